This design comes from an exercise in tuning for small area on the open sky130 flow, not from production work. At most, simulation tests tie the RTL to the original design; equivalence was not proved. Runs are listed by start time; runs that overlapped did not see each other's results, and the first one shown may already differ from the original design. The series may have gaps, and a smaller design here may also do less where the tests do not look. No functional check of the RTL was part of run 9. The clock cells of runs 5 to 16 come from the design's own scripts or RTL, not from TritonCTS. The flow treats the clock pin as an ideal source. Dropping or thinning the clock tree relies on that and would not hold on a real chip. Power figures rest on the tool's default switching activity, not on a simulated workload.

<file path="design.v">
module sensor_finish (
    input wire mclk,
    input wire rst,
    input wire sensor_clk,
    output wire es_verde,
    output wire es_rojo,
    output wire es_otro,
    output wire [1:0] filtro_sel
);
	reg [31:0] periodo;
	reg [31:0] counter; 
	reg [17:0] counter_timer; 
	reg [2:0] color_detectado;
	assign filtro_sel = 2'b00;
	assign es_rojo = color_detectado[2];
	assign es_verde = color_detectado[1];
	assign es_otro = color_detectado[0];
	parameter max=25000000; 
	always @(posedge mclk) begin   
		if (rst) begin
			counter <= 32'd0;
			periodo <= 32'd0;
		end else if(sensor_clk) begin
			counter <= counter + 32'b1;
		end else begin
			if(counter != 32'b0) begin
				periodo <= counter;
			end 
			counter <= + 32'b0;
		end
	end
	always @(posedge mclk) begin 
		if (rst) begin
		counter_timer <= 18'd0;
		color_detectado <= 3'b000;
		end else if(counter_timer >= max) begin
		counter_timer <= 18'd0;
			if ( periodo > 32'd18000 && periodo < 32'd23000) begin 
			color_detectado<=3'b100; 
			end
			else if( periodo > 32'd10400 && periodo < 32'd17900) begin 
			color_detectado<=3'b010; 
			end
			else begin 
			color_detectado<=3'b001; 
			end
		end
		else begin
		counter_timer <= counter_timer + 1;
		end
	end
endmodule
module servomotor_finish(
    input wire clk,      
    input wire rst,      
    input wire state, 
    output reg pwm_out   
);
    reg [12:0] pwm_counter;   
    parameter CLK_FREQ = 25000000;    
    parameter PWM_PERIOD = 500000;   
    parameter PULSE_90 = 50000;       
    parameter PULSE_0 = 25000;        
    parameter WAIT_TIME = 75000000;   
    always @(posedge clk) begin
        if (rst) begin
            pwm_counter <= 0;
            pwm_out <= 0;
        end else begin
        if (pwm_counter >= PWM_PERIOD) begin
            pwm_counter <= 0;
        end else begin
            pwm_counter <= pwm_counter + 1;
        end
        case (state)
            1'b0: begin
                if (pwm_counter <= PULSE_90) begin
                    pwm_out <= 1;
                end else begin
                    pwm_out <= 0;
                end
            end
            1'b1: begin
                if (pwm_counter <= PULSE_0) begin
                    pwm_out <= 1;
                end else begin
                    pwm_out <= 0;
                end
            end
        endcase
        end
    end
endmodule
module stepper_motor_control (
    input wire clk,           
    input wire rst,           
    output reg [3:0] motor    
);
    reg [7:0] counter;        
    reg [2:0] step_index;     
    reg [3:0] step_sequence;
    parameter STEP_DELAY = 22000;   
    always @(*) begin
        case (step_index)
            3'd0: step_sequence = 4'b1000;
            3'd1: step_sequence = 4'b1100;
            3'd2: step_sequence = 4'b0100;
            3'd3: step_sequence = 4'b0110;
            3'd4: step_sequence = 4'b0010;
            3'd5: step_sequence = 4'b0011;
            3'd6: step_sequence = 4'b0001;
            default: step_sequence = 4'b1001;
        endcase
    end
    always @(posedge clk) begin
        if (rst) begin
            counter <= 0;
            step_index <= 0;
            motor <= 4'b0000;
        end else if (counter >= STEP_DELAY) begin
            counter <= 0;
            step_index <= step_index + 1;
            motor <= step_sequence;
        end else begin
            counter <= counter + 1;
        end
    end
endmodule
module top (
   input wire mclk,         
   input wire rst,          
   input wire sensor_clk,   
   input wire detecto,  
   output wire [1:0] filtro_sel,   
   output wire pwm_out1,     
   output wire pwm_out2,     
   output wire motor1,        
   output wire motor2,        
   output wire motor3,        
   output wire motor4,         
   output wire motor5,        
   output wire motor6,        
   output wire motor7,        
   output wire motor8         
);
   wire es_verde; 
   wire es_rojo;
   wire es_otro;
   reg [1:0] estado_servos;
   reg cont_iniciado;
   reg [18:0] contador_main;   
   parameter max_contador = 32'd500000;
   sensor_finish #(.max(250000)) sensor (
      .mclk(mclk),
      .rst(rst),
      .sensor_clk(sensor_clk),
      .es_verde(es_verde),
      .es_rojo(es_rojo),
      .es_otro(es_otro),
      .filtro_sel(filtro_sel)
   );
   servomotor_finish #(.PWM_PERIOD(5000), .PULSE_90(500), .PULSE_0(250)) servo1 (
      .clk(mclk),    
      .rst(rst),
      .pwm_out(pwm_out1),
      .state(estado_servos[0])  
   );
   servomotor_finish #(.PWM_PERIOD(5000), .PULSE_90(500), .PULSE_0(250)) servo2 (
      .clk(mclk),   
      .rst(rst),
      .pwm_out(pwm_out2),
      .state(estado_servos[1])  
   );
    stepper_motor_control #(.STEP_DELAY(220)) motor_control (
        .clk(mclk),                         
        .rst(rst),
        .motor({motor4, motor3, motor2, motor1})   
    );
    stepper_motor_control #(.STEP_DELAY(220)) motor_control2 (
        .clk(mclk),                         
        .rst(rst),
        .motor({motor8, motor7, motor6, motor5})   
    );
   always @(posedge mclk) begin
      if (rst) begin
         estado_servos <= 2'b00;
         cont_iniciado <= 1'b0;
         contador_main <= 19'd0;
      end
      else if (!detecto && !cont_iniciado) begin
            cont_iniciado <= 1'b1;
            if(es_verde) begin
            estado_servos <= 2'b10;
            end
            else if(es_rojo) begin
            estado_servos <= 2'b01; 
            end
            else begin 
            estado_servos <= 2'b00; 
            end
      end 
      else if (cont_iniciado && contador_main < max_contador) begin
         contador_main <= contador_main + 1;
      end 
      else if (cont_iniciado && contador_main >= max_contador) begin
         estado_servos <= 2'b00;
         cont_iniciado <= 1'b0;       
         contador_main <= 19'd0;        
      end
   end
endmodule
</file>
<file path="run.sh">
#!/bin/bash
# synth_recipe.tcl (not shown) runs the flow's synth.tcl, then flattens the netlist and writes it again
# the make line also repeats each setting of config.mk as NAME=value (left out here)
make -C /OpenROAD-flow-scripts/flow DESIGN_CONFIG=/design/flow/config.mk WORK_HOME=/design/flow/orfs CLKGATE_MAP_FILE= SYNTH_SCRIPT=/design/flow/synth_recipe.tcl finish
</file>
<file path="config.mk">
export PLATFORM = sky130hd
export DESIGN_NAME = top
export DESIGN_NICKNAME = top
export VERILOG_FILES = /design/flow/design.v
export SDC_FILE = /design/flow/constraint.sdc
export NUM_CORES = 4
export LEC_CHECK = 0
export CAP_MARGIN = 20
export CORE_MARGIN = 2
export CORE_UTILIZATION = 40
export SLEW_MARGIN = 20
</file>
<file path="constraint.sdc">
create_clock -name core_clock -period 5.0 [get_ports {mclk}]
set_input_delay 1.0000 -clock core_clock [delete_from_list [all_inputs] [get_ports {mclk}]]
set_output_delay 1.0000 -clock core_clock [all_outputs]
set_load 0.01 [all_outputs]
</file>
==> results.py, run 1 <==
metrics = {
    "routing": {
        "ant_nets": 0,
        "routed_wl_mm": 13.4,
        "wl_per_cell_um": 12.3,
        "firstDrtPassIters": 4,
        "drt-initial-drc-count": 297,
        "drc": 0,
        "viasPerCell": 5.09,
        "vias": 5543,
    },
    "grt": {
        "grt_pass1_vias": 5021,
        "grt_use_total_pct": 14.3,
        "antenna_found_initial": 0,
        "grt_overflow": 0,
        "grt_pass1_wl_mm": 23.3,
        "grt_max_degree": 39,
    },
    "yosys": {
        "syn_area_um2": 7380,
        "dominantRegCellSynth": "dfxtp_1",
        "ys_seq_elements": 164,
        "synth_async_sr_flop_share_pct": 0,
        "synthDistinctLibCells": 58,
        "ys_seq_area_share_pct": 44.5,
        "syn_area_per_cell_um2": 8.74,
        "synthCells": 845,
        "synth_edf_count": 0,
        "yosysWarningCount": 4,
    },
    "setup_path": {
        "critical_path.top_delay_family": "buffers and inverters",
        "worst_setup_path_start_kind": "flip-flop",
        "max_stage_delay_ns": 0.55,
        "path_buf_inv": 1,
        "critPathKind": "flip-flop to output port",
        "crit_fanout": 2,
        "crit_chain": "clkdlybuf4s50_1",
        "worst_setup_path_end_kind": "output port",
        "worst_ep_required_time_ns": 4.00,
        "arrival_ns": 1.33,
        "crit_path_top_delay_cell": "clkdlybuf4s50_1",
    },
    "final_layout": {
        "nets": 875,
        "drive_gt1_share_pct": 5.81,
        "area_growth_pct": 11.6,
        "diodes": 0,
    },
    "status": {
        "status": "timing/DRC/antenna clean",
    },
    "sta": {
        "fin_skew_ns": 0.00963,
        "finalCritPeriodShare_pct": 46.7,
        "tightest_slew_ns": 0.953,
        "max_freq_mhz": 428,
        "whs_ns": 0.449,
        "final.setup.tns_ns": 0,
        "slew_headroom_pct": 36.2,
        "hold_viol_final": 0,
        "rsz0062_at_grt": "no",
        "period_minus_slack_ns": 2.33,
        "setup_viol": 0,
        "drv_slew": 0,
    },
    "floorplanning": {
        "start_util_pct": 41.0,
        "dieHeight_um": 140,
        "io_pins": 16,
        "core_area_um2": 18000,
        "placement_rows": 49,
        "dieArea_um2": 19600,
        "fp.dieW_um": 140,
    },
    "clocking": {
        "clk_latency_ns": 0.43,
        "cts_buffer_depth": 2,
        "cts_setup_buffers": 0,
        "cts.hold.buffers_added": 0,
        "tritoncts": "built",
        "htreeDepth": 4,
        "cts.sinks": 164,
        "numCtsBuffers": 17,
        "clk_pin_slew_ns": 0.07,
        "cts-root-buf": "clkbuf_16",
        "cts_resized": 0,
    },
    "pwr": {
        "pwr-share-clk_pct": 47.6,
        "power_switching_mw": 0.609,
        "p_leak_nw": 3.12,
        "ir_worst_vdd_mv": 0.214,
        "p_int_mw": 2.09,
        "power.density_nw_per_um2": 327,
        "total_power_mw": 2.70,
        "pwr-share-comb_pct": 2.8,
        "p_sw_share_pct": 22.6,
        "p_seq_share_pct": 49.7,
    },
    "placement": {
        "gp_congestion": 0.754,
        "place_hpwl_mm": 8.87,
        "portBuffers": 13,
    },
    "flow_run": {
        "cap_viol_max_count": 0,
    },
    "hold_path": {
        "min_path_type": "flip-flop to flip-flop",
    },
}
[per-stage QoR]
step	utilization [%]	cells	cell area [um^2]	setup WS, ns
after floorplan	-	846	7390	3.04
after global placement	42.5	1058	7660	2.45
after detailed placement	42.5	1058	7660	2.43
after CTS	45.7	1090	8240	2.65
after global routing	45.7	1090	8240	2.64
final	45.7	1090	8240	2.67
[placed cells by master, fill, tap and decap left out, types with 3 or more instances in the layout]
cell type and instances:
buf_4 3, inv_6 3, nor2_1 177, clkinv_2 3
and4_1 4, ha_1 23, nor3_1 24, o21ai_0 19
clkdlybuf4s50_1 12, xnor2_1 48, clkbuf_16 17, nand4b_1 3
a21o_1 3, or3_1 9, a21oi_1 32, nand2b_1 5
and3_1 15, xor2_1 41, nand3_1 42, and2_1 3
mux2i_1 33, inv_1 34, dfxtp_1 164, o211ai_1 5
o31ai_1 3, nor4_1 21, nand4_1 21, nand2_1 41
clkinvlp_4 5
[flip-flops by register name, indices dropped and copies added (netlist names)]
name,cells
motor_control2.counter,8
motor_control2.motor,4
motor_control.counter,8
servo1.pwm_counter,13
sensor.counter,32
motor_control.motor,4
motor_control.step_index,3
servo1.pwm_out,1
motor_control2.step_index,3
estado_servos,2
servo2.pwm_out,1
servo2.pwm_counter,13
sensor.color_detectado,2
sensor.counter_timer,18
contador_main,19
sensor.periodo,32
cont_iniciado,1
[worst reg2reg max path: stages, from the launching register on]
cell and delay, ns:
dfxtp_1 0.37, inv_1 0.08, ha_1 0.14, nor4b_1 0.27, nand4_1 0.20, o21bai_4 0.16, buf_4 0.46, mux2i_1 0.27
nor2_1 0.05
[cell families (layout without fill, tap and decap cells)]
group | count (synthesis) | count (layout) | synth area share [%]
buffers and inverters | 67 | 82 | 4.05
muxes | 33 | 33 | 4.47
and+or+nand+nor | 383 | 383 | 25.3
xor gates and xnor gates | 89 | 89 | 10.6
AOI/OAI and AO/OA | 85 | 85 | 7.17
DFF | 164 | 164 | 44.5
adders and majority gates | 23 | 23 | 3.90
other | 1 | 2 | 0.0508
[power groups by stage]
stage	Clock, mW	Combinational (mW)	Sequential [mW]
final	1.28	0.0747	1.34
after CTS	1.32	0.0766	1.34
after global routing	1.37	0.0855	1.34
after detailed placement	0	0.0763	1.37
after floorplan	0	0.0649	1.36
after global placement	0	0.0756	1.37
[cells in the mapped netlist, drive strengths merged (5+ instances only)]
library cell    n  share of area (%)
or3             9               0.76
nand2b          5               0.42
a21oi          32                2.2
xor2           41                4.9
buf            15                1.2
nand2          41                2.1
inv            34                1.7
clkbuf         18                1.1
ha             23                3.9
o21ai          20                1.4
nand4          23                2.4
nand3          42                2.8
o211ai          5               0.51
and4            5               0.63
nor2          178                9.1
and3           17                1.5
dfxtp         164                 44
mux2i          33                4.5
nor4           24                2.4
xnor2          48                5.7
nor3           24                1.6
[layout make-up]
type                    count  area [um^2]
fillers                  1786         9780
inverters                  34          128
clock inverters            15          156
flip-flops and latches    164         3280
multi-input cells         615         3820
clock buffers              17          425
well taps                 229          287
repair buffers             16          148
[layer usage]
layer  part of all wire (%)  up-vias  track usage [%]
li1                       -     2890                -
met2                     43       61             21.3
met5                      0        -                0
met3                    3.0       21             3.85
met1                     52     2571             19.8
met4                    1.9        0             5.63
[worst paths after layout]
kind                                               from                      to  slack (ns)  cells after the start
worst max-delay path            motor_control2.motor[2]                  motor7        2.67                      1
worst min-delay path             motor_control.motor[3]  motor_control.motor[3]        0.45                      2
worst max register to register        sensor.counter[0]       sensor.periodo[3]        2.86                      8
worst min register to register   motor_control.motor[3]  motor_control.motor[3]        0.45                      2
==> inputs of run 2 (changes only) <==
==> design.v (replaced) <==
module top (
   input wire mclk,
   input wire rst,
   input wire sensor_clk,
   input wire detecto,
   output wire [1:0] filtro_sel,
   output wire pwm_out1,
   output wire pwm_out2,
   output wire motor1,
   output wire motor2,
   output wire motor3,
   output wire motor4,
   output wire motor5,
   output wire motor6,
   output wire motor7,
   output wire motor8
);
   assign filtro_sel = 2'b00;
   reg [14:0] scnt;
   reg        p_red, p_green;       
   reg [17:0] tmr;                  
   reg        c_red, c_green;       
   wire       s_sat = scnt[14] & scnt[13];
   wire       s_nz  = |scnt;
   wire       tmr_end = tmr[17] & tmr[16] & tmr[15] & tmr[14] & tmr[12] & tmr[7] & tmr[4];
   always @(posedge mclk) begin
      if (rst)
         scnt <= 15'd0;
      else if (sensor_clk)
         scnt <= scnt + {14'd0, ~s_sat};
      else
         scnt <= 15'd0;
   end
   always @(posedge mclk) begin
      if (rst) begin
         p_red <= 1'b0;
         p_green <= 1'b0;
      end else if (!sensor_clk && s_nz) begin
         p_red <= (scnt > 15'd18000) && (scnt < 15'd23000);
         p_green <= (scnt > 15'd10400) && (scnt < 15'd17900);
      end
   end
   always @(posedge mclk) begin
      if (rst) begin
         tmr <= 18'd0;
         c_red <= 1'b0;
         c_green <= 1'b0;
      end else if (tmr_end) begin
         tmr <= 18'd0;
         c_red <= p_red;
         c_green <= p_green;
      end else
         tmr <= tmr + 18'd1;
   end
   reg [1:0]  est;
   reg        run;
   reg [18:0] mc;
   wire       mc_end = mc[18] & mc[17] & mc[16] & mc[15] & mc[13] & mc[8] & mc[5];
   always @(posedge mclk) begin
      if (rst) begin
         est <= 2'b00;
         run <= 1'b0;
         mc <= 19'd0;
      end else if (!detecto && !run) begin
         run <= 1'b1;
         est <= {c_green, c_red};
      end else if (run && !mc_end)
         mc <= mc + 19'd1;
      else if (run) begin
         est <= 2'b00;
         run <= 1'b0;
         mc <= 19'd0;
      end
   end
   reg [12:0] pc;
   reg        pwm1, pwm2;
   wire       pc_end = pc[12] & pc[9] & pc[8] & pc[7] & pc[3];
   wire       le250 = pc <= 13'd250;
   wire       le500 = pc <= 13'd500;
   always @(posedge mclk) begin
      if (rst) begin
         pc <= 13'd0;
         pwm1 <= 1'b0;
         pwm2 <= 1'b0;
      end else begin
         pc <= pc_end ? 13'd0 : pc + 13'd1;
         pwm1 <= est[0] ? le250 : le500;
         pwm2 <= est[1] ? le250 : le500;
      end
   end
   assign pwm_out1 = pwm1;
   assign pwm_out2 = pwm2;
   reg [7:0] sc;
   reg [3:0] m;                     
   wire      sc_end = sc[7] & sc[6] & sc[4] & sc[3] & sc[2];
   always @(posedge mclk) begin
      if (rst) begin
         sc <= 8'd0;
         m <= 4'b0000;
      end else if (sc_end) begin
         sc <= 8'd0;
         m[3] <= ~(m[2] | m[1]);
         m[2] <= (m[3] | m[2]) & ~(m[1] | m[0]);
         m[1] <= (m[2] | m[1]) & ~(m[0] | m[3]);
         m[0] <= (m[1] | m[0]) & ~(m[3] | m[2]);
      end else
         sc <= sc + 8'd1;
   end
   assign {motor4, motor3, motor2, motor1} = m;
   assign {motor8, motor7, motor6, motor5} = m;
endmodule
==> run 2 against run 1 <==
Against the previous run:
- still clean on timing, DRC and antenna
- final area is 47% lower
- first-iteration DRC count is 63% lower
- sequential power decreased by 48%
- cell count fell by 45%
- flip-flop and latch count shrank 78
- register-to-register slack improved by 0.34 ns
- via count is 45% lower
- clock skew grew 0.0021 ns
- maximum frequency fell by 17%
- synthesized area shrank 47%
- sequential share of layout area is 0.65 points lower
- count of clock-buffer cells in the layout is 6 lower
==> results.py, run 2 <==
metrics = {
    "status": {
        "status": "timing/DRC/antenna clean",
    },
    "grt": {
        "grt_overflow": 0,
        "grt_pass1_wl_mm": 12.9,
        "grt_use_total_pct": 15.1,
        "grt.met3_usage_pct": 3.32,
        "antenna_found_initial": 0,
        "met2_usage_pct": 22.7,
        "grt_busiest_layer": "met2",
        "grt_util_met1_pct": 21.2,
        "grt_pass1_vias": 2882,
        "grt_max_degree": 19,
    },
    "routing": {
        "viasPerCell": 5.09,
        "routed_wl_mm": 7.22,
        "ant_nets": 0,
        "drc": 0,
        "vias": 3048,
        "wl_per_cell_um": 12.1,
        "firstDrtPassIters": 4,
        "drt-initial-drc-count": 110,
    },
    "placement": {
        "gp_congestion": 0.865,
        "place_hpwl_mm": 4.98,
        "portBuffers": 13,
        "pre_cts_slack_ns": 1.78,
    },
    "floorplanning": {
        "dieArea_um2": 10600,
        "start_util_pct": 40.6,
        "dieHeight_um": 103,
        "placement_rows": 36,
        "core_area_um2": 9640,
        "fp.dieW_um": 103,
        "io_pins": 16,
    },
    "sta": {
        "drv_slew": 0,
        "setup_viol": 0,
        "slew_headroom_pct": 51.6,
        "hold_viol_final": 0,
        "max_freq_mhz": 355,
        "final.setup.tns_ns": 0,
        "fin_ws_ns": 2.18,
        "finalCritPeriodShare_pct": 56.3,
        "fin_skew_ns": 0.0118,
        "tightest_slew_ns": 0.726,
        "period_minus_slack_ns": 2.82,
        "rsz0062_at_grt": "no",
    },
    "yosys": {
        "synth_edf_count": 0,
        "yosys.area.top_type": "dfxtp_1",
        "syn_area_per_cell_um2": 8.52,
        "synthDistinctLibCells": 46,
        "dominantRegCellSynth": "dfxtp_1",
        "ys_seq_elements": 86,
        "yosysMostFrequentCell": "dfxtp_1",
        "synth_async_sr_flop_share_pct": 0,
        "synth_top_cell_area_share_pct": 43.9,
        "synth.cells.most_frequent": "86 x dfxtp_1, 80 x nor2_1, 27 x xor2_1",
        "yosysWarningCount": 1,
        "synth_area_leaders": "dfxtp_1 44%, nor2_1 7.7%, xor2_1 6.0%, xnor2_1 4.7%, nand3_1 3.2%",
        "ys_seq_area_share_pct": 43.9,
        "synthCells": 460,
        "syn_area_um2": 3920,
    },
    "final_layout": {
        "largest_reg_flops": 19,
        "diodes": 0,
        "mostFrequentLayoutCells": "86 x dfxtp_1, 80 x nor2_1, 27 x xor2_1",
        "nets": 472,
        "area_growth_pct": 12.2,
        "final_common_cell": "dfxtp_1",
        "drive_gt1_share_pct": 5.58,
        "top_regs": "mc: 19 flops, tmr: 18 flops, scnt: 15 flops",
        "regMostFlops": "mc",
    },
    "setup_path": {
        "crit_fanout": 18,
        "crit_path_top_delay_cell": "clkdlybuf4s50_1",
        "worst_setup_path_start_kind": "primary input",
        "worst_setup_path_end_kind": "flip-flop",
        "arrival_ns": 3.12,
        "worst_ep_required_time_ns": 5.30,
        "max_stage_delay_ns": 0.73,
        "cpMostUsedCell": "nand2_1",
        "path_buf_inv": 2,
        "critical_path.top_delay_family": "buffers and inverters",
        "crit_chain": "clkdlybuf4s50_1 > inv_1 > nand2_1 > or4_1 > nand2_1",
        "critPathKind": "primary input to flip-flop",
    },
    "clocking": {
        "tritoncts": "built",
        "cts_setup_buffers": 0,
        "cts.hold.buffers_added": 0,
        "numCtsBuffers": 9,
        "cts-root-buf": "clkbuf_8",
        "cts_buffer_depth": 2,
        "cts.sinks": 86,
        "htreeDepth": 3,
        "cts_resized": 0,
        "clk_latency_ns": 0.36,
        "clk_pin_slew_ns": 0.08,
    },
    "hold_path": {
        "min_path_type": "flip-flop to flip-flop",
    },
    "pwr": {
        "p_leak_nw": 1.51,
        "power.density_nw_per_um2": 319,
        "ir_worst_vdd_mv": 0.155,
    },
    "flow_run": {
        "cap_viol_max_count": 0,
    },
}
## run 2: final timing paths
check          from       end  slack, ns  cells past startpoint
min           sc[0]     sc[0]       0.44                      1
max             rst  scnt[13]       2.18                      5
min reg2reg   sc[0]     sc[0]       0.44                      1
max reg2reg  tmr[0]   tmr[16]       3.20                      5
## run 2: report_power, final
part | internal, mW | switching [mW]
combinational | 0.0167 | 0.0267
sequential | 0.694 | 0.00951
clock | 0.411 | 0.243
## run 2: final cells by class
class	instances	area, um^2
Clock inverter	5	129
Fill cell	977	5250
Clock buffer	11	151
Inverter	14	52.6
Sequential cell	86	1720
Tap cell	133	166
Multi-Input combinational cell	336	2040
Timing Repair Buffer	14	138
## run 2: cells by family (layout without fill, tap and decap cells)
family / after synthesis / after routing / synth area share (%)
XOR/XNOR: 48 / 48 / 10.7
multiplexers: 5 / 5 / 1.28
AO/OA/AOI/OAI: 61 / 61 / 9.84
flip-flops: 86 / 86 / 43.9
other: 1 / 2 / 0.0957
AND/OR/NAND/NOR: 213 / 213 / 27.2
adder cells (fa/ha/maj): 7 / 7 / 2.24
buffers and inverters: 39 / 44 / 4.63
## run 2: metrics by stage
stage	cell area [um^2]	total power, mW	util, %	std cells	hold WS, ns
final	4390	1.40	45.6	599	0.443
after global routing	4390	1.46	45.6	599	0.483
after CTS	4390	1.42	45.6	599	0.453
after detailed placement	4110	0.763	42.7	583	0.438
after global placement	4100	0.761	42.5	583	0.425
after floorplan	3920	0.749	-	461	0.413
## run 2: routing by layer
| metal | up-vias | share of wire, % | wire length [um] |
|---|---|---|---|
| li1 | 1593 | - | - |
| met1 | 1401 | 52 | 3760 |
| met2 | 44 | 43 | 3100 |
| met3 | 10 | 3.3 | 239 |
| met4 | 0 | 1.7 | 120 |
| met5 | - | 0 | 0 |
==> inputs of run 3 (changes only) <==
==> design.v (replaced) <==
module top (
   input wire mclk,
   input wire rst,
   input wire sensor_clk,
   input wire detecto,
   output wire [1:0] filtro_sel,
   output wire pwm_out1,
   output wire pwm_out2,
   output wire motor1,
   output wire motor2,
   output wire motor3,
   output wire motor4,
   output wire motor5,
   output wire motor6,
   output wire motor7,
   output wire motor8
);
   assign filtro_sel = 2'b00;
   localparam ZZ = 3'b000, Z0 = 3'b001, Z1 = 3'b011, Z2 = 3'b010, Z3 = 3'b110, Z4 = 3'b111;
   reg [2:0] z;
   reg       p_red, p_green;        
   reg       c_red, c_green;        
   reg [13:0] sl;
   always @(posedge mclk)
      if (rst | ~sensor_clk) sl <= 14'd0;
      else sl <= {~sl[12:0], sl[0] ^ sl[13]};
   wire sd0 = ~sl[0] & sl[1] & sl[2] & ~sl[3] & sl[4] & ~sl[6] & ~sl[7] & ~sl[8] & ~sl[9] & ~sl[10] & sl[11] & ~sl[12];
   wire sd1 = ~sl[0] & ~sl[1] & sl[2] & ~sl[3] & sl[4] & ~sl[5] & ~sl[7] & sl[8] & sl[9] & sl[10] & ~sl[11] & ~sl[12];
   wire sd2 = ~sl[4] & sl[6] & sl[8] & ~sl[12];
   wire sd3 = sl[0] & ~sl[1] & sl[3] & sl[4] & ~sl[5] & sl[7] & ~sl[8] & sl[9] & ~sl[11] & sl[12] & ~sl[13];
   always @(posedge mclk) begin
      if (rst | ~sensor_clk)
         z <= ZZ;
      else case (z)
         ZZ: z <= Z0;
         Z0: if (sd0) z <= Z1;
         Z1: if (sd1) z <= Z2;
         Z2: if (sd2) z <= Z3;
         Z3: if (sd3) z <= Z4;
         default: z <= Z4;
      endcase
   end
   always @(posedge mclk) begin
      if (rst) begin
         p_red <= 1'b0;
         p_green <= 1'b0;
      end else if (~sensor_clk && z != ZZ) begin
         p_red <= z == Z3;
         p_green <= z == Z1;
      end
   end
   wire tmr_end;
   reg [17:0] tmr;
   always @(posedge mclk)
      if (rst | tmr_end) tmr <= 18'd0;
      else tmr <= {~tmr[16:0], tmr[0] ^ tmr[17]};
   wire tmr_last = ~tmr[0] & tmr[1] & ~tmr[2] & tmr[3] & tmr[4] & tmr[5] & tmr[6] & ~tmr[7] & ~tmr[8] & ~tmr[9] & tmr[10] & tmr[11] & tmr[12] & ~tmr[13] & tmr[14] & tmr[15] & tmr[16] & ~tmr[17];
   assign tmr_end = tmr_last;
   always @(posedge mclk) begin
      if (rst) begin
         c_red <= 1'b0;
         c_green <= 1'b0;
      end else if (tmr_end) begin
         c_red <= p_red;
         c_green <= p_green;
      end
   end
   reg [1:0] est;
   reg       run;
   wire      mc_end;
   reg [18:0] mc;
   always @(posedge mclk)
      if (rst | ~run | mc_end) mc <= 19'd0;
      else mc <= {~mc[17:0], mc[11] ^ mc[18]};
   wire mc_last = ~mc[0] & mc[1] & ~mc[2] & mc[3] & ~mc[4] & mc[5] & mc[6] & mc[7] & mc[8] & mc[10] & mc[11] & ~mc[12] & ~mc[13] & mc[14] & ~mc[15] & ~mc[16] & mc[17] & mc[18];
   assign mc_end = mc_last;
   always @(posedge mclk) begin
      if (rst) begin
         est <= 2'b00;
         run <= 1'b0;
      end else if (!run) begin
         if (!detecto) begin
            run <= 1'b1;
            est <= {c_green, c_red};
         end
      end else if (mc_end) begin
         est <= 2'b00;
         run <= 1'b0;
      end
   end
   wire pc_end;
   reg  f250, f500, pwm1, pwm2;
   reg [12:0] pc;
   always @(posedge mclk)
      if (rst | pc_end) pc <= 13'd0;
      else pc <= {~pc[11:0], ~(pc[2] ^ pc[12])};
   wire pc_last = ~pc[1] & ~pc[2] & ~pc[3] & ~pc[4] & ~pc[5] & pc[6] & ~pc[7] & pc[8] & ~pc[9] & ~pc[10];
   wire pc250 = ~pc[0] & ~pc[4] & pc[7] & pc[11] & ~pc[12];
   wire pc500 = pc[0] & pc[3] & pc[4] & pc[5] & pc[6] & ~pc[8] & pc[9];
   assign pc_end = pc_last;
   always @(posedge mclk) begin
      if (rst | pc_end) begin
         f250 <= 1'b1;
         f500 <= 1'b1;
      end else begin
         if (pc250) f250 <= 1'b0;
         if (pc500) f500 <= 1'b0;
      end
   end
   always @(posedge mclk) begin
      if (rst) begin
         pwm1 <= 1'b0;
         pwm2 <= 1'b0;
      end else begin
         pwm1 <= est[0] ? f250 : f500;
         pwm2 <= est[1] ? f250 : f500;
      end
   end
   assign pwm_out1 = pwm1;
   assign pwm_out2 = pwm2;
   wire sc_end;
   reg [3:0] m;                     
   reg [7:0] sc;
   always @(posedge mclk)
      if (rst | sc_end) sc <= 8'd0;
      else sc <= {~sc[6:0], sc[1] ^ sc[2] ^ sc[5] ^ sc[7]};
   wire sc_last = sc[0] & sc[1] & ~sc[2] & ~sc[4] & ~sc[6] & sc[7];
   assign sc_end = sc_last;
   always @(posedge mclk) begin
      if (rst)
         m <= 4'b0000;
      else if (sc_end) begin
         m[3] <= ~(m[2] | m[1]);
         m[2] <= (m[3] | m[2]) & ~(m[1] | m[0]);
         m[1] <= (m[2] | m[1]) & ~(m[0] | m[3]);
         m[0] <= (m[1] | m[0]) & ~(m[3] | m[2]);
      end
   end
   assign {motor4, motor3, motor2, motor1} = m;
   assign {motor8, motor7, motor6, motor5} = m;
endmodule
==> run 3 against run 2 <==
Against the previous run:
- power shrank 6.9%
- die area is 27% lower
- worst hold slack worse by 0.060 ns
- critical path type is now flip-flop to output port
- largest cell class is now sequential cells
- highest routed layer unchanged
==> results.py, run 3 <==
metrics = {
    "yosys": {
        "syn_area_um2": 2840,
        "synth_async_sr_flop_share_pct": 0,
        "synth_top_cell_area_share_pct": 63.5,
        "ys_seq_area_share_pct": 63.5,
        "synth_edf_count": 0,
        "dominantRegCellSynth": "dfxtp_1",
        "synth.cells.most_frequent": "90 x dfxtp_1, 82 x nor2_1, 8 x a21oi_1",
        "synthCells": 274,
        "ys_seq_elements": 90,
        "yosysMostFrequentCell": "dfxtp_1",
        "synth_area_leaders": "dfxtp_1 63%, nor2_1 11%, buf_4 1.9%, xnor2_1 1.9%, mux2i_1 1.8%",
        "yosysWarningCount": 1,
        "synthDistinctLibCells": 40,
        "syn_area_per_cell_um2": 10.4,
        "yosys.area.top_type": "dfxtp_1",
    },
    "setup_path": {
        "worst_setup_path_start_kind": "flip-flop",
        "max_stage_delay_ns": 0.57,
        "crit_path_top_delay_cell": "clkdlybuf4s50_1",
        "crit_fanout": 6,
        "path_buf_inv": 1,
        "startpoint": "m[3]",
        "arrival_ns": 1.34,
        "worst_ep_required_time_ns": 4.00,
        "crit_chain": "clkdlybuf4s50_1",
        "rr_startpoint": "mc[2]",
        "critical_path.top_delay_family": "buffers and inverters",
        "critPathKind": "flip-flop to output port",
        "worst_setup_path_end_kind": "output port",
    },
    "pwr": {
        "p_leak_nw": 1.25,
        "ir_worst_vdd_mv": 0.245,
        "power.density_nw_per_um2": 410,
    },
    "status": {
        "status": "timing/DRC/antenna clean",
    },
    "routing": {
        "vias": 1794,
        "drc": 0,
        "wl_per_cell_um": 11.0,
        "firstDrtPassIters": 4,
        "viasPerCell": 4.67,
        "ant_nets": 0,
        "drt-initial-drc-count": 45,
        "routed_wl_mm": 4.23,
    },
    "placement": {
        "gp_congestion": 0.725,
        "portBuffers": 13,
        "place_hpwl_mm": 2.87,
        "dp.cells": 369,
    },
    "clocking": {
        "numCtsBuffers": 9,
        "cts_resized": 0,
        "htreeDepth": 3,
        "clk_latency_ns": 0.34,
        "clk_pin_slew_ns": 0.08,
        "cts-root-buf": "clkbuf_8",
        "cts.sinks": 90,
        "tritoncts": "built",
        "cts_setup_buffers": 0,
        "cts.hold.buffers_added": 0,
        "cts_buffer_depth": 2,
    },
    "flow_run": {
        "cap_viol_max_count": 0,
    },
    "grt": {
        "antenna_found_initial": 0,
        "grt_pass1_wl_mm": 7.24,
        "grt_overflow": 0,
        "grt_max_degree": 20,
        "grt_use_total_pct": 12.0,
        "grt_pass1_vias": 1658,
    },
    "final_layout": {
        "nets": 288,
        "largest_reg_flops": 19,
        "drive_gt1_share_pct": 8.68,
        "top_regs": "mc: 19 flops, tmr: 18 flops, sl: 14 flops",
        "regMostFlops": "mc",
        "finalNonFillerCells": 384,
        "mostFrequentLayoutCells": "90 x dfxtp_1, 82 x nor2_1, 13 x clkdlybuf4s50_1",
        "final_common_cell": "dfxtp_1",
        "area_growth_pct": 12.2,
        "diodes": 0,
    },
    "sta": {
        "rsz0062_at_grt": "no",
        "fin_skew_ns": 0.00887,
        "setup_viol": 0,
        "slew_headroom_pct": 52.8,
        "final.setup.tns_ns": 0,
        "tightest_slew_ns": 0.707,
        "drv_slew": 0,
        "finalCritPeriodShare_pct": 46.8,
        "hold_viol_final": 0,
        "max_freq_mhz": 428,
        "period_minus_slack_ns": 2.34,
    },
    "floorplanning": {
        "dieHeight_um": 88.2,
        "core_area_um2": 6830,
        "start_util_pct": 41.5,
        "dieArea_um2": 7780,
        "fp.dieW_um": 88.2,
        "placement_rows": 30,
        "io_pins": 16,
    },
    "hold_path": {
        "min_path_type": "flip-flop to flip-flop",
        "hp-start": "mc[9]",
    },
}
run 3: cell types whose count changed after synthesis, sizes merged, moves of 12 or more:
cell / previous run / this run
a21oi: 21 / 8
nand4: 16 / 3
xor2: 27 / 1
nand2: 25 / 1
xnor2: 21 / 6
nand3: 25 / 4
inv: 14 / 2
run 3: layout make-up:
cell class	instances	area [um^2]
fill	676	3650
sequential	90	1800
multi-input combinational	167	932
timing repair buffer	14	138
clock buffer	10	128
tap	96	120
clock inverter	5	56.3
inverter	2	7.51
run 3: power breakdown:
| part | switching, mW | total (mW) | internal (mW) |
|---|---|---|---|
| Combinational | 0.0289 | 0.0574 | 0.0286 |
| Clock | 0.231 | 0.458 | 0.227 |
| Sequential | 0.0281 | 0.789 | 0.761 |
| Total | 0.288 | 1.30 | 1.02 |
run 3: cells by family (layout without fill, tap and decap cells):
family	Yosys count	count (layout)	synth area share, %
other cells	1	2	0.132
buf+inv	18	31	3.79
flops	90	90	63.5
mux	5	5	1.76
xor+xnor	7	7	2.16
compound gates	24	24	5.60
simple gates	129	129	23.1
run 3: final timing paths:
kind	endpoint	slack, ns	cells past startpoint
max	motor4	2.66	1
min	mc[10]	0.38	1
max reg2reg	mc[0]	3.37	4
min reg2reg	mc[10]	0.38	1
run 3: per-layer routing:
layer  GRT usage, %  vias to the layer above  part of all wire [%]
li1               -                      933                     -
met1           15.2                      832                    49
met2           17.9                       23                    45
met3           5.41                        6                   4.1
met4           4.96                        0                   1.4
met5              0                        -                     0
run 3: metrics by stage:
step | hold slack [ns] | utilization [%] | area, um^2 | total power [mW] | setup WS [ns]
final | 0.383 | 46.6 | 3180 | 1.30 | 2.66
after CTS | 0.388 | 46.6 | 3180 | 1.32 | 2.64
after global routing | 0.403 | 46.6 | 3180 | 1.37 | 2.53
after detailed placement | 0.377 | 43.9 | 3000 | 0.864 | 2.30
after floorplan | 0.368 | - | 2840 | 0.847 | 3.15
after global placement | 0.369 | 43.9 | 3000 | 0.862 | 2.33
==> inputs of run 4 (changes only) <==
--- a/config.mk
+++ b/config.mk
@@ -7,5 +7,8 @@
 export LEC_CHECK = 0
 export CAP_MARGIN = 20
 export CORE_MARGIN = 2
-export CORE_UTILIZATION = 40
+export CORE_UTILIZATION = 60
+export CTS_BUF_LIST = sky130_fd_sc_hd__clkbuf_16
+export CTS_CLUSTER_DIAMETER = 500
+export CTS_CLUSTER_SIZE = 100
 export SLEW_MARGIN = 20
==> run 4 against run 3 <==
Against the previous run:
- still clean
- flip-flop and latch count unchanged
- sequential power is essentially flat
- wire length grew 2.1%
- critical endpoint is now motor7
- highest routed layer unchanged
==> results.py, run 4 <==
metrics = {
    "final_layout": {
        "drive_gt1_share_pct": 8.39,
        "largest_reg_flops": 19,
        "regMostFlops": "mc",
        "finalNonFillerCells": 340,
        "final_common_cell": "dfxtp_1",
        "fin_area_um2": 3240,
        "area_growth_pct": 14.2,
        "multi_input_area_um2": 932,
        "diodes": 0,
        "top_regs": "mc: 19 flops, tmr: 18 flops, sl: 14 flops",
        "nFillCells": 349,
        "mostFrequentLayoutCells": "90 x dfxtp_1, 82 x nor2_1, 13 x clkdlybuf4s50_1",
        "seq_area_um2": 1800,
        "nets": 288,
    },
    "clocking": {
        "clk_pin_slew_ns": 0.06,
        "cts_resized": 0,
        "tritoncts": "built",
        "cts_setup_buffers": 0,
        "cts.hold.buffers_added": 0,
        "cts-root-buf": "clkbuf_16",
        "clk_latency_ns": 0.33,
        "cts.sinks": 90,
        "cts_buffer_depth": 2,
        "htreeDepth": 3,
        "numCtsBuffers": 9,
    },
    "floorplanning": {
        "core_area_um2": 4630,
        "dieHeight_um": 72.8,
        "fp.dieW_um": 72.8,
        "placement_rows": 25,
        "start_util_pct": 61.3,
        "io_pins": 16,
        "dieArea_um2": 5300,
    },
    "setup_path": {
        "crit_fanout": 6,
        "r2r-end": "mc[12]",
        "crit_chain": "clkdlybuf4s50_1",
        "crit_path_top_delay_cell": "clkdlybuf4s50_1",
        "max_stage_delay_ns": 0.58,
        "worst_setup_path_start_kind": "flip-flop",
        "worst_setup_path_end_kind": "output port",
        "r2r_setup_slack_ns": 3.34,
        "rr_startpoint": "mc[2]",
        "critPathKind": "flip-flop to output port",
        "worst_ep_required_time_ns": 4.00,
        "arrival_ns": 1.34,
        "critical_path.top_delay_family": "buffers and inverters",
        "path_buf_inv": 1,
        "r2r_cells": 4,
    },
    "yosys": {
        "synth_area_leaders": "dfxtp_1 63%, nor2_1 11%, buf_4 1.9%, xnor2_1 1.9%, mux2i_1 1.8%",
        "synth_edf_count": 0,
        "syn_area_per_cell_um2": 10.4,
        "yosys.area.top_type": "dfxtp_1",
        "yosysWarningCount": 1,
        "synthCells": 274,
        "synth_top_cell_area_share_pct": 63.5,
        "synth.cells.most_frequent": "90 x dfxtp_1, 82 x nor2_1, 8 x a21oi_1",
        "ys_seq_area_share_pct": 63.5,
        "dominantRegCellSynth": "dfxtp_1",
        "synthDistinctLibCells": 40,
        "yosysMostFrequentCell": "dfxtp_1",
        "syn_area_um2": 2840,
        "synth_async_sr_flop_share_pct": 0,
        "ys_seq_elements": 90,
    },
    "grt": {
        "grt_overflow": 0,
        "grt_use_total_pct": 18.6,
        "antenna_found_initial": 0,
        "grt_pass1_wl_mm": 7.48,
        "grt_pass1_vias": 1648,
        "grt_max_degree": 20,
    },
    "sta": {
        "fin_skew_ns": 0.00581,
        "setup_viol": 0,
        "hold_viol_final": 0,
        "final.setup.tns_ns": 0,
        "slew_headroom_pct": 54.9,
        "tightest_slew_ns": 0.676,
        "rsz0062_at_grt": "no",
        "drv_slew": 0,
        "max_freq_mhz": 427,
        "finalCritPeriodShare_pct": 46.8,
        "whs_ns": 0.385,
        "period_minus_slack_ns": 2.34,
    },
    "hold_path": {
        "hold_depth": 1,
        "hp-start": "mc[9]",
        "min_path_type": "flip-flop to flip-flop",
        "whs_endpoint": "mc[10]",
    },
    "placement": {
        "portBuffers": 13,
        "dp.cells": 327,
        "placed_area_um2": 2950,
        "place_hpwl_mm": 2.95,
        "gp_congestion": 0.745,
    },
    "routing": {
        "drt-initial-drc-count": 124,
        "ant_nets": 0,
        "top_layer": "met4",
        "wl_met2_mm": 1.78,
        "wl_met3_um": 170,
        "viasPerCell": 5.29,
        "wl_met1_mm": 2.30,
        "routed_wl_mm": 4.31,
        "wl_per_cell_um": 12.7,
        "firstDrtPassIters": 4,
        "vias": 1800,
        "drc": 0,
    },
    "pwr": {
        "p_leak_nw": 1.30,
        "ir_worst_vdd_mv": 0.277,
        "power.density_nw_per_um2": 469,
    },
    "flow_run": {
        "cap_viol_max_count": 0,
    },
    "status": {
        "status": "timing/DRC/antenna clean",
    },
}
run 4: report_power, final:
part	switching, mW	internal, mW	leakage, nW
combinational	0.0298	0.0286	0.409
clock	0.245	0.427	0.147
sequential	0.0289	0.762	0.746
total	0.303	1.22	1.30
run 4: layout make-up:
cell class	instances	share of cell area, %
sequential	90	55.6
multi-input combinational	167	28.8
clock buffer	9	6.95
timing repair buffer	14	4.25
clock inverter	4	2.16
tap	54	2.08
inverter	2	0.232
run 4: routing by layer:
layer / track usage [%] / up-vias
met1: 27.0 / 822
li1: - / 941
met4: 8.44 / 0
met5: 0 / -
met2: 24.9 / 26
met3: 6.49 / 11
run 4: cells by family after synthesis:
family,count (synthesis),share of synthesized area (%)
DFF,90,63.5
muxes,5,1.76
and+or+nand+nor,129,23.1
buffers and inverters,18,3.79
AOI/OAI and AO/OA,24,5.60
other,1,0.132
xor gates and xnor gates,7,2.16
run 4: worst max path at each step:
stage / start / endpoint / slack (ns) / cells after the start
6_report: m[2] / motor7 / 2.66 / 1
5_1_grt: rst / mc[12] / 2.50 / 5
4_1_cts: m[2] / motor7 / 2.65 / 1
3_5_place_dp: rst / mc[0] / 2.32 / 5
3_3_place_gp: rst / z[1] / 2.32 / 3
2_1_floorplan: rst / sl[5] / 3.15 / 5
run 4: per-stage QoR:
step / utilization (%) / worst slack [ns] / total power, mW
floorplan: - / 3.15 / 0.847
global placement: 63.6 / 2.32 / 0.863
detailed placement: 63.6 / 2.32 / 0.864
CTS: 70.0 / 2.65 / 1.53
global route: 70.0 / 2.50 / 1.58
finish: 70.0 / 2.66 / 1.52
==> inputs of run 5 (changes only) <==
==> flow/run.sh (new file) <==
#!/bin/bash
# Standard ORFS layout, with two changes:
#  - ports are buffered with sky130_fd_sc_hd__buf_1 instead of the default buffer;
#  - the clock tree is a single level of CLK_K clock buffers (CLK_BUF), each driving one
#    placement cluster of registers, built by flow/clock_tree.tcl in place of TritonCTS.
set -euo pipefail
export BUFFER_PORTS_ARGS="-buffer_cell sky130_fd_sc_hd__buf_1"
export PRE_CTS_TCL="$PWD/flow/clock_tree.tcl"
export CLK_K="${CLK_K:-3}"
export CLK_BUF="${CLK_BUF:-sky130_fd_sc_hd__clkbuf_16}"
bash standard.sh finish > standard.log 2>&1
==> flow/clock_tree.tcl (new file) <==
# Replaces TritonCTS: cluster the register clock pins by placement (k-means) and drive each
# cluster from its own clock buffer, placed at the cluster's centre. The clock port drives
# only these buffers, so every register sees one buffer between the port and its clock pin.
set K $::env(CLK_K)
set clk_net [[ord::get_db_block] findNet mclk]
set pts {}
foreach it [$clk_net getITerms] {
  set b [[$it getInst] getBBox]
  lappend pts [list [expr {([$b xMin] + [$b xMax]) / 2000.0}] \
                    [expr {([$b yMin] + [$b yMax]) / 2000.0}] [$it getName]]
}
set pts [lsort -real -index 0 $pts]
set cs {}
for {set i 0} {$i < $K} {incr i} {
  lappend cs [lrange [lindex $pts [expr {($i * [llength $pts] + [llength $pts] / 2) / $K}]] 0 1]
}
for {set iter 0} {$iter < 50} {incr iter} {
  set asg {}
  foreach p $pts {
    set best 0
    set bd 1e18
    for {set i 0} {$i < $K} {incr i} {
      set c [lindex $cs $i]
      set d [expr {abs([lindex $p 0] - [lindex $c 0]) + abs([lindex $p 1] - [lindex $c 1])}]
      if {$d < $bd} { set bd $d; set best $i }
    }
    lappend asg $best
  }
  set ncs {}
  for {set i 0} {$i < $K} {incr i} {
    set sx 0; set sy 0; set n 0
    foreach p $pts a $asg {
      if {$a == $i} { set sx [expr {$sx + [lindex $p 0]}]; set sy [expr {$sy + [lindex $p 1]}]; incr n }
    }
    if {$n} { lappend ncs [list [expr {$sx / $n}] [expr {$sy / $n}]] } else { lappend ncs [lindex $cs $i] }
  }
  set cs $ncs
}
for {set i 0} {$i < $K} {incr i} {
  set pins {}
  foreach p $pts a $asg { if {$a == $i} { lappend pins [get_pins [lindex $p 2]] } }
  if {[llength $pins] == 0} { continue }
  puts "clock cluster $i: [llength $pins] registers at [lindex $cs $i]"
  insert_buffer -buffer_cell $::env(CLK_BUF) -net mclk -load_pins $pins \
    -location [lindex $cs $i] -buffer_name clkbuf_leaf_$i -net_name clknet_leaf_$i
}
# The tree is built; the CTS step then only marks the clock as propagated.
proc clock_tree_synthesis { args } {
  puts "clock tree built by clock_tree.tcl"
  set_propagated_clock [all_clocks]
}
==> standard.sh (new file) <==
#!/bin/bash
# synth_recipe.tcl (not shown) runs the flow's synth.tcl, then flattens the netlist and writes it again
# the make line also repeats each setting of config.mk as NAME=value (left out here)
make -C /OpenROAD-flow-scripts/flow DESIGN_CONFIG=/design/flow/config.mk WORK_HOME=/design/flow/orfs CLKGATE_MAP_FILE= SYNTH_SCRIPT=/design/flow/synth_recipe.tcl "${@:-finish}"
==> config.mk (replaced) <==
export PLATFORM = sky130hd
export DESIGN_NAME = top
export DESIGN_NICKNAME = top
export VERILOG_FILES = /design/flow/design.v
export SDC_FILE = /design/flow/constraint.sdc
export NUM_CORES = 4
export LEC_CHECK = 0
export CAP_MARGIN = 20
export CORE_MARGIN = 2
export CORE_UTILIZATION = 40
export SLEW_MARGIN = 20
removed: run.sh
==> run 5 against run 4 <==
Against the previous run:
- global-route usage decreased by 8.1 points
- worst setup slack improved by 0.20 ns
- clock skew increased by 0.0080 ns
- critical path type is now primary input to flip-flop
- critical endpoint is now z[1]
- largest cell class unchanged
==> results.py, run 5 <==
metrics = {
    "grt": {
        "grt_use_total_pct": 10.5,
        "antenna_found_initial": 0,
        "grt_max_degree": 33,
        "grt_pass1_wl_mm": 7.01,
        "grt_pass1_vias": 1589,
        "grt_overflow": 0,
    },
    "routing": {
        "ant_nets": 0,
        "vias": 1722,
        "drt-initial-drc-count": 47,
        "viasPerCell": 4.63,
        "drc": 0,
        "routed_wl_mm": 4.02,
        "firstDrtPassIters": 4,
        "wl_per_cell_um": 10.8,
    },
    "final_layout": {
        "nets": 282,
        "final_common_cell": "dfxtp_1",
        "diodes": 0,
        "mostFrequentLayoutCells": "90 x dfxtp_1, 82 x nor2_1, 13 x buf_1",
        "regMostFlops": "mc",
        "largest_reg_flops": 19,
        "top_regs": "mc: 19 flops, tmr: 18 flops, sl: 14 flops",
        "area_growth_pct": 5.47,
        "drive_gt1_share_pct": 5.07,
        "nFillCells": 703,
        "finalNonFillerCells": 372,
    },
    "placement": {
        "gp_congestion": 0.753,
        "place_hpwl_mm": 2.88,
        "pre_cts_slack_ns": 2.63,
        "dp.cells": 369,
        "portBuffers": 13,
    },
    "status": {
        "status": "timing/DRC/antenna clean",
    },
    "yosys": {
        "synthCells": 274,
        "syn_area_um2": 2840,
        "dominantRegCellSynth": "dfxtp_1",
        "yosysWarningCount": 1,
        "yosys.area.top_type": "dfxtp_1",
        "synthDistinctLibCells": 40,
        "ys_seq_elements": 90,
        "synth.cells.most_frequent": "90 x dfxtp_1, 82 x nor2_1, 8 x a21oi_1",
        "synth_edf_count": 0,
        "synth_area_leaders": "dfxtp_1 63%, nor2_1 11%, buf_4 1.9%, xnor2_1 1.9%, mux2i_1 1.8%",
        "yosysMostFrequentCell": "dfxtp_1",
        "syn_area_per_cell_um2": 10.4,
        "synth_top_cell_area_share_pct": 63.5,
        "ys_seq_area_share_pct": 63.5,
        "synth_async_sr_flop_share_pct": 0,
    },
    "setup_path": {
        "crit_chain": "buf_1 > buf_4 > nand2b_1 > nor2_1",
        "r2r_cells": 4,
        "critical_path.top_delay_family": "simple AND/OR/NAND/NOR gates",
        "crit_fanout": 20,
        "crit_path_top_delay_cell": "nand2b_1",
        "r2r-end": "mc[0]",
        "path_buf_inv": 2,
        "arrival_ns": 2.20,
        "r2r_setup_slack_ns": 3.33,
        "rr_startpoint": "mc[2]",
        "max_stage_delay_ns": 0.52,
        "worst_setup_path_end_kind": "flip-flop",
        "critPathKind": "primary input to flip-flop",
        "worst_setup_path_start_kind": "primary input",
        "worst_ep_required_time_ns": 5.05,
    },
    "flow_run": {
        "cap_viol_max_count": 0,
    },
    "clocking": {
        "clk_pin_slew_ns": 0.11,
        "cts.hold.buffers_added": 0,
        "cts_setup_buffers": 0,
        "cts_resized": 0,
        "clk_latency_ns": 0.17,
    },
    "sta": {
        "finalCritPeriodShare_pct": 42.9,
        "fin_ws_ns": 2.85,
        "period_minus_slack_ns": 2.15,
        "slew_headroom_pct": 52.8,
        "final.setup.tns_ns": 0,
        "fin_skew_ns": 0.0138,
        "max_freq_mhz": 466,
        "rsz0062_at_grt": "no",
        "drv_slew": 0,
        "setup_viol": 0,
        "hold_viol_final": 0,
        "tightest_slew_ns": 0.708,
    },
    "floorplanning": {
        "io_pins": 16,
        "core_area_um2": 6830,
        "dieArea_um2": 7780,
        "fp.dieW_um": 88.2,
        "dieHeight_um": 88.2,
        "start_util_pct": 41.5,
        "placement_rows": 30,
    },
    "hold_path": {
        "hp-start": "sc[3]",
        "hold_depth": 1,
        "min_path_type": "flip-flop to flip-flop",
        "whs_endpoint": "sc[4]",
    },
    "pwr": {
        "p_leak_nw": 1.16,
        "power.density_nw_per_um2": 375,
        "ir_worst_vdd_mv": 0.208,
        "total_power_mw": 1.12,
    },
}
==> run 5: cell types whose count changed in the layout (fill, tap and decap cells not counted) <==
cell	change
buf_1	+13
clkinv_2	-2
clkdlybuf4s50_1	-13
bufinv_16	-2
clkbuf_16	-6
==> run 5: stage by stage <==
| stage | instance area, um^2 | hold WS, ns | utilization, % |
|---|---|---|---|
| after global routing | 2990 | 0.403 | 43.8 |
| after floorplan | 2840 | 0.368 | - |
| after global placement | 2920 | 0.370 | 42.7 |
| after detailed placement | 2920 | 0.375 | 42.7 |
| final | 2990 | 0.386 | 43.8 |
| after CTS | 2990 | 0.390 | 43.8 |
==> run 5: worst max-delay path by stage <==
stage	from	endpoint	slack [ns]	cells after the start
2_1_floorplan	rst	sl[5]	3.15	5
3_3_place_gp	rst	z[1]	2.65	4
3_5_place_dp	rst	z[1]	2.63	4
4_1_cts	rst	z[1]	2.83	4
5_1_grt	rst	z[2]	2.69	4
6_report	rst	z[1]	2.85	4
==> run 5: cell families (layout without fill, tap and decap cells) <==
kind of cell | Yosys count | in the layout | synth area share (%)
multiplexers | 5 | 5 | 1.76
flip-flops | 90 | 90 | 63.5
buffers and inverters | 18 | 19 | 3.79
AND/OR/NAND/NOR | 129 | 129 | 23.1
other | 1 | 2 | 0.132
XOR/XNOR | 7 | 7 | 2.16
AO/OA/AOI/OAI | 24 | 24 | 5.60
==> run 5: cell type report, without the clock buffers <==
cell class	count	area (um^2)	share of cell area (%)
flip-flops and latches	90	1800	60.2
repair buffers	14	56.3	1.88
well taps	96	120	4.01
inverters	2	7.51	0.251
multi-input cells	167	932	31.1
==> run 5: power by group <==
| group | total [mW] | leakage (nW) | internal (mW) | switching [mW] |
|---|---|---|---|---|
| clock network | 0.279 | 0.0370 | 0.111 | 0.168 |
| registers | 0.789 | 0.746 | 0.761 | 0.0277 |
| logic | 0.0543 | 0.377 | 0.0255 | 0.0288 |
| total | 1.12 | 1.16 | 0.898 | 0.225 |
==> run 5: routing by layer <==
layer | wire [um] | global-route usage, %
met2 | 1780 | 18.3
met5 | 0 | 0
met4 | 38 | 0.826
met3 | 83 | 0.933
met1 | 2120 | 15.0
==> run 5: worst reg2reg max path, stage by stage, from the launching register on <==
cell      delay, ns
dfxtp_1        0.33
nor4_1         0.31
nand4b_1       0.18
o21ai_2        0.61
nor2_1         0.10
==> inputs of run 6 (changes only) <==
--- a/design.v
+++ b/design.v
@@ -31,22 +31,19 @@
    always @(posedge mclk) begin
       if (rst | ~sensor_clk)
          z <= ZZ;
-      else case (z)
-         ZZ: z <= Z0;
-         Z0: if (sd0) z <= Z1;
-         Z1: if (sd1) z <= Z2;
-         Z2: if (sd2) z <= Z3;
-         Z3: if (sd3) z <= Z4;
-         default: z <= Z4;
-      endcase
+      else begin
+         z[0] <= ~z[1] | (z[0] & ~z[2] & ~sd1) | (z[2] & (z[0] | sd3));
+         z[1] <= z[1] | (z[0] & sd0);
+         z[2] <= z[2] | (z[1] & ~z[0] & sd2);
+      end
    end
    always @(posedge mclk) begin
       if (rst) begin
          p_red <= 1'b0;
          p_green <= 1'b0;
-      end else if (~sensor_clk && z != ZZ) begin
-         p_red <= z == Z3;
-         p_green <= z == Z1;
+      end else if (~sensor_clk && (z[0] | z[1])) begin
+         p_red <= z[2] & ~z[0];
+         p_green <= z[0] & z[1] & ~z[2];
       end
    end
    wire tmr_end;
@@ -65,9 +62,10 @@
          c_green <= p_green;
       end
    end
-   reg [1:0] est;
-   reg       run;
-   wire      mc_end;
+   reg  [1:0] srt;
+   wire       run = srt[1] | srt[0];
+   wire [1:0] est = {srt[1] & ~srt[0], srt[0] & ~srt[1]};    
+   wire       mc_end;
    reg [18:0] mc;
    always @(posedge mclk)
       if (rst | ~run | mc_end) mc <= 19'd0;
@@ -75,18 +73,13 @@
    wire mc_last = ~mc[0] & mc[1] & ~mc[2] & mc[3] & ~mc[4] & mc[5] & mc[6] & mc[7] & mc[8] & mc[10] & mc[11] & ~mc[12] & ~mc[13] & mc[14] & ~mc[15] & ~mc[16] & mc[17] & mc[18];
    assign mc_end = mc_last;
    always @(posedge mclk) begin
-      if (rst) begin
-         est <= 2'b00;
-         run <= 1'b0;
-      end else if (!run) begin
-         if (!detecto) begin
-            run <= 1'b1;
-            est <= {c_green, c_red};
-         end
-      end else if (mc_end) begin
-         est <= 2'b00;
-         run <= 1'b0;
-      end
+      if (rst)
+         srt <= 2'b00;
+      else if (!run) begin
+         if (!detecto)
+            srt <= {~c_red, ~c_green};
+      end else if (mc_end)
+         srt <= 2'b00;
    end
    wire pc_end;
    reg  f250, f500, pwm1, pwm2;
@@ -112,8 +105,8 @@
          pwm1 <= 1'b0;
          pwm2 <= 1'b0;
       end else begin
-         pwm1 <= est[0] ? f250 : f500;
-         pwm2 <= est[1] ? f250 : f500;
+         pwm1 <= f250 | (f500 & ~est[0]);    
+         pwm2 <= f250 | (f500 & ~est[1]);
       end
    end
    assign pwm_out1 = pwm1;
==> run 6 against run 5 <==
Against the previous run:
- largest power group unchanged
- core utilization down 0.66 points
- clock skew down 0.0048 ns
- combinational power up 19%
- worst setup slack better by 0.19 ns
- sequential power up 0.9%
- first-iteration DRC count down 4.3%
- die area down 2.1%
- power up 0.88%
==> results.py, run 6 <==
metrics = {
    "pwr": {
        "ir_worst_vdd_mv": 0.167,
        "p_leak_nw": 1.13,
        "total_power_mw": 1.13,
        "power.density_nw_per_um2": 388,
    },
    "final_layout": {
        "fin_util_pct": 43.1,
        "area_growth_pct": 5.10,
        "final_common_cell": "dfxtp_1",
        "top_regs": "mc: 19 flops, tmr: 18 flops, sl: 14 flops",
        "nFillCells": 663,
        "fin_area_um2": 2920,
        "regMostFlops": "mc",
        "drive_gt1_share_pct": 2.93,
        "finalNonFillerCells": 353,
        "diodes": 0,
        "seq_area_um2": 1780,
        "nets": 279,
        "mostFrequentLayoutCells": "89 x dfxtp_1, 82 x nor2_1, 13 x buf_1",
        "multi_input_area_um2": 902,
        "largest_reg_flops": 19,
    },
    "routing": {
        "wl_met1_mm": 2.13,
        "firstDrtPassIters": 4,
        "vias": 1745,
        "ant_nets": 0,
        "wl_met3_um": 90,
        "drt-initial-drc-count": 45,
        "drc": 0,
        "routed_wl_mm": 4.05,
        "top_layer": "met4",
        "viasPerCell": 4.94,
        "wl_met2_mm": 1.73,
        "wl_per_cell_um": 11.5,
    },
    "placement": {
        "portBuffers": 13,
        "dp.cells": 350,
        "pre_cts_slack_ns": 2.87,
        "gp_congestion": 0.762,
        "place_hpwl_mm": 2.85,
        "placed_area_um2": 2840,
    },
    "hold_path": {
        "hold_depth": 1,
        "hp-start": "mc[9]",
        "whs_endpoint": "mc[10]",
        "min_path_type": "flip-flop to flip-flop",
    },
    "floorplanning": {
        "fp.dieW_um": 87.3,
        "placement_rows": 30,
        "start_util_pct": 41.1,
        "core_area_um2": 6760,
        "io_pins": 16,
        "dieArea_um2": 7620,
        "dieHeight_um": 87.3,
    },
    "setup_path": {
        "rr_startpoint": "tmr[1]",
        "r2r-end": "tmr[0]",
        "crit_chain": "buf_1 > buf_4 > nand2b_1 > nor2_1",
        "critPathKind": "primary input to flip-flop",
        "worst_setup_path_start_kind": "primary input",
        "r2r_cells": 4,
        "worst_ep_required_time_ns": 5.04,
        "max_stage_delay_ns": 0.53,
        "r2r_setup_slack_ns": 3.39,
        "crit_path_top_delay_cell": "nand2b_1",
        "arrival_ns": 1.99,
        "worst_setup_path_end_kind": "flip-flop",
        "crit_fanout": 26,
    },
    "yosys": {
        "ys_seq_area_share_pct": 64.2,
        "ys_seq_elements": 89,
        "synth_top_cell_area_share_pct": 64.2,
        "synth.cells.most_frequent": "89 x dfxtp_1, 82 x nor2_1, 11 x a21oi_1",
        "yosysMostFrequentCell": "dfxtp_1",
        "dominantRegCellSynth": "dfxtp_1",
        "synth_edf_count": 0,
        "syn_area_per_cell_um2": 10.3,
        "synth_area_leaders": "dfxtp_1 64%, nor2_1 11%, a21oi_1 2.0%, buf_4 1.9%, xnor2_1 1.9%",
        "syn_area_um2": 2770,
        "synthCells": 270,
        "yosysWarningCount": 1,
        "yosys.area.top_type": "dfxtp_1",
        "synth_async_sr_flop_share_pct": 0,
        "synthDistinctLibCells": 36,
    },
    "sta": {
        "tightest_slew_ns": 0.592,
        "max_freq_mhz": 512,
        "setup_viol": 0,
        "fin_skew_ns": 0.00901,
        "hold_viol_final": 0,
        "fin_ws_ns": 3.05,
        "slew_headroom_pct": 60.5,
        "whs_ns": 0.387,
        "period_minus_slack_ns": 1.95,
        "finalCritPeriodShare_pct": 39.0,
        "drv_slew": 0,
        "rsz0062_at_grt": "no",
        "final.setup.tns_ns": 0,
    },
    "clocking": {
        "cts_setup_buffers": 0,
        "cts.hold.buffers_added": 0,
        "cts_resized": 0,
        "clk_pin_slew_ns": 0.11,
        "clk_latency_ns": 0.16,
    },
    "grt": {
        "grt_pass1_wl_mm": 7.03,
        "grt_use_total_pct": 10.8,
        "antenna_found_initial": 0,
        "grt_max_degree": 34,
        "grt_pass1_vias": 1582,
        "grt_overflow": 0,
    },
    "flow_run": {
        "cap_viol_max_count": 0,
    },
    "status": {
        "status": "timing/DRC/antenna clean",
    },
}
==> run 6: cell count changes after synthesis, sizes merged, moves of 3 or more <==
cell    change
nor4bb      +3
a21oi       +3
mux2i       -4
a31oi       +3
nor3        -3
==> run 6: final cells by class, without the clock buffers <==
class | instances | area share [%]
well taps | 80 | 3.43
repair buffers | 14 | 1.93
multi-input cells | 167 | 30.9
flip-flops and latches | 89 | 61.1
==> run 6: logic make-up (layout without fill, tap and decap cells) <==
logic type | count (synthesis) | in the layout | share of synthesized area [%]
mux | 1 | 1 | 0.361
flops | 89 | 89 | 64.2
xor+xnor | 7 | 7 | 2.21
other cells | 1 | 2 | 0.135
compound gates | 28 | 28 | 6.31
simple gates | 129 | 129 | 23.4
buf+inv | 15 | 17 | 3.38
==> run 6: worst max-delay path by stage <==
stage          startpoint      to  slack (ns)  depth (start not counted)
2_1_floorplan         rst  sl[10]        3.08                          5
3_3_place_gp          rst   sl[0]        2.90                          4
3_5_place_dp          rst   sl[0]        2.87                          4
4_1_cts               rst   sl[0]        3.05                          4
5_1_grt               rst   sl[0]        2.94                          4
6_report              rst   sl[0]        3.05                          4
==> run 6: metal layers <==
metal	GRT usage, %	up-vias
li1	-	909
met1	15.6	815
met2	17.7	16
met3	0.853	5
met4	2.10	0
met5	0	-
==> run 6: critical path: cells and delay by family <==
family / cells / cell delay (ns)
AND/OR/NAND/NOR: 2 / 0.65
buffers and inverters: 2 / 0.32
==> run 6: power breakdown <==
group / leakage (nW) / switching, mW / internal, mW
combinational: 0.356 / 0.0346 / 0.0299
clock: 0.0370 / 0.161 / 0.111
sequential: 0.738 / 0.0340 / 0.762
total: 1.13 / 0.229 / 0.903
==> inputs of run 7 (changes only) <==
--- a/flow/run.sh
+++ b/flow/run.sh
@@ -4,6 +4,7 @@
 #  - the clock tree is a single level of CLK_K clock buffers (CLK_BUF), each driving one
 #    placement cluster of registers, built by flow/clock_tree.tcl in place of TritonCTS.
 set -euo pipefail
+export RECOVER_POWER=100
 export BUFFER_PORTS_ARGS="-buffer_cell sky130_fd_sc_hd__buf_1"
 export PRE_CTS_TCL="$PWD/flow/clock_tree.tcl"
 export CLK_K="${CLK_K:-3}"
==> run 7 against run 6 <==
Against the previous run:
- now fails the layout checks on max-capacitance violations, max-slew violations
- flip-flop and latch count is the same
- register-to-register slack got worse by 0.92 ns
- sequential power about the same
- final area down 0.52%
- global-route usage unchanged
- critical path depth rose by 1
- core utilization down 0.22 points
- wire length up 0.15%
- combinational power down 1%
- clock skew about the same
- power is essentially flat
- critical path type unchanged
- largest power group unchanged
==> results.py, run 7 <==
metrics = {
    "floorplanning": {
        "placement_rows": 30,
        "dieHeight_um": 87.3,
        "fp.dieW_um": 87.3,
        "start_util_pct": 41.1,
        "io_pins": 16,
        "core_area_um2": 6760,
        "dieArea_um2": 7620,
    },
    "yosys": {
        "yosysWarningCount": 1,
        "synth_top_cell_area_share_pct": 64.2,
        "syn_area_per_cell_um2": 10.3,
        "synth_edf_count": 0,
        "ys_seq_area_share_pct": 64.2,
        "yosys.area.top_type": "dfxtp_1",
        "ys_seq_elements": 89,
        "synthDistinctLibCells": 36,
        "synth.cells.most_frequent": "89 x dfxtp_1, 82 x nor2_1, 11 x a21oi_1",
        "synth_area_leaders": "dfxtp_1 64%, nor2_1 11%, a21oi_1 2.0%, buf_4 1.9%, xnor2_1 1.9%",
        "synth_async_sr_flop_share_pct": 0,
        "synthCells": 270,
        "syn_area_um2": 2770,
        "dominantRegCellSynth": "dfxtp_1",
        "yosysMostFrequentCell": "dfxtp_1",
    },
    "setup_path": {
        "worst_ep_required_time_ns": 4.99,
        "startpoint": "rst",
        "worst_setup_path_end_kind": "flip-flop",
        "crit_path_end": "mc[0]",
        "r2r-end": "mc[0]",
        "critPathKind": "primary input to flip-flop",
        "rr_startpoint": "mc[16]",
        "r2r_cells": 4,
        "arrival_ns": 2.78,
        "crit_fanout": 26,
        "r2r_setup_slack_ns": 2.47,
        "worst_setup_path_start_kind": "primary input",
    },
    "grt": {
        "grt.met3_usage_pct": 0.853,
        "grt_pass1_vias": 1582,
        "met2_usage_pct": 17.7,
        "grt_pass1_wl_mm": 7.03,
        "grt_overflow": 0,
        "grt_max_degree": 34,
        "antenna_found_initial": 0,
        "grt_use_total_pct": 10.8,
        "grt_util_met1_pct": 15.6,
        "grt_busiest_layer": "met2",
    },
    "placement": {
        "place_hpwl_mm": 2.85,
        "portBuffers": 13,
        "gp_congestion": 0.762,
        "dp.cells": 350,
    },
    "routing": {
        "ant_nets": 0,
        "routed_wl_mm": 4.05,
        "drc": 0,
        "firstDrtPassIters": 4,
        "drt-initial-drc-count": 40,
        "wl_per_cell_um": 11.5,
        "viasPerCell": 4.95,
        "vias": 1747,
    },
    "final_layout": {
        "mostFrequentLayoutCells": "89 x dfxtp_1, 82 x nor2_1, 13 x buf_1",
        "final_common_cell": "dfxtp_1",
        "nFillCells": 665,
        "top_regs": "mc: 19 flops, tmr: 18 flops, sl: 14 flops",
        "area_growth_pct": 4.56,
        "regMostFlops": "mc",
        "diodes": 0,
        "finalNonFillerCells": 353,
        "drive_gt1_share_pct": 2.20,
        "nets": 279,
        "largest_reg_flops": 19,
    },
    "pwr": {
        "ir_worst_vdd_mv": 0.167,
        "pwr-share-comb_pct": 5.6,
        "p_seq_share_pct": 70.3,
        "p_sw_share_pct": 20.2,
        "power_switching_mw": 0.229,
        "p_int_mw": 0.903,
        "p_leak_nw": 1.13,
        "pwr-share-clk_pct": 24.0,
        "power.density_nw_per_um2": 390,
    },
    "hold_path": {
        "min_path_type": "flip-flop to flip-flop",
        "hold_depth": 1,
        "hp-start": "mc[9]",
    },
    "sta": {
        "drv_slew": 19,
        "whs_ns": 0.387,
        "hold_viol_final": 0,
        "max_freq_mhz": 359,
        "rsz0062_at_grt": "no",
        "tightest_slew_ns": 1.75,
        "period_minus_slack_ns": 2.79,
        "finalCritPeriodShare_pct": 55.8,
        "setup_viol": 0,
        "slew_headroom_pct": -17.9,
        "fin_skew_ns": 0.00890,
        "final.setup.tns_ns": 0,
    },
    "clocking": {
        "cts_setup_buffers": 0,
        "cts_resized": 0,
        "clk_pin_slew_ns": 0.11,
        "clk_latency_ns": 0.16,
        "cts.hold.buffers_added": 0,
    },
    "status": {
        "so_faults": "max-capacitance violations, max-slew violations",
        "status": "failed layout checks",
    },
    "flow_run": {
        "cap_viol_max_count": 1,
    },
}
## run 7: cell counts after synthesis
Identical to the previous run, type by type.
## run 7: power by group through the flow
stage / sequential [mW] / clock [mW] / combinational [mW]
floorplan: 0.803 / 0 / 0.0581
global placement: 0.811 / 0 / 0.0644
detailed placement: 0.812 / 0 / 0.0660
CTS: 0.796 / 0.284 / 0.0663
global route: 0.804 / 0.312 / 0.0738
finish: 0.796 / 0.272 / 0.0638
## run 7: worst max-delay path, stage by stage
cell and delay, ns:
buf_1 0.06, clkbuf_1 0.80, nor2_1 0.11, o21ai_0 0.68
nor2_1 0.13
## run 7: cell families after synthesis
| group | after synthesis | share of synthesized area [%] |
|---|---|---|
| and+or+nand+nor | 129 | 23.4 |
| DFF | 89 | 64.2 |
| buffers and inverters | 15 | 3.38 |
| AOI/OAI and AO/OA | 28 | 6.31 |
| other | 1 | 0.135 |
| muxes | 1 | 0.361 |
| xor gates and xnor gates | 7 | 2.21 |
## run 7: how the worst min path moves through the flow
stage,slack [ns],endpoint
6_report,0.39,mc[10]
5_1_grt,0.40,sc[4]
4_1_cts,0.39,mc[10]
2_1_floorplan,0.37,mc[10]
3_3_place_gp,0.37,mc[10]
3_5_place_dp,0.38,mc[10]
## run 7: metrics by stage
stage,setup slack (ns),utilization [%],power [mW],area (um^2)
2_1_floorplan,3.08,-,0.861,2780
3_3_place_gp,2.90,42.0,0.876,2840
3_5_place_dp,2.87,42.0,0.878,2840
4_1_cts,3.05,43.1,1.15,2920
5_1_grt,1.94,42.9,1.19,2900
6_report,2.21,42.9,1.13,2900
## run 7: metal layers
layer / share of wire [%] / wire length (um)
met1: 53 / 2140
met3: 2.2 / 90
met4: 2.4 / 98
met2: 43 / 1730
met5: 0 / 0
## run 7: final cells by class, without the clock buffers
type / instances / area [um^2] / share of cell area, %
multi-input combinational: 167 / 891 / 30.7
sequential: 89 / 1780 / 61.4
timing repair buffer: 14 / 52.6 / 1.81
tap: 80 / 100 / 3.45
==> inputs of run 8 (changes only) <==
==> flow/run.sh (replaced) <==
#!/bin/bash
# Standard ORFS layout, with two changes:
#  - ports are buffered with sky130_fd_sc_hd__buf_1 instead of the default buffer;
#  - the clock tree is a single level of CLK_K clock buffers, each driving one
#    placement cluster of registers, built by flow/clock_tree.tcl in place of TritonCTS;
#    each buffer starts as CLK_BUF and is sized up until its estimated slew is under
#    CLK_SLEW_TARGET ns.
set -euo pipefail
export BUFFER_PORTS_ARGS="-buffer_cell sky130_fd_sc_hd__buf_1"
export PRE_CTS_TCL="$PWD/flow/clock_tree.tcl"
export CLK_K=3
export CLK_BUF=sky130_fd_sc_hd__buf_8
export CLK_SLEW_TARGET=0.125
bash standard.sh finish > standard.log 2>&1
--- a/flow/clock_tree.tcl
+++ b/flow/clock_tree.tcl
@@ -36,13 +36,38 @@
   }
   set cs $ncs
 }
+set first_pins {}
 for {set i 0} {$i < $K} {incr i} {
   set pins {}
   foreach p $pts a $asg { if {$a == $i} { lappend pins [get_pins [lindex $p 2]] } }
   if {[llength $pins] == 0} { continue }
   puts "clock cluster $i: [llength $pins] registers at [lindex $cs $i]"
+  lappend first_pins [lindex $pins 0]
   insert_buffer -buffer_cell $::env(CLK_BUF) -net mclk -load_pins $pins \
     -location [lindex $cs $i] -buffer_name clkbuf_leaf_$i -net_name clknet_leaf_$i
+}
+set sizes {sky130_fd_sc_hd__buf_8 sky130_fd_sc_hd__buf_12 sky130_fd_sc_hd__buf_16}
+set target $::env(CLK_SLEW_TARGET)
+set_propagated_clock [all_clocks]
+for {set pass 0} {$pass < 3} {incr pass} {
+  estimate_parasitics -placement
+  set i 0
+  foreach fp $first_pins {
+    set net [get_nets -of_objects $fp]
+    set inst [get_cells -of_objects [get_pins -of_objects $net -filter "direction==output"]]
+    incr i
+    set mx 0
+    foreach p [get_pins -of_objects $net -filter "direction==input"] {
+      set s [get_property $p slew_max]
+      if {$s > $mx} { set mx $s }
+    }
+    set cell [get_property $inst ref_name]
+    puts "clock buffer $i: $cell, estimated register clock slew $mx"
+    set idx [lsearch $sizes $cell]
+    if {$mx > $target && $idx >= 0 && $idx < [llength $sizes] - 1} {
+      replace_cell $inst [lindex $sizes [expr {$idx + 1}]]
+    }
+  }
 }
 # The tree is built; the CTS step then only marks the clock as propagated.
 proc clock_tree_synthesis { args } {
==> run 8 against run 7 <==
Against the previous run:
- now clean on timing, DRC and antenna
- global-route usage is essentially flat
- clock power shrank 4%
- critical path type unchanged
- synthesized cell count is the same
==> results.py, run 8 <==
metrics = {
    "status": {
        "status": "timing/DRC/antenna clean",
    },
    "final_layout": {
        "diodes": 0,
        "finalNonFillerCells": 353,
        "drive_gt1_share_pct": 2.93,
        "mostFrequentLayoutCells": "89 x dfxtp_1, 82 x nor2_1, 13 x buf_1",
        "largest_reg_flops": 19,
        "area_growth_pct": 4.56,
        "top_regs": "mc: 19 flops, tmr: 18 flops, sl: 14 flops",
        "regMostFlops": "mc",
        "nFillCells": 665,
        "nets": 279,
        "final_common_cell": "dfxtp_1",
    },
    "grt": {
        "antenna_found_initial": 0,
        "grt_max_degree": 34,
        "grt_use_total_pct": 10.7,
        "grt_overflow": 0,
        "grt_pass1_vias": 1582,
        "grt_pass1_wl_mm": 7.02,
    },
    "setup_path": {
        "crit_chain": "buf_1 > buf_4 > nand2b_1 > nor2_1",
        "r2r-end": "tmr[0]",
        "crit_fanout": 26,
        "crit_path_top_delay_cell": "nand2b_1",
        "arrival_ns": 1.98,
        "r2r_setup_slack_ns": 3.39,
        "cp.depth": 4,
        "max_stage_delay_ns": 0.53,
        "critPathKind": "primary input to flip-flop",
        "startpoint": "rst",
        "worst_setup_path_start_kind": "primary input",
        "worst_setup_path_end_kind": "flip-flop",
        "path_buf_inv": 2,
        "r2r_cells": 4,
        "rr_startpoint": "tmr[1]",
        "crit_path_end": "sl[0]",
        "critical_path.top_delay_family": "simple AND/OR/NAND/NOR gates",
        "worst_ep_required_time_ns": 5.01,
    },
    "clocking": {
        "clk_pin_slew_ns": 0.11,
        "cts_resized": 0,
        "clk_latency_ns": 0.14,
        "cts.hold.buffers_added": 0,
        "cts_setup_buffers": 0,
    },
    "yosys": {
        "synth_edf_count": 0,
        "dominantRegCellSynth": "dfxtp_1",
        "yosysMostFrequentCell": "dfxtp_1",
        "synth.cells.most_frequent": "89 x dfxtp_1, 82 x nor2_1, 11 x a21oi_1",
        "yosysWarningCount": 1,
        "ys_seq_area_share_pct": 64.2,
        "synth_area_leaders": "dfxtp_1 64%, nor2_1 11%, a21oi_1 2.0%, buf_4 1.9%, xnor2_1 1.9%",
        "synth_top_cell_area_share_pct": 64.2,
        "synth_async_sr_flop_share_pct": 0,
        "synthDistinctLibCells": 36,
        "ys_seq_elements": 89,
        "yosys.area.top_type": "dfxtp_1",
        "synthCells": 270,
        "syn_area_um2": 2770,
        "syn_area_per_cell_um2": 10.3,
    },
    "floorplanning": {
        "io_pins": 16,
        "placement_rows": 30,
        "core_area_um2": 6760,
        "start_util_pct": 41.1,
        "fp.dieW_um": 87.3,
        "dieHeight_um": 87.3,
        "dieArea_um2": 7620,
    },
    "sta": {
        "final.setup.tns_ns": 0,
        "hold_viol_final": 0,
        "tightest_slew_ns": 0.583,
        "period_minus_slack_ns": 1.97,
        "rsz0062_at_grt": "no",
        "fin_skew_ns": 0.0112,
        "max_freq_mhz": 508,
        "drv_slew": 0,
        "whs_ns": 0.389,
        "slew_headroom_pct": 61.1,
        "setup_viol": 0,
        "finalCritPeriodShare_pct": 39.4,
    },
    "routing": {
        "viasPerCell": 4.93,
        "drc": 0,
        "ant_nets": 0,
        "vias": 1739,
        "routed_wl_mm": 4.04,
        "firstDrtPassIters": 4,
        "drt-initial-drc-count": 45,
        "wl_per_cell_um": 11.5,
    },
    "pwr": {
        "power.density_nw_per_um2": 386,
        "total_power_mw": 1.12,
        "p_leak_nw": 1.12,
        "ir_worst_vdd_mv": 0.161,
    },
    "hold_path": {
        "min_path_type": "flip-flop to flip-flop",
    },
    "placement": {
        "portBuffers": 13,
        "gp_congestion": 0.762,
        "dp.cells": 350,
        "place_hpwl_mm": 2.85,
    },
    "flow_run": {
        "cap_viol_max_count": 0,
    },
}
[run 8: cells by family after synthesis]
kind of cell | synth area share (%)
simple gates | 23.4
flops | 64.2
other cells | 0.135
xor+xnor | 2.21
compound gates | 6.31
buf+inv | 3.38
mux | 0.361
[run 8: cell type report, without the clock buffers]
class | instances | area [um^2] | share of cell area [%]
timing repair buffer | 14 | 56.3 | 1.94
tap | 80 | 100 | 3.45
multi-input combinational | 167 | 902 | 31.1
sequential | 89 | 1780 | 61.4
[run 8: worst reg2reg max path, stage by stage (launching register included)]
cell and delay (ns):
dfxtp_1 0.34, nor4bb_1 0.43, and3_1 0.27, a21o_1 0.38
nor2_1 0.09
[run 8: per-layer routing]
layer	share of wire [%]	track usage, %
met5	0	0
met4	1.3	1.26
met3	2.8	1.33
met2	43	17.7
met1	52	15.6
[run 8: per-stage QoR]
step	instance area (um^2)	utilization [%]	setup slack [ns]
2_1_floorplan	2780	-	3.08
3_3_place_gp	2840	42.0	2.90
3_5_place_dp	2840	42.0	2.87
4_1_cts	2900	42.9	3.03
5_1_grt	2900	42.9	2.92
6_report	2900	42.9	3.03
[run 8: how the worst min path moves through the flow]
| stage | end | startpoint | depth (start not counted) |
|---|---|---|---|
| floorplan | mc[10] | mc[9] | 1 |
| CTS | mc[10] | mc[9] | 1 |
| global route | sc[4] | sc[3] | 1 |
| finish | mc[10] | mc[9] | 1 |
| global placement | mc[10] | mc[9] | 1 |
| detailed placement | mc[10] | mc[9] | 1 |
[run 8: where the power goes]
part           switching [mW]  leakage (nW)  internal [mW]
logic                  0.0346         0.356         0.0299
registers              0.0340         0.738          0.762
clock network           0.163        0.0282         0.0980
total                   0.231          1.12          0.890
==> inputs of run 9 (changes only) <==
--- a/design.v
+++ b/design.v
@@ -27,7 +27,7 @@
    wire sd0 = ~sl[0] & sl[1] & sl[2] & ~sl[3] & sl[4] & ~sl[6] & ~sl[7] & ~sl[8] & ~sl[9] & ~sl[10] & sl[11] & ~sl[12];
    wire sd1 = ~sl[0] & ~sl[1] & sl[2] & ~sl[3] & sl[4] & ~sl[5] & ~sl[7] & sl[8] & sl[9] & sl[10] & ~sl[11] & ~sl[12];
    wire sd2 = ~sl[4] & sl[6] & sl[8] & ~sl[12];
-   wire sd3 = sl[0] & ~sl[1] & sl[3] & sl[4] & ~sl[5] & sl[7] & ~sl[8] & sl[9] & ~sl[11] & sl[12] & ~sl[13];
+   wire sd3 = sl[0] & sl[3] & sl[4] & ~sl[5] & sl[7] & ~sl[8] & sl[9] & ~sl[11] & sl[12] & ~sl[13];
    always @(posedge mclk) begin
       if (rst | ~sensor_clk)
          z <= ZZ;
@@ -51,7 +51,7 @@
    always @(posedge mclk)
       if (rst | tmr_end) tmr <= 18'd0;
       else tmr <= {~tmr[16:0], tmr[0] ^ tmr[17]};
-   wire tmr_last = ~tmr[0] & tmr[1] & ~tmr[2] & tmr[3] & tmr[4] & tmr[5] & tmr[6] & ~tmr[7] & ~tmr[8] & ~tmr[9] & tmr[10] & tmr[11] & tmr[12] & ~tmr[13] & tmr[14] & tmr[15] & tmr[16] & ~tmr[17];
+   wire tmr_last = ~tmr[0] & tmr[1] & ~tmr[2] & tmr[3] & tmr[4] & tmr[5] & tmr[6] & ~tmr[8] & ~tmr[9] & tmr[10] & tmr[11] & tmr[12] & ~tmr[13] & tmr[14] & tmr[15] & tmr[16] & ~tmr[17];
    assign tmr_end = tmr_last;
    always @(posedge mclk) begin
       if (rst) begin
@@ -116,8 +116,8 @@
    reg [7:0] sc;
    always @(posedge mclk)
       if (rst | sc_end) sc <= 8'd0;
-      else sc <= {~sc[6:0], sc[1] ^ sc[2] ^ sc[5] ^ sc[7]};
-   wire sc_last = sc[0] & sc[1] & ~sc[2] & ~sc[4] & ~sc[6] & sc[7];
+      else sc <= {~sc[6:0], sc[7] ^ (sc[3] & ~sc[4])};
+   wire sc_last = ~sc[0] & ~sc[1] & ~sc[2] & ~sc[4] & ~sc[5] & sc[7];
    assign sc_end = sc_last;
    always @(posedge mclk) begin
       if (rst)
==> flow/run.sh (replaced) <==
#!/bin/bash
# Standard ORFS layout, with two changes:
#  - ports are buffered with sky130_fd_sc_hd__buf_1 instead of the default buffer;
#  - the clock tree is a single level of CLK_K clock buffers, each driving one equal-sized
#    placement cluster of registers, built by flow/clock_tree.tcl in place of TritonCTS;
#    each buffer starts as CLK_BUF and is sized up until its estimated slew is under
#    CLK_SLEW_TARGET ns.
set -euo pipefail
export BUFFER_PORTS_ARGS="-buffer_cell sky130_fd_sc_hd__buf_1"
export PRE_CTS_TCL="$PWD/flow/clock_tree.tcl"
export CLK_K=3
export CLK_BUF=sky130_fd_sc_hd__buf_8
export CLK_SLEW_TARGET=0.12
bash standard.sh finish > standard.log 2>&1
--- a/flow/clock_tree.tcl
+++ b/flow/clock_tree.tcl
@@ -1,6 +1,7 @@
-# Replaces TritonCTS: cluster the register clock pins by placement (k-means) and drive each
-# cluster from its own clock buffer, placed at the cluster's centre. The clock port drives
-# only these buffers, so every register sees one buffer between the port and its clock pin.
+# Replaces TritonCTS: split the registers into CLK_K equal-sized placement clusters
+# (balanced k-means on their positions) and drive each cluster's clock pins from its own
+# buffer at the cluster's centre. The clock port drives only these buffers, so every
+# register sees exactly one buffer between the port and its clock pin.
 set K $::env(CLK_K)
 set clk_net [[ord::get_db_block] findNet mclk]
 set pts {}
@@ -10,21 +11,30 @@
                     [expr {([$b yMin] + [$b yMax]) / 2000.0}] [$it getName]]
 }
 set pts [lsort -real -index 0 $pts]
+set np [llength $pts]
+set cap [expr {($np + $K - 1) / $K}]
 set cs {}
 for {set i 0} {$i < $K} {incr i} {
-  lappend cs [lrange [lindex $pts [expr {($i * [llength $pts] + [llength $pts] / 2) / $K}]] 0 1]
+  lappend cs [lrange [lindex $pts [expr {($i * $np + $np / 2) / $K}]] 0 1]
 }
-for {set iter 0} {$iter < 50} {incr iter} {
-  set asg {}
+for {set iter 0} {$iter < 40} {incr iter} {
+  # assign points to centres nearest-first, at most cap points per centre
+  set pairs {}
+  set j 0
   foreach p $pts {
-    set best 0
-    set bd 1e18
     for {set i 0} {$i < $K} {incr i} {
       set c [lindex $cs $i]
-      set d [expr {abs([lindex $p 0] - [lindex $c 0]) + abs([lindex $p 1] - [lindex $c 1])}]
-      if {$d < $bd} { set bd $d; set best $i }
+      lappend pairs [list [expr {abs([lindex $p 0] - [lindex $c 0]) + abs([lindex $p 1] - [lindex $c 1])}] $j $i]
     }
-    lappend asg $best
+    incr j
+  }
+  set asg [lrepeat $np -1]
+  set cnt [lrepeat $K 0]
+  foreach pr [lsort -real -index 0 $pairs] {
+    lassign $pr d j i
+    if {[lindex $asg $j] >= 0 || [lindex $cnt $i] >= $cap} { continue }
+    lset asg $j $i
+    lset cnt $i [expr {[lindex $cnt $i] + 1}]
   }
   set ncs {}
   for {set i 0} {$i < $K} {incr i} {
@@ -46,11 +56,14 @@
   insert_buffer -buffer_cell $::env(CLK_BUF) -net mclk -load_pins $pins \
     -location [lindex $cs $i] -buffer_name clkbuf_leaf_$i -net_name clknet_leaf_$i
 }
+# Size each buffer up until the slew it gives its registers' clock pins is inside
+# CLK_SLEW_TARGET (placement-based estimate, clock propagated).
 set sizes {sky130_fd_sc_hd__buf_8 sky130_fd_sc_hd__buf_12 sky130_fd_sc_hd__buf_16}
 set target $::env(CLK_SLEW_TARGET)
 set_propagated_clock [all_clocks]
-for {set pass 0} {$pass < 3} {incr pass} {
+for {set pass 0} {$pass < 8} {incr pass} {
   estimate_parasitics -placement
+  set changed 0
   set i 0
   foreach fp $first_pins {
     set net [get_nets -of_objects $fp]
@@ -66,8 +79,10 @@
     set idx [lsearch $sizes $cell]
     if {$mx > $target && $idx >= 0 && $idx < [llength $sizes] - 1} {
       replace_cell $inst [lindex $sizes [expr {$idx + 1}]]
+      set changed 1
     }
   }
+  if {!$changed} { break }
 }
 # The tree is built; the CTS step then only marks the clock as propagated.
 proc clock_tree_synthesis { args } {
==> run 9 against run 8 <==
Against the previous run:
- still clean
- first-iteration DRC count up 78%
- wire length down 2.0%
- sequential power up 1%
- global-route usage down 0.22 points
- power up 1.9%
- register-to-register slack worse by 0.14 ns
- critical path depth unchanged
- clock power up 2%
- critical path type unchanged
- largest cell class unchanged
==> results.py, run 9 <==
metrics = {
    "sta": {
        "period_minus_slack_ns": 1.94,
        "finalCritPeriodShare_pct": 38.9,
        "tightest_slew_ns": 0.713,
        "max_freq_mhz": 515,
        "final.setup.tns_ns": 0,
        "fin_skew_ns": 0.00974,
        "fin_ws_ns": 3.06,
        "setup_viol": 0,
        "drv_slew": 0,
        "whs_ns": 0.396,
        "slew_headroom_pct": 52.4,
        "rsz0062_at_grt": "no",
        "hold_viol_final": 0,
    },
    "setup_path": {
        "worst_ep_required_time_ns": 5.02,
        "r2r_setup_slack_ns": 3.25,
        "r2r_cells": 4,
        "crit_fanout": 26,
        "worst_setup_path_start_kind": "primary input",
        "critPathKind": "primary input to flip-flop",
        "worst_setup_path_end_kind": "flip-flop",
        "rr_startpoint": "mc[18]",
        "arrival_ns": 1.96,
        "r2r-end": "mc[0]",
    },
    "final_layout": {
        "nFillCells": 635,
        "mostFrequentLayoutCells": "89 x dfxtp_1, 82 x nor2_1, 13 x buf_1",
        "drive_gt1_share_pct": 3.30,
        "nets": 279,
        "area_growth_pct": 4.64,
        "diodes": 0,
        "largest_reg_flops": 19,
        "final_common_cell": "dfxtp_1",
        "top_regs": "mc: 19 flops, tmr: 18 flops, sl: 14 flops",
        "fin_util_pct": 43.0,
        "regMostFlops": "mc",
    },
    "grt": {
        "grt_max_degree": 31,
        "grt_pass1_wl_mm": 6.91,
        "grt_use_total_pct": 10.5,
        "grt_pass1_vias": 1556,
        "antenna_found_initial": 0,
        "grt_overflow": 0,
    },
    "routing": {
        "firstDrtPassIters": 4,
        "ant_nets": 0,
        "wl_per_cell_um": 11.2,
        "vias": 1688,
        "routed_wl_mm": 3.96,
        "viasPerCell": 4.78,
        "drc": 0,
        "drt-initial-drc-count": 80,
    },
    "pwr": {
        "total_power_mw": 1.14,
        "power.density_nw_per_um2": 393,
        "pwr-share-clk_pct": 23.4,
        "ir_worst_vdd_mv": 0.168,
        "power_switching_mw": 0.245,
        "p_sw_share_pct": 21.4,
        "p_seq_share_pct": 70.4,
        "p_int_mw": 0.897,
        "pwr-share-comb_pct": 6.2,
        "p_leak_nw": 1.13,
    },
    "yosys": {
        "dominantRegCellSynth": "dfxtp_1",
        "synth.cells.most_frequent": "89 x dfxtp_1, 82 x nor2_1, 9 x a21oi_1",
        "yosys.area.top_type": "dfxtp_1",
        "synth_edf_count": 0,
        "synth_async_sr_flop_share_pct": 0,
        "syn_area_per_cell_um2": 10.3,
        "synthCells": 269,
        "synth_top_cell_area_share_pct": 64.1,
        "yosysWarningCount": 1,
        "yosysMostFrequentCell": "dfxtp_1",
        "syn_area_um2": 2780,
        "ys_seq_elements": 89,
        "synthDistinctLibCells": 44,
        "synth_area_leaders": "dfxtp_1 64%, nor2_1 11%, a21oi_1 1.6%, buf_4 1.6%, nand2b_1 1.6%",
        "ys_seq_area_share_pct": 64.1,
    },
    "clocking": {
        "cts.hold.buffers_added": 0,
        "cts_resized": 0,
        "clk_latency_ns": 0.14,
        "clk_pin_slew_ns": 0.11,
        "cts_setup_buffers": 0,
    },
    "floorplanning": {
        "fp.dieW_um": 87.3,
        "dieArea_um2": 7630,
        "io_pins": 16,
        "core_area_um2": 6760,
        "dieHeight_um": 87.3,
        "placement_rows": 30,
        "start_util_pct": 41.1,
    },
    "placement": {
        "gp_congestion": 0.801,
        "pre_cts_slack_ns": 2.87,
        "portBuffers": 13,
        "place_hpwl_mm": 2.71,
    },
    "status": {
        "status": "timing/DRC/antenna clean",
    },
    "hold_path": {
        "whs_endpoint": "sc[7]",
        "hold_depth": 1,
        "min_path_type": "flip-flop to flip-flop",
        "hp-start": "sc[6]",
    },
    "flow_run": {
        "cap_viol_max_count": 0,
    },
}
[run 9: cell count changes after synthesis, moves of 2 or more]
| cell | before | now |
|---|---|---|
| and4_1 | 0 | 2 |
| o21ai_0 | 6 | 3 |
| xnor2_1 | 6 | 4 |
| a21oi_1 | 11 | 9 |
| buf_2 | 3 | 1 |
| o22ai_1 | 0 | 2 |
| nand2b_1 | 4 | 7 |
| nand4b_1 | 4 | 0 |
[run 9: kinds of logic after synthesis]
kind of cell           share of synthesized area, %
AO/OA/AOI/OAI                                  6.40
buffers and inverters                          3.42
AND/OR/NAND/NOR                                24.0
XOR/XNOR                                       1.58
multiplexers                                  0.360
other                                         0.135
flip-flops                                     64.1
[run 9: metrics by stage]
stage	cells	cell area, um^2
floorplan	270	2780
global placement	350	2850
detailed placement	350	2850
CTS	353	2910
global route	353	2910
finish	353	2910
[run 9: metal layers]
layer	track usage, %	part of all wire [%]	routed length, um
met3	1.23	3.2	127
met1	16.3	56	2230
met5	0	0	0
met4	1.12	1.3	53
met2	16.2	39	1560
[run 9: power by group through the flow]
stage | combinational [mW] | sequential (mW) | clock (mW)
after floorplan | 0.0632 | 0.812 | 0
after global placement | 0.0705 | 0.820 | 0
after detailed placement | 0.0720 | 0.820 | 0
after CTS | 0.0722 | 0.804 | 0.279
after global routing | 0.0829 | 0.813 | 0.304
final | 0.0707 | 0.804 | 0.267
[run 9: final cells by class, without the clock buffers]
cell class,instances,area [um^2],share of cell area (%)
inverter,1,3.75,0.129
multi-input combinational,166,905,31.1
sequential,89,1780,61.3
tap,80,100,3.44
timing repair buffer,14,56.3,1.94
[run 9: worst max-delay path by stage]
stage	endpoint	slack, ns	start
after floorplan	sl[10]	3.24	rst
after global placement	z[1]	2.88	rst
after detailed placement	z[1]	2.87	rst
after CTS	sl[0]	3.04	rst
after global routing	z[1]	2.89	rst
final	z[1]	3.06	rst
[run 9: critical path: stages]
cell	delay [ns]
buf_1	0.07
buf_4	0.25
nand2b_1	0.53
nor2_1	0.10
==> inputs of run 10 (changes only) <==
--- a/design.v
+++ b/design.v
@@ -27,7 +27,7 @@
    wire sd0 = ~sl[0] & sl[1] & sl[2] & ~sl[3] & sl[4] & ~sl[6] & ~sl[7] & ~sl[8] & ~sl[9] & ~sl[10] & sl[11] & ~sl[12];
    wire sd1 = ~sl[0] & ~sl[1] & sl[2] & ~sl[3] & sl[4] & ~sl[5] & ~sl[7] & sl[8] & sl[9] & sl[10] & ~sl[11] & ~sl[12];
    wire sd2 = ~sl[4] & sl[6] & sl[8] & ~sl[12];
-   wire sd3 = sl[0] & sl[3] & sl[4] & ~sl[5] & sl[7] & ~sl[8] & sl[9] & ~sl[11] & sl[12] & ~sl[13];
+   wire sd3 = sl[0] & ~sl[1] & sl[3] & sl[4] & ~sl[5] & sl[7] & ~sl[8] & sl[9] & ~sl[11] & sl[12] & ~sl[13];
    always @(posedge mclk) begin
       if (rst | ~sensor_clk)
          z <= ZZ;
@@ -51,7 +51,7 @@
    always @(posedge mclk)
       if (rst | tmr_end) tmr <= 18'd0;
       else tmr <= {~tmr[16:0], tmr[0] ^ tmr[17]};
-   wire tmr_last = ~tmr[0] & tmr[1] & ~tmr[2] & tmr[3] & tmr[4] & tmr[5] & tmr[6] & ~tmr[8] & ~tmr[9] & tmr[10] & tmr[11] & tmr[12] & ~tmr[13] & tmr[14] & tmr[15] & tmr[16] & ~tmr[17];
+   wire tmr_last = ~tmr[0] & tmr[1] & ~tmr[2] & tmr[3] & tmr[4] & tmr[5] & tmr[6] & ~tmr[7] & ~tmr[8] & ~tmr[9] & tmr[10] & tmr[11] & tmr[12] & ~tmr[13] & tmr[14] & tmr[15] & tmr[16] & ~tmr[17];
    assign tmr_end = tmr_last;
    always @(posedge mclk) begin
       if (rst) begin
@@ -116,8 +116,8 @@
    reg [7:0] sc;
    always @(posedge mclk)
       if (rst | sc_end) sc <= 8'd0;
-      else sc <= {~sc[6:0], sc[7] ^ (sc[3] & ~sc[4])};
-   wire sc_last = ~sc[0] & ~sc[1] & ~sc[2] & ~sc[4] & ~sc[5] & sc[7];
+      else sc <= {~sc[6:0], sc[1] ^ sc[2] ^ sc[5] ^ sc[7]};
+   wire sc_last = sc[0] & sc[1] & ~sc[2] & ~sc[4] & ~sc[6] & sc[7];
    assign sc_end = sc_last;
    always @(posedge mclk) begin
       if (rst)
==> run 10 against run 9 <==
Against the previous run:
- still clean
- global-route usage is 0.30 points higher
- synthesized cell count is 0.37% higher
- worst hold slack worse by 0.0094 ns
- die area is 0.13% lower
- final area is 0.22% lower
- clock power is 1% lower
- register-to-register slack better by 0.13 ns
- sequential power is 1% lower
- clock skew is 0.0025 ns lower
- critical path type unchanged
- largest cell class unchanged
- largest power group unchanged
==> results.py, run 10 <==
metrics = {
    "status": {
        "status": "timing/DRC/antenna clean",
    },
    "sta": {
        "setup_viol": 0,
        "slew_headroom_pct": 60.6,
        "drv_slew": 0,
        "tightest_slew_ns": 0.591,
        "fin_skew_ns": 0.00720,
        "period_minus_slack_ns": 1.98,
        "fin_ws_ns": 3.02,
        "final.setup.tns_ns": 0,
        "finalCritPeriodShare_pct": 39.6,
        "hold_viol_final": 0,
        "max_freq_mhz": 505,
        "rsz0062_at_grt": "no",
    },
    "final_layout": {
        "fin_area_um2": 2900,
        "nFillCells": 664,
        "area_growth_pct": 4.56,
        "largest_reg_flops": 19,
        "nets": 279,
        "regMostFlops": "mc",
        "drive_gt1_share_pct": 2.93,
        "final_common_cell": "dfxtp_1",
        "diodes": 0,
        "top_regs": "mc: 19 flops, tmr: 18 flops, sl: 14 flops",
        "mostFrequentLayoutCells": "89 x dfxtp_1, 82 x nor2_1, 13 x buf_1",
    },
    "yosys": {
        "syn_area_per_cell_um2": 10.3,
        "yosys.area.top_type": "dfxtp_1",
        "synth_async_sr_flop_share_pct": 0,
        "synth.cells.most_frequent": "89 x dfxtp_1, 82 x nor2_1, 11 x a21oi_1",
        "synthDistinctLibCells": 36,
        "ys_seq_area_share_pct": 64.2,
        "synth_top_cell_area_share_pct": 64.2,
        "ys_seq_elements": 89,
        "synthCells": 270,
        "yosysWarningCount": 1,
        "synth_edf_count": 0,
        "syn_area_um2": 2770,
        "yosysMostFrequentCell": "dfxtp_1",
        "dominantRegCellSynth": "dfxtp_1",
        "synth_area_leaders": "dfxtp_1 64%, nor2_1 11%, a21oi_1 2.0%, buf_4 1.9%, xnor2_1 1.9%",
    },
    "floorplanning": {
        "dieArea_um2": 7620,
        "placement_rows": 30,
        "core_area_um2": 6760,
        "fp.dieW_um": 87.3,
        "io_pins": 16,
        "dieHeight_um": 87.3,
        "start_util_pct": 41.1,
    },
    "grt": {
        "grt_pass1_wl_mm": 7.07,
        "grt_max_degree": 31,
        "grt_use_total_pct": 10.8,
        "antenna_found_initial": 0,
        "grt_overflow": 0,
        "grt_pass1_vias": 1580,
    },
    "routing": {
        "viasPerCell": 4.89,
        "wl_per_cell_um": 11.5,
        "firstDrtPassIters": 4,
        "drc": 0,
        "vias": 1726,
        "routed_wl_mm": 4.05,
        "drt-initial-drc-count": 56,
        "ant_nets": 0,
    },
    "clocking": {
        "cts_resized": 0,
        "cts_setup_buffers": 0,
        "clk_latency_ns": 0.14,
        "clk_pin_slew_ns": 0.11,
        "cts.hold.buffers_added": 0,
    },
    "placement": {
        "portBuffers": 13,
        "placed_area_um2": 2840,
        "gp_congestion": 0.762,
        "place_hpwl_mm": 2.85,
        "pre_cts_slack_ns": 2.87,
    },
    "pwr": {
        "power.density_nw_per_um2": 387,
        "ir_worst_vdd_mv": 0.183,
        "p_int_mw": 0.889,
        "p_seq_share_pct": 70.8,
        "power_switching_mw": 0.234,
        "p_leak_nw": 1.12,
        "pwr-share-clk_pct": 23.4,
        "pwr-share-comb_pct": 5.8,
        "total_power_mw": 1.12,
        "p_sw_share_pct": 20.8,
    },
    "hold_path": {
        "min_path_type": "flip-flop to flip-flop",
    },
    "setup_path": {
        "worst_setup_path_end_kind": "flip-flop",
        "worst_ep_required_time_ns": 5.01,
        "critPathKind": "primary input to flip-flop",
        "arrival_ns": 1.99,
        "worst_setup_path_start_kind": "primary input",
        "crit_fanout": 26,
    },
    "flow_run": {
        "cap_viol_max_count": 0,
    },
}
==> run 10: changes by cell type after synthesis, sizes merged, moves of 2 or more <==
cell,change
o22ai,-2
nand2b,-3
or3,+2
and4,-2
buf,+2
xnor2,+2
or4b,-2
o31ai,-2
a21oi,+2
nand4b,+4
o21ai,+4
==> run 10: kinds of logic after synthesis <==
logic type | count (synthesis) | synth area share [%]
AOI/OAI and AO/OA | 28 | 6.31
muxes | 1 | 0.361
and+or+nand+nor | 129 | 23.4
DFF | 89 | 64.2
xor gates and xnor gates | 7 | 2.21
buffers and inverters | 15 | 3.38
other | 1 | 0.135
==> run 10: power groups by stage <==
| stage | sequential, mW | combinational, mW | clock (mW) |
|---|---|---|---|
| after detailed placement | 0.812 | 0.0660 | 0 |
| final | 0.796 | 0.0648 | 0.263 |
| after global routing | 0.804 | 0.0744 | 0.302 |
| after CTS | 0.796 | 0.0663 | 0.276 |
| after floorplan | 0.803 | 0.0581 | 0 |
| after global placement | 0.811 | 0.0644 | 0 |
==> run 10: layout make-up, without the clock buffers <==
| class | instances | area [um^2] | share of cell area, % |
|---|---|---|---|
| timing repair buffer | 14 | 56.3 | 1.94 |
| multi-input combinational | 167 | 902 | 31.1 |
| tap | 80 | 100 | 3.45 |
| sequential | 89 | 1780 | 61.4 |
==> run 10: worst paths after layout <==
check          from  endpoint  slack [ns]  depth (start not counted)
max             rst     sl[0]        3.02                          4
min           mc[9]    mc[10]        0.39                          1
max reg2reg  tmr[1]   tmr[10]        3.38                          4
min reg2reg   mc[9]    mc[10]        0.39                          1
==> run 10: critical path: stages <==
cell	delay [ns]
buf_1	0.06
buf_4	0.27
nand2b_1	0.53
nor2_1	0.12
==> run 10: layer usage <==
metal / vias up / global-route usage (%) / part of all wire [%]
li1: 908 / - / -
met3: 3 / 0.948 / 2.5
met2: 18 / 18.3 / 43
met4: 0 / 1.26 / 1.4
met5: - / 0 / 0
met1: 797 / 15.6 / 53
==> run 10: metrics by stage <==
stage	util, %	hold slack, ns	instances
2_1_floorplan	-	0.368	271
3_3_place_gp	42.0	0.369	350
3_5_place_dp	42.0	0.376	350
4_1_cts	42.9	0.391	353
5_1_grt	42.9	0.401	353
6_report	42.9	0.387	353
==> inputs of run 11 (changes only) <==
==> flow/run.sh (replaced) <==
#!/bin/bash
# ORFS layout with three changes to the standard one:
#  - after the standard synthesis, flow/remap.tcl re-maps its combinational logic for area
#    with ABC's &nf mapper (two rounds); every flip-flop instance is kept as the standard
#    synthesis made it (same names, same cells);
#  - ports are buffered with sky130_fd_sc_hd__buf_1 instead of the default buffer;
#  - the clock tree is a single level of CLK_K clock buffers, each driving one equal-sized
#    placement cluster of registers, built by flow/clock_tree.tcl in place of TritonCTS;
#    each buffer starts as CLK_BUF and is sized up until its estimated slew is under
#    CLK_SLEW_TARGET ns.
# Each tool's output goes to a log file of its own in this folder.
set -euo pipefail
R=orfs/results/${FLOW_PLATFORM}/top/base
bash standard.sh synth > synth.log 2>&1
cp $R/1_2_yosys.v $R/1_2_yosys_standard.v
export REMAP_LIB=$FLOW_HOME/platforms/${FLOW_PLATFORM}/lib/sky130_fd_sc_hd__tt_025C_1v80.lib
export REMAP_DONT_USE="sky130_fd_sc_hd__probe_p_8 sky130_fd_sc_hd__probec_p_8 sky130_fd_sc_hd__lpflow_bleeder_1 sky130_fd_sc_hd__lpflow_clkbufkapwr_1 sky130_fd_sc_hd__lpflow_clkbufkapwr_16 sky130_fd_sc_hd__lpflow_clkbufkapwr_2 sky130_fd_sc_hd__lpflow_clkbufkapwr_4 sky130_fd_sc_hd__lpflow_clkbufkapwr_8 sky130_fd_sc_hd__lpflow_clkinvkapwr_1 sky130_fd_sc_hd__lpflow_clkinvkapwr_16 sky130_fd_sc_hd__lpflow_clkinvkapwr_2 sky130_fd_sc_hd__lpflow_clkinvkapwr_4 sky130_fd_sc_hd__lpflow_clkinvkapwr_8 sky130_fd_sc_hd__lpflow_decapkapwr_12 sky130_fd_sc_hd__lpflow_decapkapwr_3 sky130_fd_sc_hd__lpflow_decapkapwr_4 sky130_fd_sc_hd__lpflow_decapkapwr_6 sky130_fd_sc_hd__lpflow_decapkapwr_8 sky130_fd_sc_hd__lpflow_inputiso0n_1 sky130_fd_sc_hd__lpflow_inputiso0p_1 sky130_fd_sc_hd__lpflow_inputiso1n_1 sky130_fd_sc_hd__lpflow_inputiso1p_1 sky130_fd_sc_hd__lpflow_inputisolatch_1 sky130_fd_sc_hd__lpflow_isobufsrc_1 sky130_fd_sc_hd__lpflow_isobufsrc_16 sky130_fd_sc_hd__lpflow_isobufsrc_2 sky130_fd_sc_hd__lpflow_isobufsrc_4 sky130_fd_sc_hd__lpflow_isobufsrc_8 sky130_fd_sc_hd__lpflow_isobufsrckapwr_16 sky130_fd_sc_hd__lpflow_lsbuf_lh_hl_isowell_tap_1 sky130_fd_sc_hd__lpflow_lsbuf_lh_hl_isowell_tap_2 sky130_fd_sc_hd__lpflow_lsbuf_lh_hl_isowell_tap_4 sky130_fd_sc_hd__lpflow_lsbuf_lh_isowell_4 sky130_fd_sc_hd__lpflow_lsbuf_lh_isowell_tap_1 sky130_fd_sc_hd__lpflow_lsbuf_lh_isowell_tap_2 sky130_fd_sc_hd__lpflow_lsbuf_lh_isowell_tap_4 "
export REMAP_IN=$R/1_2_yosys_standard.v
export REMAP_OUT=$R/1_2_yosys.v
export REMAP_SCRIPT="+strash;&get,-n;&dch,-f;&nf,-R,1000;&put;strash;&get,-n;&dch,-f;&nf,-R,1000;&put"
YOSYS=$FLOW_HOME/../tools/install/yosys/bin/yosys
[ -x "$YOSYS" ] || YOSYS=yosys
"$YOSYS" -c flow/remap.tcl > remap.log 2>&1
bash standard.sh do-1_synth > synth_odb.log 2>&1
export BUFFER_PORTS_ARGS="-buffer_cell sky130_fd_sc_hd__buf_1"
export PRE_CTS_TCL="$PWD/flow/clock_tree.tcl"
export CLK_K=3
export CLK_BUF=sky130_fd_sc_hd__buf_8
export CLK_SLEW_TARGET=0.12
bash standard.sh finish > standard.log 2>&1
==> flow/remap.tcl (new file) <==
# Re-map the combinational logic of the standard synthesis netlist for area, keeping every
# flip-flop instance (name and cell) as the standard synthesis made it.
yosys -import
set lib $::env(REMAP_LIB)
set dont_use {}
foreach c $::env(REMAP_DONT_USE) { lappend dont_use -dont_use $c }
read_liberty -ignore_miss_func $lib
read_verilog $::env(REMAP_IN)
hierarchy -top top
set fh [open $::env(REMAP_IN)]
set txt [read $fh]
close $fh
foreach m [lsort -unique [regexp -all -inline {sky130_fd_sc_hd__df\w+} $txt]] { blackbox $m }
flatten
opt_clean -purge
hierarchy -top top
abc -liberty $lib {*}$dont_use -script $::env(REMAP_SCRIPT)
read_liberty -lib -overwrite $lib
opt_clean -purge
splitnets
opt_clean -purge
hilomap -singleton -hicell sky130_fd_sc_hd__conb_1 HI -locell sky130_fd_sc_hd__conb_1 LO
insbuf -buf sky130_fd_sc_hd__buf_4 A X
opt_clean -purge
check -assert
stat -liberty $lib
write_verilog -noattr -nohex -nodec $::env(REMAP_OUT)
==> run 11 against run 10 <==
Against the previous run:
- core utilization is 1.3 points higher
- worst hold slack better by 0.0021 ns
- largest cell class unchanged
- clock power is 8.4% higher
- via count is 0.17% higher
- combinational power is 6.2% lower
- flip-flop and latch count stayed put
- critical path type unchanged
- register-to-register slack worse by 0.08 ns
- power is 1.7% higher
- maximum frequency is 0.73% higher
==> results.py, run 11 <==
metrics = {
    "setup_path": {
        "critPathKind": "primary input to flip-flop",
        "worst_ep_required_time_ns": 5.03,
        "startpoint": "rst",
        "crit_fanout": 26,
        "r2r_cells": 4,
        "arrival_ns": 2.00,
        "r2r_setup_slack_ns": 3.30,
        "crit_path_end": "f250",
        "r2r-end": "m[2]",
        "worst_setup_path_start_kind": "primary input",
        "worst_setup_path_end_kind": "flip-flop",
        "rr_startpoint": "sc[2]",
    },
    "clocking": {
        "clk_latency_ns": 0.14,
        "cts_setup_buffers": 0,
        "clk_pin_slew_ns": 0.11,
        "cts.hold.buffers_added": 0,
        "cts_resized": 0,
    },
    "sta": {
        "tightest_slew_ns": 0.599,
        "fin_skew_ns": 0.00500,
        "hold_viol_final": 0,
        "final.setup.tns_ns": 0,
        "setup_viol": 0,
        "finalCritPeriodShare_pct": 39.3,
        "drv_slew": 0,
        "rsz0062_at_grt": "no",
        "slew_headroom_pct": 60.1,
        "fin_ws_ns": 3.04,
        "period_minus_slack_ns": 1.96,
        "max_freq_mhz": 509,
    },
    "floorplanning": {
        "dieHeight_um": 85.4,
        "dieArea_um2": 7290,
        "core_area_um2": 6390,
        "placement_rows": 29,
        "start_util_pct": 41.5,
        "fp.dieW_um": 85.4,
        "io_pins": 16,
    },
    "grt": {
        "grt_overflow": 0,
        "antenna_found_initial": 0,
        "grt_pass1_wl_mm": 7.13,
        "grt_use_total_pct": 11.3,
        "grt_max_degree": 31,
        "grt_pass1_vias": 1587,
    },
    "yosys": {
        "syn_area_um2": 2650,
        "syn_area_per_cell_um2": 10.0,
        "yosysWarningCount": 1,
        "synthCells": 264,
    },
    "routing": {
        "wl_per_cell_um": 11.4,
        "drc": 0,
        "viasPerCell": 4.90,
        "drt-initial-drc-count": 92,
        "ant_nets": 0,
        "routed_wl_mm": 4.02,
        "vias": 1729,
        "firstDrtPassIters": 4,
    },
    "flow_run": {
        "cap_viol_max_count": 0,
    },
    "pwr": {
        "pwr-share-clk_pct": 25.0,
        "p_leak_nw": 1.12,
        "power.density_nw_per_um2": 404,
        "p_int_mw": 0.899,
        "p_seq_share_pct": 69.7,
        "pwr-share-comb_pct": 5.3,
        "power_switching_mw": 0.243,
        "p_sw_share_pct": 21.3,
        "ir_worst_vdd_mv": 0.356,
    },
    "final_layout": {
        "final_common_cell": "dfxtp_1",
        "nets": 282,
        "diodes": 0,
        "area_growth_pct": 6.76,
        "largest_reg_flops": 19,
        "mostFrequentLayoutCells": "89 x dfxtp_1, 88 x nor2_1, 13 x buf_1",
        "regMostFlops": "mc",
        "top_regs": "mc: 19 flops, tmr: 18 flops, sl: 14 flops",
        "drive_gt1_share_pct": 1.45,
    },
    "placement": {
        "pre_cts_slack_ns": 2.85,
        "portBuffers": 13,
        "gp_congestion": 0.766,
        "place_hpwl_mm": 2.71,
    },
    "hold_path": {
        "min_path_type": "flip-flop to flip-flop",
    },
    "status": {
        "status": "timing/DRC/antenna clean",
    },
}
[run 11: critical path, stage by stage]
cell and delay, ns:
buf_1 0.07, buf_4 0.20, nand2b_1 0.36, nor4_1 0.25, a31oi_1 0.11
[run 11: layer usage]
layer | global-route usage (%) | vias up | share of wire [%]
li1 | - | 909 | -
met1 | 16.4 | 796 | 53
met2 | 18.7 | 21 | 42
met3 | 1.36 | 3 | 3.6
met4 | 1.15 | 0 | 1.1
met5 | 0 | - | 0
[run 11: per-stage QoR]
step / total power, mW / util, % / area, um^2 / hold WS, ns / cells
after floorplan: 0.852 / - / 2650 / 0.368 / 265
after global placement: 0.873 / 43.2 / 2760 / 0.371 / 350
after detailed placement: 0.875 / 43.2 / 2760 / 0.372 / 350
after CTS: 1.16 / 44.3 / 2830 / 0.391 / 353
after global routing: 1.20 / 44.3 / 2830 / 0.410 / 353
final: 1.14 / 44.3 / 2830 / 0.389 / 353
[run 11: layout make-up, without the clock buffers]
class	count	area, um^2
well taps	77	96.3
inverters	2	7.51
repair buffers	14	56.3
multi-input cells	168	817
flip-flops and latches	89	1780
fillers	630	3560
[run 11: worst min-delay path by stage]
stage | start | endpoint | slack, ns | cells past startpoint
2_1_floorplan | mc[9] | mc[10] | 0.37 | 1
3_3_place_gp | sc[3] | sc[4] | 0.37 | 1
3_5_place_dp | sc[3] | sc[4] | 0.37 | 1
4_1_cts | sc[3] | sc[4] | 0.39 | 1
5_1_grt | mc[9] | mc[10] | 0.41 | 1
6_report | mc[9] | mc[10] | 0.39 | 1
[run 11: power by group through the flow]
stage               Sequential, mW  Combinational [mW]  Clock, mW
detailed placement           0.813              0.0619          0
finish                       0.796              0.0608      0.285
floorplan                    0.804              0.0487          0
global placement             0.813              0.0603          0
CTS                          0.797              0.0623      0.297
global route                 0.804              0.0718      0.325
==> inputs of run 12 (changes only) <==
--- a/config.mk
+++ b/config.mk
@@ -7,5 +7,6 @@
 export LEC_CHECK = 0
 export CAP_MARGIN = 20
 export CORE_MARGIN = 2
-export CORE_UTILIZATION = 40
+export CORE_UTILIZATION = 70
+export PLACE_DENSITY = 0.85
 export SLEW_MARGIN = 20
==> run 12 against run 11 <==
Against the previous run:
- flip-flop and latch count did not move
- global-route usage rose by 9.8 points
- core utilization rose by 32 points
- critical endpoint unchanged
==> results.py, run 12 <==
metrics = {
    "grt": {
        "grt_use_total_pct": 21.1,
        "grt_pass1_vias": 1616,
        "grt_pass1_wl_mm": 7.25,
        "grt_overflow": 0,
        "grt_max_degree": 31,
        "antenna_found_initial": 0,
    },
    "sta": {
        "max_freq_mhz": 413,
        "fin_ws_ns": 2.58,
        "final.setup.tns_ns": 0,
        "slew_headroom_pct": 35.7,
        "setup_viol": 0,
        "tightest_slew_ns": 0.965,
        "hold_viol_final": 0,
        "fin_skew_ns": 0.0113,
        "period_minus_slack_ns": 2.42,
        "drv_slew": 0,
        "finalCritPeriodShare_pct": 48.4,
        "rsz0062_at_grt": "no",
    },
    "setup_path": {
        "worst_setup_path_end_kind": "flip-flop",
        "critPathKind": "primary input to flip-flop",
        "r2r_setup_slack_ns": 3.16,
        "rr_startpoint": "mc[18]",
        "startpoint": "rst",
        "r2r-end": "mc[0]",
        "r2r_cells": 7,
        "crit_path_end": "f250",
        "worst_ep_required_time_ns": 5.07,
        "arrival_ns": 2.49,
        "worst_setup_path_start_kind": "primary input",
        "crit_fanout": 26,
    },
    "routing": {
        "wl_per_cell_um": 13.8,
        "drc": 0,
        "ant_nets": 0,
        "vias": 1770,
        "viasPerCell": 5.48,
        "firstDrtPassIters": 4,
        "drt-initial-drc-count": 104,
        "routed_wl_mm": 4.47,
    },
    "floorplanning": {
        "fp.dieW_um": 65.5,
        "dieArea_um2": 4290,
        "start_util_pct": 72.3,
        "dieHeight_um": 65.5,
        "placement_rows": 22,
        "core_area_um2": 3660,
        "io_pins": 16,
    },
    "pwr": {
        "p_leak_nw": 1.11,
        "power.density_nw_per_um2": 407,
        "ir_worst_vdd_mv": 0.323,
        "total_power_mw": 1.13,
    },
    "placement": {
        "dp.cells": 320,
        "gp_congestion": 0.812,
        "pre_cts_slack_ns": 2.45,
        "place_hpwl_mm": 2.91,
        "placed_area_um2": 2720,
        "portBuffers": 13,
    },
    "final_layout": {
        "nets": 281,
        "fin_area_um2": 2780,
        "regMostFlops": "mc",
        "mostFrequentLayoutCells": "89 x dfxtp_1, 88 x nor2_1, 13 x buf_1",
        "area_growth_pct": 4.82,
        "final_common_cell": "dfxtp_1",
        "drive_gt1_share_pct": 1.09,
        "top_regs": "mc: 19 flops, tmr: 18 flops, sl: 14 flops",
        "seq_area_um2": 1780,
        "largest_reg_flops": 19,
        "nFillCells": 242,
        "diodes": 0,
        "multi_input_area_um2": 817,
        "finalNonFillerCells": 323,
    },
    "clocking": {
        "cts_resized": 0,
        "clk_latency_ns": 0.15,
        "cts_setup_buffers": 0,
        "cts.hold.buffers_added": 0,
        "clk_pin_slew_ns": 0.11,
    },
    "yosys": {
        "syn_area_um2": 2650,
        "yosysWarningCount": 1,
        "syn_area_per_cell_um2": 10.0,
        "synthCells": 264,
    },
    "flow_run": {
        "cap_viol_max_count": 0,
    },
    "hold_path": {
        "min_path_type": "flip-flop to flip-flop",
    },
    "status": {
        "status": "timing/DRC/antenna clean",
    },
}
-- run 12: critical path: stages --
cell and delay [ns]:
buf_1 0.70, nand2b_1 0.51, nor4_1 0.09, a31oi_1 0.18
-- run 12: per-stage QoR --
step           hold WS, ns  util [%]
2_1_floorplan        0.368         -
3_5_place_dp         0.375      74.2
5_1_grt              0.410      75.8
3_3_place_gp         0.369      74.2
6_report             0.392      75.8
4_1_cts              0.399      75.8
-- run 12: how the worst min path moves through the flow --
stage,start,end,slack (ns),depth (start not counted)
after floorplan,mc[9],mc[10],0.37,1
after global placement,mc[9],mc[10],0.37,1
after detailed placement,mc[9],mc[10],0.37,1
after CTS,sc[3],sc[4],0.40,1
after global routing,mc[9],mc[10],0.41,1
final,mc[9],mc[10],0.39,1
-- run 12: area by class of cell, without the clock buffers --
class                           instances  area share (%)
Sequential cell                        89            64.2
Multi-Input combinational cell        168            29.4
Tap cell                               48            2.16
Timing Repair Buffer                   13            1.76
Inverter                                2           0.271
-- run 12: metal layers --
metal / track usage, % / vias up / share of wire, %
met5: 0 / - / 0
met4: 4.95 / 0 / 2.5
met3: 1.20 / 11 / 2.9
met2: 38.3 / 41 / 49
met1: 27.8 / 810 / 46
li1: - / 908 / -
-- run 12: power breakdown --
part           internal [mW]  total (mW)  switching, mW
registers              0.762       0.799         0.0372
clock network         0.0981       0.268          0.170
logic                 0.0263      0.0637         0.0374
total                  0.886        1.13          0.245
==> inputs of run 13 (changes only) <==
--- a/config.mk
+++ b/config.mk
@@ -7,6 +7,6 @@
 export LEC_CHECK = 0
 export CAP_MARGIN = 20
 export CORE_MARGIN = 2
-export CORE_UTILIZATION = 70
-export PLACE_DENSITY = 0.85
+export CORE_UTILIZATION = 85
+export PLACE_DENSITY = 0.95
 export SLEW_MARGIN = 20
==> run 13 against run 12 <==
Against the previous run:
- synthesized area stayed put
- worst setup slack better by 0.0010 ns
- final area shrank 0.68%
- still clean on timing, DRC and antenna
- wire length is 14% higher
- synthesized cell count is the same
==> results.py, run 13 <==
metrics = {
    "sta": {
        "max_freq_mhz": 413,
        "finalCritPeriodShare_pct": 48.4,
        "final.setup.tns_ns": 0,
        "fin_ws_ns": 2.58,
        "setup_viol": 0,
        "drv_slew": 0,
        "period_minus_slack_ns": 2.42,
        "hold_viol_final": 0,
        "slew_headroom_pct": 36.8,
        "fin_skew_ns": 0.00861,
        "tightest_slew_ns": 0.948,
        "rsz0062_at_grt": "no",
        "whs_ns": 0.397,
    },
    "floorplanning": {
        "dieArea_um2": 3580,
        "fp.dieW_um": 59.8,
        "core_area_um2": 3000,
        "io_pins": 16,
        "dieHeight_um": 59.8,
        "start_util_pct": 88.2,
        "placement_rows": 20,
    },
    "pwr": {
        "p_leak_nw": 1.11,
        "power.density_nw_per_um2": 409,
        "ir_worst_vdd_mv": 0.383,
    },
    "final_layout": {
        "fin_area_um2": 2760,
        "area_growth_pct": 4.11,
        "regMostFlops": "mc",
        "nFillCells": 123,
        "top_regs": "mc: 19 flops, tmr: 18 flops, sl: 14 flops",
        "largest_reg_flops": 19,
        "diodes": 0,
        "drive_gt1_share_pct": 1.09,
        "final_common_cell": "dfxtp_1",
        "mostFrequentLayoutCells": "89 x dfxtp_1, 88 x nor2_1, 13 x buf_1",
        "nets": 281,
    },
    "clocking": {
        "clk_pin_slew_ns": 0.11,
        "cts_resized": 0,
        "cts_setup_buffers": 0,
        "clk_latency_ns": 0.14,
        "cts.hold.buffers_added": 0,
    },
    "grt": {
        "grt_overflow": 0,
        "grt_pass1_wl_mm": 8.07,
        "grt_use_total_pct": 29.8,
        "antenna_found_initial": 0,
        "grt_pass1_vias": 1751,
        "grt_max_degree": 31,
    },
    "yosys": {
        "synthCells": 264,
        "yosysWarningCount": 1,
        "syn_area_per_cell_um2": 10.0,
        "syn_area_um2": 2650,
    },
    "routing": {
        "drc": 0,
        "routed_wl_mm": 5.07,
        "ant_nets": 0,
        "vias": 1888,
        "wl_per_cell_um": 16.5,
        "viasPerCell": 6.13,
        "drt-initial-drc-count": 195,
        "firstDrtPassIters": 6,
    },
    "setup_path": {
        "critPathKind": "primary input to flip-flop",
        "worst_setup_path_end_kind": "flip-flop",
        "worst_setup_path_start_kind": "primary input",
        "r2r_setup_slack_ns": 3.24,
        "worst_ep_required_time_ns": 5.07,
        "crit_fanout": 26,
        "arrival_ns": 2.49,
    },
    "placement": {
        "placed_area_um2": 2700,
        "portBuffers": 13,
        "pre_cts_slack_ns": 2.45,
        "place_hpwl_mm": 3.51,
        "gp_congestion": 0.781,
    },
    "hold_path": {
        "min_path_type": "flip-flop to flip-flop",
    },
    "flow_run": {
        "cap_viol_max_count": 0,
    },
    "status": {
        "status": "timing/DRC/antenna clean",
    },
}
==> run 13: path summary, 6_finish.rpt <==
check,startpoint,to,cells past startpoint
max,rst,f250,4
min,mc[9],mc[10],1
max reg2reg,mc[18],mc[0],7
min reg2reg,mc[9],mc[10],1
==> run 13: worst max-delay path: stages <==
cell,delay (ns)
buf_1,0.69
nand2b_1,0.51
nor4_1,0.10
a31oi_1,0.18
==> run 13: final cells by class, without the clock buffers <==
type / count / area [um^2] / share of cell area, %
flip-flops and latches: 89 / 1780 / 64.6
repair buffers: 13 / 48.8 / 1.77
inverters: 2 / 7.51 / 0.272
well taps: 33 / 41.3 / 1.50
multi-input cells: 168 / 817 / 29.6
==> run 13: routing by layer <==
| metal | GRT usage (%) | wire (um) | up-vias |
|---|---|---|---|
| met2 | 56.5 | 2740 | 61 |
| met3 | 1.52 | 228 | 10 |
| li1 | - | - | 915 |
| met4 | 5.71 | 103 | 0 |
| met5 | 0 | 0 | - |
| met1 | 37.4 | 2000 | 902 |
==> run 13: metrics by stage <==
stage / utilization [%] / std cells / power, mW
global route: 91.8 / 308 / 1.16
finish: 91.8 / 308 / 1.13
global placement: 89.8 / 305 / 0.870
CTS: 91.8 / 308 / 1.13
detailed placement: 89.8 / 305 / 0.879
floorplan: - / 265 / 0.852
==> run 13: where the power goes <==
part,internal [mW],leakage (nW),switching (mW),total [mW]
Clock,0.0980,0.0282,0.162,0.260
Sequential,0.762,0.738,0.0396,0.801
Combinational,0.0263,0.341,0.0390,0.0653
==> inputs of run 14 (changes only) <==
--- a/design.v
+++ b/design.v
@@ -27,7 +27,7 @@
    wire sd0 = ~sl[0] & sl[1] & sl[2] & ~sl[3] & sl[4] & ~sl[6] & ~sl[7] & ~sl[8] & ~sl[9] & ~sl[10] & sl[11] & ~sl[12];
    wire sd1 = ~sl[0] & ~sl[1] & sl[2] & ~sl[3] & sl[4] & ~sl[5] & ~sl[7] & sl[8] & sl[9] & sl[10] & ~sl[11] & ~sl[12];
    wire sd2 = ~sl[4] & sl[6] & sl[8] & ~sl[12];
-   wire sd3 = sl[0] & ~sl[1] & sl[3] & sl[4] & ~sl[5] & sl[7] & ~sl[8] & sl[9] & ~sl[11] & sl[12] & ~sl[13];
+   wire sd3 = sl[0] & sl[3] & sl[4] & ~sl[5] & sl[7] & ~sl[8] & sl[9] & ~sl[11] & sl[12] & ~sl[13];
    always @(posedge mclk) begin
       if (rst | ~sensor_clk)
          z <= ZZ;
@@ -51,7 +51,7 @@
    always @(posedge mclk)
       if (rst | tmr_end) tmr <= 18'd0;
       else tmr <= {~tmr[16:0], tmr[0] ^ tmr[17]};
-   wire tmr_last = ~tmr[0] & tmr[1] & ~tmr[2] & tmr[3] & tmr[4] & tmr[5] & tmr[6] & ~tmr[7] & ~tmr[8] & ~tmr[9] & tmr[10] & tmr[11] & tmr[12] & ~tmr[13] & tmr[14] & tmr[15] & tmr[16] & ~tmr[17];
+   wire tmr_last = ~tmr[0] & tmr[1] & ~tmr[2] & tmr[3] & tmr[4] & tmr[5] & tmr[6] & ~tmr[8] & ~tmr[9] & tmr[10] & tmr[11] & tmr[12] & ~tmr[13] & tmr[14] & tmr[15] & tmr[16] & ~tmr[17];
    assign tmr_end = tmr_last;
    always @(posedge mclk) begin
       if (rst) begin
@@ -86,10 +86,10 @@
    reg [12:0] pc;
    always @(posedge mclk)
       if (rst | pc_end) pc <= 13'd0;
-      else pc <= {~pc[11:0], ~(pc[2] ^ pc[12])};
-   wire pc_last = ~pc[1] & ~pc[2] & ~pc[3] & ~pc[4] & ~pc[5] & pc[6] & ~pc[7] & pc[8] & ~pc[9] & ~pc[10];
-   wire pc250 = ~pc[0] & ~pc[4] & pc[7] & pc[11] & ~pc[12];
-   wire pc500 = pc[0] & pc[3] & pc[4] & pc[5] & pc[6] & ~pc[8] & pc[9];
+      else pc <= {~pc[11:0], pc[12] ^ (pc[5] & pc[11])};
+   wire pc_last = ~pc[1] & pc[2] & pc[3] & pc[4] & pc[6] & ~pc[7] & ~pc[9] & pc[10] & ~pc[11];
+   wire pc250 = pc[0] & ~pc[1] & ~pc[3] & ~pc[7] & pc[12];
+   wire pc500 = pc[2] & pc[4] & ~pc[7] & pc[8] & pc[9] & pc[11];
    assign pc_end = pc_last;
    always @(posedge mclk) begin
       if (rst | pc_end) begin
@@ -116,8 +116,8 @@
    reg [7:0] sc;
    always @(posedge mclk)
       if (rst | sc_end) sc <= 8'd0;
-      else sc <= {~sc[6:0], sc[1] ^ sc[2] ^ sc[5] ^ sc[7]};
-   wire sc_last = sc[0] & sc[1] & ~sc[2] & ~sc[4] & ~sc[6] & sc[7];
+      else sc <= {~sc[6:0], sc[7] ^ (sc[3] & ~sc[4])};
+   wire sc_last = ~sc[0] & ~sc[1] & ~sc[2] & ~sc[4] & ~sc[5] & sc[7];
    assign sc_end = sc_last;
    always @(posedge mclk) begin
       if (rst)
--- a/config.mk
+++ b/config.mk
@@ -7,6 +7,6 @@
 export LEC_CHECK = 0
 export CAP_MARGIN = 20
 export CORE_MARGIN = 2
-export CORE_UTILIZATION = 85
-export PLACE_DENSITY = 0.95
+export CORE_UTILIZATION = 70
+export PLACE_DENSITY = 0.85
 export SLEW_MARGIN = 20
==> run 14 against run 13 <==
Against the previous run:
- still clean on timing, DRC and antenna
- combinational power down 4.9%
- register-to-register slack got worse by 0.06 ns
- synthesized cell count increased by 0.76%
- core utilization fell by 15 points
- global-route usage fell by 9.8 points
- via count down 6.4%
==> results.py, run 14 <==
metrics = {
    "sta": {
        "drv_slew": 0,
        "setup_viol": 0,
        "period_minus_slack_ns": 1.98,
        "hold_viol_final": 0,
        "final.setup.tns_ns": 0,
        "finalCritPeriodShare_pct": 39.7,
        "fin_skew_ns": 0.00938,
        "rsz0062_at_grt": "no",
        "fin_ws_ns": 3.02,
        "slew_headroom_pct": 59.9,
        "tightest_slew_ns": 0.602,
        "max_freq_mhz": 504,
    },
    "floorplanning": {
        "core_area_um2": 3630,
        "dieArea_um2": 4280,
        "io_pins": 16,
        "dieHeight_um": 65.4,
        "start_util_pct": 72.7,
        "fp.dieW_um": 65.4,
        "placement_rows": 22,
    },
    "grt": {
        "grt_use_total_pct": 19.9,
        "grt_max_degree": 31,
        "antenna_found_initial": 0,
        "grt_overflow": 0,
        "grt_pass1_wl_mm": 6.95,
        "grt_pass1_vias": 1626,
    },
    "pwr": {
        "p_leak_nw": 1.11,
        "power.density_nw_per_um2": 403,
        "ir_worst_vdd_mv": 0.306,
        "p_seq_share_pct": 71.0,
        "power_switching_mw": 0.234,
        "p_int_mw": 0.884,
        "pwr-share-comb_pct": 5.6,
        "pwr-share-clk_pct": 23.5,
        "p_sw_share_pct": 20.9,
    },
    "routing": {
        "ant_nets": 0,
        "firstDrtPassIters": 4,
        "drt-initial-drc-count": 91,
        "viasPerCell": 5.42,
        "routed_wl_mm": 4.07,
        "drc": 0,
        "vias": 1768,
        "wl_per_cell_um": 12.5,
    },
    "final_layout": {
        "final_common_cell": "nor2_1",
        "regMostFlops": "mc",
        "largest_reg_flops": 19,
        "mostFrequentLayoutCells": "90 x nor2_1, 89 x dfxtp_1, 13 x buf_1",
        "drive_gt1_share_pct": 1.44,
        "diodes": 0,
        "area_growth_pct": 5.12,
        "top_regs": "mc: 19 flops, tmr: 18 flops, sl: 14 flops",
        "nets": 284,
    },
    "placement": {
        "pre_cts_slack_ns": 2.87,
        "place_hpwl_mm": 2.82,
        "portBuffers": 13,
        "gp_congestion": 0.810,
    },
    "yosys": {
        "syn_area_per_cell_um2": 9.92,
        "syn_area_um2": 2640,
        "synthCells": 266,
        "yosysWarningCount": 1,
    },
    "setup_path": {
        "critPathKind": "primary input to flip-flop",
        "arrival_ns": 2.00,
        "rr_startpoint": "mc[2]",
        "worst_ep_required_time_ns": 5.01,
        "crit_fanout": 27,
        "r2r_cells": 6,
        "startpoint": "rst",
        "worst_setup_path_end_kind": "flip-flop",
        "worst_setup_path_start_kind": "primary input",
    },
    "status": {
        "status": "timing/DRC/antenna clean",
    },
    "clocking": {
        "cts_setup_buffers": 0,
        "clk_pin_slew_ns": 0.11,
        "cts.hold.buffers_added": 0,
        "cts_resized": 0,
        "clk_latency_ns": 0.14,
    },
    "hold_path": {
        "min_path_type": "flip-flop to flip-flop",
        "hp-start": "mc[9]",
        "hold_depth": 1,
    },
    "flow_run": {
        "cap_viol_max_count": 0,
    },
}
run 14: cell count changes in the layout (fill, tap and decap cells not counted), moves of 2 or more:
cell,change
a21o_1,+2
a21oi_1,+4
a31oi_1,-2
nand2_1,+3
nand3_1,+2
nand4_1,-2
nor2_1,+2
nor2b_1,+2
nor3_1,-2
nor4_1,-2
xor2_1,-2
run 14: metal layers:
metal  GRT usage [%]  part of all wire [%]
met5               0                     0
met4            2.08                  0.79
met3            1.54                   3.0
met2            35.7                    48
met1            27.4                    48
run 14: power groups by stage:
| stage | logic, mW | registers (mW) | clock network [mW] |
|---|---|---|---|
| floorplan | 0.0480 | 0.801 | 0 |
| global placement | 0.0590 | 0.808 | 0 |
| detailed placement | 0.0625 | 0.809 | 0 |
| CTS | 0.0633 | 0.793 | 0.271 |
| global route | 0.0726 | 0.800 | 0.296 |
| finish | 0.0621 | 0.794 | 0.263 |
run 14: worst paths after layout:
kind / to / slack (ns)
min reg2reg: mc[10] / 0.40
min: mc[10] / 0.40
max: z[1] / 3.02
max reg2reg: mc[0] / 3.18
run 14: critical path: stages:
cell and delay, ns:
buf_1 0.07, buf_4 0.27, nand2b_1 0.54, nor2_1 0.11
run 14: cell type report, without the clock buffers:
type | count | area (um^2)
well taps | 48 | 60.1
inverters | 2 | 7.51
flip-flops and latches | 89 | 1780
fillers | 263 | 858
repair buffers | 14 | 56.3
multi-input cells | 170 | 810
run 14: metrics by stage:
stage                     total power, mW  std cells  util (%)  hold WS, ns  area, um^2
final                                1.12        326      76.4        0.397        2780
after global routing                 1.17        326      76.4        0.416        2780
after CTS                            1.13        326      76.4        0.398        2780
after detailed placement            0.872        323      74.7        0.379        2720
after global placement              0.867        323      74.7        0.371        2720
after floorplan                     0.849        267         -        0.368        2640
==> inputs of run 15 (changes only) <==
--- a/flow/run.sh
+++ b/flow/run.sh
@@ -1,8 +1,9 @@
 #!/bin/bash
-# ORFS layout with three changes to the standard one:
+# ORFS layout with four changes to the standard one:
 #  - after the standard synthesis, flow/remap.tcl re-maps its combinational logic for area
 #    with ABC's &nf mapper (two rounds); every flip-flop instance is kept as the standard
 #    synthesis made it (same names, same cells);
+#  - ports tied to the same constant share one tie cell (flow/ties.tcl, run with the CTS hook);
 #  - ports are buffered with sky130_fd_sc_hd__buf_1 instead of the default buffer;
 #  - the clock tree is a single level of CLK_K clock buffers, each driving one equal-sized
 #    placement cluster of registers, built by flow/clock_tree.tcl in place of TritonCTS;
--- a/flow/clock_tree.tcl
+++ b/flow/clock_tree.tcl
@@ -1,3 +1,4 @@
+source [file join [file dirname [info script]] ties.tcl]
 # Replaces TritonCTS: split the registers into CLK_K equal-sized placement clusters
 # (balanced k-means on their positions) and drive each cluster's clock pins from its own
 # buffer at the cluster's centre. The clock port drives only these buffers, so every
==> flow/ties.tcl (new file) <==
# Constant outputs: the floorplan step gives every constant port its own tie cell. Drive all
# ports tied to the same value from one tie cell instead (one net, one driver).
set block [ord::get_db_block]
foreach pin {LO HI} {
  set keep_net ""
  foreach inst [$block getInsts] {
    if {[[$inst getMaster] getName] ne "sky130_fd_sc_hd__conb_1"} { continue }
    set it [$inst findITerm $pin]
    set net [$it getNet]
    if {$net eq "NULL" || $net eq ""} { continue }
    # only ties whose net drives ports and nothing else
    if {[llength [$net getITerms]] != 1 || [llength [$net getBTerms]] == 0} { continue }
    if {$keep_net eq ""} { set keep_net $net; continue }
    foreach bt [$net getBTerms] {
      $bt disconnect
      $bt connect $keep_net
      puts "tie merge: port [$bt getName] now on net [$keep_net getName]"
    }
    set other [$inst findITerm [expr {$pin eq "LO" ? "HI" : "LO"}]]
    if {[$other getNet] ne "NULL" && [$other getNet] ne ""} { continue }
    odb::dbInst_destroy $inst
    odb::dbNet_destroy $net
  }
}
==> run 15 against run 14 <==
Against the previous run:
- clock power barely moved
- worst setup slack gained 0.0051 ns
- critical endpoint unchanged
- sequential power about the same
- first-iteration DRC count shrank 5.5%
==> results.py, run 15 <==
metrics = {
    "sta": {
        "final.setup.tns_ns": 0,
        "fin_skew_ns": 0.00687,
        "rsz0062_at_grt": "no",
        "slew_headroom_pct": 60.0,
        "fin_ws_ns": 3.02,
        "finalCritPeriodShare_pct": 39.6,
        "drv_slew": 0,
        "max_freq_mhz": 505,
        "setup_viol": 0,
        "whs_ns": 0.399,
        "tightest_slew_ns": 0.595,
        "period_minus_slack_ns": 1.98,
        "hold_viol_final": 0,
    },
    "pwr": {
        "p_sw_share_pct": 21.1,
        "pwr-share-comb_pct": 5.6,
        "pwr-share-clk_pct": 23.6,
        "p_int_mw": 0.884,
        "power.density_nw_per_um2": 404,
        "ir_worst_vdd_mv": 0.305,
        "power_switching_mw": 0.236,
        "p_seq_share_pct": 70.8,
        "p_leak_nw": 1.11,
    },
    "placement": {
        "gp_congestion": 0.810,
        "pre_cts_slack_ns": 2.87,
        "place_hpwl_mm": 2.82,
        "portBuffers": 13,
    },
    "floorplanning": {
        "io_pins": 16,
        "dieArea_um2": 4280,
        "fp.dieW_um": 65.4,
        "start_util_pct": 72.7,
        "core_area_um2": 3630,
        "dieHeight_um": 65.4,
        "placement_rows": 22,
    },
    "hold_path": {
        "hold_depth": 1,
        "min_path_type": "flip-flop to flip-flop",
    },
    "grt": {
        "grt_pass1_wl_mm": 7.04,
        "grt_use_total_pct": 20.3,
        "grt_overflow": 0,
        "grt_max_degree": 31,
        "antenna_found_initial": 0,
        "grt_pass1_vias": 1612,
    },
    "final_layout": {
        "nets": 283,
        "largest_reg_flops": 19,
        "area_growth_pct": 4.98,
        "multi_input_area_um2": 806,
        "regMostFlops": "mc",
        "diodes": 0,
        "top_regs": "mc: 19 flops, tmr: 18 flops, sl: 14 flops",
        "nFillCells": 265,
        "seq_area_um2": 1780,
        "mostFrequentLayoutCells": "90 x nor2_1, 89 x dfxtp_1, 13 x buf_1",
        "drive_gt1_share_pct": 1.44,
        "final_common_cell": "nor2_1",
    },
    "setup_path": {
        "worst_setup_path_end_kind": "flip-flop",
        "critPathKind": "primary input to flip-flop",
        "worst_ep_required_time_ns": 5.01,
        "crit_path_top_delay_cell": "nand2b_1",
        "crit_chain": "buf_1 > buf_4 > nand2b_1 > nor2_1",
        "r2r_cells": 5,
        "critical_path.top_delay_family": "simple AND/OR/NAND/NOR gates",
        "crit_fanout": 27,
        "path_buf_inv": 2,
        "arrival_ns": 1.99,
        "cp.depth": 4,
        "max_stage_delay_ns": 0.53,
        "worst_setup_path_start_kind": "primary input",
    },
    "routing": {
        "viasPerCell": 5.44,
        "routed_wl_mm": 4.18,
        "firstDrtPassIters": 4,
        "wl_per_cell_um": 12.8,
        "drt-initial-drc-count": 86,
        "drc": 0,
        "vias": 1769,
        "ant_nets": 0,
    },
    "yosys": {
        "syn_area_um2": 2640,
        "synthCells": 266,
        "yosysWarningCount": 1,
        "syn_area_per_cell_um2": 9.92,
    },
    "clocking": {
        "clk_latency_ns": 0.14,
        "cts.hold.buffers_added": 0,
        "clk_pin_slew_ns": 0.11,
        "cts_resized": 0,
        "cts_setup_buffers": 0,
    },
    "status": {
        "status": "timing/DRC/antenna clean",
    },
    "flow_run": {
        "cap_viol_max_count": 0,
    },
}
[run 15: path summary, 6_finish.rpt]
kind,start,endpoint,slack (ns)
min reg2reg,mc[9],mc[10],0.40
max reg2reg,sc[2],m[0],3.17
max,rst,z[1],3.02
min,mc[9],mc[10],0.40
[run 15: per-layer routing]
layer | wire length (um) | share of wire (%) | global-route usage (%) | up-vias
met4 | 32 | 0.77 | 1.82 | 0
met3 | 107 | 2.6 | 1.54 | 4
met5 | 0 | 0 | 0 | -
met1 | 1980 | 47 | 28.1 | 848
li1 | - | - | - | 902
met2 | 2050 | 49 | 36.5 | 15
[run 15: metrics by stage]
stage               util, %  area, um^2  cells  total power, mW
detailed placement     74.7        2720    323            0.872
finish                 76.3        2770    325             1.12
CTS                    76.3        2770    325             1.13
global route           76.3        2770    325             1.17
floorplan                 -        2640    267            0.849
global placement       74.7        2720    323            0.867
[run 15: area by class of cell, without the clock buffers]
| cell class | count | area share (%) |
|---|---|---|
| Tap cell | 48 | 2.17 |
| Inverter | 2 | 0.271 |
| Timing Repair Buffer | 14 | 2.03 |
| Sequential cell | 89 | 64.3 |
| Multi-Input combinational cell | 169 | 29.1 |
[run 15: power by group through the flow]
stage | combinational (mW) | clock (mW) | sequential (mW)
after detailed placement | 0.0625 | 0 | 0.809
after floorplan | 0.0480 | 0 | 0.801
after global placement | 0.0590 | 0 | 0.808
final | 0.0626 | 0.264 | 0.794
after CTS | 0.0633 | 0.271 | 0.793
after global routing | 0.0729 | 0.298 | 0.800
==> inputs of run 16 (changes only) <==
--- a/config.mk
+++ b/config.mk
@@ -8,5 +8,6 @@
 export CAP_MARGIN = 20
 export CORE_MARGIN = 2
 export CORE_UTILIZATION = 70
+export GPL_TIMING_DRIVEN = 0
 export PLACE_DENSITY = 0.85
 export SLEW_MARGIN = 20
==> run 16 against run 15 <==
Against the previous run:
- sequential power hardly changed
- synthesized cell count stayed put
- clock skew fell by 0.0020 ns
- critical endpoint unchanged
- combinational power increased by 0.8%
- worst setup slack got worse by 0.13 ns
- sequential share of layout area down 0.97 points
- maximum frequency is 6.4% lower
- first-iteration DRC count grew 33%
- power fell by 0.25%
- critical path type unchanged
- cell count rose by 1.8%
- clock power is essentially flat
- register-to-register slack is essentially flat
==> results.py, run 16 <==
metrics = {
    "status": {
        "status": "timing/DRC/antenna clean",
    },
    "setup_path": {
        "crit_chain": "clkbuf_2 > nand2b_1 > nor2_1",
        "path_buf_inv": 1,
        "cp.depth": 3,
        "worst_setup_path_start_kind": "primary input",
        "crit_fanout": 27,
        "crit_path_top_delay_cell": "nand2b_1",
        "worst_ep_required_time_ns": 5.01,
        "critical_path.top_delay_family": "simple AND/OR/NAND/NOR gates",
        "worst_setup_path_end_kind": "flip-flop",
        "max_stage_delay_ns": 0.58,
        "r2r_cells": 6,
        "arrival_ns": 2.12,
        "critPathKind": "primary input to flip-flop",
    },
    "sta": {
        "rsz0062_at_grt": "no",
        "finalCritPeriodShare_pct": 42.3,
        "final.setup.tns_ns": 0,
        "period_minus_slack_ns": 2.11,
        "fin_skew_ns": 0.00487,
        "hold_viol_final": 0,
        "slew_headroom_pct": 58.4,
        "max_freq_mhz": 473,
        "drv_slew": 0,
        "tightest_slew_ns": 0.625,
        "setup_viol": 0,
    },
    "floorplanning": {
        "dieHeight_um": 65.4,
        "io_pins": 16,
        "start_util_pct": 72.7,
        "dieArea_um2": 4280,
        "fp.dieW_um": 65.4,
        "placement_rows": 22,
        "core_area_um2": 3630,
    },
    "pwr": {
        "ir_worst_vdd_mv": 0.276,
        "total_power_mw": 1.12,
        "power.density_nw_per_um2": 397,
        "p_leak_nw": 1.14,
    },
    "final_layout": {
        "final_common_cell": "nor2_1",
        "finalNonFillerCells": 331,
        "area_growth_pct": 6.59,
        "nFillCells": 238,
        "fin_area_um2": 2810,
        "nets": 289,
        "drive_gt1_share_pct": 3.53,
        "largest_reg_flops": 19,
        "top_regs": "mc: 19 flops, tmr: 18 flops, sl: 14 flops",
        "regMostFlops": "mc",
        "mostFrequentLayoutCells": "90 x nor2_1, 89 x dfxtp_1, 12 x a21oi_1, 12 x buf_1, 10 x nand2_1",
        "diodes": 0,
    },
    "clocking": {
        "cts_setup_buffers": 0,
        "clk_latency_ns": 0.14,
        "cts.hold.buffers_added": 0,
        "clk_pin_slew_ns": 0.11,
        "cts_resized": 0,
    },
    "flow_run": {
        "cap_viol_max_count": 0,
    },
    "yosys": {
        "syn_area_um2": 2640,
        "syn_area_per_cell_um2": 9.92,
        "yosysWarningCount": 1,
        "synthCells": 266,
    },
    "grt": {
        "grt_overflow": 0,
        "grt_pass1_wl_mm": 6.65,
        "grt_use_total_pct": 18.8,
        "grt_max_degree": 31,
        "grt_pass1_vias": 1558,
        "antenna_found_initial": 0,
    },
    "placement": {
        "gp_congestion": 0.802,
        "place_hpwl_mm": 2.62,
        "portBuffers": 13,
        "dp.cells": 328,
        "placed_area_um2": 2750,
    },
    "routing": {
        "routed_wl_mm": 3.88,
        "viasPerCell": 5.34,
        "vias": 1768,
        "wl_per_cell_um": 11.7,
        "ant_nets": 0,
        "drt-initial-drc-count": 114,
        "drc": 0,
        "firstDrtPassIters": 4,
    },
    "hold_path": {
        "min_path_type": "flip-flop to flip-flop",
        "hold_depth": 1,
    },
}
==> run 16: worst paths after layout <==
path          from  endpoint  slack, ns
max            rst      z[1]       2.89
min          mc[9]    mc[10]       0.38
max reg2reg  mc[2]     mc[1]       3.17
min reg2reg  mc[9]    mc[10]       0.38
==> run 16: layout make-up, without the clock buffers <==
cell class                      count  area [um^2]  area share [%]
Sequential cell                    89         1780            63.3
Multi-Input combinational cell    170          810            28.8
Tap cell                           48         60.1            2.13
Timing Repair Buffer               13         50.0            1.78
Buffer                              6         45.0            1.60
Inverter                            2         7.51           0.267
==> run 16: metal layers <==
layer  up-vias  GRT usage [%]  part of all wire (%)  wire [um]
met5         -              0                     0          0
li1        916              -                     -          -
met1       835           27.4                    51       1990
met2        13           31.8                    45       1760
met3         4           1.20                   2.3         88
met4         0           2.60                   1.0         40
==> run 16: report_power, final <==
part,switching [mW],internal [mW]
combinational,0.0360,0.0272
clock,0.163,0.0980
sequential,0.0329,0.761
total,0.232,0.886
==> run 16: worst register-to-register path, cell delays in order, from the launching register on <==
cell and delay (ns):
dfxtp_1 0.33, nor4_1 0.32, nand4_1 0.13, nor4_1 0.19
nand4_1 0.18, nand2_1 0.44, nor2_1 0.11
==> run 16: stage by stage <==
| step | util (%) | worst slack, ns | hold slack, ns |
|---|---|---|---|
| 6_report | 77.4 | 2.89 | 0.384 |
| 5_1_grt | 77.4 | 2.81 | 0.421 |
| 4_1_cts | 77.4 | 2.49 | 0.391 |
| 3_5_place_dp | 75.8 | 2.34 | 0.377 |
| 3_3_place_gp | 75.8 | 2.38 | 0.369 |
| 2_1_floorplan | - | 3.43 | 0.368 |

==> re-timing with driven ports <==
The results above use ideal ports. As a check the final layouts listed here were re-extracted and re-timed, cells and wires unchanged.
Step 1 assumes that a clkbuf_16 drives the clock port and a buf_2 every other input.
Step 2 moves the port delays by t, midway between the first and last clock arrival at a register: inputs arrive t later, outputs are due t later. That takes back most of the time a late clock gives input paths.
Three values: ideal, step 1, step 2; two values: the first two.
| run | t (ns) | setup WS [ns] | worst setup path after step 2 | slew at the worst register clock pin (ns) | pins driven straight from the clock port |
|---|---|---|---|---|---|
| run 1 | 0.465 | 2.665 / 2.626 / 2.424 | input to register | 0.07 / 0.07 | 1 |
| run 2 | 0.380 | 2.183 / 2.193 / 1.813 | input to register | 0.09 / 0.09 | 1 |
| run 3 | 0.366 | 2.661 / 2.634 / 2.316 | input to register | 0.08 / 0.08 | 1 |
| run 4 | 0.356 | 2.660 / 2.629 / 2.328 | input to register | 0.06 / 0.06 | 1 |
| run 5 | 0.224 | 2.855 / 2.892 / 2.668 | input to register | 0.11 / 0.11 | 3 |
| run 6 | 0.225 | 3.048 / 3.092 / 2.867 | input to register | 0.11 / 0.11 | 3 |
| run 7 | 0.225 | 2.211 / 2.255 / 2.031 | input to register | 0.11 / 0.11 | 3 |
| run 8 | 0.204 | 3.030 / 3.077 / 2.873 | input to register | 0.11 / 0.11 | 3 |
| run 9 | 0.209 | 3.057 / 3.094 / 2.885 | input to register | 0.11 / 0.11 | 3 |
| run 10 | 0.201 | 3.021 / 3.065 / 2.864 | input to register | 0.11 / 0.11 | 3 |
| run 11 | 0.211 | 3.036 / 3.087 / 2.876 | input to register | 0.11 / 0.11 | 3 |
| run 12 | 0.206 | 2.580 / 2.614 / 2.409 | input to register | 0.11 / 0.11 | 3 |
| run 13 | 0.199 | 2.581 / 2.614 / 2.415 | input to register | 0.11 / 0.11 | 3 |
| run 14 | 0.199 | 3.016 / 3.054 / 2.856 | input to register | 0.11 / 0.11 | 3 |
| run 15 | 0.200 | 3.021 / 3.059 / 2.859 | input to register | 0.11 / 0.11 | 3 |
| run 16 | 0.199 | 2.886 / 2.923 / 2.724 | input to register | 0.11 / 0.11 | 3 |
For run 2, which loses most, drivers alone change the setup slack by +0.010 ns; drivers and shift together by -0.370 ns.
